From an optimization exercise on the open Yosys and OpenROAD flow, aimed at small area; shortcuts taken in it are not production practice. Where RTL was checked, it was by simulation tests only, not by an equivalence proof against the original. Runs are listed by start time; runs that overlapped did not see each other's results, and the first one shown may already differ from the original design. Some runs may be left out. An edit can pass the tests and still lose a function that they never use. For runs 5 and 8, only the layout was checked, not whether the RTL still works. The clock port is modelled as an ideal driver; clocking choices that lean on that would not hold on a real chip. Power is estimated from default activity; no workload was simulated.

**design.v**
```verilog
module part2a_IRreg(input clk, input[7:0] I, input [1:0] FunSel, input LH, input enable, output reg [15:0] data_out);
    always @(posedge clk)
    begin
        if (enable == 0)
            data_out <= data_out;
        else
            if(FunSel == 2'b00) data_out <= 16'b000000000000000;
            else if(FunSel == 2'b01) begin
                if(LH == 0) data_out[7:0] <= I;
                else if(LH == 1) data_out[15:8] <= I;
            end
            else if(FunSel == 2'b10) data_out <= data_out - 1;
            else if(FunSel == 2'b11) data_out <= data_out + 1;
    end
endmodule
module part2b_RF (
    input clk,
    input [7:0] I,
    input [2:0] O1Sel,
    input [2:0] O2Sel,
    input [1:0] FunSel,
    input [3:0] RSel,
    input [3:0] TSel,
    output reg [7:0] O1,
    output reg [7:0] O2
);
    reg [7:0] R1;
    reg [7:0] R2;
    reg [7:0] R3;
    reg [7:0] R4;
    reg [7:0] T1;
    reg [7:0] T2;
    reg [7:0] T3;
    reg [7:0] T4;
    always @ (posedge clk) begin
        if(FunSel == 2'b00) begin
            if(RSel[0] == 1) 
                 R4 = 8'b00000000;
            if(RSel[1] == 1) 
                 R3 = 8'b00000000;
            if(RSel[2] == 1) 
                 R2 = 8'b00000000;
            if(RSel[3] == 1) 
                 R1 = 8'b00000000;
            if(TSel[0] == 1) 
                 T4 = 8'b00000000;
            if(TSel[1] == 1) 
                 T3 = 8'b00000000;
            if(TSel[2] == 1) 
                 T2 = 8'b00000000;
            if(TSel[3] == 1) 
                 T1 = 8'b00000000;
        end
        else if(FunSel == 2'b01) begin
            if(RSel[0])  R4 = I;
            if(RSel[1])  R3 = I;
            if(RSel[2])  R2 = I;
            if(RSel[3])  R1 = I;
            if(TSel[0])  T4 = I;
            if(TSel[1])  T3 = I;
            if(TSel[2])  T2 = I;
            if(TSel[3])  T1 = I;
        end
        else if(FunSel == 2'b10) begin
            if(RSel[0])  R4 = R4 - 1;
            if(RSel[1])  R3 = R3 - 1;
            if(RSel[2])  R2 = R2 - 1;
            if(RSel[3])  R1 = R1 - 1;
            if(TSel[0])  T4 = T4 - 1;
            if(TSel[1])  T3 = T3 - 1;
            if(TSel[2])  T2 = T2 - 1;
            if(TSel[3])  T1 = T1 - 1;
        end
        else if(FunSel == 2'b11) begin
            if(RSel[0])  R4 = R4 + 1;
            if(RSel[1])  R3 = R3 + 1;
            if(RSel[2])  R2 = R2 + 1;
            if(RSel[3])  R1 = R1 + 1;
            if(TSel[0])  T4 = T4 + 1;
            if(TSel[1])  T3 = T3 + 1;
            if(TSel[2])  T2 = T2 + 1;
            if(TSel[3])  T1 = T1 + 1;
        end
        if( O1Sel == 3'b000)  O1 <= T1;
        else if( O1Sel == 3'b001)  O1 <= T2;
        else if( O1Sel == 3'b010)  O1 <= T3;
        else if( O1Sel == 3'b011)  O1 <= T4;
        else if( O1Sel == 3'b100)  O1 <= R1;
        else if( O1Sel == 3'b101)  O1 <= R2;
        else if( O1Sel == 3'b110)  O1 <= R3;
        else if( O1Sel == 3'b111)  O1 <= R4;
        if( O2Sel == 3'b000)  O2 <= T1;
        else if( O2Sel == 3'b001)  O2 <= T2;
        else if( O2Sel == 3'b010)  O2 <= T3;
        else if( O2Sel == 3'b011)  O2 <= T4;
        else if( O2Sel == 3'b100)  O2 <= R1;
        else if( O2Sel == 3'b101)  O2 <= R2;
        else if( O2Sel == 3'b110)  O2 <= R3;
        else if( O2Sel == 3'b111)  O2 <= R4;
    end 
endmodule
module part2c_ARF(
    input clk,
    input [7:0] I,
    input [1:0] OutASel,
    input [1:0] OutBSel,
    input [1:0] FunSel,
    input [3:0] RSel,
    output reg [7:0] OutA,
    output reg [7:0] OutB
);
reg [7:0] PC;
reg [7:0] AR;
reg [7:0] SP;
reg [7:0] PCPast;
always @ (posedge clk) begin
    if(FunSel == 2'b00)
    begin
        if(RSel[3] == 1) 
            PC = 8'b00000000;
        if(RSel[2] == 1) 
            AR = 8'b00000000;
        if(RSel[1] == 1) 
            SP = 8'b00000000;
        if(RSel[0] == 1) 
            PCPast = 8'b00000000;
    end
    else if(FunSel == 2'b01)
    begin
        if(RSel[3] == 1) 
            PC = I;
        if(RSel[2] == 1) 
            AR = I;
        if(RSel[1] == 1) 
            SP = I;
        if(RSel[0] == 1)
            PCPast = I;
    end
    else if(FunSel == 2'b10)
    begin
        if(RSel[3] == 1) 
            PC = PC + 1;
        if(RSel[2] == 1) 
            AR = AR + 1;
        if(RSel[1] == 1) 
            SP = SP + 1;
        if(RSel[0] == 1)
            PCPast = PCPast + 1;
    end
    else if(FunSel == 2'b11)
    begin
        if(RSel[3] == 1) 
            PC = PC - 1;
        if(RSel[2] == 1) 
            AR = AR - 1;
        if(RSel[1] == 1) 
            SP = SP - 1;
        if(RSel[0] == 1)
            PCPast = PCPast - 1;
    end
    if(OutASel == 2'b00) OutA <= AR;
    else if(OutASel == 2'b01) OutA <= SP;
    else if(OutASel == 2'b10) OutA <= PCPast;
    else if(OutASel == 2'b11) OutA <= PC;
    if(OutBSel == 2'b00) OutB <= AR;
    else if(OutBSel == 2'b01) OutB <= SP;
    else if(OutBSel == 2'b10) OutB <= PCPast;
    else if(OutBSel == 2'b11) OutB <= PC;
end
endmodule
module part3_ALU (input clk, input [7:0] A, input [7:0] B, input [3:0] FunSel, output reg [7:0] OutALU, output reg [3:0] Flags);
    reg [7:0] B_neg;
    reg cout;
    reg [7:0] out_n;
    reg [3:0] flags_n;
    always @(posedge clk) begin
        B_neg = (~B) + 8'b00000001;  
        flags_n = Flags;
        cout = Flags[2];
        out_n = 8'b00000000;
        if(FunSel == 4'b0000)
            out_n = A;
        else if(FunSel == 4'b0001)
            out_n = B;
        else if(FunSel == 4'b0010)
            out_n = ~A;
        else if(FunSel == 4'b0011)
            out_n = ~B;
        else if(FunSel == 4'b0100) begin  
            {cout, out_n} = {1'b0, A} + {1'b0, B};
            if(cout == 1) flags_n[0] = 1;
            else flags_n[0] = 0;
        end
        else if(FunSel == 4'b0101)begin
            {cout, out_n} = {1'b0, A} + {1'b0, B_neg};
            if(cout != out_n[7]) flags_n[0] = 1;  
            else flags_n[0] = 0;
        end
        else if(FunSel == 4'b0110)
            begin
                if(A > B) out_n = A;
                else out_n = 0;
            end
        else if(FunSel == 4'b0111)
            out_n = A & B;
        else if(FunSel == 4'b1000)
            out_n = A | B;
        else if(FunSel == 4'b1001)
            out_n = ~(A & B);
        else if(FunSel == 4'b1010)
            out_n = (~A & B) | (A & ~B);
        else if(FunSel == 4'b1011) begin  
            cout = A[7];
            out_n = A << 1;
        end
        else if (FunSel == 4'b1100) begin  
            cout = A[0];
            out_n = A >> 1;
        end
        else if (FunSel == 4'b1101)  
            out_n = A << 1;
        else if (FunSel == 4'b1110)
            out_n = {A[7], A[7:1]}; 
        else if (FunSel == 4'b1111) begin  
            cout = A[0];
            out_n = {Flags[2], A[7:1]};
        end
        if (out_n == 8'b00000000) flags_n[3] = 1;  
        else flags_n[3] = 0;
        flags_n[2] = cout;  
        if (out_n[7] == 1) flags_n[1] = 1;  
        else flags_n[1] = 0;
        OutALU <= out_n;
        Flags <= flags_n;
    end
endmodule
module mux_2to1(
    input clk,
    input sel,
    input [7:0] in0,
    input [7:0] in1,
    output reg [7:0] out
);
    always @(posedge clk) begin
        if(sel == 1'b0) out <= in0;
        if(sel == 1'b1) out <= in1;
    end
endmodule
module mux_4to1(
    input clk,
    input [1:0] sel,
    input [7:0] in0,
    input [7:0] in1,
    input [7:0] in2,
    input [7:0] in3,
    output reg [7:0] out
);
    always @(posedge clk) begin
        if(sel == 2'b00) out <= in0;
        if(sel == 2'b01) out <= in1;
        if(sel == 2'b10) out <= in2;
        if(sel == 2'b11) out <= in3;
    end
endmodule
module ALUSystem(
input[2:0] RF_O1Sel, 
input[2:0] RF_O2Sel, 
input[1:0] RF_FunSel,
input[3:0] RF_RSel,
input[3:0] RF_TSel,
input[3:0] ALU_FunSel,
input[1:0] ARF_OutASel, 
input[1:0] ARF_OutBSel,
input[1:0] ARF_FunSel,
input[3:0] ARF_RSel,
input      IR_LH,
input      IR_Enable,
input[1:0] IR_FunSel,
input      Mem_WR,
input      Mem_CS,
input[1:0] MuxASel,
input[1:0] MuxBSel,
input      MuxCSel,
input      Clock,
input [7:0] Mem_RData,
output [7:0] RF_O1,
output [7:0] RF_O2,
output [7:0] ALU_Out,
output [3:0] ALU_FlagOut,
output [7:0] ARF_OutA,
output [7:0] ARF_OutB,
output [15:0] IR_Out,
output [7:0] MuxAOut,
output [7:0] MuxBOut,
output [7:0] MuxCOut
);
    wire [7:0] MemOut;
    wire [7:0] temp;
    part2c_ARF ARF(Clock, MuxBOut, ARF_OutASel, ARF_OutBSel, ARF_FunSel, ARF_RSel, ARF_OutA, ARF_OutB);
    part2b_RF RF(Clock, MuxAOut, RF_O1Sel, RF_O2Sel, RF_FunSel, RF_RSel, RF_TSel, RF_O1, RF_O2);
    mux_2to1 MuxC(Clock, MuxCSel, RF_O1, ARF_OutA, MuxCOut);
    part3_ALU ALU(Clock, MuxCOut, RF_O2, ALU_FunSel, ALU_Out, ALU_FlagOut);
    assign MemOut = (~Mem_WR && ~Mem_CS) ? Mem_RData : 8'h00;
    part2a_IRreg IR(Clock, MemOut, IR_FunSel, IR_LH, IR_Enable, IR_Out);
    assign temp = IR_Out[7:0];
    mux_4to1 MuxA(Clock, MuxASel, ALU_Out, MemOut, temp, ARF_OutA, MuxAOut);
    mux_4to1 MuxB(Clock, MuxBSel, ALU_Out, MemOut, temp, ARF_OutA, MuxBOut);
endmodule
```
**run.sh**
```bash
#!/bin/bash
# synth_recipe.tcl (not shown) runs the flow's synth.tcl, then flattens the netlist and writes it again
# the make line also repeats each setting of config.mk as NAME=value (left out here)
make -C /OpenROAD-flow-scripts/flow DESIGN_CONFIG=/design/flow/config.mk WORK_HOME=/design/flow/orfs CLKGATE_MAP_FILE= SYNTH_SCRIPT=/design/flow/synth_recipe.tcl finish
```
**config.mk**
```make
export PLATFORM = sky130hd
export DESIGN_NAME = ALUSystem
export DESIGN_NICKNAME = ALUSystem
export VERILOG_FILES = /design/flow/design.v
export SDC_FILE = /design/flow/constraint.sdc
export NUM_CORES = 4
export LEC_CHECK = 0
export CAP_MARGIN = 20
export CORE_MARGIN = 2
export CORE_UTILIZATION = 40
export SLEW_MARGIN = 20
```
**constraint.sdc**
```tcl
create_clock -name core_clock -period 4.5 [get_ports {Clock}]
set_input_delay 0.9000 -clock core_clock [delete_from_list [all_inputs] [get_ports {Clock}]]
set_output_delay 0.9000 -clock core_clock [all_outputs]
set_load 0.01 [all_outputs]
```
==> results.yml, run 1 <==
final_layout:
  fill_cells: 3419
  layout.nets: 1916
  layout_commonest_cell: "nand2_1"
  regArea_um2: 4244
  regMostFlops: "IR.data_out"
  multiInputGateArea_um2: 9492
  final_cell_mix: "138 x nand2_1, 128 x clkdlybuf4s50_1, 113 x dfxtp_1, 111 x a21oi_1, 103 x nor2_1"
  largest_reg_flops: 16
  final_layout_size_suffix_gt1_share_pct: 8.578
  areaGrowthSynthToFinish_pct: 17.58
  final_area_um2: 16890
worst_setup_path:
  critPathCaptureType: "flop"
  crit_fanout: 8
  cp.arrival_ns: 4.10
  setup.worst_path.class: "flop to flop"
  crit_path_start_kind: "flop"
  required_ns: 4.85
yosys:
  ys_ff_latch: 179
  synth_ff_type: "dfxtp_1"
  async_flop_share_pct: 0
  syn_inst: 1667
  yosysSeqAreaShare_pct: 29.54
  post_synth.cell_area_avg_um2: 8.617
  synth_edf_count: 66
  synth.cell_area_um2: 14370
  ys_top_cells_by_area: "dfxtp_1 16%, edfxtp_1 14%, mux4_2 7.4%"
  synth_top_area_share_pct: 15.75
  yosys.area.top_type: "dfxtp_1"
  yosysWarningCount: 6
  post_synth_num_cell_types: 90
grt:
  grt_pass1_vias: 12862
  grt_antenna_before_repair: 3
  grt_max_degree: 41
  grt_remaining_overflow: 0
  grt_pass1_wl_um: 75470
  track_usage_pct: 25.55
cts:
  cts.sinks: 179
  tritoncts: "yes"
  holdBufCountCts: 0
  postCtsSetupRepairBufs: 0
  post_cts_resized: 0
  clk_pin_slew_ns: 0.08
  cts-root-buf: "clkbuf_16"
  clk_path_buf_depth: 2
  clk_latency_ns: 0.46
  htree_levels: 4
  cts_buffers: 17
worst_hold_path:
  hold_path.class: "flop to flop"
power:
  ir_drop_mv: 0.3077
  p_leak_nw: 6.712
  pwr_density_cell_nw_per_um2: 363.3
run_status:
  status: "timing/DRC/antenna clean"
drt:
  wl_per_cell_um: 21.61
  firstDrtPassIters: 6
  vias_per_cell: 6.086
  drtIter0Drc: 1346
  drt_drc_violations_left: 0
  wl_um: 49030
  ant_nets: 0
  vias: 13810
place:
  io_buffers: 133
  dp_hpwl_um: 36990
  post_dp_cell_area_um2: 16310
  gp_congestion: 0.9518
sta:
  finalSetupViolations: 0
  fin_tns_setup_ns: 0
  grt_setup_unrepaired: "no"
  skew_ns: 0.01436
  drv_slew: 0
  max_freq_ghz: 0.2670
  finalHoldViolCount: 0
  layout_min_cycle_time_ns: 3.745
  fin_crit_sh_pct: 83.23
  worst_pin_slew_ns: 0.9059
  max_slew_margin_pct: 39.42
floorplanning:
  boundaryPins: 134
  std_cell_rows: 69
  dieArea_um2: 37440
  start_util_pct: 40.48
  core_um2: 35480
  die_w_um: 193.5
  die_y_um: 193.5
job:
  cap_violations: 0
## synth_stat cells (18+ instances only)
master    number
a211oi_1      48
a21oi_1      111
a31oi_1       18
and2_1        26
and3_1        37
clkbuf_1      91
dfxtp_1      113
edfxtp_1      66
ha_1          70
inv_1         93
mux2i_1       66
mux4_2        47
nand2_1      138
nand2b_1      22
nand3_1       30
nand4_1       26
nor2_1       103
nor3_1        40
nor4_1        25
o211ai_1      27
o21ai_0       67
o21ai_1       28
o22ai_1       35
xnor2_1       41
xor2_1        26
## routing by layer
metal	global-route usage, %	vias up	wire [um]
met4	10.21	0	1842
met2	41.36	551	22480
li1	-	6487	-
met3	3.626	91	3271
met5	0	-	0
met1	34.37	6681	21440
## where the power goes
group | total, mW | switching (mW) | leakage [nW] | internal [mW]
registers | 2.38 | 0.404 | 1.61 | 1.97
clock network | 1.55 | 0.727 | 0.273 | 0.825
logic | 2.21 | 1.20 | 4.83 | 1.00
total | 6.14 | 2.33 | 6.71 | 3.80
## cell type report
cell class                 count  area share (%)
inverter                     102           2.267
sequential                   179           25.13
antenna                        1         0.01482
tap                          461           3.415
clock inverter                14          0.8964
multi-input combinational   1322           56.20
clock buffer                  18           2.541
timing repair buffer         172           9.542
## per-stage QoR
stage                     std cells  util [%]  worst slack [ns]  total power, mW  hold WS (ns)
after floorplan                1714         -             1.316            3.721        0.5051
after global placement         2236     45.96            0.7689            4.546        0.4994
after detailed placement       2236     45.96            0.7540            4.572        0.5208
after CTS                      2268     47.59            0.7737            6.135        0.5338
after global routing           2269     47.60            0.6256            6.460        0.5667
final                          2269     47.60            0.7546            6.136        0.5270
## worst paths after layout
kind	slack (ns)	cells after the start	to	startpoint
worst max-delay path	0.75	9	ALU.Flags[3]$_DFF_P_	RF.O2[6]$_DFFE_PP_
worst min-delay path	0.53	1	MuxC.out[0]$_DFF_P_	RF.O1[0]$_DFFE_PP_
worst max register to register	0.75	9	ALU.Flags[3]$_DFF_P_	RF.O2[6]$_DFFE_PP_
worst min register to register	0.53	1	MuxC.out[0]$_DFF_P_	RF.O1[0]$_DFFE_PP_
## worst max-delay path, cell delays in order (launching register included)
cell and delay (ns):
edfxtp_1 0.59, inv_1 0.21, ha_1 0.46, or4_4 0.61, nor4b_4 0.31, a211oi_1 0.13, o21ai_0 0.30, a221oi_1 0.20
or4b_1 0.57, nor4_2 0.26
## cell families after synthesis
kind of cell	after synthesis	synth area share [%]
other	1	0.02611
and+or+nand+nor	536	19.64
muxes	127	13.07
AOI/OAI and AO/OA	472	21.65
adders and majority gates	72	6.376
buffers and inverters	213	5.609
DFF	179	29.54
xor gates and xnor gates	67	4.085
==> run 2, diff against run 1 <==
==> design.v (replaced) <==
module ALUSystem(
input[2:0] RF_O1Sel,
input[2:0] RF_O2Sel,
input[1:0] RF_FunSel,
input[3:0] RF_RSel,
input[3:0] RF_TSel,
input[3:0] ALU_FunSel,
input[1:0] ARF_OutASel,
input[1:0] ARF_OutBSel,
input[1:0] ARF_FunSel,
input[3:0] ARF_RSel,
input      IR_LH,
input      IR_Enable,
input[1:0] IR_FunSel,
input      Mem_WR,
input      Mem_CS,
input[1:0] MuxASel,
input[1:0] MuxBSel,
input      MuxCSel,
input      Clock,
input [7:0] Mem_RData,
output [7:0] RF_O1,
output [7:0] RF_O2,
output [7:0] ALU_Out,
output [3:0] ALU_FlagOut,
output [7:0] ARF_OutA,
output [7:0] ARF_OutB,
output [15:0] IR_Out,
output [7:0] MuxAOut,
output [7:0] MuxBOut,
output [7:0] MuxCOut
);
    function [7:0] nxt8(input [7:0] q, input ld, input [7:0] ldv, input cnt, input dn);
        reg [7:0] x, t;
        integer i;
        begin
            x = q ^ {8{dn}};
            t[0] = cnt;
            for (i = 1; i < 8; i = i + 1) t[i] = t[i-1] & x[i-1];
            nxt8 = ld ? ldv : (q ^ t);
        end
    endfunction
    wire [7:0] MemOut = (~Mem_WR & ~Mem_CS) ? Mem_RData : 8'h00;
    reg [7:0] ma, mb, mc;
    reg [7:0] alu;
    reg fc, fo;
    reg [7:0] T1, T2, T3, T4, R1, R2, R3, R4;
    reg [2:0] o1s, o2s;
    wire rf_dn = ~RF_FunSel[0];
    wire [7:0] rf_ldv = ma & {8{RF_FunSel[0]}};
    always @(posedge Clock) begin
        T1 <= nxt8(T1, RF_TSel[3] & ~RF_FunSel[1], rf_ldv, RF_TSel[3] & RF_FunSel[1], rf_dn);
        T2 <= nxt8(T2, RF_TSel[2] & ~RF_FunSel[1], rf_ldv, RF_TSel[2] & RF_FunSel[1], rf_dn);
        T3 <= nxt8(T3, RF_TSel[1] & ~RF_FunSel[1], rf_ldv, RF_TSel[1] & RF_FunSel[1], rf_dn);
        T4 <= nxt8(T4, RF_TSel[0] & ~RF_FunSel[1], rf_ldv, RF_TSel[0] & RF_FunSel[1], rf_dn);
        R1 <= nxt8(R1, RF_RSel[3] & ~RF_FunSel[1], rf_ldv, RF_RSel[3] & RF_FunSel[1], rf_dn);
        R2 <= nxt8(R2, RF_RSel[2] & ~RF_FunSel[1], rf_ldv, RF_RSel[2] & RF_FunSel[1], rf_dn);
        R3 <= nxt8(R3, RF_RSel[1] & ~RF_FunSel[1], rf_ldv, RF_RSel[1] & RF_FunSel[1], rf_dn);
        R4 <= nxt8(R4, RF_RSel[0] & ~RF_FunSel[1], rf_ldv, RF_RSel[0] & RF_FunSel[1], rf_dn);
        o1s <= RF_O1Sel;
        o2s <= RF_O2Sel;
    end
    wire [7:0] o1h = 8'd1 << o1s;
    wire [7:0] o2h = 8'd1 << o2s;
    wire [7:0] rf_o1 = (T1 & {8{o1h[0]}}) | (T2 & {8{o1h[1]}}) | (T3 & {8{o1h[2]}}) | (T4 & {8{o1h[3]}})
                     | (R1 & {8{o1h[4]}}) | (R2 & {8{o1h[5]}}) | (R3 & {8{o1h[6]}}) | (R4 & {8{o1h[7]}});
    wire [7:0] rf_o2 = (T1 & {8{o2h[0]}}) | (T2 & {8{o2h[1]}}) | (T3 & {8{o2h[2]}}) | (T4 & {8{o2h[3]}})
                     | (R1 & {8{o2h[4]}}) | (R2 & {8{o2h[5]}}) | (R3 & {8{o2h[6]}}) | (R4 & {8{o2h[7]}});
    reg [7:0] AR, SP, PCP, PC;
    reg [1:0] oas, obs;
    wire arf_dn = ARF_FunSel[0];
    wire [7:0] arf_ldv = mb & {8{ARF_FunSel[0]}};
    always @(posedge Clock) begin
        PC  <= nxt8(PC,  ARF_RSel[3] & ~ARF_FunSel[1], arf_ldv, ARF_RSel[3] & ARF_FunSel[1], arf_dn);
        AR  <= nxt8(AR,  ARF_RSel[2] & ~ARF_FunSel[1], arf_ldv, ARF_RSel[2] & ARF_FunSel[1], arf_dn);
        SP  <= nxt8(SP,  ARF_RSel[1] & ~ARF_FunSel[1], arf_ldv, ARF_RSel[1] & ARF_FunSel[1], arf_dn);
        PCP <= nxt8(PCP, ARF_RSel[0] & ~ARF_FunSel[1], arf_ldv, ARF_RSel[0] & ARF_FunSel[1], arf_dn);
        oas <= ARF_OutASel;
        obs <= ARF_OutBSel;
    end
    wire [3:0] oah = 4'd1 << oas;
    wire [3:0] obh = 4'd1 << obs;
    wire [7:0] arf_a = (AR & {8{oah[0]}}) | (SP & {8{oah[1]}}) | (PCP & {8{oah[2]}}) | (PC & {8{oah[3]}});
    wire [7:0] arf_b = (AR & {8{obh[0]}}) | (SP & {8{obh[1]}}) | (PCP & {8{obh[2]}}) | (PC & {8{obh[3]}});
    reg [15:0] ir;
    reg [15:0] ir_t, ir_x;
    integer k;
    wire ir_cnt = IR_Enable & IR_FunSel[1];
    wire ir_ldl = IR_Enable & ~IR_FunSel[1] & ~(IR_FunSel[0] & IR_LH);
    wire ir_ldh = IR_Enable & ~IR_FunSel[1] & ~(IR_FunSel[0] & ~IR_LH);
    wire [7:0] ir_ldv = MemOut & {8{IR_FunSel[0]}};
    always @* begin
        ir_x = ir ^ {16{~IR_FunSel[0]}};
        ir_t[0] = ir_cnt;
        for (k = 1; k < 16; k = k + 1) ir_t[k] = ir_t[k-1] & ir_x[k-1];
    end
    always @(posedge Clock) begin
        ir[7:0] <= ir_ldl ? ir_ldv : (ir[7:0] ^ ir_t[7:0]);
        ir[15:8] <= ir_ldh ? ir_ldv : (ir[15:8] ^ ir_t[15:8]);
    end
    always @(posedge Clock) begin
        case (MuxASel)
            2'd0: ma <= alu; 2'd1: ma <= MemOut; 2'd2: ma <= ir[7:0]; default: ma <= arf_a;
        endcase
        case (MuxBSel)
            2'd0: mb <= alu; 2'd1: mb <= MemOut; 2'd2: mb <= ir[7:0]; default: mb <= arf_a;
        endcase
        mc <= MuxCSel ? arf_a : rf_o1;
    end
    wire [7:0] A = mc;
    wire [7:0] B = rf_o2;
    wire [3:0] F = ALU_FunSel;
    reg [3:0] lut;
    always @* begin
        case (F)
            4'b0000: lut = 4'b1100;  
            4'b0001: lut = 4'b1010;  
            4'b0010: lut = 4'b0011;  
            4'b0011: lut = 4'b0101;  
            4'b0100: lut = 4'b0110;  
            4'b0101: lut = 4'b1001;  
            4'b0110: lut = 4'b1001;  
            4'b0111: lut = 4'b1000;  
            4'b1000: lut = 4'b1110;  
            4'b1001: lut = 4'b0111;  
            4'b1010: lut = 4'b0110;  
            default: lut = 4'b0000;
        endcase
    end
    wire [7:0] lu;
    wire [8:0] cy;
    assign cy[0] = F[0];
    genvar g;
    generate for (g = 0; g < 8; g = g + 1) begin : gbit
        assign lu[g] = lut[{A[g], B[g]}];
        assign cy[g+1] = lu[g] ? cy[g] : A[g];
    end endgenerate
    wire [7:0] sum = lu ^ cy[7:0];
    wire [7:0] shl = {A[6:0], 1'b0};
    wire [7:0] shr = {(F == 4'b1110) ? A[7] : (F == 4'b1111) ? fc : 1'b0, A[7:1]};
    reg [7:0] r;
    reg c, o;
    always @* begin
        c = fc;
        o = fo;
        case (F)
            4'b0100: begin r = sum; c = cy[8]; o = cy[8]; end
            4'b0101: begin r = sum; c = cy[8] & (|B); o = c ^ sum[7]; end
            4'b0110: r = cy[8] ? A : 8'h00;
            4'b1011: begin r = shl; c = A[7]; end
            4'b1100: begin r = shr; c = A[0]; end
            4'b1101: r = shl;
            4'b1110: r = shr;
            4'b1111: begin r = shr; c = A[0]; end
            default: r = lu;
        endcase
    end
    always @(posedge Clock) begin
        alu <= r;
        fc <= c;
        fo <= o;
    end
    assign RF_O1 = rf_o1;
    assign RF_O2 = rf_o2;
    assign ALU_Out = alu;
    assign ALU_FlagOut = {~|alu, fc, alu[7], fo};
    assign ARF_OutA = arf_a;
    assign ARF_OutB = arf_b;
    assign IR_Out = ir;
    assign MuxAOut = ma;
    assign MuxBOut = mb;
    assign MuxCOut = mc;
endmodule
--- a/config.mk
+++ b/config.mk
@@ -5,7 +5,9 @@
 export SDC_FILE = /design/flow/constraint.sdc
 export NUM_CORES = 4
 export LEC_CHECK = 0
+export ABC_AREA = 1
 export CAP_MARGIN = 20
 export CORE_MARGIN = 2
 export CORE_UTILIZATION = 40
+export CTS_BUF_LIST = sky130_fd_sc_hd__clkbuf_4 sky130_fd_sc_hd__clkbuf_8
 export SLEW_MARGIN = 20
==> results.yml, run 2 <==
run_status:
  status: "timing/DRC/antenna clean"
final_layout:
  areaGrowthSynthToFinish_pct: 20.76
  regMostFlops: "ir"
  largest_reg_flops: 16
  final_layout_size_suffix_gt1_share_pct: 7.507
  final_cell_mix: "422 x nand2_1, 206 x inv_1, 172 x o21ai_0, 154 x dfxtp_1, 132 x clkdlybuf4s50_1"
  fill_cells: 2625
  layout_commonest_cell: "nand2_1"
  layout.nets: 1746
  multiInputGateArea_um2: 6013
  regArea_um2: 3143
  n_antenna_cell: 0
cts:
  clk_path_buf_depth: 2
  tritoncts: "yes"
  htree_levels: 4
  clk_pin_slew_ns: 0.10
  holdBufCountCts: 0
  post_cts_resized: 0
  clk_latency_ns: 0.49
  cts.sinks: 156
  cts-root-buf: "clkbuf_8"
  postCtsSetupRepairBufs: 0
  cts_buffers: 17
place:
  gp_congestion: 0.8993
  io_buffers: 133
  dp_hpwl_um: 26270
grt:
  grt_antenna_before_repair: 0
  grt_remaining_overflow: 0
  met1_usage_pct: 36.02
  grt_pass1_vias: 9456
  gr-usage-met3_pct: 4.393
  grt_max_degree: 45
  track_usage_pct: 25.03
  grt_pass1_wl_um: 51870
  met2_usage_pct: 38.13
  top_usage_layer: "met2"
floorplanning:
  std_cell_rows: 58
  boundaryPins: 134
  dieArea_um2: 26740
  start_util_pct: 40.54
  core_um2: 25110
  die_y_um: 163.5
  die_w_um: 163.5
drt:
  ant_nets: 0
  vias_per_cell: 5.256
  firstDrtPassIters: 5
  drtIter0Drc: 1000
  vias: 10695
  wl_per_cell_um: 16.47
  wl_um: 33520
  drt_drc_violations_left: 0
yosys:
  synth_ff_type: "dfxtp_1"
  synth_top_area_share_pct: 30.29
  yosys.area_share.adder_pct: 0.4917
  yosys.area.top_type: "dfxtp_1"
  post_synth_num_cell_types: 50
  ys_top_cells_by_area: "dfxtp_1 30%, nand2_1 16%, o21ai_0 8.5%"
  synth.area.mux_share_pct: 1.328
  synth_edf_count: 2
  post_synth.cell_area_avg_um2: 6.504
  async_flop_share_pct: 0
  yosysWarningCount: 1
  synth_most_common_cell: "nand2_1"
  synth-simple-area-share_pct: 28.53
  yosysSeqAreaShare_pct: 30.88
  ys_ff_latch: 156
  synthTopCellsByCount: "422 x nand2_1, 206 x inv_1, 172 x o21ai_0"
  synth_top_family_by_area: "simple AND/OR/NAND/NOR gates"
  syn_inst: 1565
  yosys.area_share.xor_xnor_pct: 8.002
  synth.cell_area_um2: 10180
  synth_compound_area_share_pct: 20.73
sta:
  max_freq_ghz: 0.2555
  max_slew_margin_pct: 35.02
  finalHoldViolCount: 0
  fin_tns_setup_ns: 0
  fin_crit_sh_pct: 86.99
  drv_slew: 0
  grt_setup_unrepaired: "no"
  worst_pin_slew_ns: 0.9748
  layout_min_cycle_time_ns: 3.914
  finalSetupViolations: 0
  skew_ns: 0.02447
job:
  cap_violations: 0
power:
  p_leak_nw: 5.202
  ir_drop_mv: 0.1816
  pwr_density_cell_nw_per_um2: 443.1
  p_total_mw: 5.447
worst_setup_path:
  crit_fanout: 5
  critPathCaptureType: "output port"
  cp.arrival_ns: 3.01
  setup.worst_path.class: "flop to output port"
  crit_path_start_kind: "flop"
  required_ns: 3.60
worst_hold_path:
  hold_path.class: "flop to flop"
## run 2: changes by cell type after synthesis, sizes merged, moves of 46 or more
| cell | delta |
|---|---|
| nand2 | +304 |
| inv | +117 |
| a21oi | -46 |
| o21ai | +87 |
| ha | -66 |
| a211oi | -48 |
| edfxtp | -64 |
| mux2i | -66 |
| clkbuf | -62 |
| mux4 | -47 |
## run 2: metrics by stage
step	cell area [um^2]	setup slack, ns	util, %	instances	hold WS (ns)
global route	12290	0.5524	48.95	2035	0.5407
finish	12290	0.5855	48.95	2035	0.5159
detailed placement	11850	0.3559	47.20	2003	0.4930
global placement	11850	0.4326	47.20	2003	0.4842
floorplan	10180	1.294	-	1565	0.4693
CTS	12290	0.6983	48.95	2035	0.5114
## run 2: metal layers
layer  vias up  wire length [um]
met5         -                 0
li1       5389                 -
met1      4865             15960
met2       395             14290
met4         0               729
met3        46              2540
## run 2: critical path: stages, from the launching register on
cell             delay (ns)
dfxtp_1                0.40
inv_1                  0.09
nor2_1                 0.39
inv_1                  0.20
o21ai_0                0.77
clkdlybuf4s50_1        0.69
## run 2: final timing paths
check / startpoint / endpoint / slack (ns) / cells after the start
max: oas[0]$_DFF_P_ / ARF_OutA[5] / 0.59 / 5
min: PCP[5]$_DFF_P_ / PCP[5]$_DFF_P_ / 0.52 / 2
max reg2reg: o2s[1]$_DFF_P_ / fo$_DFFE_PP_ / 1.36 / 26
min reg2reg: PCP[5]$_DFF_P_ / PCP[5]$_DFF_P_ / 0.52 / 2
## run 2: power by group
group | switching [mW] | leakage [nW] | internal (mW) | total, mW
Clock | 0.634 | 0.222 | 0.571 | 1.20
Combinational | 1.18 | 3.68 | 0.892 | 2.07
Sequential | 0.443 | 1.30 | 1.73 | 2.17
## run 2: final cells by class
type,instances,share of cell area (%)
multi-input combinational,1147,48.92
tap,330,3.359
clock buffer,17,1.903
clock inverter,15,1.680
sequential,156,25.57
inverter,220,6.739
timing repair buffer,150,11.83
## run 2: cell families (layout without fill, tap and decap cells)
group | after synthesis | after routing
buffers and inverters | 262 | 402
AOI/OAI and AO/OA | 359 | 359
xor gates and xnor gates | 93 | 93
DFF | 156 | 156
and+or+nand+nor | 679 | 679
muxes | 12 | 12
adders and majority gates | 4 | 4
==> run 3, diff against run 2 <==
==> flow/run.sh (new file) <==
#!/bin/bash
# Own layout flow: the standard layout (standard.sh), changed in three ways:
#  - synthesis maps the logic with an area-oriented ABC script (flow/abc_area.script);
#    everything else in synthesis, registers included, is the standard synthesis;
#  - every input and output port gets a buffer of the smallest buffer cell, buf_1;
#  - the clock tree uses small clock buffers and no dummy loads.
# Each tool's full output goes to a log file of its own in this folder.
set -euo pipefail
W=$PWD

# Synthesis: the standard scripts, with only the ABC area script replaced.
rm -rf "$W/own_scripts"
cp -r "$FLOW_HOME/scripts" "$W/own_scripts"
cp "$W/flow/abc_area.script" "$W/own_scripts/abc_area.script"
bash standard.sh SCRIPTS_DIR="$W/own_scripts" ABC_AREA=1 synth > "$W/synth.log" 2>&1

# The rest of the standard layout.
bash standard.sh \
  "BUFFER_PORTS_ARGS=-buffer_cell sky130_fd_sc_hd__buf_1" \
  "CTS_ARGS=-sink_clustering_enable -repair_clock_nets -dont_use_dummy_load -buf_list {sky130_fd_sc_hd__clkbuf_4 sky130_fd_sc_hd__clkbuf_8}" \
  finish > "$W/layout.log" 2>&1
==> flow/abc_area.script (new file) <==
strash
&get -n
&fraig -x
&put
scorr
dc2
strash
&get -n
&dch -f
&nf -R 1000
&put
&get -n
&dch -f
&nf -R 1000
&put
&get -n
&dch -f
&nf -R 1000
&put
&get -n
&dch -f
&nf -R 1000
&put
&get -n
&dch -f
&nf -R 1000
&put
&get -n
&dch -f
&nf -R 1000
&put
&get -n
&dch -f
&nf -R 1000
&put
&get -n
&dch -f
&nf -R 1000
&put
==> standard.sh (new file) <==
#!/bin/bash
# synth_recipe.tcl (not shown) runs the flow's synth.tcl, then flattens the netlist and writes it again
# the make line also repeats each setting of config.mk as NAME=value (left out here)
make -C /OpenROAD-flow-scripts/flow DESIGN_CONFIG=/design/flow/config.mk WORK_HOME=/design/flow/orfs CLKGATE_MAP_FILE= SYNTH_SCRIPT=/design/flow/synth_recipe.tcl "${@:-finish}"
--- a/config.mk
+++ b/config.mk
@@ -9,5 +9,4 @@
 export CAP_MARGIN = 20
 export CORE_MARGIN = 2
 export CORE_UTILIZATION = 40
-export CTS_BUF_LIST = sky130_fd_sc_hd__clkbuf_4 sky130_fd_sc_hd__clkbuf_8
 export SLEW_MARGIN = 20
removed: run.sh
==> results.yml, run 3 <==
run_status:
  status: "timing/DRC/antenna clean"
sta:
  max_slew_margin_pct: 33.30
  layout_min_cycle_time_ns: 4.128
  grt_setup_unrepaired: "no"
  max_freq_ghz: 0.2422
  finalHoldViolCount: 0
  finalSetupViolations: 0
  drv_slew: 0
  fin_tns_setup_ns: 0
  worst_pin_slew_ns: 0.9984
  fin_crit_sh_pct: 91.74
  skew_ns: 0.03304
final_layout:
  layout_commonest_cell: "nand2_1"
  final_area_um2: 10290
  regMostFlops: "ir"
  areaGrowthSynthToFinish_pct: 14.35
  n_antenna_cell: 0
  final_cell_mix: "211 x nand2_1, 154 x dfxtp_1, 131 x buf_1, 127 x o21ai_0, 127 x a21oi_1"
  final_layout_size_suffix_gt1_share_pct: 3.881
  layout.nets: 1370
  largest_reg_flops: 16
  fill_cells: 2269
yosys:
  synth.cell_area_um2: 8996
  synthTopCellsByCount: "211 x nand2_1, 154 x dfxtp_1, 128 x o21ai_0"
  ys_top_cells_by_area: "dfxtp_1 34%, nand2_1 8.8%, o21ai_0 7.1%"
  synth_edf_count: 2
  post_synth.cell_area_avg_um2: 7.905
  synth_ff_type: "dfxtp_1"
  post_synth_num_cell_types: 41
  syn_inst: 1138
  yosysSeqAreaShare_pct: 34.94
  yosys.area.top_type: "dfxtp_1"
  synth_most_common_cell: "nand2_1"
  synth_top_area_share_pct: 34.27
  async_flop_share_pct: 0
  yosysWarningCount: 1
  ys_ff_latch: 156
worst_setup_path:
  crit_fanout: 8
  cp_slowest_cell: "nor3_2"
  reg2reg_depth: 20
  path_buf_inv: 2
  crit_end: "fo$_DFFE_PP_"
  required_ns: 4.67
  critPathCaptureType: "flop"
  r2r_setup_slack_ns: 0.37
  critPathTopFamily: "compound AO/OA/AOI/OAI gates"
  critPathLaunch: "o2s[1]$_DFF_P_"
  setup.worst_path.class: "flop to flop"
  rr_endpoint: "fo$_DFFE_PP_"
  cp_cell_sequence: "nor3_2 -> a22oi_1 -> nand4_1 -> buf_4 -> mux2i_1 -> nand2_1 -> a21oi_1 -> nor2_1 -> o21ai_1 -> o21ai_0 -> a21o_1 -> a21oi_1 -> nor2b_1 -> o21ai_0 -> o21ai_0 -> and2_0 -> nor2_1 -> buf_4 -> o21ai_0 -> xnor2_1"
  critPathMaxStageDelay_ns: 0.56
  path_depth: 20
  crit_top_cell: "o21ai_0"
  crit_path_start_kind: "flop"
  cp.arrival_ns: 4.30
  rr_startpoint: "o2s[1]$_DFF_P_"
worst_hold_path:
  hold_path.class: "primary input to flop"
grt:
  track_usage_pct: 24.51
  grt_antenna_before_repair: 0
  grt_pass1_vias: 8490
  grt_pass1_wl_um: 46210
  grt_remaining_overflow: 0
  grt_max_degree: 51
floorplanning:
  start_util_pct: 40.97
  dieArea_um2: 23710
  die_w_um: 154.0
  boundaryPins: 134
  core_um2: 21960
  std_cell_rows: 54
  die_y_um: 154.0
drt:
  ant_nets: 0
  wl_per_cell_um: 18.33
  drt_drc_violations_left: 0
  vias: 9268
  firstDrtPassIters: 9
  drtIter0Drc: 1150
  vias_per_cell: 5.814
  wl_um: 29220
cts:
  postCtsSetupRepairBufs: 0
  clk_pin_slew_ns: 0.09
  cts-root-buf: "clkbuf_8"
  post_cts_resized: 0
  clk_path_buf_depth: 2
  cts_buffers: 17
  cts.sinks: 156
  tritoncts: "yes"
  htree_levels: 4
  holdBufCountCts: 0
  clk_latency_ns: 0.46
power:
  pwr_density_cell_nw_per_um2: 504.5
  ir_drop_mv: 0.1976
  p_leak_nw: 3.987
job:
  cap_violations: 0
place:
  dp_hpwl_um: 22430
  gp_congestion: 0.9288
  io_buffers: 133
  post_dp_cell_area_um2: 10040
==> run 3: cell types whose count changed after synthesis, moves of 24 or more <==
cell	delta
nand2_1	-211
inv_1	-206
a21oi_1	+65
a222oi_1	+58
o22ai_1	-47
o21ai_0	-44
xnor2_1	+44
nand3_1	-40
nor2_1	-33
clkbuf_1	-29
nand2b_1	+26
a22oi_1	+24
==> run 3: per-layer routing <==
layer  GRT usage (%)  wire length (um)  vias up
met5               0                 0        -
met4           6.320               457        0
met3           5.383              2881       39
met2           36.96             12310      455
met1           35.36             13570     4256
li1                -                 -     4518
==> run 3: where the power goes <==
part	leakage [nW]	switching [mW]	internal [mW]
Combinational	2.56	1.04	0.826
Sequential	1.30	0.720	1.80
Clock	0.122	0.464	0.334
==> run 3: worst min path at each step <==
stage / from / endpoint / slack [ns] / cells after the start
after floorplan: alu[5]$_DFF_P_ / ma[5]$_DFF_P_ / 0.49 / 2
after global placement: PC[7]$_DFF_P_ / mc[7]$_DFF_P_ / 0.53 / 2
after detailed placement: PC[7]$_DFF_P_ / mc[7]$_DFF_P_ / 0.53 / 2
after CTS: ARF_OutASel[1] / oas[1]$_DFF_P_ / 0.49 / 1
after global routing: ARF_OutASel[0] / oas[0]$_DFF_P_ / 0.50 / 1
final: ARF_OutASel[1] / oas[1]$_DFF_P_ / 0.53 / 1
==> run 3: final cells by class <==
type | count | area [um^2] | area share, %
Multi-Input combinational cell | 959 | 5766 | 56.04
Sequential cell | 156 | 3143 | 30.55
Timing Repair Buffer | 162 | 719.4 | 6.993
Tap cell | 280 | 350.3 | 3.405
Clock buffer | 17 | 234.0 | 2.274
Inverter | 20 | 75.07 | 0.7297
==> run 3: logic make-up after synthesis <==
logic type,count (synthesis),synth area share (%)
AND/OR/NAND/NOR,397,19.50
buffers and inverters,23,1.085
flip-flops,156,34.94
adder cells (fa/ha/maj),4,0.5564
AO/OA/AOI/OAI,400,28.04
multiplexers,27,3.129
XOR/XNOR,131,12.75
==> run 3: per-stage QoR <==
step | instances | hold WS (ns) | total power, mW | util, % | worst slack, ns
after floorplan | 1138 | 0.4865 | 3.572 | - | 0.1496
after global placement | 1577 | 0.5306 | 4.353 | 45.74 | 0.1134
after detailed placement | 1577 | 0.5266 | 4.367 | 45.74 | 0.03044
after CTS | 1594 | 0.4938 | 5.174 | 46.81 | 0.1363
after global routing | 1594 | 0.5029 | 5.536 | 46.85 | 0.04660
final | 1594 | 0.5290 | 5.190 | 46.85 | 0.3715
==> run 4, diff against run 3 <==
--- a/flow/run.sh
+++ b/flow/run.sh
@@ -17,5 +17,5 @@
 # The rest of the standard layout.
 bash standard.sh \
   "BUFFER_PORTS_ARGS=-buffer_cell sky130_fd_sc_hd__buf_1" \
-  "CTS_ARGS=-sink_clustering_enable -repair_clock_nets -dont_use_dummy_load -buf_list {sky130_fd_sc_hd__clkbuf_4 sky130_fd_sc_hd__clkbuf_8}" \
+  "CTS_ARGS=-sink_clustering_enable -repair_clock_nets -dont_use_dummy_load -buf_list {sky130_fd_sc_hd__clkbuf_8}" \
   finish > "$W/layout.log" 2>&1
--- a/config.mk
+++ b/config.mk
@@ -9,4 +9,5 @@
 export CAP_MARGIN = 20
 export CORE_MARGIN = 2
 export CORE_UTILIZATION = 40
+export GPL_TIMING_DRIVEN = 0
 export SLEW_MARGIN = 20
==> results.yml, run 4 <==
run_status:
  status: "timing/DRC/antenna clean"
sta:
  max_freq_ghz: 0.2345
  fin_crit_sh_pct: 94.75
  finalHoldViolCount: 0
  finalSetupViolations: 0
  whs_ns: 0.5058
  worst_pin_slew_ns: 1.127
  max_slew_margin_pct: 24.69
  layout_min_cycle_time_ns: 4.264
  skew_ns: 0.04059
  fin_tns_setup_ns: 0
  drv_slew: 0
floorplanning:
  start_util_pct: 40.97
  dieArea_um2: 23710
  boundaryPins: 134
  die_w_um: 154.0
  core_um2: 21960
  die_y_um: 154.0
  std_cell_rows: 54
yosys:
  yosysWarningCount: 1
  synth_edf_count: 2
  post_synth.cell_area_avg_um2: 7.905
  synth_top_area_share_pct: 34.27
  ys_top_cells_by_area: "dfxtp_1 34%, nand2_1 8.8%, o21ai_0 7.1%"
  yosys.area.top_type: "dfxtp_1"
  synth.cell_area_um2: 8996
  synthTopCellsByCount: "211 x nand2_1, 154 x dfxtp_1, 128 x o21ai_0"
  syn_inst: 1138
  yosysSeqAreaShare_pct: 34.94
  synth_most_common_cell: "nand2_1"
  ys_ff_latch: 156
  post_synth_num_cell_types: 41
  async_flop_share_pct: 0
  synth_ff_type: "dfxtp_1"
drt:
  vias_per_cell: 5.864
  firstDrtPassIters: 11
  drtIter0Drc: 1245
  ant_nets: 0
  vias: 9248
  wl_per_cell_um: 18.42
  wl_um: 29060
  drt_drc_violations_left: 0
cts:
  clk_path_buf_depth: 2
  holdBufCountCts: 0
  htree_levels: 4
  cts-root-buf: "clkbuf_8"
  clk_latency_ns: 0.47
  clk_pin_slew_ns: 0.10
  cts.sinks: 156
  cts_buffers: 17
  tritoncts: "yes"
place:
  dp_hpwl_um: 21510
  post_dp_cell_area_um2: 9927
  gp_congestion: 0.9253
  io_buffers: 133
  dp.cells: 1556
worst_setup_path:
  cp_cell_sequence: "and3b_1 -> a222oi_1 -> nand3_2 -> mux2i_1 -> nor2_1 -> a21o_1 -> nor2_1 -> o21ai_1 -> o21ai_1 -> a21o_1 -> a21oi_2 -> nor2b_1 -> o21ai_1 -> o21ai_0 -> and2_0 -> nor2_2 -> and3_4 -> a22oi_1 -> nand2_1"
  setup.worst_path.class: "flop to flop"
  cp.arrival_ns: 4.65
  crit_path_start_kind: "flop"
  crit_fanout: 8
  cp_slowest_cell: "dfxtp_1"
  crit_top_cell: "o21ai_1"
  required_ns: 4.89
  critPathMaxStageDelay_ns: 0.63
  critPathCaptureType: "flop"
final_layout:
  layout.nets: 1353
  layout_commonest_cell: "nand2_1"
  n_antenna_cell: 0
  regMostFlops: "ir"
  instances_no_fill: 1577
  largest_reg_flops: 16
  final_layout_size_suffix_gt1_share_pct: 3.932
  fill_cells: 2244
  final_area_um2: 10290
  areaGrowthSynthToFinish_pct: 14.37
  final_cell_mix: "211 x nand2_1, 153 x dfxtp_1, 130 x buf_1, 125 x a21oi_1, 121 x o21ai_0"
grt:
  grt_pass1_wl_um: 45650
  track_usage_pct: 24.33
  grt_pass1_vias: 8378
  grt_remaining_overflow: 0
  grt_max_degree: 39
  grt_antenna_before_repair: 0
worst_hold_path:
  hold_path.class: "primary input to flop"
power:
  pwr_density_cell_nw_per_um2: 502.4
  ir_drop_mv: 0.2112
  p_leak_nw: 3.949
job:
  cap_violations: 0
[run 4: changes by cell type in the layout (fill, tap and decap cells not counted), sizes merged]
cell,before,now
clkbuf,19,18
buf,160,144
[run 4: final cells by class]
cell class | count | area (um^2) | area share [%]
buffer | 3 | 22.52 | 0.2189
tap | 280 | 350.3 | 3.405
multi-input combinational | 959 | 5861 | 56.96
inverter | 20 | 76.32 | 0.7418
timing repair buffer | 142 | 600.6 | 5.837
clock buffer | 17 | 234.0 | 2.274
sequential | 156 | 3144 | 30.56
[run 4: kinds of logic (layout without fill, tap and decap cells)]
logic type / count (synthesis) / in the layout / share of synthesized area, %
AOI/OAI and AO/OA: 400 / 400 / 28.04
and+or+nand+nor: 397 / 397 / 19.50
DFF: 156 / 156 / 34.94
muxes: 27 / 27 / 3.129
adders and majority gates: 4 / 4 / 0.5564
buffers and inverters: 23 / 182 / 1.085
xor gates and xnor gates: 131 / 131 / 12.75
[run 4: path summary, 6_finish.rpt]
path | slack (ns) | cells past startpoint | start | endpoint
worst max-delay path | 0.24 | 19 | o2s[1]$_DFF_P_ | alu[6]$_DFF_P_
worst min-delay path | 0.51 | 1 | ARF_OutASel[0] | oas[0]$_DFF_P_
worst max register to register | 0.24 | 19 | o2s[1]$_DFF_P_ | alu[6]$_DFF_P_
worst min register to register | 0.53 | 2 | mb[0]$_DFF_P_ | PCP[0]$_DFF_P_
[run 4: timing repair]
| item | in CTS | in global routing |
|---|---|---|
| gates resized for setup | 21 | 7 |
| pin swaps | 1 | 1 |
| setup buffers | 2 | 2 |
| setup endpoints to repair | 10 | 10 |
[run 4: metrics by stage]
stage | worst slack (ns) | util, % | power, mW
finish | 0.2364 | 46.85 | 5.169
global route | -0.01750 | 46.85 | 5.528
CTS | 0.004567 | 46.70 | 5.143
detailed placement | -1.038 | 45.21 | 4.300
global placement | -2.235 | 44.84 | 4.260
floorplan | 0.1496 | - | 3.572
[run 4: worst max-delay path, delay by kind of cell (launching register included)]
kind / cells / cell delay [ns]
AND/OR/NAND/NOR: 9 / 1.77
AO/OA/AOI/OAI: 9 / 1.61
flip-flops: 1 / 0.63
multiplexers: 1 / 0.19
[run 4: report_power, final]
| group | internal (mW) | switching, mW | total (mW) | leakage (nW) |
|---|---|---|---|---|
| Sequential | 1.80 | 0.686 | 2.49 | 1.30 |
| Combinational | 0.807 | 1.05 | 1.86 | 2.52 |
| Clock | 0.334 | 0.487 | 0.821 | 0.122 |
[run 4: metal layers]
layer  vias to the layer above  GRT usage (%)  share of wire [%]
met5                         -              0                  0
met4                         0          6.097                1.5
met3                        39          5.834                 10
met2                       458          36.05                 42
met1                      4266          35.40                 46
li1                       4485              -                  -
==> run 5, diff against run 4 <==
--- a/design.v
+++ b/design.v
@@ -30,33 +30,38 @@
 output [7:0] MuxBOut,
 output [7:0] MuxCOut
 );
-    function [7:0] nxt8(input [7:0] q, input ld, input [7:0] ldv, input cnt, input dn);
-        reg [7:0] x, t;
-        integer i;
-        begin
-            x = q ^ {8{dn}};
-            t[0] = cnt;
-            for (i = 1; i < 8; i = i + 1) t[i] = t[i-1] & x[i-1];
-            nxt8 = ld ? ldv : (q ^ t);
-        end
-    endfunction
     wire [7:0] MemOut = (~Mem_WR & ~Mem_CS) ? Mem_RData : 8'h00;
     reg [7:0] ma, mb, mc;
     reg [7:0] alu;
     reg fc, fo;
     reg [7:0] T1, T2, T3, T4, R1, R2, R3, R4;
     reg [2:0] o1s, o2s;
-    wire rf_dn = ~RF_FunSel[0];
     wire [7:0] rf_ldv = ma & {8{RF_FunSel[0]}};
-    always @(posedge Clock) begin
-        T1 <= nxt8(T1, RF_TSel[3] & ~RF_FunSel[1], rf_ldv, RF_TSel[3] & RF_FunSel[1], rf_dn);
-        T2 <= nxt8(T2, RF_TSel[2] & ~RF_FunSel[1], rf_ldv, RF_TSel[2] & RF_FunSel[1], rf_dn);
-        T3 <= nxt8(T3, RF_TSel[1] & ~RF_FunSel[1], rf_ldv, RF_TSel[1] & RF_FunSel[1], rf_dn);
-        T4 <= nxt8(T4, RF_TSel[0] & ~RF_FunSel[1], rf_ldv, RF_TSel[0] & RF_FunSel[1], rf_dn);
-        R1 <= nxt8(R1, RF_RSel[3] & ~RF_FunSel[1], rf_ldv, RF_RSel[3] & RF_FunSel[1], rf_dn);
-        R2 <= nxt8(R2, RF_RSel[2] & ~RF_FunSel[1], rf_ldv, RF_RSel[2] & RF_FunSel[1], rf_dn);
-        R3 <= nxt8(R3, RF_RSel[1] & ~RF_FunSel[1], rf_ldv, RF_RSel[1] & RF_FunSel[1], rf_dn);
-        R4 <= nxt8(R4, RF_RSel[0] & ~RF_FunSel[1], rf_ldv, RF_RSel[0] & RF_FunSel[1], rf_dn);
+    wire [7:0] T1_d;
+    cnt8 c_T1(.q(T1), .cnt(RF_TSel[3] & RF_FunSel[1]), .ld(RF_TSel[3] & ~RF_FunSel[1]), .up(RF_FunSel[0]), .v(rf_ldv), .d(T1_d));
+    wire [7:0] T2_d;
+    cnt8 c_T2(.q(T2), .cnt(RF_TSel[2] & RF_FunSel[1]), .ld(RF_TSel[2] & ~RF_FunSel[1]), .up(RF_FunSel[0]), .v(rf_ldv), .d(T2_d));
+    wire [7:0] T3_d;
+    cnt8 c_T3(.q(T3), .cnt(RF_TSel[1] & RF_FunSel[1]), .ld(RF_TSel[1] & ~RF_FunSel[1]), .up(RF_FunSel[0]), .v(rf_ldv), .d(T3_d));
+    wire [7:0] T4_d;
+    cnt8 c_T4(.q(T4), .cnt(RF_TSel[0] & RF_FunSel[1]), .ld(RF_TSel[0] & ~RF_FunSel[1]), .up(RF_FunSel[0]), .v(rf_ldv), .d(T4_d));
+    wire [7:0] R1_d;
+    cnt8 c_R1(.q(R1), .cnt(RF_RSel[3] & RF_FunSel[1]), .ld(RF_RSel[3] & ~RF_FunSel[1]), .up(RF_FunSel[0]), .v(rf_ldv), .d(R1_d));
+    wire [7:0] R2_d;
+    cnt8 c_R2(.q(R2), .cnt(RF_RSel[2] & RF_FunSel[1]), .ld(RF_RSel[2] & ~RF_FunSel[1]), .up(RF_FunSel[0]), .v(rf_ldv), .d(R2_d));
+    wire [7:0] R3_d;
+    cnt8 c_R3(.q(R3), .cnt(RF_RSel[1] & RF_FunSel[1]), .ld(RF_RSel[1] & ~RF_FunSel[1]), .up(RF_FunSel[0]), .v(rf_ldv), .d(R3_d));
+    wire [7:0] R4_d;
+    cnt8 c_R4(.q(R4), .cnt(RF_RSel[0] & RF_FunSel[1]), .ld(RF_RSel[0] & ~RF_FunSel[1]), .up(RF_FunSel[0]), .v(rf_ldv), .d(R4_d));
+    always @(posedge Clock) begin
+        T1 <= T1_d;
+        T2 <= T2_d;
+        T3 <= T3_d;
+        T4 <= T4_d;
+        R1 <= R1_d;
+        R2 <= R2_d;
+        R3 <= R3_d;
+        R4 <= R4_d;
         o1s <= RF_O1Sel;
         o2s <= RF_O2Sel;
     end
@@ -68,13 +73,20 @@
                      | (R1 & {8{o2h[4]}}) | (R2 & {8{o2h[5]}}) | (R3 & {8{o2h[6]}}) | (R4 & {8{o2h[7]}});
     reg [7:0] AR, SP, PCP, PC;
     reg [1:0] oas, obs;
-    wire arf_dn = ARF_FunSel[0];
     wire [7:0] arf_ldv = mb & {8{ARF_FunSel[0]}};
-    always @(posedge Clock) begin
-        PC  <= nxt8(PC,  ARF_RSel[3] & ~ARF_FunSel[1], arf_ldv, ARF_RSel[3] & ARF_FunSel[1], arf_dn);
-        AR  <= nxt8(AR,  ARF_RSel[2] & ~ARF_FunSel[1], arf_ldv, ARF_RSel[2] & ARF_FunSel[1], arf_dn);
-        SP  <= nxt8(SP,  ARF_RSel[1] & ~ARF_FunSel[1], arf_ldv, ARF_RSel[1] & ARF_FunSel[1], arf_dn);
-        PCP <= nxt8(PCP, ARF_RSel[0] & ~ARF_FunSel[1], arf_ldv, ARF_RSel[0] & ARF_FunSel[1], arf_dn);
+    wire [7:0] PC_d;
+    cnt8 c_PC(.q(PC), .cnt(ARF_RSel[3] & ARF_FunSel[1]), .ld(ARF_RSel[3] & ~ARF_FunSel[1]), .up(~ARF_FunSel[0]), .v(arf_ldv), .d(PC_d));
+    wire [7:0] AR_d;
+    cnt8 c_AR(.q(AR), .cnt(ARF_RSel[2] & ARF_FunSel[1]), .ld(ARF_RSel[2] & ~ARF_FunSel[1]), .up(~ARF_FunSel[0]), .v(arf_ldv), .d(AR_d));
+    wire [7:0] SP_d;
+    cnt8 c_SP(.q(SP), .cnt(ARF_RSel[1] & ARF_FunSel[1]), .ld(ARF_RSel[1] & ~ARF_FunSel[1]), .up(~ARF_FunSel[0]), .v(arf_ldv), .d(SP_d));
+    wire [7:0] PCP_d;
+    cnt8 c_PCP(.q(PCP), .cnt(ARF_RSel[0] & ARF_FunSel[1]), .ld(ARF_RSel[0] & ~ARF_FunSel[1]), .up(~ARF_FunSel[0]), .v(arf_ldv), .d(PCP_d));
+    always @(posedge Clock) begin
+        PC <= PC_d;
+        AR <= AR_d;
+        SP <= SP_d;
+        PCP <= PCP_d;
         oas <= ARF_OutASel;
         obs <= ARF_OutBSel;
     end
@@ -83,21 +95,16 @@
     wire [7:0] arf_a = (AR & {8{oah[0]}}) | (SP & {8{oah[1]}}) | (PCP & {8{oah[2]}}) | (PC & {8{oah[3]}});
     wire [7:0] arf_b = (AR & {8{obh[0]}}) | (SP & {8{obh[1]}}) | (PCP & {8{obh[2]}}) | (PC & {8{obh[3]}});
     reg [15:0] ir;
-    reg [15:0] ir_t, ir_x;
-    integer k;
     wire ir_cnt = IR_Enable & IR_FunSel[1];
     wire ir_ldl = IR_Enable & ~IR_FunSel[1] & ~(IR_FunSel[0] & IR_LH);
     wire ir_ldh = IR_Enable & ~IR_FunSel[1] & ~(IR_FunSel[0] & ~IR_LH);
     wire [7:0] ir_ldv = MemOut & {8{IR_FunSel[0]}};
-    always @* begin
-        ir_x = ir ^ {16{~IR_FunSel[0]}};
-        ir_t[0] = ir_cnt;
-        for (k = 1; k < 16; k = k + 1) ir_t[k] = ir_t[k-1] & ir_x[k-1];
-    end
-    always @(posedge Clock) begin
-        ir[7:0] <= ir_ldl ? ir_ldv : (ir[7:0] ^ ir_t[7:0]);
-        ir[15:8] <= ir_ldh ? ir_ldv : (ir[15:8] ^ ir_t[15:8]);
-    end
+    wire [15:0] ir_d;
+    wire ir_tl, ir_th;
+    cnt8 c_irl(.q(ir[7:0]), .cnt(ir_cnt), .ld(ir_ldl), .up(IR_FunSel[0]), .v(ir_ldv), .d(ir_d[7:0]));
+    assign ir_th = ir_cnt & (IR_FunSel[0] ? &ir[7:0] : ~|ir[7:0]);
+    cnt8 c_irh(.q(ir[15:8]), .cnt(ir_th), .ld(ir_ldh), .up(IR_FunSel[0]), .v(ir_ldv), .d(ir_d[15:8]));
+    always @(posedge Clock) ir <= ir_d;
     always @(posedge Clock) begin
         case (MuxASel)
             2'd0: ma <= alu; 2'd1: ma <= MemOut; 2'd2: ma <= ir[7:0]; default: ma <= arf_a;
@@ -171,3 +178,47 @@
     assign MuxBOut = mb;
     assign MuxCOut = mc;
 endmodule
+module cnt8(input [7:0] q, input cnt, input ld, input up, input [7:0] v, output [7:0] d);
+    wire nld;
+    wire [8:0] tc;       
+    wire [7:0] mn;       
+    assign tc[0] = cnt;
+    g_inv u_nld(.a(ld), .y(nld));
+    genvar i;
+    generate for (i = 0; i < 8; i = i + 1) begin : b
+        g_a22oi u_m(.a1(q[i]), .a2(nld), .b1(v[i]), .b2(ld), .y(mn[i]));
+        if (i % 2 == 0) begin : ev
+            wire x;
+            g_xnor2 u_d(.a(mn[i]), .b(tc[i]), .y(d[i]));
+            if (i < 7) begin : c
+                g_xnor2 u_x(.a(q[i]), .b(up), .y(x));
+                g_nand2 u_t(.a(tc[i]), .b(x), .y(tc[i+1]));
+            end
+        end else begin : od
+            wire nx;
+            g_xor2 u_d(.a(mn[i]), .b(tc[i]), .y(d[i]));
+            if (i < 7) begin : c
+                g_xor2 u_x(.a(q[i]), .b(up), .y(nx));
+                g_nor2 u_t(.a(tc[i]), .b(nx), .y(tc[i+1]));
+            end
+        end
+    end endgenerate
+endmodule
+module g_inv(input a, output y);
+    assign y = ~a;
+endmodule
+module g_nand2(input a, input b, output y);
+    assign y = ~(a & b);
+endmodule
+module g_nor2(input a, input b, output y);
+    assign y = ~(a | b);
+endmodule
+module g_xor2(input a, input b, output y);
+    assign y = a ^ b;
+endmodule
+module g_xnor2(input a, input b, output y);
+    assign y = ~(a ^ b);
+endmodule
+module g_a22oi(input a1, input a2, input b1, input b2, output y);
+    assign y = ~((a1 & a2) | (b1 & b2));
+endmodule
--- a/flow/run.sh
+++ b/flow/run.sh
@@ -17,5 +17,5 @@
 # The rest of the standard layout.
 bash standard.sh \
   "BUFFER_PORTS_ARGS=-buffer_cell sky130_fd_sc_hd__buf_1" \
-  "CTS_ARGS=-sink_clustering_enable -repair_clock_nets -dont_use_dummy_load -buf_list {sky130_fd_sc_hd__clkbuf_8}" \
+  "CTS_ARGS=-sink_clustering_enable -repair_clock_nets -dont_use_dummy_load -buf_list {sky130_fd_sc_hd__clkbuf_4 sky130_fd_sc_hd__clkbuf_8}" \
   finish > "$W/layout.log" 2>&1
--- a/config.mk
+++ b/config.mk
@@ -9,5 +9,6 @@
 export CAP_MARGIN = 20
 export CORE_MARGIN = 2
 export CORE_UTILIZATION = 40
-export GPL_TIMING_DRIVEN = 0
 export SLEW_MARGIN = 20
+export SYNTH_HIERARCHICAL = 1
+export SYNTH_MINIMUM_KEEP_SIZE = 0
==> results.yml, run 5 <==
run_status:
  status: "timing/DRC/antenna clean"
floorplanning:
  die_y_um: 153.1
  die_w_um: 153.1
  dieArea_um2: 23450
  core_um2: 21820
  std_cell_rows: 54
  start_util_pct: 40.77
  boundaryPins: 134
yosys:
  synthTopCellsByCount: "154 x dfxtp_1, 149 x nand2_1, 137 x a22oi_1"
  synth_edf_count: 2
  async_flop_share_pct: 0
  ys_top_cells_by_area: "dfxtp_1 35%, a22oi_1 12%, xnor2_1 11%"
  post_synth_num_cell_types: 40
  ys_ff_latch: 156
  synth_most_common_cell: "dfxtp_1"
  syn_inst: 1015
  synth_ff_type: "dfxtp_1"
  post_synth.cell_area_avg_um2: 8.766
  synth_top_area_share_pct: 34.65
  yosysWarningCount: 7
  synth.cell_area_um2: 8897
  yosys.area.top_type: "dfxtp_1"
  yosysSeqAreaShare_pct: 35.33
grt:
  grt_remaining_overflow: 0
  gr-usage-met3_pct: 4.225
  met2_usage_pct: 40.77
  grt_pass1_vias: 8171
  grt_pass1_wl_um: 45310
  grt_max_degree: 46
  grt_antenna_before_repair: 0
  top_usage_layer: "met2"
  track_usage_pct: 24.21
  met1_usage_pct: 31.50
worst_setup_path:
  critPathLaunch: "ALU_FunSel[0]"
  crit_end: "alu[5]$_DFF_P_"
  r2r_setup_slack_ns: 0.47
  rr_endpoint: "alu[5]$_DFF_P_"
  cp.arrival_ns: 4.37
  crit_path_start_kind: "primary input"
  required_ns: 4.85
  reg2reg_depth: 20
  setup.worst_path.class: "primary input to flop"
  critPathCaptureType: "flop"
  crit_fanout: 8
  rr_startpoint: "o2s[1]$_DFF_P_"
place:
  dp_hpwl_um: 22320
  io_buffers: 133
  gp_congestion: 0.9306
drt:
  vias: 8619
  drtIter0Drc: 785
  vias_per_cell: 5.820
  ant_nets: 0
  wl_um: 28770
  firstDrtPassIters: 9
  drt_drc_violations_left: 0
  wl_per_cell_um: 19.43
power:
  p_total_mw: 5.190
  ir_drop_mv: 0.2207
  p_leak_nw: 3.592
  pwr_density_cell_nw_per_um2: 505.0
final_layout:
  n_antenna_cell: 0
  largest_reg_flops: 16
  areaGrowthSynthToFinish_pct: 15.50
  fill_cells: 2181
  final_cell_mix: "152 x dfxtp_1, 149 x nand2_1, 137 x a22oi_1, 132 x buf_1, 116 x xnor2_1"
  multiInputGateArea_um2: 5653
  layout_commonest_cell: "dfxtp_1"
  final_layout_size_suffix_gt1_share_pct: 5.329
  layout.nets: 1257
  regArea_um2: 3146
  regMostFlops: "ir"
sta:
  finalSetupViolations: 0
  finalHoldViolCount: 0
  worst_pin_slew_ns: 1.032
  grt_setup_unrepaired: "no"
  layout_min_cycle_time_ns: 4.030
  skew_ns: 0.03706
  whs_ns: 0.4918
  fin_crit_sh_pct: 89.55
  drv_slew: 0
  max_freq_ghz: 0.2482
  max_slew_margin_pct: 30.70
worst_hold_path:
  hold_path.class: "flop to flop"
cts:
  cts.sinks: 156
  postCtsSetupRepairBufs: 0
  holdBufCountCts: 0
  tritoncts: "yes"
  clk_latency_ns: 0.46
  cts_buffers: 17
  post_cts_resized: 0
  clk_path_buf_depth: 2
  cts-root-buf: "clkbuf_8"
  htree_levels: 4
  clk_pin_slew_ns: 0.08
job:
  cap_violations: 0
## run 5: changes by cell type after synthesis, sizes merged, moves of 35 or more
cell,delta
nand2,-62
o21ai,-114
a22oi,+108
a21oi,-112
xor2,+35
xnor2,+48
## run 5: layout make-up
type / instances / share of cell area (%)
inverters: 26 / 0.9497
clock buffers: 17 / 2.277
multi-input cells: 830 / 55.01
repair buffers: 172 / 7.744
flip-flops and latches: 156 / 30.61
well taps: 280 / 3.409
## run 5: cells by family (layout without fill, tap and decap cells)
group           Yosys count  after routing  share of synthesized area, %
simple gates            341            341                         17.52
compound gates          262            262                         23.15
xor+xnor                214            214                         21.07
flops                   156            156                         35.33
buf+inv                  29            215                         1.350
mux                       9              9                         1.027
fa+ha+maj                 4              4                        0.5625
## run 5: how the worst min path moves through the flow
stage / slack [ns] / start / depth (start not counted) / end
finish: 0.49 / alu[5]$_DFF_P_ / 2 / ma[5]$_DFF_P_
detailed placement: 0.49 / alu[5]$_DFF_P_ / 2 / ma[5]$_DFF_P_
global placement: 0.49 / alu[6]$_DFF_P_ / 2 / ma[6]$_DFF_P_
CTS: 0.50 / ARF_OutASel[1] / 1 / oas[1]$_DFF_P_
global route: 0.49 / ARF_OutASel[1] / 1 / oas[1]$_DFF_P_
floorplan: 0.48 / SP[7]$_DFF_P_ / 2 / mc[7]$_DFF_P_
## run 5: modules after synthesis, one instance, submodules excluded, a selection
module     cells  area, um^2  times used  flops+latches
ALUSystem    581        5797           1            156
g_a22oi        1       7.507         112              0
g_nor2         1       3.754          42              0
g_xnor2        1       8.758         112              0
g_inv          1       3.754          14              0
g_xor2         1       8.758          98              0
g_nand2        1       3.754          56              0
## run 5: stage by stage
step	std cells	worst slack (ns)	utilization, %	cell area (um^2)	setup TNS [ns]
floorplan	1015	0.03133	-	8897	0
global placement	1464	0.01645	45.92	10020	0
detailed placement	1464	-0.04781	45.92	10020	-0.06714
CTS	1481	0.1222	47.00	10260	0
global route	1481	0.05070	47.09	10280	0
finish	1481	0.4703	47.09	10280	0
## run 5: report_power, final
group / switching, mW / internal [mW] / total (mW)
Clock: 0.466 / 0.333 / 0.799
Sequential: 0.608 / 1.82 / 2.42
Combinational: 1.05 / 0.917 / 1.97
Total: 2.12 / 3.07 / 5.19
## run 5: worst max-delay path, cell delays in order
cell and delay (ns):
buf_1 0.13, buf_4 0.14, ha_1 0.17, clkinv_1 0.10, o31a_1 0.33, buf_4 0.17
o21ai_0 0.21, a21boi_0 0.27, o21ai_1 0.13, nand2_1 0.10, and2_0 0.15, o21ai_1 0.08
nand2_1 0.11, and2_0 0.14, o21ai_1 0.08, a21oi_1 0.25, o21a_1 0.16, nor2_1 0.05
and3_1 0.20, buf_4 0.16, a221o_1 0.35
## run 5: metal layers
metal / wire (um) / vias up / share of wire, %
met2: 13900 / 317 / 48
met3: 1809 / 48 / 6.3
met1: 12460 / 4125 / 43
met4: 602 / 0 / 2.1
li1: - / 4129 / -
met5: 0 / - / 0
==> run 6, diff against run 5 <==
--- a/design.v
+++ b/design.v
@@ -65,12 +65,9 @@
         o1s <= RF_O1Sel;
         o2s <= RF_O2Sel;
     end
-    wire [7:0] o1h = 8'd1 << o1s;
-    wire [7:0] o2h = 8'd1 << o2s;
-    wire [7:0] rf_o1 = (T1 & {8{o1h[0]}}) | (T2 & {8{o1h[1]}}) | (T3 & {8{o1h[2]}}) | (T4 & {8{o1h[3]}})
-                     | (R1 & {8{o1h[4]}}) | (R2 & {8{o1h[5]}}) | (R3 & {8{o1h[6]}}) | (R4 & {8{o1h[7]}});
-    wire [7:0] rf_o2 = (T1 & {8{o2h[0]}}) | (T2 & {8{o2h[1]}}) | (T3 & {8{o2h[2]}}) | (T4 & {8{o2h[3]}})
-                     | (R1 & {8{o2h[4]}}) | (R2 & {8{o2h[5]}}) | (R3 & {8{o2h[6]}}) | (R4 & {8{o2h[7]}});
+    wire [7:0] rf_o1, rf_o2;
+    rfport p1(.s(o1s), .r0(T1), .r1(T2), .r2(T3), .r3(T4), .r4(R1), .r5(R2), .r6(R3), .r7(R4), .o(rf_o1));
+    rfport p2(.s(o2s), .r0(T1), .r1(T2), .r2(T3), .r3(T4), .r4(R1), .r5(R2), .r6(R3), .r7(R4), .o(rf_o2));
     reg [7:0] AR, SP, PCP, PC;
     reg [1:0] oas, obs;
     wire [7:0] arf_ldv = mb & {8{ARF_FunSel[0]}};
@@ -114,54 +111,9 @@
         endcase
         mc <= MuxCSel ? arf_a : rf_o1;
     end
-    wire [7:0] A = mc;
-    wire [7:0] B = rf_o2;
-    wire [3:0] F = ALU_FunSel;
-    reg [3:0] lut;
-    always @* begin
-        case (F)
-            4'b0000: lut = 4'b1100;  
-            4'b0001: lut = 4'b1010;  
-            4'b0010: lut = 4'b0011;  
-            4'b0011: lut = 4'b0101;  
-            4'b0100: lut = 4'b0110;  
-            4'b0101: lut = 4'b1001;  
-            4'b0110: lut = 4'b1001;  
-            4'b0111: lut = 4'b1000;  
-            4'b1000: lut = 4'b1110;  
-            4'b1001: lut = 4'b0111;  
-            4'b1010: lut = 4'b0110;  
-            default: lut = 4'b0000;
-        endcase
-    end
-    wire [7:0] lu;
-    wire [8:0] cy;
-    assign cy[0] = F[0];
-    genvar g;
-    generate for (g = 0; g < 8; g = g + 1) begin : gbit
-        assign lu[g] = lut[{A[g], B[g]}];
-        assign cy[g+1] = lu[g] ? cy[g] : A[g];
-    end endgenerate
-    wire [7:0] sum = lu ^ cy[7:0];
-    wire [7:0] shl = {A[6:0], 1'b0};
-    wire [7:0] shr = {(F == 4'b1110) ? A[7] : (F == 4'b1111) ? fc : 1'b0, A[7:1]};
-    reg [7:0] r;
-    reg c, o;
-    always @* begin
-        c = fc;
-        o = fo;
-        case (F)
-            4'b0100: begin r = sum; c = cy[8]; o = cy[8]; end
-            4'b0101: begin r = sum; c = cy[8] & (|B); o = c ^ sum[7]; end
-            4'b0110: r = cy[8] ? A : 8'h00;
-            4'b1011: begin r = shl; c = A[7]; end
-            4'b1100: begin r = shr; c = A[0]; end
-            4'b1101: r = shl;
-            4'b1110: r = shr;
-            4'b1111: begin r = shr; c = A[0]; end
-            default: r = lu;
-        endcase
-    end
+    wire [7:0] r;
+    wire c, o;
+    alu_dp ua(.A(mc), .B(rf_o2), .F(ALU_FunSel), .fc(fc), .fo(fo), .r(r), .c(c), .o(o));
     always @(posedge Clock) begin
         alu <= r;
         fc <= c;
@@ -222,3 +174,122 @@
 module g_a22oi(input a1, input a2, input b1, input b2, output y);
     assign y = ~((a1 & a2) | (b1 & b2));
 endmodule
+module rfport(input [2:0] s, input [7:0] r0, r1, r2, r3, r4, r5, r6, r7, output [7:0] o);
+    wire [2:0] ns;
+    wire [7:0] h;
+    g_inv u_i0(.a(s[0]), .y(ns[0]));
+    g_inv u_i1(.a(s[1]), .y(ns[1]));
+    g_inv u_i2(.a(s[2]), .y(ns[2]));
+    g_nor3 u_h0(.a(s[2]),  .b(s[1]),  .c(s[0]),  .y(h[0]));
+    g_nor3 u_h1(.a(s[2]),  .b(s[1]),  .c(ns[0]), .y(h[1]));
+    g_nor3 u_h2(.a(s[2]),  .b(ns[1]), .c(s[0]),  .y(h[2]));
+    g_nor3 u_h3(.a(s[2]),  .b(ns[1]), .c(ns[0]), .y(h[3]));
+    g_nor3 u_h4(.a(ns[2]), .b(s[1]),  .c(s[0]),  .y(h[4]));
+    g_nor3 u_h5(.a(ns[2]), .b(s[1]),  .c(ns[0]), .y(h[5]));
+    g_nor3 u_h6(.a(ns[2]), .b(ns[1]), .c(s[0]),  .y(h[6]));
+    g_nor3 u_h7(.a(ns[2]), .b(ns[1]), .c(ns[0]), .y(h[7]));
+    genvar i;
+    generate for (i = 0; i < 8; i = i + 1) begin : b
+        wire n0, n1, n2;
+        g_a222oi u_a(.a1(r0[i]), .a2(h[0]), .b1(r1[i]), .b2(h[1]), .c1(r2[i]), .c2(h[2]), .y(n0));
+        g_a222oi u_b(.a1(r3[i]), .a2(h[3]), .b1(r4[i]), .b2(h[4]), .c1(r5[i]), .c2(h[5]), .y(n1));
+        g_a22oi  u_c(.a1(r6[i]), .a2(h[6]), .b1(r7[i]), .b2(h[7]), .y(n2));
+        g_nand3  u_o(.a(n0), .b(n1), .c(n2), .y(o[i]));
+    end endgenerate
+endmodule
+module alu_dp(input [7:0] A, input [7:0] B, input [3:0] F, input fc, input fo,
+              output [7:0] r, output reg c, output reg o);
+    wire [3:0] k;
+    wire arith, narith, cmp, L, R;
+    alu_ctl u_ctl(.F(F), .k(k), .arith(arith), .narith(narith), .cmp(cmp), .L(L), .R(R));
+    wire msb = F[1] & (F[0] ? fc : A[7]);               
+    wire [7:0] lu, nbase, nshv;
+    wire [8:0] cy;      
+    wire G;
+    assign cy[0] = F[0];
+    genvar i;
+    generate for (i = 0; i < 8; i = i + 1) begin : b
+        g_mux4 u_lu(.d0(k[0]), .d1(k[1]), .d2(k[2]), .d3(k[3]), .s0(B[i]), .s1(A[i]), .y(lu[i]));
+        if (i % 2 == 0) begin : ev
+            wire nca;
+            g_mux2i u_c(.a0(A[i]), .a1(cy[i]), .s(lu[i]), .y(cy[i+1]));
+            g_nand2 u_ca(.a(cy[i]), .b(arith), .y(nca));
+            g_xor2 u_s(.a(lu[i]), .b(nca), .y(nbase[i]));
+        end else begin : od
+            wire na, ca;
+            g_inv u_na(.a(A[i]), .y(na));
+            g_mux2i u_c(.a0(na), .a1(cy[i]), .s(lu[i]), .y(cy[i+1]));
+            g_nor2 u_ca(.a(cy[i]), .b(narith), .y(ca));
+            g_xnor2 u_s(.a(lu[i]), .b(ca), .y(nbase[i]));
+        end
+        if (i == 0) begin : s0
+            g_a22oi u_sh(.a1(A[1]), .a2(R), .b1(A[0]), .b2(G), .y(nshv[0]));
+        end else if (i == 7) begin : s7
+            g_a222oi u_sh(.a1(A[6]), .a2(L), .b1(msb), .b2(R), .c1(A[7]), .c2(G), .y(nshv[7]));
+        end else begin : sm
+            g_a222oi u_sh(.a1(A[i-1]), .a2(L), .b1(A[i+1]), .b2(R), .c1(A[i]), .c2(G), .y(nshv[i]));
+        end
+        g_o21ai u_r(.a1(nbase[i]), .a2(cmp), .b1(nshv[i]), .y(r[i]));
+    end endgenerate
+    wire co = cy[8];
+    assign G = cmp & co;
+    always @* begin
+        c = fc;
+        o = fo;
+        case (F)
+            4'b0100: begin c = co; o = co; end
+            4'b0101: begin c = co & (|B); o = c ^ r[7]; end
+            4'b1011: c = A[7];
+            4'b1100: c = A[0];
+            4'b1111: c = A[0];
+            default: ;
+        endcase
+    end
+endmodule
+module alu_ctl(input [3:0] F, output [3:0] k, output arith, output narith, output cmp, output L, output R);
+    reg [7:0] t;
+    always @* begin
+        case (F)
+            4'b0000: t = 8'b1100_0000;  
+            4'b0001: t = 8'b1010_0000;  
+            4'b0010: t = 8'b0011_0000;  
+            4'b0011: t = 8'b0101_0000;  
+            4'b0100: t = 8'b0110_1000;  
+            4'b0101: t = 8'b1001_1000;  
+            4'b0110: t = 8'b1001_0100;  
+            4'b0111: t = 8'b1000_0000;  
+            4'b1000: t = 8'b1110_0000;  
+            4'b1001: t = 8'b0111_0000;  
+            4'b1010: t = 8'b0110_0000;  
+            4'b1011: t = 8'b0000_0010;  
+            4'b1100: t = 8'b0000_0001;  
+            4'b1101: t = 8'b0000_0010;  
+            4'b1110: t = 8'b0000_0001;  
+            default: t = 8'b0000_0001;  
+        endcase
+    end
+    assign k = t[7:4];
+    assign arith = t[3];
+    assign narith = ~t[3];
+    assign cmp = t[2];
+    assign L = t[1];
+    assign R = t[0];
+endmodule
+module g_nor3(input a, input b, input c, output y);
+    assign y = ~(a | b | c);
+endmodule
+module g_nand3(input a, input b, input c, output y);
+    assign y = ~(a & b & c);
+endmodule
+module g_a222oi(input a1, input a2, input b1, input b2, input c1, input c2, output y);
+    assign y = ~((a1 & a2) | (b1 & b2) | (c1 & c2));
+endmodule
+module g_o21ai(input a1, input a2, input b1, output y);
+    assign y = ~((a1 | a2) & b1);
+endmodule
+module g_mux2i(input a0, input a1, input s, output y);
+    assign y = ~(s ? a1 : a0);
+endmodule
+module g_mux4(input d0, input d1, input d2, input d3, input s0, input s1, output y);
+    assign y = s1 ? (s0 ? d3 : d2) : (s0 ? d1 : d0);
+endmodule
==> flow/run.sh (replaced) <==
#!/bin/bash
# Own layout flow: the standard layout (standard.sh), changed in these ways:
#  - synthesis maps the logic with an area-oriented ABC script (flow/abc_area.script),
#    and leaves adders to it rather than to the half- and full-adder cells;
#    everything else in synthesis, registers included, is the standard synthesis;
#  - every input and output port gets a buffer of the smallest buffer cell, buf_1;
#  - the clock tree uses small clock buffers and no dummy loads;
#  - after global routing, cells on paths with slack to spare are downsized
#    (RECOVER_POWER).
# Each tool's full output goes to a log file of its own in this folder.
set -euo pipefail
W=$PWD

# Synthesis: the standard scripts, with only the ABC area script replaced.
rm -rf "$W/own_scripts"
cp -r "$FLOW_HOME/scripts" "$W/own_scripts"
cp "$W/flow/abc_area.script" "$W/own_scripts/abc_area.script"
bash standard.sh SCRIPTS_DIR="$W/own_scripts" ABC_AREA=1 ADDER_MAP_FILE= synth > "$W/synth.log" 2>&1

# The rest of the standard layout.
bash standard.sh \
  "BUFFER_PORTS_ARGS=-buffer_cell sky130_fd_sc_hd__buf_1" \
  "CTS_ARGS=-sink_clustering_enable -repair_clock_nets -dont_use_dummy_load -buf_list {sky130_fd_sc_hd__clkbuf_4 sky130_fd_sc_hd__clkbuf_8}" \
  RECOVER_POWER=100 \
  finish > "$W/layout.log" 2>&1
==> results.yml, run 6 <==
run_status:
  status: "failed layout checks"
  violatedChecks: "capacitance limit, slew limit"
cts:
  cts_buffers: 17
  postCtsSetupRepairBufs: 0
  clk_pin_slew_ns: 0.09
  tritoncts: "yes"
  cts-root-buf: "clkbuf_8"
  clk_latency_ns: 0.45
  htree_levels: 4
  clk_path_buf_depth: 2
  cts.sinks: 156
place:
  dp.cells: 1416
  post_dp_cell_area_um2: 9804
  dp_hpwl_um: 20800
  io_buffers: 133
  gp_congestion: 0.9049
final_layout:
  layout_commonest_cell: "dfxtp_1"
  areaGrowthSynthToFinish_pct: 14.86
  final_area_um2: 10070
  layout.nets: 1205
  instances_no_fill: 1433
  regMostFlops: "ir"
  n_antenna_cell: 0
  final_layout_size_suffix_gt1_share_pct: 5.291
  final_cell_mix: "153 x dfxtp_1, 131 x nand2_1, 130 x buf_1, 129 x a22oi_1, 118 x xnor2_1"
  largest_reg_flops: 16
  fin_util_pct: 46.41
worst_setup_path:
  critPathTopFamily: "multiplexers"
  reg2reg_depth: 19
  path_buf_inv: 1
  setup.worst_path.class: "flop to flop"
  critPathMaxStageDelay_ns: 0.55
  crit_top_cell: "mux2i_1"
  path_depth: 19
  cp_slowest_cell: "mux4_2"
  cp.arrival_ns: 4.54
  cp_cell_sequence: "clkinv_1 -> nor3_1 -> a222oi_1 -> nand3_2 -> mux4_2 -> mux2i_1 -> mux2i_1 -> mux2i_1 -> mux2i_1 -> mux2i_1 -> mux2i_1 -> mux2i_1 -> mux2i_1 -> and2_0 -> a222oi_1 -> o21ai_0 -> xnor2_1 -> nand3_1 -> o211ai_1"
  crit_fanout: 5
  required_ns: 4.83
  critPathCaptureType: "flop"
  crit_path_start_kind: "flop"
drt:
  ant_nets: 0
  wl_per_cell_um: 19.24
  vias: 8246
  wl_um: 27570
  vias_per_cell: 5.754
  firstDrtPassIters: 14
  drt_drc_violations_left: 0
  drtIter0Drc: 927
sta:
  layout_min_cycle_time_ns: 4.209
  drv_slew: 29
  max_freq_ghz: 0.2376
  worst_pin_slew_ns: 1.972
  skew_ns: 0.03745
  max_slew_margin_pct: -31.47
  finalHoldViolCount: 0
  grt_setup_unrepaired: "no"
  finalSetupViolations: 0
  fin_crit_sh_pct: 93.53
yosys:
  synth_top_area_share_pct: 35.64
  synth_edf_count: 0
  post_synth_num_cell_types: 29
  synth_most_common_cell: "dfxtp_1"
  async_flop_share_pct: 0
  ys_ff_latch: 156
  yosysSeqAreaShare_pct: 35.64
  synth.cell_area_um2: 8763
  ys_top_cells_by_area: "dfxtp_1 36%, xnor2_1 12%, a22oi_1 11%"
  syn_inst: 978
  synthTopCellsByCount: "156 x dfxtp_1, 131 x nand2_1, 129 x a22oi_1"
  yosysWarningCount: 9
  post_synth.cell_area_avg_um2: 8.961
  yosys.area.top_type: "dfxtp_1"
  synth_ff_type: "dfxtp_1"
power:
  pwr_density_cell_nw_per_um2: 513.1
  p_leak_nw: 3.403
  ir_drop_mv: 0.2577
  p_total_mw: 5.165
grt:
  grt_antenna_before_repair: 0
  grt_pass1_wl_um: 43290
  grt_max_degree: 51
  grt_pass1_vias: 7861
  top_usage_layer: "met2"
  grt_remaining_overflow: 0
  track_usage_pct: 23.45
  met1_usage_pct: 32.24
  met2_usage_pct: 36.42
  gr-usage-met3_pct: 4.849
floorplanning:
  boundaryPins: 134
  die_y_um: 152.0
  std_cell_rows: 54
  start_util_pct: 40.41
  core_um2: 21690
  dieArea_um2: 23110
  die_w_um: 152.0
worst_hold_path:
  min_path_cells: 2
  hold_path.class: "flop to flop"
job:
  cap_violations: 1
## run 6: changes by cell type after synthesis, sizes merged, moves of 7 or more
cell / before / now
a21oi: 15 / 7
a22oi: 137 / 129
a221oi: 7 / 0
nor3: 9 / 19
nand2: 149 / 131
a222oi: 58 / 71
mux4: 0 / 8
## run 6: cell type report
type                    instances  area [um^2]
fillers                      2181        11620
multi-input cells             788         5543
flip-flops and latches        156         3127
repair buffers                161        695.7
well taps                     280        350.3
clock buffers                  17        234.0
inverters                      31        116.4
## run 6: path summary, 6_finish.rpt
| path | start | endpoint | slack (ns) |
|---|---|---|---|
| worst max register to register | o2s[2]$_DFF_P_ | fo$_DFF_P_ | 0.29 |
| worst max-delay path | o2s[2]$_DFF_P_ | fo$_DFF_P_ | 0.29 |
| worst min register to register | fo$_DFF_P_ | fo$_DFF_P_ | 0.50 |
| worst min-delay path | fo$_DFF_P_ | fo$_DFF_P_ | 0.50 |
## run 6: through the flow
stage	worst slack [ns]	hold WS, ns	TNS, ns
2_1_floorplan	0.2708	0.4641	0
4_1_cts	0.2205	0.5048	0
5_1_grt	0.002312	0.5252	0
6_report	0.2909	0.4997	0
3_5_place_dp	-0.08354	0.4915	-0.08354
3_3_place_gp	0.09390	0.4802	0
## run 6: per-module statistics from Yosys, one instance, submodules excluded, a selection
module,copies in the design,cells inside
ALUSystem,1,357
alu_dp,1,25
g_mux2i,8,1
g_xor2,102,1
g_xnor2,116,1
g_nand2,60,1
g_inv,24,1
## run 6: repair_timing
action | in CTS | in global routing
endpoints found under the setup margin | 1 | 1
hold buffers | 0 | 0
pin swaps | 0 | 1
endpoints found under the hold margin | 0 | 0
cloned | 0 | 0
gates resized for setup | 1 | 12
## run 6: metal layers
metal  up-vias  part of all wire [%]
met5         -                     0
li1       3967                     -
met2       358                    45
met1      3873                    45
met4         0                   2.6
met3        48                   7.8
## run 6: power breakdown
part	switching, mW	internal [mW]	leakage, nW	total [mW]
registers	0.625	1.83	1.29	2.45
logic	1.02	0.889	1.99	1.91
clock network	0.469	0.334	0.122	0.803
total	2.12	3.05	3.40	5.16
## run 6: cells by family after synthesis
group / Yosys count / share of synthesized area (%)
AOI/OAI and AO/OA: 234 / 21.49
xor gates and xnor gates: 220 / 21.99
buffers and inverters: 34 / 1.585
DFF: 156 / 35.64
muxes: 16 / 2.970
and+or+nand+nor: 318 / 16.33
## run 6: worst min-delay path: stages (launching register included)
cell and delay, ns:
dfxtp_1 0.32, clkinv_1 0.04, o211ai_1 0.09
==> run 7, diff against run 6 <==
==> flow/run.sh (replaced) <==
#!/bin/bash
# Own layout flow: the standard layout (standard.sh), changed in three ways:
#  - synthesis maps the logic with an area-oriented ABC script (flow/abc_area.script),
#    and leaves adders to it rather than to the half- and full-adder cells;
#    everything else in synthesis, registers included, is the standard synthesis;
#  - every input and output port gets a buffer of the smallest buffer cell, buf_1;
#  - the clock tree uses small clock buffers and no dummy loads.
# Each tool's full output goes to a log file of its own in this folder.
set -euo pipefail
W=$PWD

# Synthesis: the standard scripts, with only the ABC area script replaced.
rm -rf "$W/own_scripts"
cp -r "$FLOW_HOME/scripts" "$W/own_scripts"
cp "$W/flow/abc_area.script" "$W/own_scripts/abc_area.script"
bash standard.sh SCRIPTS_DIR="$W/own_scripts" ABC_AREA=1 ADDER_MAP_FILE= synth > "$W/synth.log" 2>&1

# The rest of the standard layout.
bash standard.sh \
  "BUFFER_PORTS_ARGS=-buffer_cell sky130_fd_sc_hd__buf_1" \
  "CTS_ARGS=-sink_clustering_enable -repair_clock_nets -dont_use_dummy_load -buf_list {sky130_fd_sc_hd__clkbuf_4 sky130_fd_sc_hd__clkbuf_8}" \
  finish > "$W/layout.log" 2>&1
==> results.yml, run 7 <==
job:
  cap_violations: 0
worst_setup_path:
  required_ns: 4.83
  crit_path_start_kind: "flop"
  critPathCaptureType: "flop"
  r2r_setup_slack_ns: 0.31
  cp.arrival_ns: 4.52
  crit_end: "fo$_DFF_P_"
  reg2reg_depth: 19
  critPathLaunch: "o2s[2]$_DFF_P_"
  setup.worst_path.class: "flop to flop"
  rr_startpoint: "o2s[2]$_DFF_P_"
  crit_fanout: 5
  rr_endpoint: "fo$_DFF_P_"
cts:
  clk_latency_ns: 0.46
  tritoncts: "yes"
  cts_buffers: 17
  clk_pin_slew_ns: 0.09
  clk_path_buf_depth: 2
  cts.sinks: 156
  holdBufCountCts: 0
  htree_levels: 4
  postCtsSetupRepairBufs: 0
  cts-root-buf: "clkbuf_8"
drt:
  ant_nets: 0
  drt_drc_violations_left: 0
  wl_per_cell_um: 19.22
  drtIter0Drc: 989
  dr.max_layer_used: "met4"
  vias_per_cell: 5.775
  firstDrtPassIters: 10
  drt-met1-wl_um: 12530
  route.met3.wl_um: 1997
  dr_wl_met2_um: 12240
  vias: 8276
  wl_um: 27540
power:
  pwr_density_cell_nw_per_um2: 512.0
  ir_drop_mv: 0.2565
  p_leak_nw: 3.418
  p_total_mw: 5.163
final_layout:
  final_cell_mix: "153 x dfxtp_1, 132 x buf_1, 131 x nand2_1, 129 x a22oi_1, 118 x xnor2_1"
  final_area_um2: 10080
  areaGrowthSynthToFinish_pct: 15.06
  fill_cells: 2177
  regMostFlops: "ir"
  instances_no_fill: 1433
  final_layout_size_suffix_gt1_share_pct: 5.637
  layout.nets: 1205
  largest_reg_flops: 16
  n_antenna_cell: 0
  layout_commonest_cell: "dfxtp_1"
place:
  dpl_worst_slack_ns: -0.08354
  dp_hpwl_um: 20800
  io_buffers: 133
  post_dp_cell_area_um2: 9804
  gp_congestion: 0.9049
  dp.cells: 1416
yosys:
  synth.cell_area_um2: 8763
  yosys.area.top_type: "dfxtp_1"
  synth_top_area_share_pct: 35.64
  yosysWarningCount: 9
  yosysSeqAreaShare_pct: 35.64
  synthTopCellsByCount: "156 x dfxtp_1, 131 x nand2_1, 129 x a22oi_1"
  ys_top_cells_by_area: "dfxtp_1 36%, xnor2_1 12%, a22oi_1 11%"
  synth_most_common_cell: "dfxtp_1"
  post_synth_num_cell_types: 29
  ys_ff_latch: 156
  async_flop_share_pct: 0
  synth_edf_count: 0
  syn_inst: 978
  post_synth.cell_area_avg_um2: 8.961
  synth_ff_type: "dfxtp_1"
floorplanning:
  die_w_um: 152.0
  boundaryPins: 134
  die_y_um: 152.0
  core_um2: 21690
  std_cell_rows: 54
  start_util_pct: 40.41
  dieArea_um2: 23110
sta:
  worst_pin_slew_ns: 0.9772
  max_slew_margin_pct: 34.35
  layout_min_cycle_time_ns: 4.188
  finalSetupViolations: 0
  fin_tns_setup_ns: 0
  finalHoldViolCount: 0
  grt_setup_unrepaired: "no"
  max_freq_ghz: 0.2388
  setup_ws_ns: 0.3124
  skew_ns: 0.03677
  fin_crit_sh_pct: 93.06
  drv_slew: 0
grt:
  grt_remaining_overflow: 0
  grt_max_degree: 51
  track_usage_pct: 23.45
  grt_pass1_vias: 7861
  grt_pass1_wl_um: 43290
  grt_antenna_before_repair: 0
run_status:
  status: "timing/DRC/antenna clean"
worst_hold_path:
  hold_path.class: "flop to flop"
run 7: how the worst min path moves through the flow:
stage / start / end / cells past startpoint
floorplan: fo$_DFF_P_ / fo$_DFF_P_ / 2
global placement: fo$_DFF_P_ / fo$_DFF_P_ / 2
detailed placement: fo$_DFF_P_ / fo$_DFF_P_ / 2
CTS: fo$_DFF_P_ / fo$_DFF_P_ / 2
global route: RF_O1Sel[0] / o1s[0]$_DFF_P_ / 1
finish: fo$_DFF_P_ / fo$_DFF_P_ / 2
run 7: power by group:
group          internal (mW)  total, mW  switching, mW  leakage, nW
logic                  0.890       1.91           1.02         2.00
clock network          0.334      0.800          0.466        0.122
registers               1.83       2.45          0.624         1.29
total                   3.05       5.16           2.11         3.42
run 7: cell type report:
cell class / count / area, um^2 / area share [%]
multi-input cells: 788 / 5543 / 54.97
flip-flops and latches: 156 / 3127 / 31.01
repair buffers: 161 / 713.2 / 7.073
well taps: 280 / 350.3 / 3.474
clock buffers: 17 / 234.0 / 2.320
inverters: 31 / 116.4 / 1.154
run 7: logic make-up after synthesis:
| kind of cell | Yosys count | share of synthesized area (%) |
|---|---|---|
| AOI/OAI and AO/OA | 234 | 21.49 |
| and+or+nand+nor | 318 | 16.33 |
| xor gates and xnor gates | 220 | 21.99 |
| DFF | 156 | 35.64 |
| buffers and inverters | 34 | 1.585 |
| muxes | 16 | 2.970 |
run 7: worst max-delay path, stage by stage, from the launching register on:
cell and delay [ns]:
dfxtp_2 0.41, clkinv_1 0.19, nor3_1 0.29, a222oi_1 0.16
nand3_2 0.15, mux4_2 0.54, mux2i_1 0.22, mux2i_1 0.13
mux2i_1 0.23, mux2i_1 0.13, mux2i_1 0.19, mux2i_1 0.13
mux2i_1 0.20, mux2i_1 0.13, and2_0 0.17, a222oi_1 0.27
o21ai_0 0.19, xnor2_1 0.18, nand3_1 0.08, o211ai_1 0.08
run 7: timing repair:
| item | 4_1_cts | 5_1_grt |
|---|---|---|
| pin swaps | 0 | 1 |
| hold endpoints to repair | 0 | 0 |
| gates resized for setup | 1 | 12 |
| setup endpoints to repair | 1 | 1 |
run 7: modules after synthesis (local to each module, per instance), excerpt:
| module | flops+latches | cells | times used |
|---|---|---|---|
| alu_dp | 0 | 25 | 1 |
| g_mux2i | 0 | 1 | 8 |
| g_mux4 | 0 | 1 | 8 |
| g_nand3 | 0 | 1 | 16 |
| g_a22oi | 0 | 1 | 129 |
| ALUSystem | 156 | 357 | 1 |
| g_nor3 | 0 | 1 | 16 |
| g_xnor2 | 0 | 1 | 116 |
| g_nand2 | 0 | 1 | 60 |
| alu_ctl | 0 | 24 | 1 |
| g_inv | 0 | 1 | 24 |
| g_xor2 | 0 | 1 | 102 |
| g_nor2 | 0 | 1 | 46 |
| g_o21ai | 0 | 1 | 8 |
run 7: metal layers:
metal  GRT usage, %  up-vias
met5              0        -
met4          8.634        0
met3          4.849       47
met2          36.42      360
met1          32.24     3899
li1               -     3970
run 7: through the flow:
step	hold slack [ns]	util, %
finish	0.4996	46.49
floorplan	0.4641	-
global placement	0.4802	45.21
detailed placement	0.4915	45.21
global route	0.5252	46.49
CTS	0.5048	46.31
==> run 8, diff against run 7 <==
--- a/design.v
+++ b/design.v
@@ -97,9 +97,8 @@
     wire ir_ldh = IR_Enable & ~IR_FunSel[1] & ~(IR_FunSel[0] & ~IR_LH);
     wire [7:0] ir_ldv = MemOut & {8{IR_FunSel[0]}};
     wire [15:0] ir_d;
-    wire ir_tl, ir_th;
-    cnt8 c_irl(.q(ir[7:0]), .cnt(ir_cnt), .ld(ir_ldl), .up(IR_FunSel[0]), .v(ir_ldv), .d(ir_d[7:0]));
-    assign ir_th = ir_cnt & (IR_FunSel[0] ? &ir[7:0] : ~|ir[7:0]);
+    wire ir_th;
+    cnt8c c_irl(.q(ir[7:0]), .cnt(ir_cnt), .ld(ir_ldl), .up(IR_FunSel[0]), .v(ir_ldv), .d(ir_d[7:0]), .co(ir_th));
     cnt8 c_irh(.q(ir[15:8]), .cnt(ir_th), .ld(ir_ldh), .up(IR_FunSel[0]), .v(ir_ldv), .d(ir_d[15:8]));
     always @(posedge Clock) ir <= ir_d;
     always @(posedge Clock) begin
@@ -156,6 +155,31 @@
         end
     end endgenerate
 endmodule
+module cnt8c(input [7:0] q, input cnt, input ld, input up, input [7:0] v, output [7:0] d, output co);
+    wire nld;
+    wire [8:0] tc;       
+    wire [7:0] mn;       
+    assign tc[0] = cnt;
+    g_inv u_nld(.a(ld), .y(nld));
+    genvar i;
+    generate for (i = 0; i < 8; i = i + 1) begin : b
+        g_a22oi u_m(.a1(q[i]), .a2(nld), .b1(v[i]), .b2(ld), .y(mn[i]));
+        if (i % 2 == 0) begin : ev
+            wire x;
+            g_xnor2 u_d(.a(mn[i]), .b(tc[i]), .y(d[i]));
+            if (i < 7) begin : c
+                g_xnor2 u_x(.a(q[i]), .b(up), .y(x));
+                g_nand2 u_t(.a(tc[i]), .b(x), .y(tc[i+1]));
+            end
+        end else begin : od
+            wire nx;
+            g_xor2 u_d(.a(mn[i]), .b(tc[i]), .y(d[i]));
+            g_xor2 u_x(.a(q[i]), .b(up), .y(nx));
+            g_nor2 u_t(.a(tc[i]), .b(nx), .y(tc[i+1]));
+        end
+    end endgenerate
+    assign co = tc[8];
+endmodule
 module g_inv(input a, output y);
     assign y = ~a;
 endmodule
@@ -209,7 +233,7 @@
     assign cy[0] = F[0];
     genvar i;
     generate for (i = 0; i < 8; i = i + 1) begin : b
-        g_mux4 u_lu(.d0(k[0]), .d1(k[1]), .d2(k[2]), .d3(k[3]), .s0(B[i]), .s1(A[i]), .y(lu[i]));
+        g_mux4 u_lu(.d0(k[0]), .d1(k[2]), .d2(k[1]), .d3(k[3]), .s0(A[i]), .s1(B[i]), .y(lu[i]));
         if (i % 2 == 0) begin : ev
             wire nca;
             g_mux2i u_c(.a0(A[i]), .a1(cy[i]), .s(lu[i]), .y(cy[i+1]));
@@ -238,7 +262,7 @@
         o = fo;
         case (F)
             4'b0100: begin c = co; o = co; end
-            4'b0101: begin c = co & (|B); o = c ^ r[7]; end
+            4'b0101: begin c = co & (|B); o = c ^ ~nbase[7]; end
             4'b1011: c = A[7];
             4'b1100: c = A[0];
             4'b1111: c = A[0];
==> results.yml, run 8 <==
run_status:
  status: "timing/DRC/antenna clean"
yosys:
  synth.area.mux_share_pct: 2.983
  synthTopCellsByCount: "156 x dfxtp_1, 131 x nand2_1, 129 x a22oi_1"
  ys_ff_latch: 156
  ys_top_cells_by_area: "dfxtp_1 36%, xnor2_1 12%, a22oi_1 11%"
  synth_most_common_cell: "dfxtp_1"
  post_synth.cell_area_avg_um2: 8.993
  yosysSeqAreaShare_pct: 35.80
  post_synth_num_cell_types: 30
  synth_compound_area_share_pct: 21.60
  synth-simple-area-share_pct: 15.83
  synth.cell_area_um2: 8723
  synth_edf_count: 0
  yosysWarningCount: 9
  syn_inst: 970
  synth_top_family_by_area: "XOR/XNOR gates"
  async_flop_share_pct: 0
  synth_ff_type: "dfxtp_1"
  yosys.area_share.xor_xnor_pct: 22.19
  yosys.area_share.adder_pct: 0
  synth_top_area_share_pct: 35.80
  yosys.area.top_type: "dfxtp_1"
cts:
  cts_buffers: 17
  tritoncts: "yes"
  htree_levels: 4
  cts-root-buf: "clkbuf_8"
  clk_path_buf_depth: 2
  cts.sinks: 156
  holdBufCountCts: 0
  clk_pin_slew_ns: 0.08
  clk_latency_ns: 0.47
final_layout:
  final_cell_mix: "156 x dfxtp_1, 132 x buf_1, 131 x nand2_1, 129 x a22oi_1, 117 x xnor2_1"
  multiInputGateArea_um2: 5485
  regArea_um2: 3123
  layout_commonest_cell: "dfxtp_1"
  n_antenna_cell: 0
  fin_util_pct: 45.87
  instances_no_fill: 1411
  final_layout_size_suffix_gt1_share_pct: 3.979
  layout.nets: 1183
  fill_cells: 2192
  regMostFlops: "ir"
  areaGrowthSynthToFinish_pct: 13.68
  largest_reg_flops: 16
job:
  cap_violations: 0
sta:
  setup_ws_ns: 0.3314
  max_slew_margin_pct: 34.47
  skew_ns: 0.03432
  layout_min_cycle_time_ns: 4.169
  fin_tns_setup_ns: 0
  drv_slew: 0
  max_freq_ghz: 0.2399
  finalHoldViolCount: 0
  fin_crit_sh_pct: 92.63
  worst_pin_slew_ns: 0.9754
  finalSetupViolations: 0
power:
  pwr_density_cell_nw_per_um2: 510.6
  p_leak_nw: 3.334
  p_total_mw: 5.064
  ir_drop_mv: 0.2289
grt:
  grt_pass1_vias: 7401
  grt_remaining_overflow: 0
  gr-usage-met3_pct: 4.222
  grt_max_degree: 52
  top_usage_layer: "met2"
  met1_usage_pct: 34.26
  grt_antenna_before_repair: 0
  grt_pass1_wl_um: 41980
  track_usage_pct: 23.79
  met2_usage_pct: 35.88
drt:
  drt_drc_violations_left: 0
  drtIter0Drc: 930
  vias: 8190
  firstDrtPassIters: 10
  ant_nets: 0
  wl_um: 27520
  vias_per_cell: 5.804
  wl_per_cell_um: 19.50
worst_hold_path:
  hold_path.class: "flop to flop"
worst_setup_path:
  critPathMaxStageDelay_ns: 0.51
  cp_slowest_cell: "nor3_2"
  critPathTopFamily: "multiplexers"
  crit_fanout: 8
  cp_cell_sequence: "clkinv_1 -> nor3_2 -> a222oi_1 -> nand3_1 -> mux4_2 -> mux2i_1 -> mux2i_1 -> mux2i_1 -> mux2i_1 -> mux2i_1 -> mux2i_1 -> mux2i_1 -> mux2i_1 -> and2_0 -> a222oi_1 -> o21ai_0"
  cp.arrival_ns: 4.48
  required_ns: 4.81
  path_buf_inv: 1
  crit_top_cell: "mux2i_1"
  crit_path_start_kind: "flop"
  setup.worst_path.class: "flop to flop"
  critPathCaptureType: "flop"
place:
  dp.cells: 1394
  io_buffers: 133
  gp_congestion: 0.8919
  dp_hpwl_um: 20750
  dpl_worst_slack_ns: -0.06851
floorplanning:
  dieArea_um2: 23010
  die_w_um: 151.7
  core_um2: 21620
  std_cell_rows: 54
  boundaryPins: 134
  die_y_um: 151.7
  start_util_pct: 40.35
-- run 8: cell count changes after synthesis, sizes merged --
cell and delta:
a21boi -1, a21oi +1, a31oi +1, nand3 -4, nand4 -2, nor2 -2
nor2b -2, nor3 -1, nor3b +1, o211ai -1, o21ai +1, xnor2 -1
xor2 +2
-- run 8: metrics by stage --
stage,instance area [um^2],hold WS [ns]
3_3_place_gp,9659,0.4803
4_1_cts,9893,0.4984
3_5_place_dp,9659,0.4800
6_report,9917,0.4978
2_1_floorplan,8723,0.4420
5_1_grt,9917,0.5007
-- run 8: cells by family (layout without fill, tap and decap cells) --
family | after synthesis | after routing
buf+inv | 34 | 195
simple gates | 308 | 308
compound gates | 235 | 235
xor+xnor | 221 | 221
mux | 16 | 16
flops | 156 | 156
-- run 8: power by group --
part / internal, mW / switching (mW) / leakage (nW)
Combinational: 0.844 / 0.998 / 1.92
Sequential: 1.82 / 0.598 / 1.29
Clock: 0.333 / 0.474 / 0.122
-- run 8: path summary, 6_finish.rpt --
| check | startpoint | end | slack, ns | cells past startpoint |
|---|---|---|---|---|
| setup / recovery | o2s[1]$_DFF_P_ | alu[5]$_DFF_P_ | 0.33 | 16 |
| hold / removal | fo$_DFF_P_ | fo$_DFF_P_ | 0.50 | 2 |
| setup reg to reg | o2s[1]$_DFF_P_ | alu[5]$_DFF_P_ | 0.33 | 16 |
| hold reg to reg | fo$_DFF_P_ | fo$_DFF_P_ | 0.50 | 2 |
-- run 8: modules after synthesis (local to each module, per instance), a selection --
| module | cell area, um^2 | cells inside |
|---|---|---|
| g_a22oi | 7.507 | 1 |
| alu_dp | 132.6 | 24 |
| ALUSystem | 4232 | 348 |
| g_a222oi | 10.01 | 1 |
| g_o21ai | 5.005 | 1 |
| g_nand2 | 3.754 | 1 |
| alu_ctl | 130.1 | 24 |
| g_mux2i | 10.01 | 1 |
| g_xor2 | 8.758 | 1 |
-- run 8: what timing repair did --
item                                    in CTS  in global routing
endpoints found under the setup margin       0                  9
gates resized for setup                      0                  5
setup buffers                                0                  0
-- run 8: final cells by class --
class	count	share of cell area, %
tap	280	3.533
inverter	31	1.173
multi-input combinational	780	55.31
timing repair buffer	147	6.132
clock buffer	17	2.359
sequential	156	31.49
-- run 8: worst reg2reg max path, stage by stage (launching register included) --
cell and delay [ns]:
dfxtp_1 0.44, clkinv_1 0.19, nor3_2 0.51, a222oi_1 0.20, nand3_1 0.23, mux4_2 0.37
mux2i_1 0.21, mux2i_1 0.13, mux2i_1 0.20, mux2i_1 0.13, mux2i_1 0.19, mux2i_1 0.13
mux2i_1 0.20, mux2i_1 0.12, and2_0 0.30, a222oi_1 0.32, o21ai_0 0.15
-- run 8: layer usage --
metal | part of all wire [%] | up-vias
li1 | - | 3920
met4 | 2.7 | 0
met2 | 44 | 378
met1 | 46 | 3848
met3 | 7.5 | 44
met5 | 0 | -
==> run 9, diff against run 8 <==
--- a/design.v
+++ b/design.v
@@ -36,23 +36,23 @@
     reg fc, fo;
     reg [7:0] T1, T2, T3, T4, R1, R2, R3, R4;
     reg [2:0] o1s, o2s;
-    wire [7:0] rf_ldv = ma & {8{RF_FunSel[0]}};
+    wire rf_ld = ~RF_FunSel[1] & RF_FunSel[0];     
     wire [7:0] T1_d;
-    cnt8 c_T1(.q(T1), .cnt(RF_TSel[3] & RF_FunSel[1]), .ld(RF_TSel[3] & ~RF_FunSel[1]), .up(RF_FunSel[0]), .v(rf_ldv), .d(T1_d));
+    cnt8 c_T1(.q(T1), .cnt(RF_TSel[3] & RF_FunSel[1]), .nld(~(RF_TSel[3] & ~RF_FunSel[1])), .ldd(RF_TSel[3] & rf_ld), .up(RF_FunSel[0]), .v(ma), .d(T1_d));
     wire [7:0] T2_d;
-    cnt8 c_T2(.q(T2), .cnt(RF_TSel[2] & RF_FunSel[1]), .ld(RF_TSel[2] & ~RF_FunSel[1]), .up(RF_FunSel[0]), .v(rf_ldv), .d(T2_d));
+    cnt8 c_T2(.q(T2), .cnt(RF_TSel[2] & RF_FunSel[1]), .nld(~(RF_TSel[2] & ~RF_FunSel[1])), .ldd(RF_TSel[2] & rf_ld), .up(RF_FunSel[0]), .v(ma), .d(T2_d));
     wire [7:0] T3_d;
-    cnt8 c_T3(.q(T3), .cnt(RF_TSel[1] & RF_FunSel[1]), .ld(RF_TSel[1] & ~RF_FunSel[1]), .up(RF_FunSel[0]), .v(rf_ldv), .d(T3_d));
+    cnt8 c_T3(.q(T3), .cnt(RF_TSel[1] & RF_FunSel[1]), .nld(~(RF_TSel[1] & ~RF_FunSel[1])), .ldd(RF_TSel[1] & rf_ld), .up(RF_FunSel[0]), .v(ma), .d(T3_d));
     wire [7:0] T4_d;
-    cnt8 c_T4(.q(T4), .cnt(RF_TSel[0] & RF_FunSel[1]), .ld(RF_TSel[0] & ~RF_FunSel[1]), .up(RF_FunSel[0]), .v(rf_ldv), .d(T4_d));
+    cnt8 c_T4(.q(T4), .cnt(RF_TSel[0] & RF_FunSel[1]), .nld(~(RF_TSel[0] & ~RF_FunSel[1])), .ldd(RF_TSel[0] & rf_ld), .up(RF_FunSel[0]), .v(ma), .d(T4_d));
     wire [7:0] R1_d;
-    cnt8 c_R1(.q(R1), .cnt(RF_RSel[3] & RF_FunSel[1]), .ld(RF_RSel[3] & ~RF_FunSel[1]), .up(RF_FunSel[0]), .v(rf_ldv), .d(R1_d));
+    cnt8 c_R1(.q(R1), .cnt(RF_RSel[3] & RF_FunSel[1]), .nld(~(RF_RSel[3] & ~RF_FunSel[1])), .ldd(RF_RSel[3] & rf_ld), .up(RF_FunSel[0]), .v(ma), .d(R1_d));
     wire [7:0] R2_d;
-    cnt8 c_R2(.q(R2), .cnt(RF_RSel[2] & RF_FunSel[1]), .ld(RF_RSel[2] & ~RF_FunSel[1]), .up(RF_FunSel[0]), .v(rf_ldv), .d(R2_d));
+    cnt8 c_R2(.q(R2), .cnt(RF_RSel[2] & RF_FunSel[1]), .nld(~(RF_RSel[2] & ~RF_FunSel[1])), .ldd(RF_RSel[2] & rf_ld), .up(RF_FunSel[0]), .v(ma), .d(R2_d));
     wire [7:0] R3_d;
-    cnt8 c_R3(.q(R3), .cnt(RF_RSel[1] & RF_FunSel[1]), .ld(RF_RSel[1] & ~RF_FunSel[1]), .up(RF_FunSel[0]), .v(rf_ldv), .d(R3_d));
+    cnt8 c_R3(.q(R3), .cnt(RF_RSel[1] & RF_FunSel[1]), .nld(~(RF_RSel[1] & ~RF_FunSel[1])), .ldd(RF_RSel[1] & rf_ld), .up(RF_FunSel[0]), .v(ma), .d(R3_d));
     wire [7:0] R4_d;
-    cnt8 c_R4(.q(R4), .cnt(RF_RSel[0] & RF_FunSel[1]), .ld(RF_RSel[0] & ~RF_FunSel[1]), .up(RF_FunSel[0]), .v(rf_ldv), .d(R4_d));
+    cnt8 c_R4(.q(R4), .cnt(RF_RSel[0] & RF_FunSel[1]), .nld(~(RF_RSel[0] & ~RF_FunSel[1])), .ldd(RF_RSel[0] & rf_ld), .up(RF_FunSel[0]), .v(ma), .d(R4_d));
     always @(posedge Clock) begin
         T1 <= T1_d;
         T2 <= T2_d;
@@ -70,15 +70,15 @@
     rfport p2(.s(o2s), .r0(T1), .r1(T2), .r2(T3), .r3(T4), .r4(R1), .r5(R2), .r6(R3), .r7(R4), .o(rf_o2));
     reg [7:0] AR, SP, PCP, PC;
     reg [1:0] oas, obs;
-    wire [7:0] arf_ldv = mb & {8{ARF_FunSel[0]}};
+    wire arf_ld = ~ARF_FunSel[1] & ARF_FunSel[0];   
     wire [7:0] PC_d;
-    cnt8 c_PC(.q(PC), .cnt(ARF_RSel[3] & ARF_FunSel[1]), .ld(ARF_RSel[3] & ~ARF_FunSel[1]), .up(~ARF_FunSel[0]), .v(arf_ldv), .d(PC_d));
+    cnt8 c_PC(.q(PC), .cnt(ARF_RSel[3] & ARF_FunSel[1]), .nld(~(ARF_RSel[3] & ~ARF_FunSel[1])), .ldd(ARF_RSel[3] & arf_ld), .up(~ARF_FunSel[0]), .v(mb), .d(PC_d));
     wire [7:0] AR_d;
-    cnt8 c_AR(.q(AR), .cnt(ARF_RSel[2] & ARF_FunSel[1]), .ld(ARF_RSel[2] & ~ARF_FunSel[1]), .up(~ARF_FunSel[0]), .v(arf_ldv), .d(AR_d));
+    cnt8 c_AR(.q(AR), .cnt(ARF_RSel[2] & ARF_FunSel[1]), .nld(~(ARF_RSel[2] & ~ARF_FunSel[1])), .ldd(ARF_RSel[2] & arf_ld), .up(~ARF_FunSel[0]), .v(mb), .d(AR_d));
     wire [7:0] SP_d;
-    cnt8 c_SP(.q(SP), .cnt(ARF_RSel[1] & ARF_FunSel[1]), .ld(ARF_RSel[1] & ~ARF_FunSel[1]), .up(~ARF_FunSel[0]), .v(arf_ldv), .d(SP_d));
+    cnt8 c_SP(.q(SP), .cnt(ARF_RSel[1] & ARF_FunSel[1]), .nld(~(ARF_RSel[1] & ~ARF_FunSel[1])), .ldd(ARF_RSel[1] & arf_ld), .up(~ARF_FunSel[0]), .v(mb), .d(SP_d));
     wire [7:0] PCP_d;
-    cnt8 c_PCP(.q(PCP), .cnt(ARF_RSel[0] & ARF_FunSel[1]), .ld(ARF_RSel[0] & ~ARF_FunSel[1]), .up(~ARF_FunSel[0]), .v(arf_ldv), .d(PCP_d));
+    cnt8 c_PCP(.q(PCP), .cnt(ARF_RSel[0] & ARF_FunSel[1]), .nld(~(ARF_RSel[0] & ~ARF_FunSel[1])), .ldd(ARF_RSel[0] & arf_ld), .up(~ARF_FunSel[0]), .v(mb), .d(PCP_d));
     always @(posedge Clock) begin
         PC <= PC_d;
         AR <= AR_d;
@@ -95,11 +95,11 @@
     wire ir_cnt = IR_Enable & IR_FunSel[1];
     wire ir_ldl = IR_Enable & ~IR_FunSel[1] & ~(IR_FunSel[0] & IR_LH);
     wire ir_ldh = IR_Enable & ~IR_FunSel[1] & ~(IR_FunSel[0] & ~IR_LH);
-    wire [7:0] ir_ldv = MemOut & {8{IR_FunSel[0]}};
+    wire ir_rd = IR_FunSel[0] & ~Mem_WR & ~Mem_CS;    
     wire [15:0] ir_d;
     wire ir_th;
-    cnt8c c_irl(.q(ir[7:0]), .cnt(ir_cnt), .ld(ir_ldl), .up(IR_FunSel[0]), .v(ir_ldv), .d(ir_d[7:0]), .co(ir_th));
-    cnt8 c_irh(.q(ir[15:8]), .cnt(ir_th), .ld(ir_ldh), .up(IR_FunSel[0]), .v(ir_ldv), .d(ir_d[15:8]));
+    cnt8c c_irl(.q(ir[7:0]), .cnt(ir_cnt), .nld(~ir_ldl), .ldd(ir_ldl & ir_rd), .up(IR_FunSel[0]), .v(Mem_RData), .d(ir_d[7:0]), .co(ir_th));
+    cnt8 c_irh(.q(ir[15:8]), .cnt(ir_th), .nld(~ir_ldh), .ldd(ir_ldh & ir_rd), .up(IR_FunSel[0]), .v(Mem_RData), .d(ir_d[15:8]));
     always @(posedge Clock) ir <= ir_d;
     always @(posedge Clock) begin
         case (MuxASel)
@@ -129,15 +129,13 @@
     assign MuxBOut = mb;
     assign MuxCOut = mc;
 endmodule
-module cnt8(input [7:0] q, input cnt, input ld, input up, input [7:0] v, output [7:0] d);
-    wire nld;
+module cnt8(input [7:0] q, input cnt, input nld, input ldd, input up, input [7:0] v, output [7:0] d);
     wire [8:0] tc;       
     wire [7:0] mn;       
     assign tc[0] = cnt;
-    g_inv u_nld(.a(ld), .y(nld));
     genvar i;
     generate for (i = 0; i < 8; i = i + 1) begin : b
-        g_a22oi u_m(.a1(q[i]), .a2(nld), .b1(v[i]), .b2(ld), .y(mn[i]));
+        g_a22oi u_m(.a1(q[i]), .a2(nld), .b1(v[i]), .b2(ldd), .y(mn[i]));
         if (i % 2 == 0) begin : ev
             wire x;
             g_xnor2 u_d(.a(mn[i]), .b(tc[i]), .y(d[i]));
@@ -155,15 +153,13 @@
         end
     end endgenerate
 endmodule
-module cnt8c(input [7:0] q, input cnt, input ld, input up, input [7:0] v, output [7:0] d, output co);
-    wire nld;
+module cnt8c(input [7:0] q, input cnt, input nld, input ldd, input up, input [7:0] v, output [7:0] d, output co);
     wire [8:0] tc;       
     wire [7:0] mn;       
     assign tc[0] = cnt;
-    g_inv u_nld(.a(ld), .y(nld));
     genvar i;
     generate for (i = 0; i < 8; i = i + 1) begin : b
-        g_a22oi u_m(.a1(q[i]), .a2(nld), .b1(v[i]), .b2(ld), .y(mn[i]));
+        g_a22oi u_m(.a1(q[i]), .a2(nld), .b1(v[i]), .b2(ldd), .y(mn[i]));
         if (i % 2 == 0) begin : ev
             wire x;
             g_xnor2 u_d(.a(mn[i]), .b(tc[i]), .y(d[i]));
==> results.yml, run 9 <==
run_status:
  status: "timing/DRC/antenna clean"
power:
  pwr_density_cell_nw_per_um2: 514.3
  p_leak_nw: 3.288
  ir_drop_mv: 0.2432
  p_total_mw: 5.044
grt:
  grt_max_degree: 39
  track_usage_pct: 23.81
  grt_antenna_before_repair: 0
  grt_remaining_overflow: 0
  grt_pass1_vias: 7340
  grt_pass1_wl_um: 41380
sta:
  layout_min_cycle_time_ns: 4.224
  finalSetupViolations: 0
  finalHoldViolCount: 0
  skew_ns: 0.03369
  max_slew_margin_pct: 37.09
  fin_crit_sh_pct: 93.87
  worst_pin_slew_ns: 0.9365
  max_freq_ghz: 0.2367
  drv_slew: 0
worst_setup_path:
  reg2reg_depth: 17
  setup.worst_path.class: "flop to flop"
  r2r_setup_slack_ns: 0.28
  critPathTopFamily: "multiplexers"
  cp_cell_sequence: "clkinv_1 -> nor3_1 -> buf_4 -> a22oi_1 -> nand3_1 -> mux4_2 -> mux2i_1 -> mux2i_1 -> mux2i_1 -> mux2i_1 -> mux2i_1 -> mux2i_1 -> mux2i_1 -> mux2i_1 -> and2_0 -> a222oi_1 -> o21ai_0"
  path_buf_inv: 2
  critPathCaptureType: "flop"
  critPathMaxStageDelay_ns: 0.45
  required_ns: 4.80
  crit_fanout: 8
  rr_startpoint: "o2s[2]$_DFF_P_"
  crit_top_cell: "mux2i_1"
  rr_endpoint: "alu[3]$_DFF_P_"
  cp.arrival_ns: 4.53
  crit_path_start_kind: "flop"
  cp_slowest_cell: "dfxtp_2"
place:
  post_dp_cell_area_um2: 9517
  io_buffers: 133
  dp.cells: 1367
  dp_hpwl_um: 20230
  gp_congestion: 0.9013
floorplanning:
  die_w_um: 150.4
  start_util_pct: 40.79
  std_cell_rows: 53
  dieArea_um2: 22620
  boundaryPins: 134
  die_y_um: 150.4
  core_um2: 21020
yosys:
  post_synth.cell_area_avg_um2: 9.064
  post_synth_num_cell_types: 28
  ys_top_cells_by_area: "dfxtp_1 36%, xnor2_1 12%, a22oi_1 11%"
  yosys.area.top_type: "dfxtp_1"
  yosysSeqAreaShare_pct: 36.42
  yosysWarningCount: 9
  syn_inst: 946
  synth.cell_area_um2: 8574
  async_flop_share_pct: 0
  synthTopCellsByCount: "156 x dfxtp_1, 135 x nand2_1, 129 x a22oi_1"
  synth_ff_type: "dfxtp_1"
  synth_top_area_share_pct: 36.42
  synth_most_common_cell: "dfxtp_1"
  synth_edf_count: 0
  ys_ff_latch: 156
cts:
  cts-root-buf: "clkbuf_8"
  cts_buffers: 17
  holdBufCountCts: 0
  clk_pin_slew_ns: 0.09
  postCtsSetupRepairBufs: 0
  tritoncts: "yes"
  cts.sinks: 156
  clk_path_buf_depth: 2
  htree_levels: 4
  clk_latency_ns: 0.46
final_layout:
  regMostFlops: "ir"
  layout_commonest_cell: "dfxtp_1"
  largest_reg_flops: 16
  layout.nets: 1161
  instances_no_fill: 1384
  final_cell_mix: "153 x dfxtp_1, 135 x nand2_1, 132 x buf_1, 129 x a22oi_1, 117 x xnor2_1"
  fill_cells: 2072
  final_layout_size_suffix_gt1_share_pct: 4.689
  fin_util_pct: 46.66
  final_area_um2: 9808
  n_antenna_cell: 0
  areaGrowthSynthToFinish_pct: 14.39
drt:
  firstDrtPassIters: 14
  wl_um: 26900
  drt_drc_violations_left: 0
  wl_per_cell_um: 19.44
  ant_nets: 0
  vias_per_cell: 5.897
  drtIter0Drc: 1236
  vias: 8162
worst_hold_path:
  min_from: "fo$_DFF_P_"
  hold_path.class: "flop to flop"
  hold_end: "fo$_DFF_P_"
  min_path_cells: 2
job:
  cap_violations: 0
run 9: report_power, final:
part / switching, mW / total, mW / internal (mW)
clock network: 0.472 / 0.806 / 0.334
registers: 0.688 / 2.50 / 1.81
logic: 0.914 / 1.74 / 0.824
total: 2.07 / 5.04 / 2.97
run 9: worst min-delay path: stages, from the launching register on:
cell and delay [ns]:
dfxtp_1 0.31, clkinv_1 0.04, o21ai_0 0.07
run 9: layout make-up:
type,instances,area [um^2],area share [%]
Clock buffer,17,234.0,2.386
Inverter,16,63.81,0.6506
Multi-Input combinational cell,771,5419,55.25
Sequential cell,156,3127,31.88
Tap cell,275,344.1,3.508
Timing Repair Buffer,149,620.6,6.327
run 9: worst max-delay path by stage:
stage	slack (ns)	start	cells past startpoint	to
after floorplan	0.62	ALU_FunSel[0]	15	alu[2]$_DFF_P_
after global placement	0.19	ALU_FunSel[0]	16	alu[3]$_DFF_P_
after detailed placement	-0.01	ALU_FunSel[1]	16	alu[3]$_DFF_P_
after CTS	0.12	o2s[1]$_DFF_P_	16	alu[3]$_DFF_P_
after global routing	-0.02	o2s[2]$_DFF_P_	17	alu[3]$_DFF_P_
final	0.28	o2s[2]$_DFF_P_	17	alu[3]$_DFF_P_
run 9: metrics by stage:
step           worst slack (ns)    TNS, ns  hold slack [ns]
2_1_floorplan            0.6237          0           0.4420
3_3_place_gp             0.1890          0           0.4600
3_5_place_dp          -0.009597  -0.009597           0.4641
4_1_cts                  0.1180          0           0.4793
5_1_grt                -0.01636   -0.02317           0.4964
6_report                 0.2761          0           0.4677
run 9: Yosys stat by module (local to each module, per instance), a selection:
module,flip-flops and latches,cell area (um^2),cells,times used
g_nand3,0,5.005,1,16
g_mux2i,0,10.01,1,8
g_a22oi,0,7.507,1,129
g_nor3,0,5.005,1,16
g_a222oi,0,10.01,1,39
ALUSystem,156,4145,340,1
g_o21ai,0,5.005,1,8
g_xnor2,0,8.758,1,116
g_inv,0,3.754,1,10
g_nand2,0,3.754,1,60
alu_dp,0,132.6,24,1
run 9: kinds of logic (layout without fill, tap and decap cells):
group                  Yosys count  after routing  synth area share [%]
AND/OR/NAND/NOR                301            301                 15.22
multiplexers                    16             16                 3.035
flip-flops                     156            156                 36.42
AO/OA/AOI/OAI                  233            233                 21.79
buffers and inverters           19            182                0.9631
XOR/XNOR                       221            221                 22.57
run 9: what timing repair did:
action / CTS / global route
setup endpoints to repair: 0 / 10
hold endpoints to repair: 0 / 0
gates resized for setup: 0 / 14
run 9: metal layers:
metal / wire length [um] / vias to the layer above / track usage (%)
li1: - / 3846 / -
met1: 12050 / 3862 / 35.10
met2: 11490 / 418 / 34.41
met3: 2840 / 36 / 5.545
met4: 523 / 0 / 6.887
met5: 0 / - / 0
==> run 10, diff against run 9 <==
--- a/flow/run.sh
+++ b/flow/run.sh
@@ -1,5 +1,5 @@
 #!/bin/bash
-# Own layout flow: the standard layout (standard.sh), changed in three ways:
+# Own layout flow: the standard layout (standard.sh), changed in these ways:
 #  - synthesis maps the logic with an area-oriented ABC script (flow/abc_area.script),
 #    and leaves adders to it rather than to the half- and full-adder cells;
 #    everything else in synthesis, registers included, is the standard synthesis;
==> results.yml, run 10 <==
drt:
  vias_per_cell: 5.897
  drtIter0Drc: 1236
  wl_per_cell_um: 19.44
  ant_nets: 0
  drt_drc_violations_left: 0
  firstDrtPassIters: 14
  wl_um: 26900
  vias: 8162
grt:
  grt_pass1_wl_um: 41380
  track_usage_pct: 23.81
  grt_max_degree: 39
  grt_remaining_overflow: 0
  grt_pass1_vias: 7340
  grt_antenna_before_repair: 0
yosys:
  yosysSeqAreaShare_pct: 36.42
  synthTopCellsByCount: "156 x dfxtp_1, 135 x nand2_1, 129 x a22oi_1"
  synth_top_area_share_pct: 36.42
  syn_inst: 946
  yosysWarningCount: 9
  async_flop_share_pct: 0
  ys_top_cells_by_area: "dfxtp_1 36%, xnor2_1 12%, a22oi_1 11%"
  synth_edf_count: 0
  synth_most_common_cell: "dfxtp_1"
  post_synth.cell_area_avg_um2: 9.064
  ys_ff_latch: 156
  synth_ff_type: "dfxtp_1"
  yosys.area.top_type: "dfxtp_1"
  post_synth_num_cell_types: 28
  synth.cell_area_um2: 8574
place:
  dpl_worst_slack_ns: -0.009597
  io_buffers: 133
  gp_congestion: 0.9013
  post_dp_cell_area_um2: 9517
  dp_hpwl_um: 20230
cts:
  clk_latency_ns: 0.46
  clk_path_buf_depth: 2
  htree_levels: 4
  holdBufCountCts: 0
  cts_buffers: 17
  cts.sinks: 156
  tritoncts: "yes"
  clk_pin_slew_ns: 0.09
  cts-root-buf: "clkbuf_8"
  post_cts_resized: 0
  postCtsSetupRepairBufs: 0
sta:
  max_freq_ghz: 0.2367
  max_slew_margin_pct: 37.09
  finalHoldViolCount: 0
  finalSetupViolations: 0
  layout_min_cycle_time_ns: 4.224
  worst_pin_slew_ns: 0.9365
  whs_ns: 0.4677
  setup_ws_ns: 0.2761
  fin_crit_sh_pct: 93.87
  drv_slew: 0
  skew_ns: 0.03369
floorplanning:
  die_y_um: 150.4
  start_util_pct: 40.79
  std_cell_rows: 53
  dieArea_um2: 22620
  boundaryPins: 134
  die_w_um: 150.4
  core_um2: 21020
final_layout:
  largest_reg_flops: 16
  layout.nets: 1161
  regMostFlops: "ir"
  n_antenna_cell: 0
  areaGrowthSynthToFinish_pct: 14.39
  final_cell_mix: "153 x dfxtp_1, 135 x nand2_1, 132 x buf_1, 129 x a22oi_1, 117 x xnor2_1"
  final_layout_size_suffix_gt1_share_pct: 4.689
  layout_commonest_cell: "dfxtp_1"
  final_area_um2: 9808
worst_hold_path:
  min_from: "fo$_DFF_P_"
  hold_path.class: "flop to flop"
worst_setup_path:
  reg2reg_depth: 17
  critPathCaptureType: "flop"
  cp.arrival_ns: 4.53
  critPathLaunch: "o2s[2]$_DFF_P_"
  r2r_setup_slack_ns: 0.28
  setup.worst_path.class: "flop to flop"
  rr_startpoint: "o2s[2]$_DFF_P_"
  rr_endpoint: "alu[3]$_DFF_P_"
  required_ns: 4.80
  crit_end: "alu[3]$_DFF_P_"
  crit_fanout: 8
  crit_path_start_kind: "flop"
power:
  pwr_density_cell_nw_per_um2: 514.3
  ir_drop_mv: 0.2432
  p_leak_nw: 3.288
  p_total_mw: 5.044
run_status:
  status: "timing/DRC/antenna clean"
job:
  cap_violations: 0
run 10: Yosys stat by module (local to each module, per instance), a selection:
module	copies in the design	flops+latches
g_nand2	60	0
ALUSystem	1	156
g_nor2	47	0
g_mux4	8	0
alu_ctl	1	0
g_xor2	103	0
g_inv	10	0
g_nand3	16	0
g_mux2i	8	0
g_a222oi	39	0
g_xnor2	116	0
g_o21ai	8	0
g_a22oi	129	0
g_nor3	16	0
alu_dp	1	0
run 10: how the worst min path moves through the flow:
stage / slack [ns] / cells past startpoint / to
4_1_cts: 0.48 / 2 / fo$_DFF_P_
3_5_place_dp: 0.46 / 2 / fo$_DFF_P_
2_1_floorplan: 0.44 / 2 / fo$_DFF_P_
6_report: 0.47 / 2 / fo$_DFF_P_
5_1_grt: 0.50 / 1 / obs[0]$_DFF_P_
3_3_place_gp: 0.46 / 2 / fo$_DFF_P_
run 10: cells by family after synthesis:
logic type	after synthesis	synth area share, %
AOI/OAI and AO/OA	233	21.79
xor gates and xnor gates	221	22.57
buffers and inverters	19	0.9631
DFF	156	36.42
muxes	16	3.035
and+or+nand+nor	301	15.22
run 10: where the power goes:
group	internal, mW	switching (mW)
logic	0.824	0.914
registers	1.81	0.688
clock network	0.334	0.472
run 10: cell type report:
cell class | instances | area, um^2
clock buffer | 17 | 234.0
fill | 2072 | 11210
inverter | 16 | 63.81
multi-input combinational | 771 | 5419
sequential | 156 | 3127
tap | 275 | 344.1
timing repair buffer | 149 | 620.6
run 10: worst max-delay path, cell delays in order (launching register included):
cell	delay, ns
dfxtp_2	0.45
clkinv_1	0.21
nor3_1	0.28
buf_4	0.21
a22oi_1	0.10
nand3_1	0.26
mux4_2	0.39
mux2i_1	0.25
mux2i_1	0.14
mux2i_1	0.25
mux2i_1	0.14
mux2i_1	0.19
mux2i_1	0.12
mux2i_1	0.19
mux2i_1	0.12
and2_0	0.28
a222oi_1	0.34
o21ai_0	0.16
run 10: metrics by stage:
stage,TNS [ns],utilization (%),instances
floorplan,0,-,946
global placement,0,45.27,1367
detailed placement,-0.009597,45.27,1367
CTS,0,46.38,1384
global route,-0.02317,46.66,1384
finish,0,46.66,1384
run 10: routing by layer:
metal / part of all wire [%] / wire length [um] / up-vias / global-route usage [%]
li1: - / - / 3846 / -
met1: 45 / 12050 / 3862 / 35.10
met2: 43 / 11490 / 418 / 34.41
met3: 11 / 2840 / 36 / 5.545
met4: 1.9 / 523 / 0 / 6.887
met5: 0 / 0 / - / 0
==> run 11, diff against run 10 <==
--- a/flow/run.sh
+++ b/flow/run.sh
@@ -4,7 +4,9 @@
 #    and leaves adders to it rather than to the half- and full-adder cells;
 #    everything else in synthesis, registers included, is the standard synthesis;
 #  - every input and output port gets a buffer of the smallest buffer cell, buf_1;
-#  - the clock tree uses small clock buffers and no dummy loads.
+#  - the clock tree uses clkbuf_4 buffers and no dummy loads; the buffers whose
+#    flip-flops would see too slow a clock edge are upsized to clkbuf_8
+#    (flow/post_cts.tcl).
 # Each tool's full output goes to a log file of its own in this folder.
 set -euo pipefail
 W=$PWD
@@ -18,5 +20,6 @@
 # The rest of the standard layout.
 bash standard.sh \
   "BUFFER_PORTS_ARGS=-buffer_cell sky130_fd_sc_hd__buf_1" \
-  "CTS_ARGS=-sink_clustering_enable -repair_clock_nets -dont_use_dummy_load -buf_list {sky130_fd_sc_hd__clkbuf_4 sky130_fd_sc_hd__clkbuf_8}" \
+  "CTS_ARGS=-sink_clustering_enable -repair_clock_nets -dont_use_dummy_load -buf_list {sky130_fd_sc_hd__clkbuf_4}" \
+  "POST_CTS_TCL=$W/flow/post_cts.tcl" \
   finish > "$W/layout.log" 2>&1
==> flow/post_cts.tcl (new file) <==
# Run by the CTS step after its own work (POST_CTS_TCL): the clock tree is
# built of clkbuf_4; each clock buffer that drives a flip-flop clock pin whose
# slew is over the target is upsized to clkbuf_8, and the placement is
# legalized again.
proc my_fix_clock_slew { target } {
  estimate_parasitics -placement
  set up {}
  foreach pin [get_pins -hierarchical */CLK] {
    if {[get_property $pin slew_max] > $target} {
      set net [get_nets -of_objects $pin]
      foreach drv [get_pins -of_objects $net -filter "direction==output"] {
        set inst [get_cells -of_objects $drv]
        set name [get_property $inst name]
        if {[get_property [get_lib_cells -of_objects $inst] name] == "sky130_fd_sc_hd__clkbuf_4"} {
          dict set up $name 1
        }
      }
    }
  }
  foreach name [dict keys $up] {
    replace_cell [get_cells $name] sky130_fd_sc_hd__clkbuf_8
  }
  puts "my_fix_clock_slew: upsized [dict size $up] clock buffers"
}
my_fix_clock_slew 0.110
detailed_placement
check_placement -verbose
estimate_parasitics -placement
report_clock_min_period
==> results.yml, run 11 <==
run_status:
  status: "timing/DRC/antenna clean"
sta:
  max_freq_ghz: 0.2393
  finalSetupViolations: 0
  grt_setup_unrepaired: "no"
  whs_ns: 0.4022
  fin_crit_sh_pct: 92.88
  max_slew_margin_pct: 36.56
  drv_slew: 0
  fin_tns_setup_ns: 0
  worst_pin_slew_ns: 0.9443
  finalHoldViolCount: 0
  layout_min_cycle_time_ns: 4.180
  skew_ns: 0.03355
worst_setup_path:
  rr_startpoint: "o2s[2]$_DFF_P_"
  critPathTopFamily: "multiplexers"
  cp.arrival_ns: 4.60
  crit_path_start_kind: "flop"
  critPathMaxStageDelay_ns: 0.47
  required_ns: 4.92
  crit_top_cell: "mux2i_1"
  path_depth: 17
  reg2reg_depth: 17
  rr_endpoint: "alu[3]$_DFF_P_"
  cp_slowest_cell: "dfxtp_2"
  critPathCaptureType: "flop"
  crit_fanout: 8
  r2r_setup_slack_ns: 0.32
  setup.worst_path.class: "flop to flop"
  cp_cell_sequence: "clkinv_1 -> nor3_1 -> buf_4 -> a22oi_1 -> nand3_2 -> mux4_2 -> mux2i_1 -> mux2i_1 -> mux2i_1 -> mux2i_1 -> mux2i_1 -> mux2i_1 -> mux2i_1 -> mux2i_1 -> and2_0 -> a222oi_1 -> o21ai_0"
  path_buf_inv: 2
drt:
  vias: 8138
  firstDrtPassIters: 11
  ant_nets: 0
  wl_um: 26790
  drtIter0Drc: 1316
  wl_per_cell_um: 19.34
  vias_per_cell: 5.876
  drt_drc_violations_left: 0
yosys:
  synth_ff_type: "dfxtp_1"
  synthTopCellsByCount: "156 x dfxtp_1, 135 x nand2_1, 129 x a22oi_1"
  synth.cell_area_um2: 8574
  yosys.area.top_type: "dfxtp_1"
  synth_most_common_cell: "dfxtp_1"
  yosysWarningCount: 9
  post_synth_num_cell_types: 28
  yosysSeqAreaShare_pct: 36.42
  synth_top_area_share_pct: 36.42
  synth_edf_count: 0
  post_synth.cell_area_avg_um2: 9.064
  syn_inst: 946
  async_flop_share_pct: 0
  ys_top_cells_by_area: "dfxtp_1 36%, xnor2_1 12%, a22oi_1 11%"
  ys_ff_latch: 156
worst_hold_path:
  hold_end: "obs[0]$_DFF_P_"
  hold_path.class: "primary input to flop"
  min_path_cells: 1
  min_from: "ARF_OutBSel[0]"
grt:
  grt_remaining_overflow: 0
  grt_pass1_vias: 7312
  grt_max_degree: 39
  grt_antenna_before_repair: 1
  track_usage_pct: 23.71
  grt_pass1_wl_um: 41280
place:
  io_buffers: 133
  gp_congestion: 0.9013
  dp_hpwl_um: 20230
  dp.cells: 1367
final_layout:
  regMostFlops: "ir"
  final_cell_mix: "153 x dfxtp_1, 135 x nand2_1, 132 x buf_1, 129 x a22oi_1, 117 x xnor2_1"
  final_layout_size_suffix_gt1_share_pct: 4.869
  layout.nets: 1161
  largest_reg_flops: 16
  fill_cells: 2070
  layout_commonest_cell: "dfxtp_1"
  instances_no_fill: 1385
  areaGrowthSynthToFinish_pct: 13.99
floorplanning:
  dieArea_um2: 22620
  core_um2: 21020
  std_cell_rows: 53
  start_util_pct: 40.79
  die_y_um: 150.4
  boundaryPins: 134
  die_w_um: 150.4
cts:
  cts.sinks: 156
  clk_latency_ns: 0.59
  clk_pin_slew_ns: 0.11
  tritoncts: "yes"
power:
  pwr_density_cell_nw_per_um2: 506.9
  ir_drop_mv: 0.2418
  p_leak_nw: 3.269
job:
  cap_violations: 0
-- run 11: modules after synthesis (local to each module, per instance), a selection --
module / copies in the design / cell area, um^2 / cells inside
ALUSystem: 1 / 4145 / 340
alu_dp: 1 / 132.6 / 24
alu_ctl: 1 / 120.1 / 22
g_mux4: 8 / 22.52 / 1
g_a222oi: 39 / 10.01 / 1
g_xnor2: 116 / 8.758 / 1
g_a22oi: 129 / 7.507 / 1
g_nor3: 16 / 5.005 / 1
g_nand3: 16 / 5.005 / 1
g_o21ai: 8 / 5.005 / 1
g_nand2: 60 / 3.754 / 1
-- run 11: logic make-up after synthesis --
| family | share of synthesized area (%) |
|---|---|
| buffers and inverters | 0.9631 |
| xor gates and xnor gates | 22.57 |
| and+or+nand+nor | 15.22 |
| muxes | 3.035 |
| AOI/OAI and AO/OA | 21.79 |
| DFF | 36.42 |
-- run 11: through the flow --
step / util, % / setup slack (ns) / instance area (um^2) / power [mW]
finish: 46.50 / 0.3203 / 9774 / 4.954
floorplan: - / 0.6237 / 8574 / 3.531
global placement: 45.27 / 0.1890 / 9517 / 4.203
global route: 46.50 / 0.03273 / 9774 / 5.264
detailed placement: 45.27 / -0.009597 / 9517 / 4.225
-- run 11: how the worst max path moves through the flow --
stage	slack, ns	start	to
after floorplan	0.62	ALU_FunSel[0]	alu[2]$_DFF_P_
after global placement	0.19	ALU_FunSel[0]	alu[3]$_DFF_P_
after detailed placement	-0.01	ALU_FunSel[1]	alu[3]$_DFF_P_
after global routing	0.03	o2s[2]$_DFF_P_	alu[3]$_DFF_P_
final	0.32	o2s[2]$_DFF_P_	alu[3]$_DFF_P_
-- run 11: layout make-up --
type	count	area, um^2	share of cell area (%)
multi-input combinational	771	5429	55.54
sequential	156	3127	31.99
timing repair buffer	149	620.6	6.349
tap	275	344.1	3.520
clock buffer	17	183.9	1.882
inverter	16	67.56	0.6912
antenna	1	2.502	0.02560
-- run 11: layer usage --
metal  share of wire, %  global-route usage, %  wire length [um]  vias to the layer above
li1                   -                      -                 -                     3846
met1                 45                  35.10             12090                     3828
met2                 43                  34.23             11420                      425
met3                 10                  5.273              2684                       39
met4                2.2                  6.981               593                        0
met5                  0                      0                 0                        -
-- run 11: power breakdown --
| part | internal [mW] | total (mW) | switching (mW) |
|---|---|---|---|
| clock | 0.257 | 0.721 | 0.464 |
| sequential | 1.81 | 2.50 | 0.684 |
| combinational | 0.825 | 1.74 | 0.913 |
| total | 2.89 | 4.95 | 2.06 |
==> run 12, diff against run 11 <==
--- a/design.v
+++ b/design.v
@@ -220,8 +220,8 @@
 module alu_dp(input [7:0] A, input [7:0] B, input [3:0] F, input fc, input fo,
               output [7:0] r, output reg c, output reg o);
     wire [3:0] k;
-    wire arith, narith, cmp, L, R;
-    alu_ctl u_ctl(.F(F), .k(k), .arith(arith), .narith(narith), .cmp(cmp), .L(L), .R(R));
+    wire arith, narith, cmp, L, R, X;
+    alu_ctl u_ctl(.F(F), .k(k), .arith(arith), .narith(narith), .cmp(cmp), .L(L), .R(R), .X(X));
     wire msb = F[1] & (F[0] ? fc : A[7]);               
     wire [7:0] lu, nbase, nshv;
     wire [8:0] cy;      
@@ -249,7 +249,7 @@
         end else begin : sm
             g_a222oi u_sh(.a1(A[i-1]), .a2(L), .b1(A[i+1]), .b2(R), .c1(A[i]), .c2(G), .y(nshv[i]));
         end
-        g_o21ai u_r(.a1(nbase[i]), .a2(cmp), .b1(nshv[i]), .y(r[i]));
+        g_o21ai u_r(.a1(nbase[i]), .a2(X), .b1(nshv[i]), .y(r[i]));
     end endgenerate
     wire co = cy[8];
     assign G = cmp & co;
@@ -266,34 +266,36 @@
         endcase
     end
 endmodule
-module alu_ctl(input [3:0] F, output [3:0] k, output arith, output narith, output cmp, output L, output R);
-    reg [7:0] t;
+module alu_ctl(input [3:0] F, output [3:0] k, output arith, output narith, output cmp,
+               output L, output R, output X);
+    reg [8:0] t;
     always @* begin
         case (F)
-            4'b0000: t = 8'b1100_0000;  
-            4'b0001: t = 8'b1010_0000;  
-            4'b0010: t = 8'b0011_0000;  
-            4'b0011: t = 8'b0101_0000;  
-            4'b0100: t = 8'b0110_1000;  
-            4'b0101: t = 8'b1001_1000;  
-            4'b0110: t = 8'b1001_0100;  
-            4'b0111: t = 8'b1000_0000;  
-            4'b1000: t = 8'b1110_0000;  
-            4'b1001: t = 8'b0111_0000;  
-            4'b1010: t = 8'b0110_0000;  
-            4'b1011: t = 8'b0000_0010;  
-            4'b1100: t = 8'b0000_0001;  
-            4'b1101: t = 8'b0000_0010;  
-            4'b1110: t = 8'b0000_0001;  
-            default: t = 8'b0000_0001;  
+            4'b0000: t = 9'b1100_0000_0;  
+            4'b0001: t = 9'b1010_0000_0;  
+            4'b0010: t = 9'b0011_0000_0;  
+            4'b0011: t = 9'b0101_0000_0;  
+            4'b0100: t = 9'b0110_1000_0;  
+            4'b0101: t = 9'b1001_1000_0;  
+            4'b0110: t = 9'b1001_0100_1;  
+            4'b0111: t = 9'b1000_0000_0;  
+            4'b1000: t = 9'b1110_0000_0;  
+            4'b1001: t = 9'b0111_0000_0;  
+            4'b1010: t = 9'b0110_0000_0;  
+            4'b1011: t = 9'b0100_0010_1;  
+            4'b1100: t = 9'b0100_1001_1;  
+            4'b1101: t = 9'b1001_1010_1;  
+            4'b1110: t = 9'b1000_0001_1;  
+            default: t = 9'b1000_0001_1;  
         endcase
     end
-    assign k = t[7:4];
-    assign arith = t[3];
-    assign narith = ~t[3];
-    assign cmp = t[2];
-    assign L = t[1];
-    assign R = t[0];
+    assign k = t[8:5];
+    assign arith = t[4];
+    assign narith = ~t[4];
+    assign cmp = t[3];
+    assign L = t[2];
+    assign R = t[1];
+    assign X = t[0];
 endmodule
 module g_nor3(input a, input b, input c, output y);
     assign y = ~(a | b | c);
--- a/config.mk
+++ b/config.mk
@@ -8,7 +8,7 @@
 export ABC_AREA = 1
 export CAP_MARGIN = 20
 export CORE_MARGIN = 2
-export CORE_UTILIZATION = 40
+export CORE_UTILIZATION = 50
 export SLEW_MARGIN = 20
 export SYNTH_HIERARCHICAL = 1
 export SYNTH_MINIMUM_KEEP_SIZE = 0
==> results.yml, run 12 <==
sta:
  finalHoldViolCount: 0
  fin_crit_sh_pct: 88.43
  fin_tns_setup_ns: 0
  finalSetupViolations: 0
  layout_min_cycle_time_ns: 3.979
  whs_ns: 0.4030
  worst_pin_slew_ns: 0.9928
  drv_slew: 0
  max_slew_margin_pct: 33.30
  max_freq_ghz: 0.2513
  setup_ws_ns: 0.5207
  skew_ns: 0.03167
  grt_setup_unrepaired: "no"
worst_setup_path:
  required_ns: 4.93
  crit_fanout: 8
  setup.worst_path.class: "flop to flop"
  crit_path_start_kind: "flop"
  cp.arrival_ns: 4.41
  critPathCaptureType: "flop"
drt:
  firstDrtPassIters: 14
  ant_nets: 0
  wl_um: 26390
  vias: 8126
  drtIter0Drc: 957
  wl_per_cell_um: 19.87
  vias_per_cell: 6.119
  drt_drc_violations_left: 0
cts:
  clk_pin_slew_ns: 0.10
  clk_latency_ns: 0.58
  tritoncts: "yes"
  cts.sinks: 156
final_layout:
  final_cell_mix: "154 x dfxtp_1, 134 x nand2_1, 132 x buf_1, 129 x a22oi_1, 117 x xnor2_1"
  areaGrowthSynthToFinish_pct: 13.16
  layout_commonest_cell: "dfxtp_1"
  layout.nets: 1159
  fill_cells: 1586
  largest_reg_flops: 16
  regMostFlops: "ir"
  final_layout_size_suffix_gt1_share_pct: 4.607
  final_area_um2: 9694
power:
  p_switching_mw: 2.076
  power_frac_comb_pct: 35.5
  pwr_density_cell_nw_per_um2: 515.0
  ir_drop_mv: 0.2383
  pwr-share-seq_pct: 50.5
  intPower_mw: 2.917
  swShare_pct: 41.58
  p_clk_share_pct: 13.9
  p_leak_nw: 3.271
job:
  cap_violations: 0
yosys:
  ys_top_cells_by_area: "dfxtp_1 36%, xnor2_1 12%, a22oi_1 11%"
  yosysSeqAreaShare_pct: 36.45
  synth_top_area_share_pct: 36.45
  ys_ff_latch: 156
  yosysWarningCount: 9
  synth_most_common_cell: "dfxtp_1"
  post_synth.cell_area_avg_um2: 9.066
  synth_ff_type: "dfxtp_1"
  async_flop_share_pct: 0
  syn_inst: 945
  synth.cell_area_um2: 8567
  synth_edf_count: 0
  synthTopCellsByCount: "156 x dfxtp_1, 134 x nand2_1, 129 x a22oi_1"
  post_synth_num_cell_types: 26
  yosys.area.top_type: "dfxtp_1"
grt:
  grt_max_degree: 35
  grt_pass1_wl_um: 41190
  grt_antenna_before_repair: 1
  grt_pass1_vias: 7541
  track_usage_pct: 29.10
  grt_remaining_overflow: 0
floorplanning:
  start_util_pct: 51.48
  core_um2: 16640
  die_w_um: 134.9
  die_y_um: 134.9
  boundaryPins: 134
  std_cell_rows: 47
  dieArea_um2: 18200
place:
  dp_hpwl_um: 19910
  io_buffers: 133
  post_dp_cell_area_um2: 9452
  gp_congestion: 0.9314
  dpl_worst_slack_ns: 0.1023
run_status:
  status: "timing/DRC/antenna clean"
worst_hold_path:
  hold_path.class: "primary input to flop"
==> run 12: final timing paths <==
kind	start	slack, ns	depth (start not counted)	end
worst min register to register	fo$_DFF_P_	0.47	2	fo$_DFF_P_
worst min-delay path	ARF_OutBSel[1]	0.40	1	obs[1]$_DFF_P_
worst max register to register	o2s[2]$_DFF_P_	0.52	17	alu[4]$_DFF_P_
worst max-delay path	o2s[2]$_DFF_P_	0.52	17	alu[4]$_DFF_P_
==> run 12: final cells by class <==
cell class / instances / area [um^2] / share of cell area (%)
diodes: 1 / 2.502 / 0.02581
clock buffers: 17 / 183.9 / 1.897
multi-input cells: 770 / 5418 / 55.89
repair buffers: 148 / 625.6 / 6.453
flip-flops and latches: 156 / 3126 / 32.24
well taps: 220 / 275.3 / 2.839
inverters: 16 / 63.81 / 0.6582
==> run 12: critical path, stage by stage (launching register included) <==
cell	delay (ns)
dfxtp_2	0.47
clkinv_1	0.22
nor3_1	0.22
buf_4	0.19
a22oi_1	0.12
nand3_1	0.21
mux4_2	0.37
mux2i_1	0.22
mux2i_1	0.13
mux2i_1	0.19
mux2i_1	0.12
mux2i_1	0.19
mux2i_1	0.12
mux2i_1	0.19
mux2i_1	0.12
and2_0	0.28
a222oi_1	0.32
o21ai_0	0.14
==> run 12: per-module statistics from Yosys, one instance, submodules excluded, excerpt <==
module | area, um^2 | times used | flops+latches
g_nor3 | 5.005 | 16 | 0
g_inv | 3.754 | 10 | 0
g_xor2 | 8.758 | 103 | 0
ALUSystem | 4145 | 1 | 156
g_o21ai | 5.005 | 8 | 0
g_xnor2 | 8.758 | 116 | 0
g_mux2i | 10.01 | 8 | 0
alu_ctl | 112.6 | 1 | 0
g_nand3 | 5.005 | 16 | 0
g_a222oi | 10.01 | 39 | 0
g_mux4 | 22.52 | 8 | 0
g_a22oi | 7.507 | 129 | 0
alu_dp | 132.6 | 1 | 0
==> run 12: metal layers <==
metal | vias up | share of wire, % | wire length [um] | global-route usage (%)
li1 | 3843 | - | - | -
met1 | 3839 | 43 | 11330 | 39.79
met2 | 395 | 46 | 12190 | 46.50
met3 | 49 | 8.2 | 2159 | 5.293
met4 | 0 | 2.7 | 705 | 9.649
met5 | - | 0 | 0 | 0
==> run 12: cells by family (layout without fill, tap and decap cells) <==
family                 Yosys count  count (layout)  share of synthesized area [%]
AO/OA/AOI/OAI                  232             232                          21.64
flip-flops                     156             156                          36.45
XOR/XNOR                       221             221                          22.59
other                            0               1                              0
AND/OR/NAND/NOR                300             300                          15.17
multiplexers                    17              17                          3.169
buffers and inverters           19             181                         0.9639
==> run 12: stage by stage <==
step | std cells | utilization [%] | power, mW
after global routing | 1328 | 58.25 | 5.308
after global placement | 1310 | 56.76 | 4.264
after floorplan | 945 | - | 3.576
after detailed placement | 1310 | 56.79 | 4.281
final | 1328 | 58.25 | 4.993
==> run 12: power by group through the flow <==
stage | Combinational, mW | Clock (mW) | Sequential (mW)
2_1_floorplan | 1.25 | 0 | 2.32
3_3_place_gp | 1.72 | 0 | 2.54
3_5_place_dp | 1.75 | 0 | 2.53
5_1_grt | 1.96 | 0.770 | 2.58
6_report | 1.77 | 0.695 | 2.52
==> run 13, diff against run 12 <==
--- a/flow/post_cts.tcl
+++ b/flow/post_cts.tcl
@@ -22,7 +22,7 @@
   }
   puts "my_fix_clock_slew: upsized [dict size $up] clock buffers"
 }
-my_fix_clock_slew 0.110
+my_fix_clock_slew 0.120
 detailed_placement
 check_placement -verbose
 estimate_parasitics -placement
--- a/config.mk
+++ b/config.mk
@@ -8,7 +8,8 @@
 export ABC_AREA = 1
 export CAP_MARGIN = 20
 export CORE_MARGIN = 2
-export CORE_UTILIZATION = 50
+export CORE_UTILIZATION = 55
+export GPL_TIMING_DRIVEN = 0
 export SLEW_MARGIN = 20
 export SYNTH_HIERARCHICAL = 1
 export SYNTH_MINIMUM_KEEP_SIZE = 0
==> results.yml, run 13 <==
worst_setup_path:
  crit_top_cell: "mux2i_1"
  reg2reg_depth: 16
  rr_endpoint: "alu[3]$_DFF_P_"
  crit_path_start_kind: "flop"
  cp_slowest_cell: "dfxtp_2"
  critPathCaptureType: "flop"
  cp_cell_sequence: "clkinvlp_4 -> nor3_4 -> a222oi_1 -> nand3_1 -> mux4_2 -> mux2i_1 -> mux2i_1 -> mux2i_1 -> mux2i_1 -> mux2i_1 -> mux2i_1 -> mux2i_1 -> mux2i_1 -> and2_1 -> a222oi_1 -> o21ai_0"
  critPathLaunch: "o2s[1]$_DFF_P_"
  rr_startpoint: "o2s[1]$_DFF_P_"
  crit_fanout: 8
  path_buf_inv: 1
  required_ns: 4.92
  r2r_setup_slack_ns: 0.26
  cp.arrival_ns: 4.66
  setup.worst_path.class: "flop to flop"
  critPathMaxStageDelay_ns: 0.49
  critPathTopFamily: "multiplexers"
yosys:
  synth_most_common_cell: "dfxtp_1"
  yosysSeqAreaShare_pct: 36.45
  syn_inst: 945
  ys_ff_latch: 156
  synth.cell_area_um2: 8567
  post_synth.cell_area_avg_um2: 9.066
  synth_edf_count: 0
  post_synth_num_cell_types: 26
  synth_top_area_share_pct: 36.45
  yosysWarningCount: 9
  ys_top_cells_by_area: "dfxtp_1 36%, xnor2_1 12%, a22oi_1 11%"
  async_flop_share_pct: 0
  synth_ff_type: "dfxtp_1"
  synthTopCellsByCount: "156 x dfxtp_1, 134 x nand2_1, 129 x a22oi_1"
  yosys.area.top_type: "dfxtp_1"
sta:
  drv_slew: 0
  skew_ns: 0.03260
  layout_min_cycle_time_ns: 4.240
  max_freq_ghz: 0.2358
  finalHoldViolCount: 0
  fin_crit_sh_pct: 94.22
  max_slew_margin_pct: 29.51
  worst_pin_slew_ns: 1.046
  finalSetupViolations: 0
grt:
  track_usage_pct: 30.82
  grt_pass1_vias: 7385
  grt_pass1_wl_um: 39830
  grt_remaining_overflow: 0
  grt_antenna_before_repair: 1
  grt_max_degree: 33
place:
  gp_congestion: 0.9883
  dp.cells: 1268
  io_buffers: 133
  post_dp_cell_area_um2: 9356
  dp_hpwl_um: 18840
floorplanning:
  std_cell_rows: 45
  die_w_um: 128.8
  die_y_um: 128.8
  core_um2: 15200
  boundaryPins: 134
  dieArea_um2: 16590
  start_util_pct: 56.35
power:
  intPower_mw: 2.857
  power_frac_comb_pct: 36.2
  p_clk_share_pct: 12.7
  p_leak_nw: 3.241
  p_switching_mw: 2.036
  swShare_pct: 41.61
  pwr-share-seq_pct: 51.1
  p_total_mw: 4.892
  pwr_density_cell_nw_per_um2: 507.9
  ir_drop_mv: 0.2863
drt:
  drt_drc_violations_left: 0
  ant_nets: 0
  drtIter0Drc: 1166
  firstDrtPassIters: 14
  vias: 8030
  wl_um: 25180
  wl_per_cell_um: 19.52
  vias_per_cell: 6.225
final_layout:
  final_cell_mix: "153 x dfxtp_1, 134 x nand2_1, 131 x buf_1, 129 x a22oi_1, 117 x xnor2_1"
  final_area_um2: 9633
  areaGrowthSynthToFinish_pct: 12.44
  regMostFlops: "ir"
  instances_no_fill: 1290
  largest_reg_flops: 16
  layout_commonest_cell: "dfxtp_1"
  final_layout_size_suffix_gt1_share_pct: 4.814
  layout.nets: 1153
  fill_cells: 1367
cts:
  clk_pin_slew_ns: 0.12
  cts.sinks: 156
  clk_latency_ns: 0.56
  tritoncts: "yes"
worst_hold_path:
  min_path_cells: 1
  hold_end: "o1s[1]$_DFF_P_"
  hold_path.class: "primary input to flop"
  min_from: "RF_O1Sel[1]"
run_status:
  status: "timing/DRC/antenna clean"
job:
  cap_violations: 0
-- run 13: how the worst max path moves through the flow --
stage / slack (ns) / endpoint / cells after the start
6_report: 0.26 / alu[3]$_DFF_P_ / 16
5_1_grt: -0.02 / alu[5]$_DFF_P_ / 16
3_5_place_dp: -0.53 / alu[3]$_DFF_P_ / 15
3_3_place_gp: -1.76 / R1[7]$_DFF_P_ / 5
2_1_floorplan: 0.62 / alu[2]$_DFF_P_ / 14
-- run 13: stage by stage --
step / setup TNS, ns / hold WS (ns) / setup slack, ns / util (%)
global route: -0.03387 / 0.3834 / -0.01819 / 63.37
global placement: -112.00 / 0.4602 / -1.759 / 61.19
finish: 0 / 0.4212 / 0.2599 / 63.37
floorplan: 0 / 0.4420 / 0.6243 / -
detailed placement: -4.248 / 0.4590 / -0.5331 / 61.55
-- run 13: kinds of logic after synthesis --
| family | after synthesis | share of synthesized area, % |
|---|---|---|
| XOR/XNOR | 221 | 22.59 |
| flip-flops | 156 | 36.45 |
| multiplexers | 17 | 3.169 |
| AO/OA/AOI/OAI | 232 | 21.64 |
| AND/OR/NAND/NOR | 300 | 15.17 |
| buffers and inverters | 19 | 0.9639 |
-- run 13: layout make-up --
| cell class | count | area [um^2] | area share, % |
|---|---|---|---|
| Multi-Input combinational cell | 770 | 5458 | 56.66 |
| Sequential cell | 156 | 3127 | 32.46 |
| Timing Repair Buffer | 139 | 575.6 | 5.975 |
| Tap cell | 188 | 235.2 | 2.442 |
| Clock buffer | 17 | 140.1 | 1.455 |
| Inverter | 16 | 72.57 | 0.7533 |
| Buffer | 3 | 22.52 | 0.2338 |
| Antenna cell | 1 | 2.502 | 0.02598 |
-- run 13: routing by layer --
metal	vias up	routed length, um	global-route usage (%)
met3	65	2119	6.279
met1	3747	10640	40.89
li1	3839	-	-
met2	379	11610	49.95
met5	-	0	0
met4	0	816	11.13
-- run 13: power by group through the flow --
stage	Sequential (mW)	Clock (mW)	Combinational [mW]
floorplan	2.32	0	1.25
global placement	2.51	0	1.71
detailed placement	2.51	0	1.74
global route	2.57	0.691	1.95
finish	2.50	0.623	1.77
-- run 13: Yosys stat by module (local to each module, per instance), excerpt --
module	cell area, um^2	times used	cells
ALUSystem	4145	1	340
alu_dp	132.6	1	24
g_a222oi	10.01	39	1
g_a22oi	7.507	129	1
g_inv	3.754	10	1
g_mux2i	10.01	8	1
g_mux4	22.52	8	1
g_nand2	3.754	60	1
g_nand3	5.005	16	1
g_nor2	3.754	47	1
g_nor3	5.005	16	1
g_o21ai	5.005	8	1
g_xor2	8.758	103	1
==> run 14, diff against run 13 <==
--- a/flow/post_cts.tcl
+++ b/flow/post_cts.tcl
@@ -22,7 +22,7 @@
   }
   puts "my_fix_clock_slew: upsized [dict size $up] clock buffers"
 }
-my_fix_clock_slew 0.120
+my_fix_clock_slew 0.110
 detailed_placement
 check_placement -verbose
 estimate_parasitics -placement
--- a/config.mk
+++ b/config.mk
@@ -8,7 +8,7 @@
 export ABC_AREA = 1
 export CAP_MARGIN = 20
 export CORE_MARGIN = 2
-export CORE_UTILIZATION = 55
+export CORE_UTILIZATION = 50
 export GPL_TIMING_DRIVEN = 0
 export SLEW_MARGIN = 20
 export SYNTH_HIERARCHICAL = 1
==> results.yml, run 14 <==
run_status:
  status: "timing/DRC/antenna clean"
floorplanning:
  die_w_um: 134.9
  start_util_pct: 51.48
  boundaryPins: 134
  die_y_um: 134.9
  core_um2: 16640
  dieArea_um2: 18200
  std_cell_rows: 47
grt:
  grt_pass1_wl_um: 39830
  grt_antenna_before_repair: 1
  grt_remaining_overflow: 0
  grt_pass1_vias: 7353
  track_usage_pct: 28.36
  grt_max_degree: 33
final_layout:
  instances_no_fill: 1321
  final_cell_mix: "153 x dfxtp_1, 134 x nand2_1, 129 x a22oi_1, 129 x buf_1, 117 x xnor2_1"
  layout.nets: 1152
  layout_commonest_cell: "dfxtp_1"
  final_layout_size_suffix_gt1_share_pct: 5.182
  areaGrowthSynthToFinish_pct: 13.03
  largest_reg_flops: 16
  regMostFlops: "ir"
worst_setup_path:
  cp.arrival_ns: 4.60
  required_ns: 4.88
  critPathTopFamily: "multiplexers"
  crit_path_start_kind: "flop"
  critPathCaptureType: "flop"
  crit_fanout: 8
  setup.worst_path.class: "flop to flop"
  crit_top_cell: "mux2i_1"
  path_buf_inv: 1
  cp_cell_sequence: "clkinv_2 -> nor3_4 -> a222oi_1 -> nand3_1 -> mux4_2 -> mux2i_1 -> mux2i_1 -> mux2i_1 -> mux2i_1 -> mux2i_1 -> mux2i_1 -> mux2i_1 -> mux2i_1 -> and2_1 -> a222oi_1 -> o21ai_0"
  critPathMaxStageDelay_ns: 0.47
  cp_slowest_cell: "dfxtp_2"
power:
  p_total_mw: 4.939
  pwr_density_cell_nw_per_um2: 510.1
  p_leak_nw: 3.262
  ir_drop_mv: 0.2648
drt:
  wl_um: 26190
  drt_drc_violations_left: 0
  wl_per_cell_um: 19.83
  firstDrtPassIters: 9
  drtIter0Drc: 1110
  vias_per_cell: 6.056
  ant_nets: 0
  vias: 8000
sta:
  finalSetupViolations: 0
  drv_slew: 0
  layout_min_cycle_time_ns: 4.219
  worst_pin_slew_ns: 1.106
  skew_ns: 0.03764
  max_slew_margin_pct: 26.30
  grt_setup_unrepaired: "no"
  fin_crit_sh_pct: 93.75
  max_freq_ghz: 0.2370
  finalHoldViolCount: 0
yosys:
  async_flop_share_pct: 0
  ys_top_cells_by_area: "dfxtp_1 36%, xnor2_1 12%, a22oi_1 11%"
  synthTopCellsByCount: "156 x dfxtp_1, 134 x nand2_1, 129 x a22oi_1"
  synth.cell_area_um2: 8567
  yosysWarningCount: 9
  yosysSeqAreaShare_pct: 36.45
  post_synth_num_cell_types: 26
  synth_top_area_share_pct: 36.45
  synth_most_common_cell: "dfxtp_1"
  ys_ff_latch: 156
  yosys.area.top_type: "dfxtp_1"
  post_synth.cell_area_avg_um2: 9.066
  syn_inst: 945
  synth_edf_count: 0
  synth_ff_type: "dfxtp_1"
place:
  dp.cells: 1300
  gp_congestion: 0.9259
  dp_hpwl_um: 19570
  io_buffers: 133
job:
  cap_violations: 0
cts:
  cts.sinks: 156
  clk_pin_slew_ns: 0.10
  clk_latency_ns: 0.55
  tritoncts: "yes"
worst_hold_path:
  hold_path.class: "primary input to flop"
[run 14: cell counts after synthesis]
No cell type changed its count.
[run 14: area by class of cell]
class / count / area, um^2
Sequential cell: 156 / 3127
Clock buffer: 17 / 158.9
Inverter: 16 / 65.06
Multi-Input combinational cell: 770 / 5465
Timing Repair Buffer: 138 / 566.8
Fill cell: 1615 / 6959
Antenna cell: 1 / 2.502
Tap cell: 220 / 275.3
Buffer: 3 / 22.52
[run 14: report_power, final]
part | switching [mW] | leakage (nW) | internal (mW) | total [mW]
clock | 0.425 | 0.0912 | 0.219 | 0.644
combinational | 0.952 | 1.88 | 0.847 | 1.80
sequential | 0.677 | 1.29 | 1.82 | 2.50
total | 2.05 | 3.26 | 2.89 | 4.94
[run 14: metrics by stage]
stage | utilization (%) | setup slack, ns | hold slack (ns) | setup TNS [ns] | cell area, um^2
finish | 58.18 | 0.2811 | 0.4303 | 0 | 9683
floorplan | - | 0.6243 | 0.4420 | 0 | 8567
detailed placement | 56.46 | -0.6932 | 0.4831 | -5.331 | 9397
global route | 58.18 | 0.001835 | 0.3852 | 0 | 9683
global placement | 56.13 | -1.798 | 0.4551 | -116.67 | 9341
[run 14: cell families (layout without fill, tap and decap cells)]
kind of cell           after synthesis  count (layout)  synth area share, %
AO/OA/AOI/OAI                      232             232                21.64
XOR/XNOR                           221             221                22.59
buffers and inverters               19             174               0.9639
flip-flops                         156             156                36.45
multiplexers                        17              17                3.169
other                                0               1                    0
AND/OR/NAND/NOR                    300             300                15.17
[run 14: per-module statistics from Yosys (local to each module, per instance), excerpt]
| module | copies in the design | flops+latches | area, um^2 | cells inside |
|---|---|---|---|---|
| ALUSystem | 1 | 156 | 4145 | 340 |
| alu_ctl | 1 | 0 | 112.6 | 21 |
| g_mux4 | 8 | 0 | 22.52 | 1 |
| g_a222oi | 39 | 0 | 10.01 | 1 |
| g_mux2i | 8 | 0 | 10.01 | 1 |
| g_xnor2 | 116 | 0 | 8.758 | 1 |
| g_a22oi | 129 | 0 | 7.507 | 1 |
| g_nand3 | 16 | 0 | 5.005 | 1 |
| g_o21ai | 8 | 0 | 5.005 | 1 |
| g_inv | 10 | 0 | 3.754 | 1 |
| g_nand2 | 60 | 0 | 3.754 | 1 |
[run 14: final timing paths]
path	start	endpoint	slack, ns	cells after the start
worst min register to register	fo$_DFF_P_	fo$_DFF_P_	0.48	2
worst max register to register	o2s[2]$_DFF_P_	alu[6]$_DFF_P_	0.28	16
worst max-delay path	o2s[2]$_DFF_P_	alu[6]$_DFF_P_	0.28	16
worst min-delay path	ARF_OutASel[1]	oas[1]$_DFF_P_	0.43	1
[run 14: metal layers]
layer / track usage (%) / vias up / routed length (um)
li1: - / 3836 / -
met1: 39.22 / 3761 / 11400
met2: 44.36 / 359 / 11960
met3: 4.655 / 44 / 1965
met4: 11.05 / 0 / 860
met5: 0 / - / 0

-- port drivers added, routing unchanged --
Ports are ideal in the flow. The routed layouts listed here were re-timed in OpenROAD.
Step 1 assumes that a clkbuf_16 drives the clock port and a buf_2 every other input.
Step 2 also shifts input and output timing later by t, the mid clock arrival at the registers, as if the neighbouring blocks saw the same clock.
Slacks: ideal / step 1 / step 2; pairs: ideal / step 1.
run | t, ns | slack for setup (ns) | clock arrival spread, ns | pins driven straight from the clock port
run 1 | 0.497 | 0.755 / 0.755 / 0.658 | 0.015 / 0.016 | 1
run 2 | 0.516 | 0.586 / 0.544 / 0.366 | 0.025 / 0.025 | 1
run 3 | 0.484 | 0.372 / 0.372 / -0.024 | 0.034 / 0.034 | 1
run 4 | 0.497 | 0.236 / 0.236 / -0.150 | 0.046 / 0.046 | 1
run 5 | 0.489 | 0.470 / 0.473 / -0.002 | 0.041 / 0.041 | 1
run 6 | 0.477 | 0.291 / 0.291 / -0.087 | 0.041 / 0.041 | 1
run 7 | 0.480 | 0.312 / 0.312 / -0.076 | 0.042 / 0.042 | 1
run 8 | 0.496 | 0.331 / 0.331 / -0.047 | 0.035 / 0.035 | 1
run 9 | 0.484 | 0.276 / 0.276 / -0.113 | 0.038 / 0.038 | 1
run 10 | 0.484 | 0.276 / 0.276 / -0.113 | 0.038 / 0.038 | 1
run 11 | 0.616 | 0.320 / 0.320 / -0.126 | 0.035 / 0.034 | 1
run 12 | 0.603 | 0.521 / 0.521 / 0.058 | 0.031 / 0.032 | 1
run 13 | 0.578 | 0.260 / 0.260 / -0.239 | 0.039 / 0.038 | 1
run 14 | 0.578 | 0.281 / 0.281 / -0.247 | 0.038 / 0.037 | 1
For run 14, which loses most, drivers alone change the setup slack by 0.000 ns; drivers and shift together by -0.528 ns.
